Background: an optimization exercise with open tools, aiming at small area. Do not read the settings as production practice.
Where RTL was checked, it was by simulation tests only, not by an equivalence proof against the original.
The runs stand in the order in which they began. Some may have run side by side, so a run need not build on the results above it, and the first need not be the original design.
Not every run is shown, and edits may drop behaviour that the tests do not exercise.
Only the layout flow was run in runs 3, 7, 8, 13 and 15; the RTL was not checked for function there.
Power figures rest on the tool's default switching activity, not on a simulated workload.

==> flow/design.v <==
`timescale 1ns / 1ps
module myclint #(
    parameter ADDR_W  = 32,
    parameter DATA_W  = 32,
    parameter N_CORES = 8
) (
    input                 clk,  
    input                 rt_clk,  
    input                 reset,  
    input                 valid,  
    input  [ADDR_W-1:0]   address,  
    input  [DATA_W-1:0]   wdata,  
    input  [DATA_W/8-1:0] wstrb,  
    output [DATA_W-1:0]   rdata,  
    output                ready,  
    output [N_CORES-1:0]  mtip,  
    output [N_CORES-1:0]  msip   
);
  localparam AddrSelWidth = (N_CORES == 1) ? 1 : $clog2(N_CORES);
  localparam [15:0] MSIP_BASE     = 16'h0;
  localparam [15:0] MTIMECMP_BASE = 16'h4000;
  localparam [15:0] MTIME_BASE    = 16'hbff8;
  wire   write;
  assign write = (wstrb == {4'hF});
  wire sel_timecmp = valid && (address[15:0]>=MTIMECMP_BASE) && (address[15:0]<(MTIMECMP_BASE+8*N_CORES));
  wire sel_time    = valid && (address[15:0]>=MTIME_BASE) && (address[15:0]<(MTIME_BASE+8));
  wire sel_msip    = valid && (address[15:0]>=MSIP_BASE) && (address[15:0]<(MSIP_BASE+4*N_CORES));
  reg [DATA_W-1:0] rdata_reg;
  assign rdata = rdata_reg;
  reg [63:0]        mtime_reg;
  reg [63:0]        mtimecmp_reg [N_CORES-1:0];
  reg [N_CORES-1:0] mtip_reg;
  reg               timer_rsp;
  reg               timecmp_rsp;
  wire increment_timer;
  assign mtip = mtip_reg;
  integer k, c;
  always @ ( * ) begin
    if (reset)
      for (k=0; k<N_CORES; k=k+1) begin
        mtip_reg[k] = {1'b0};
      end
    else
      for (k=0; k<N_CORES; k=k+1) begin
        mtip_reg[k] = (mtime_reg >= mtimecmp_reg[k][63:0]);
      end
  end
  always @ ( posedge clk ) begin
    if (reset) begin
      for (c=0; c<N_CORES; c=c+1) begin
        mtimecmp_reg[c] <= {64{1'b1}};
      end
      timecmp_rsp <= 0;
    end else if (sel_timecmp) begin
      if (write)
        mtimecmp_reg[address[AddrSelWidth+2:3]][(address[2]+1)*DATA_W-1 -:DATA_W] <= wdata;
      timecmp_rsp <= 1;
    end else begin
      timecmp_rsp <= 0;
    end
  end
  always @ ( posedge clk ) begin
    if (increment_timer) begin
      mtime_reg <= mtime_reg + 1;
    end
    if (reset) begin
      mtime_reg <= {64{1'b0}};
      timer_rsp <= 0;
    end else if (sel_time) begin
      if (write)
        mtime_reg[(address[2]+1)*DATA_W-1 -: DATA_W] <= wdata;
      timer_rsp <= 1;
    end else begin
      timer_rsp <= 0;
    end
  end
  reg [N_CORES-1:0] msip_reg;
  reg               msip_rsp;
  assign msip = msip_reg;
  integer j;
  always @ ( posedge clk ) begin
    if (reset) begin
      for (j=0; j<N_CORES; j=j+1) begin
        msip_reg[j] <= {1'b0};
      end
      msip_rsp <= 0;
    end else if (sel_msip) begin
      if (write) begin
        msip_reg[address[AddrSelWidth+1:2]] <= wdata[0];
      end
      msip_rsp <= 1;
    end else begin
      msip_rsp <= 0;
    end
  end
  always @ ( posedge clk ) begin
    if (reset)
      rdata_reg <= {DATA_W{1'b0}};
    else if (sel_timecmp && !write)
      rdata_reg <= mtimecmp_reg[address[AddrSelWidth+2:3]][(address[2]+1)*DATA_W-1 -: DATA_W];
    else if (sel_time && !write)
      rdata_reg <= mtime_reg[(address[2]+1)*DATA_W-1 -: DATA_W];
    else if (sel_msip && !write)
      rdata_reg <= {{31{1'b0}}, msip_reg[address[AddrSelWidth+1:2]]};
  end
  reg ready_reg;
  always @ ( posedge clk )
    ready_reg <= msip_rsp || timer_rsp || timecmp_rsp;
  assign ready = ready_reg;
  localparam STAGES = 2;
  wire rtc_value;
  reg  rtc_previous;
  reg  [STAGES-1:0] rtc_states;
  assign increment_timer =  rtc_value & (~rtc_previous);  
  assign rtc_value = rtc_states[STAGES-1];
  always @( posedge clk ) begin
    if (reset)
        rtc_states <= {STAGES{1'b0}};
    else
        rtc_states <= {rtc_states[STAGES-2:0], rt_clk};
  end
  always @( posedge clk ) begin
    if (reset)
        rtc_previous <= 1'b0;
    else
        rtc_previous <= rtc_value;
  end
endmodule
==> flow/run.sh <==
#!/bin/bash
# synth_recipe.tcl (not shown) runs the flow's synth.tcl, then flattens the netlist and writes it again
# the make line also repeats each setting of config.mk as NAME=value (left out here)
make -C /OpenROAD-flow-scripts/flow DESIGN_CONFIG=/design/flow/config.mk WORK_HOME=/design/flow/orfs CLKGATE_MAP_FILE= SYNTH_SCRIPT=/design/flow/synth_recipe.tcl finish
==> flow/config.mk <==
export PLATFORM = sky130hd
export DESIGN_NAME = myclint
export DESIGN_NICKNAME = myclint
export VERILOG_FILES = /design/flow/design.v
export SDC_FILE = /design/flow/constraint.sdc
export NUM_CORES = 4
export LEC_CHECK = 0
export CAP_MARGIN = 20
export CORE_MARGIN = 2
export CORE_UTILIZATION = 40
export SLEW_MARGIN = 20
==> flow/constraint.sdc <==
create_clock -name core_clock -period 6.0 [get_ports {clk}]
set_input_delay 1.2000 -clock core_clock [delete_from_list [all_inputs] [get_ports {clk}]]
set_output_delay 1.2000 -clock core_clock [all_outputs]
set_load 0.01 [all_outputs]
==> results of run 1 <==
routing by layer:
metal	vias to the layer above	share of wire [%]	wire length [um]
li1	15300	-	-
met1	16400	40	64800
met4	10	5.9	9520
met2	2154	41	66100
met3	390	13	21000
met5	-	0.043	69
critical path, cell delays in order, from the launching register on:
cell and delay (ps):
dfxtp_1 570, ha_1 350, a21oi_1 130, nor2_1 70, a211oi_1 510, o21ai_0 360
o311ai_1 1050, a21o_1 240, o211ai_1 210, clkdlybuf4s50_1 560
placed cells by master, fill, tap and decap left out, types with 10 or more instances in the layout:
master | synthesis | final
a21o_1 | 106 | 106
ha_1 | 516 | 516
nand3_1 | 67 | 66
mux2_2 | 12 | 12
a22o_1 | 14 | 14
nor2b_1 | 26 | 22
a221oi_1 | 36 | 36
nor3_1 | 32 | 31
o211ai_1 | 39 | 39
clkinv_2 | 0 | 11
a21oi_1 | 266 | 266
edfxtp_1 | 512 | 512
clkbuf_1 | 87 | 14
xor2_1 | 33 | 33
clkdlybuf4s50_1 | 0 | 97
nor4_1 | 20 | 20
mux4_2 | 47 | 47
a22oi_1 | 24 | 24
a211oi_1 | 71 | 71
buf_4 | 6 | 135
nor2_1 | 200 | 187
o21ai_0 | 175 | 167
or3_1 | 14 | 14
nand2_1 | 778 | 777
clkinv_1 | 1 | 10
clkbuf_16 | 0 | 76
and4_1 | 11 | 11
nand4_1 | 104 | 104
a221o_1 | 14 | 14
nand2b_1 | 12 | 12
inv_1 | 529 | 527
o22ai_1 | 11 | 11
dfxtp_1 | 111 | 111
or2_2 | 11 | 11
xnor2_1 | 26 | 26
mux2i_1 | 71 | 71
and3_1 | 14 | 14
cell families (layout without fill, tap and decap cells):
group                    count (synthesis)  in the layout  synth area share (%)
AO/OA/AOI/OAI                          839            839                  13.3
XOR/XNOR                                59             59                  1.28
adder cells (fa/ha/maj)                516            516                  16.0
buffers and inverters                  705            897                  6.80
flip-flops                             623            623                  43.5
multiplexers                           130            130                  4.71
other                                    0              1                     0
AND/OR/NAND/NOR                       1326           1326                  14.5
synth_stat cells (all sizes together) (14+ instances only):
cell | number | area (um2)
ha | 516 | 6460
buf | 88 | 433
mux4 | 47 | 1060
a21o | 106 | 796
a221o | 14 | 140
o21ai | 176 | 881
or3 | 15 | 98.8
xnor2 | 26 | 228
dfxtp | 111 | 2220
nor3 | 40 | 246
and3 | 14 | 87.6
a22oi | 24 | 180
o211ai | 39 | 293
a221oi | 36 | 315
xor2 | 33 | 289
a21oi | 266 | 1330
nand2 | 778 | 2920
inv | 529 | 1990
nor2b | 26 | 163
nor4 | 23 | 171
nor2 | 201 | 757
edfxtp | 512 | 15400
clkbuf | 87 | 327
nand3 | 67 | 335
mux2i | 71 | 711
nand4 | 104 | 651
a211oi | 72 | 546
a22o | 14 | 123
final timing paths:
| path | start | end | slack [ps] | cells past startpoint |
|---|---|---|---|---|
| min | timecmp_rsp | ready_reg | 410 | 1 |
| max | mtime_reg[4] | mtip[1] | 80 | 9 |
| max reg2reg | mtime_reg[11] | mtime_reg[61] | 2490 | 9 |
| min reg2reg | timecmp_rsp | ready_reg | 410 | 1 |
layout make-up:
class                           instances  area share [%]
Antenna cell                            1         0.00544
Clock buffer                           97            4.43
Clock inverter                         30           0.582
Inverter                              530            4.32
Multi-Input combinational cell       2870            44.3
Sequential cell                       623            38.3
Tap cell                             1298            3.53
Timing Repair Buffer                  240            4.61
metrics by stage:
step                hold slack (ps)  total power [W]  setup slack, ps  util (%)  std cells
finish                          412           0.0105             81.3      45.9       5689
global route                    435           0.0107              164      45.9       5688
CTS                             411           0.0105              277      45.9       5688
detailed placement              397          0.00608              977      43.6       5561
global placement                396          0.00607             1000      43.6       5561
floorplan                       384          0.00559              921         -       4198
power groups by stage:
stage	clock network (W)	logic, W	registers [W]
floorplan	0	0.000586	0.00500
global placement	0	0.00104	0.00503
detailed placement	0	0.00105	0.00503
CTS	0.00445	0.00106	0.00494
global route	0.00462	0.00114	0.00496
finish	0.00445	0.00108	0.00495
==> results.py, run 1 <==
metrics = {
    "sta": {
        "finalCritPeriodShare_pct": 98.6,
        "finalHoldViolCount": 0,
        "fin_tns_setup_ps": 0,
        "max_freq_mhz": 169,
        "fin_worst_skew_ps": 37.3,
        "finalMaxSlewViolations": 0,
        "relSlewSlack_pct": 21.1,
        "rsz0062_at_grt": "false",
        "min_period_ps": 5920,
        "finalSetupViolCount": 0,
        "worst_pin_slew_ps": 1170,
    },
    "floorplan": {
        "initial_core_util_pct": 40.4,
        "ios": 121,
        "dieArea_um2": 104000,
        "die_h_um": 322,
        "die_x_um": 322,
        "coreArea_um2": 100000,
        "rows": 116,
    },
    "drt": {
        "vias": 34200,
        "ant_nets": 0,
        "totalWireLength_mm": 161,
        "drcViolationCount": 0,
        "firstDrtPassIters": 8,
        "vias_per_cell": 6.02,
        "first_iter_violations": 4604,
        "routedWlPerCell_um": 28.4,
    },
    "synth": {
        "netlist_area_um2": 40500,
        "netlist_instances": 4198,
        "synth-seq-cells": 623,
        "synth_edf_count": 512,
        "syn_avg_cell_area_um2": 9.64,
        "ys_async_sr_fraction_pct": 0,
        "syn-num-nets": 4786,
        "ys_seq_area_share_pct": 43.5,
        "synth_warnings": 1,
        "synth_cell_type_count": 72,
        "ys.flop_type": "edfxtp_1",
    },
    "global_route": {
        "grt_overflow": 0,
        "grt_pass1_vias": 32300,
        "use_met1_pct": 42.5,
        "antenna_found_initial": 17,
        "met3_usage_pct": 8.03,
        "grt_pass1_wl_mm": 231,
        "met2_usage_pct": 44.7,
        "grt_usage_pct": 31.0,
        "grt_max_degree": 69,
        "grt.busiest_layer": "met2",
    },
    "cts": {
        "clk_pin_slew_ps": 60,
        "cts.sinks": 623,
        "postCtsSetupBuffers": 0,
        "cts_root_buf": "clkbuf_16",
        "h-tree-depth": 3,
        "cts_buffers": 72,
        "clk_latency_ps": 660,
        "cts_tree": "done",
        "holdBufCountCts": 0,
        "clk_path_buf_depth": 3,
        "post_cts_resized": 0,
    },
    "worst_setup_path": {
        "end_kind": "primary output",
        "worstPathMaxFanout": 14,
        "worst_ep_required_time_ps": 4800,
        "cp-start-kind": "flip-flop",
        "critical_path_class": "flip-flop to primary output",
        "crit_arrival_ps": 4720,
    },
    "cells_and_area": {
        "largest_reg_flops": 512,
        "fill_cells": 9416,
        "fin_nets": 4925,
        "finish.instance_area_um2": 46000,
        "area_growth_pct": 13.7,
        "multiInputGateArea_um2": 20400,
        "seq_area_um2": 17600,
        "drive_above_1_share_pct": 8.36,
    },
    "job": {
        "maxCapViolations": 0,
    },
    "pwr": {
        "combPwrFrac_pct": 10.3,
        "p_per_area_nw_per_um2": 228,
        "pwr-share-clk_pct": 42.4,
        "p_seq_share_pct": 47.2,
        "switching_power_w": 0.00279,
        "p_sw_share_pct": 26.6,
        "power.internal_w": 0.00769,
        "ir_drop_mv": 0.187,
        "power.leakage_nw": 20.2,
    },
    "outcome": {
        "outcome": "finished clean",
    },
    "placement": {
        "gp_congestion": 1.01,
        "dpl_cell_area_um2": 43700,
        "dp_hpwl_mm": 118,
        "io_buffers": 102,
    },
    "min_path": {
        "worstHoldPathType": "flip-flop to flip-flop",
    },
}
==> run 2, diff against run 1 <==
==> flow/design.v (replaced) <==
`timescale 1ns / 1ps
module myclint #(
    parameter ADDR_W  = 32,
    parameter DATA_W  = 32,
    parameter N_CORES = 8
) (
    input                 clk,  
    input                 rt_clk,  
    input                 reset,  
    input                 valid,  
    input  [ADDR_W-1:0]   address,  
    input  [DATA_W-1:0]   wdata,  
    input  [DATA_W/8-1:0] wstrb,  
    output [DATA_W-1:0]   rdata,  
    output                ready,  
    output [N_CORES-1:0]  mtip,  
    output [N_CORES-1:0]  msip   
);
  wire [15:0] a = address[15:0];
  wire write    = &wstrb;
  wire req      = valid & ~reset;
  wire hit_cmp  = (a[15:6] == 10'h100);    
  wire hit_time = (a[15:3] == 13'h17ff);   
  wire hit_msip = (a[15:5] == 11'h000);    
  wire wr       = req & write;
  reg rsp, ready_q;
  always @(posedge clk) begin
    rsp     <= req & (hit_cmp | hit_time | hit_msip);
    ready_q <= rsp;
  end
  assign ready = ready_q;
  reg [1:0] rtc_s;
  reg       rtc_p;
  always @(posedge clk) begin
    if (reset) begin
      rtc_s <= 2'b00;
      rtc_p <= 1'b0;
    end else begin
      rtc_s <= {rtc_s[0], rt_clk};
      rtc_p <= rtc_s[1];
    end
  end
  wire inc = rtc_s[1] & ~rtc_p;
  reg  [63:0] mtime;
  wire [63:0] mtime_inc = mtime + {63'b0, inc};
  always @(posedge clk) begin
    if (reset) begin
      mtime <= 64'b0;
    end else begin
      mtime[31:0]  <= (wr & hit_time & ~a[2]) ? wdata : mtime_inc[31:0];
      mtime[63:32] <= (wr & hit_time &  a[2]) ? wdata : mtime_inc[63:32];
    end
  end
  reg [63:0] cmpn0, cmpn1, cmpn2, cmpn3, cmpn4, cmpn5, cmpn6, cmpn7;
  wire [511:0] cmpn = {cmpn7, cmpn6, cmpn5, cmpn4, cmpn3, cmpn2, cmpn1, cmpn0};
  wire [7:0] wr_cmp_lo, wr_cmp_hi;
  genvar k;
  generate
    for (k = 0; k < 8; k = k + 1) begin : g_cmp
      assign wr_cmp_lo[k] = wr & hit_cmp & (a[5:3] == k) & ~a[2];
      assign wr_cmp_hi[k] = wr & hit_cmp & (a[5:3] == k) &  a[2];
    end
  endgenerate
  wire [31:0] wdn = ~wdata & {32{~reset}};
  always @(posedge clk) begin 
    if (reset | wr_cmp_lo[0]) cmpn0[31:0]  <= wdn; 
    if (reset | wr_cmp_hi[0]) cmpn0[63:32] <= wdn; 
  end
  always @(posedge clk) begin 
    if (reset | wr_cmp_lo[1]) cmpn1[31:0]  <= wdn; 
    if (reset | wr_cmp_hi[1]) cmpn1[63:32] <= wdn; 
  end
  always @(posedge clk) begin 
    if (reset | wr_cmp_lo[2]) cmpn2[31:0]  <= wdn; 
    if (reset | wr_cmp_hi[2]) cmpn2[63:32] <= wdn; 
  end
  always @(posedge clk) begin 
    if (reset | wr_cmp_lo[3]) cmpn3[31:0]  <= wdn; 
    if (reset | wr_cmp_hi[3]) cmpn3[63:32] <= wdn; 
  end
  always @(posedge clk) begin 
    if (reset | wr_cmp_lo[4]) cmpn4[31:0]  <= wdn; 
    if (reset | wr_cmp_hi[4]) cmpn4[63:32] <= wdn; 
  end
  always @(posedge clk) begin 
    if (reset | wr_cmp_lo[5]) cmpn5[31:0]  <= wdn; 
    if (reset | wr_cmp_hi[5]) cmpn5[63:32] <= wdn; 
  end
  always @(posedge clk) begin 
    if (reset | wr_cmp_lo[6]) cmpn6[31:0]  <= wdn; 
    if (reset | wr_cmp_hi[6]) cmpn6[63:32] <= wdn; 
  end
  always @(posedge clk) begin 
    if (reset | wr_cmp_lo[7]) cmpn7[31:0]  <= wdn; 
    if (reset | wr_cmp_hi[7]) cmpn7[63:32] <= wdn; 
  end
  generate
    for (k = 0; k < 8; k = k + 1) begin : g_ge
      myclint_ge64 u_ge (.m(mtime), .cn(cmpn[64*k +: 64]), .ge(mtip[k]));
    end
  endgenerate
  reg [7:0] msip_q;
  generate
    for (k = 0; k < 8; k = k + 1) begin : g_msip
      always @(posedge clk)
        if (reset | (wr & hit_msip & (a[4:2] == k))) msip_q[k] <= wdata[0] & ~reset;
    end
  endgenerate
  assign msip = msip_q;
  wire [63:0] cmpn_sel = cmpn[64*a[5:3] +: 64];
  wire [31:0] rsel =
      hit_cmp  ? ~(a[2] ? cmpn_sel[63:32] : cmpn_sel[31:0]) :
      hit_time ?  (a[2] ? mtime[63:32]    : mtime[31:0]) :
                  {31'b0, msip_q[a[4:2]]};
  reg [31:0] rdata_q;
  always @(posedge clk) if (valid) rdata_q <= rsel;
  assign rdata = rdata_q;
endmodule
module myclint_ge64 (input [63:0] m, input [63:0] cn, output ge);
  wire [4:0] c0;
  assign c0[1] = m[0] | cn[0];
  assign c0[2] = (m[1] & cn[1]) | (m[1] & c0[1]) | (cn[1] & c0[1]);
  assign c0[3] = (m[2] & cn[2]) | (m[2] & c0[2]) | (cn[2] & c0[2]);
  assign c0[4] = (m[3] & cn[3]) | (m[3] & c0[3]) | (cn[3] & c0[3]);
  wire [4:0] c1;
  assign c1[1] = m[4] & cn[4];
  assign c1[2] = (m[5] & cn[5]) | (m[5] & c1[1]) | (cn[5] & c1[1]);
  assign c1[3] = (m[6] & cn[6]) | (m[6] & c1[2]) | (cn[6] & c1[2]);
  assign c1[4] = (m[7] & cn[7]) | (m[7] & c1[3]) | (cn[7] & c1[3]);
  wire p1 = &(m[7:4] | cn[7:4]);
  wire [4:0] c2;
  assign c2[1] = m[8] & cn[8];
  assign c2[2] = (m[9] & cn[9]) | (m[9] & c2[1]) | (cn[9] & c2[1]);
  assign c2[3] = (m[10] & cn[10]) | (m[10] & c2[2]) | (cn[10] & c2[2]);
  assign c2[4] = (m[11] & cn[11]) | (m[11] & c2[3]) | (cn[11] & c2[3]);
  wire p2 = &(m[11:8] | cn[11:8]);
  wire [4:0] c3;
  assign c3[1] = m[12] & cn[12];
  assign c3[2] = (m[13] & cn[13]) | (m[13] & c3[1]) | (cn[13] & c3[1]);
  assign c3[3] = (m[14] & cn[14]) | (m[14] & c3[2]) | (cn[14] & c3[2]);
  assign c3[4] = (m[15] & cn[15]) | (m[15] & c3[3]) | (cn[15] & c3[3]);
  wire p3 = &(m[15:12] | cn[15:12]);
  wire [4:0] c4;
  assign c4[1] = m[16] & cn[16];
  assign c4[2] = (m[17] & cn[17]) | (m[17] & c4[1]) | (cn[17] & c4[1]);
  assign c4[3] = (m[18] & cn[18]) | (m[18] & c4[2]) | (cn[18] & c4[2]);
  assign c4[4] = (m[19] & cn[19]) | (m[19] & c4[3]) | (cn[19] & c4[3]);
  wire p4 = &(m[19:16] | cn[19:16]);
  wire [4:0] c5;
  assign c5[1] = m[20] & cn[20];
  assign c5[2] = (m[21] & cn[21]) | (m[21] & c5[1]) | (cn[21] & c5[1]);
  assign c5[3] = (m[22] & cn[22]) | (m[22] & c5[2]) | (cn[22] & c5[2]);
  assign c5[4] = (m[23] & cn[23]) | (m[23] & c5[3]) | (cn[23] & c5[3]);
  wire p5 = &(m[23:20] | cn[23:20]);
  wire [4:0] c6;
  assign c6[1] = m[24] & cn[24];
  assign c6[2] = (m[25] & cn[25]) | (m[25] & c6[1]) | (cn[25] & c6[1]);
  assign c6[3] = (m[26] & cn[26]) | (m[26] & c6[2]) | (cn[26] & c6[2]);
  assign c6[4] = (m[27] & cn[27]) | (m[27] & c6[3]) | (cn[27] & c6[3]);
  wire p6 = &(m[27:24] | cn[27:24]);
  wire [4:0] c7;
  assign c7[1] = m[28] & cn[28];
  assign c7[2] = (m[29] & cn[29]) | (m[29] & c7[1]) | (cn[29] & c7[1]);
  assign c7[3] = (m[30] & cn[30]) | (m[30] & c7[2]) | (cn[30] & c7[2]);
  assign c7[4] = (m[31] & cn[31]) | (m[31] & c7[3]) | (cn[31] & c7[3]);
  wire p7 = &(m[31:28] | cn[31:28]);
  wire [4:0] c8;
  assign c8[1] = m[32] & cn[32];
  assign c8[2] = (m[33] & cn[33]) | (m[33] & c8[1]) | (cn[33] & c8[1]);
  assign c8[3] = (m[34] & cn[34]) | (m[34] & c8[2]) | (cn[34] & c8[2]);
  assign c8[4] = (m[35] & cn[35]) | (m[35] & c8[3]) | (cn[35] & c8[3]);
  wire p8 = &(m[35:32] | cn[35:32]);
  wire [4:0] c9;
  assign c9[1] = m[36] & cn[36];
  assign c9[2] = (m[37] & cn[37]) | (m[37] & c9[1]) | (cn[37] & c9[1]);
  assign c9[3] = (m[38] & cn[38]) | (m[38] & c9[2]) | (cn[38] & c9[2]);
  assign c9[4] = (m[39] & cn[39]) | (m[39] & c9[3]) | (cn[39] & c9[3]);
  wire p9 = &(m[39:36] | cn[39:36]);
  wire [4:0] c10;
  assign c10[1] = m[40] & cn[40];
  assign c10[2] = (m[41] & cn[41]) | (m[41] & c10[1]) | (cn[41] & c10[1]);
  assign c10[3] = (m[42] & cn[42]) | (m[42] & c10[2]) | (cn[42] & c10[2]);
  assign c10[4] = (m[43] & cn[43]) | (m[43] & c10[3]) | (cn[43] & c10[3]);
  wire p10 = &(m[43:40] | cn[43:40]);
  wire [4:0] c11;
  assign c11[1] = m[44] & cn[44];
  assign c11[2] = (m[45] & cn[45]) | (m[45] & c11[1]) | (cn[45] & c11[1]);
  assign c11[3] = (m[46] & cn[46]) | (m[46] & c11[2]) | (cn[46] & c11[2]);
  assign c11[4] = (m[47] & cn[47]) | (m[47] & c11[3]) | (cn[47] & c11[3]);
  wire p11 = &(m[47:44] | cn[47:44]);
  wire [4:0] c12;
  assign c12[1] = m[48] & cn[48];
  assign c12[2] = (m[49] & cn[49]) | (m[49] & c12[1]) | (cn[49] & c12[1]);
  assign c12[3] = (m[50] & cn[50]) | (m[50] & c12[2]) | (cn[50] & c12[2]);
  assign c12[4] = (m[51] & cn[51]) | (m[51] & c12[3]) | (cn[51] & c12[3]);
  wire p12 = &(m[51:48] | cn[51:48]);
  wire [4:0] c13;
  assign c13[1] = m[52] & cn[52];
  assign c13[2] = (m[53] & cn[53]) | (m[53] & c13[1]) | (cn[53] & c13[1]);
  assign c13[3] = (m[54] & cn[54]) | (m[54] & c13[2]) | (cn[54] & c13[2]);
  assign c13[4] = (m[55] & cn[55]) | (m[55] & c13[3]) | (cn[55] & c13[3]);
  wire p13 = &(m[55:52] | cn[55:52]);
  wire [4:0] c14;
  assign c14[1] = m[56] & cn[56];
  assign c14[2] = (m[57] & cn[57]) | (m[57] & c14[1]) | (cn[57] & c14[1]);
  assign c14[3] = (m[58] & cn[58]) | (m[58] & c14[2]) | (cn[58] & c14[2]);
  assign c14[4] = (m[59] & cn[59]) | (m[59] & c14[3]) | (cn[59] & c14[3]);
  wire p14 = &(m[59:56] | cn[59:56]);
  wire [4:0] c15;
  assign c15[1] = m[60] & cn[60];
  assign c15[2] = (m[61] & cn[61]) | (m[61] & c15[1]) | (cn[61] & c15[1]);
  assign c15[3] = (m[62] & cn[62]) | (m[62] & c15[2]) | (cn[62] & c15[2]);
  assign c15[4] = (m[63] & cn[63]) | (m[63] & c15[3]) | (cn[63] & c15[3]);
  wire p15 = &(m[63:60] | cn[63:60]);
  wire t0_0g = c1[4] | (p1 & c0[4]);
  wire t0_1g = c3[4] | (p3 & c2[4]);
  wire t0_1p = p3 & p2;
  wire t0_2g = c5[4] | (p5 & c4[4]);
  wire t0_2p = p5 & p4;
  wire t0_3g = c7[4] | (p7 & c6[4]);
  wire t0_3p = p7 & p6;
  wire t0_4g = c9[4] | (p9 & c8[4]);
  wire t0_4p = p9 & p8;
  wire t0_5g = c11[4] | (p11 & c10[4]);
  wire t0_5p = p11 & p10;
  wire t0_6g = c13[4] | (p13 & c12[4]);
  wire t0_6p = p13 & p12;
  wire t0_7g = c15[4] | (p15 & c14[4]);
  wire t0_7p = p15 & p14;
  wire t1_0g = t0_1g | (t0_1p & t0_0g);
  wire t1_1g = t0_3g | (t0_3p & t0_2g);
  wire t1_1p = t0_3p & t0_2p;
  wire t1_2g = t0_5g | (t0_5p & t0_4g);
  wire t1_2p = t0_5p & t0_4p;
  wire t1_3g = t0_7g | (t0_7p & t0_6g);
  wire t1_3p = t0_7p & t0_6p;
  wire t2_0g = t1_1g | (t1_1p & t1_0g);
  wire t2_1g = t1_3g | (t1_3p & t1_2g);
  wire t2_1p = t1_3p & t1_2p;
  wire t3_0g = t2_1g | (t2_1p & t2_0g);
  assign ge = t3_0g;
endmodule
==> run 2 against run 1 <==
Compared with the run above:
- register-to-register slack worse by 640 ps
- hold slack worse by 49 ps
- final area is 18% lower
- critical path type unchanged
- largest power group unchanged
==> results.py, run 2 <==
metrics = {
    "global_route": {
        "grt_usage_pct": 27.6,
        "grt_pass1_wl_mm": 173,
        "grt_overflow": 0,
        "antenna_found_initial": 5,
        "grt_max_degree": 59,
        "grt_pass1_vias": 25000,
    },
    "pwr": {
        "power.leakage_nw": 12.2,
        "p_per_area_nw_per_um2": 288,
        "ir_drop_mv": 0.220,
    },
    "floorplan": {
        "die_x_um": 291,
        "die_h_um": 291,
        "coreArea_um2": 82000,
        "rows": 105,
        "initial_core_util_pct": 40.3,
        "dieArea_um2": 85000,
        "ios": 121,
    },
    "cts": {
        "cts_root_buf": "clkbuf_16",
        "postCtsSetupBuffers": 0,
        "clk_latency_ps": 620,
        "cts_tree": "done",
        "clk_pin_slew_ps": 60,
        "h-tree-depth": 3,
        "cts_buffers": 71,
        "clk_path_buf_depth": 3,
        "cts.sinks": 621,
    },
    "cells_and_area": {
        "drive_above_1_share_pct": 16.1,
        "area_growth_pct": 14.7,
        "final_common_cell": "edfxtp_1",
        "finalNonFillerCells": 3880,
        "fin_util_pct": 46.3,
        "mostFrequentLayoutCells": "edfxtp_1, nor2_1, o22ai_1, mux4_2, nand2_1",
        "fin_nets": 2826,
    },
    "drt": {
        "top_layer": "met5",
        "vias": 26100,
        "met2_wirelength_mm": 57.2,
        "firstDrtPassIters": 6,
        "drcViolationCount": 0,
        "first_iter_violations": 3883,
        "route.met3.wl_mm": 11.9,
        "vias_per_cell": 6.73,
        "ant_nets": 0,
        "totalWireLength_mm": 120,
        "routedWlPerCell_um": 30.8,
        "m1WireLength_mm": 46.2,
    },
    "synth": {
        "synth_edf_count": 552,
        "ys.flop_type": "edfxtp_1",
        "synthTopCellsByArea": "edfxtp_1, mux4_2, dfxtp_1",
        "syn-num-nets": 2780,
        "syn_avg_cell_area_um2": 12.2,
        "yosysMostFrequentCell": "edfxtp_1",
        "synth_cell_type_count": 89,
        "yosysTopAreaCellShare_pct": 50.1,
        "ys_seq_area_share_pct": 54.3,
        "synth_top_cell_by_area": "edfxtp_1",
        "netlist_area_um2": 33100,
        "ys_async_sr_fraction_pct": 0,
        "synth_warnings": 1,
        "synth_common_cells": "edfxtp_1, nor2_1, o22ai_1",
        "synth-seq-cells": 621,
        "netlist_instances": 2706,
    },
    "worst_setup_path": {
        "end_kind": "primary output",
        "rr_worst_depth": 8,
        "worst_ep_required_time_ps": 4800,
        "crit_arrival_ps": 4610,
        "critical_path_class": "flip-flop to primary output",
        "critPathLaunch": "mtime[44]",
        "r2r-start": "mtime[13]",
        "worstPathMaxFanout": 24,
        "cp-endpoint": "mtip[0]",
        "cp-start-kind": "flip-flop",
        "regToRegSetupSlack_ps": 1850,
        "worst_r2r_endpoint": "mtime[63]",
    },
    "min_path": {
        "min_path_cells": 0,
        "worstHoldPathType": "flip-flop to flip-flop",
    },
    "placement": {
        "dp_hpwl_mm": 84.0,
        "io_buffers": 102,
        "dpl.cell_count": 3749,
        "gp_congestion": 0.979,
    },
    "sta": {
        "finalHoldViolCount": 0,
        "fin_tns_setup_ps": 0,
        "rsz0062_at_grt": "false",
        "min_period_ps": 5810,
        "worst_pin_slew_ps": 1180,
        "finalCritPeriodShare_pct": 96.8,
        "finalMaxSlewViolations": 0,
        "finalSetupViolCount": 0,
        "fin_worst_skew_ps": 26.0,
        "max_freq_mhz": 172,
        "relSlewSlack_pct": 20.9,
    },
    "job": {
        "maxCapViolations": 0,
    },
    "outcome": {
        "outcome": "finished clean",
    },
}
[run 2: cell count changes after synthesis, sizes merged, moves of 115 or more]
cell   previous run  this run
inv             529        22
o22ai            11       180
nand2           778       119
ha              516         2
mux4             47       162
a21oi           266       115
[run 2: worst max-delay path, cell delays in order (launching register included)]
cell             delay (ps)
dfxtp_1                 960
nor2_1                   80
nor4_1                  440
nor4b_1                 320
buf_4                   220
o211ai_1                200
or3_1                   530
a31o_1                  220
a31oi_1                 310
or3_1                   180
clkdlybuf4s50_1         530
[run 2: cell type report]
cell class / instances / area [um2]
Multi-Input combinational cell: 1822 / 14100
Sequential cell: 621 / 18000
Clock inverter: 30 / 408
Fill cell: 7359 / 44100
Tap cell: 1070 / 1340
Antenna cell: 1 / 2.50
Clock buffer: 100 / 2070
Inverter: 22 / 82.6
Timing Repair Buffer: 214 / 1920
[run 2: logic make-up (layout without fill, tap and decap cells)]
logic type	after synthesis	after routing	share of synthesized area, %
muxes	196	196	12.1
xor gates and xnor gates	60	60	1.59
buffers and inverters	263	366	3.32
other	0	1	0
AOI/OAI and AO/OA	820	820	16.8
and+or+nand+nor	665	665	9.40
DFF	621	621	54.3
adders and majority gates	81	81	2.51
[run 2: metrics by stage]
stage	worst slack [ps]	hold slack, ps	power (W)	area (um2)
global route	43.7	369	0.0112	37900
finish	194	363	0.0109	37900
global placement	170	323	0.00632	35400
floorplan	1530	310	0.00588	33100
detailed placement	425	321	0.00635	35400
CTS	75.5	360	0.0109	37900
[run 2: worst min-delay path by stage]
stage / start / endpoint / slack [ps]
2_1_floorplan: rsp / ready_q / 310
3_3_place_gp: rsp / ready_q / 320
3_5_place_dp: rsp / ready_q / 320
4_1_cts: rsp / ready_q / 360
5_1_grt: rsp / ready_q / 370
6_report: rsp / ready_q / 360
[run 2: power by group]
group	leakage, nW	switching (W)	internal, W	total [W]
clock	1.20	0.00182	0.00281	0.00462
sequential	5.90	0.000295	0.00505	0.00535
combinational	5.12	0.000511	0.000424	0.000935
total	12.2	0.00262	0.00829	0.0109
[run 2: metal layers]
layer  vias up  global-route usage [%]
met4         6                    9.43
met1     13300                    37.0
met2      1604                    45.3
met5         -                       0
met3       207                    4.98
li1      11000                       -
[run 2: repair_timing]
| item | in CTS | in global routing |
|---|---|---|
| pin swaps | 0 | 0 |
| endpoints found under the setup margin | 1 | 1 |
| hold buffers | 0 | 0 |
| gates resized for setup | 1 | 1 |
==> run 3, diff against run 2 <==
--- a/flow/design.v
+++ b/flow/design.v
@@ -107,11 +107,26 @@
     end
   endgenerate
   assign msip = msip_q;
-  wire [63:0] cmpn_sel = cmpn[64*a[5:3] +: 64];
-  wire [31:0] rsel =
-      hit_cmp  ? ~(a[2] ? cmpn_sel[63:32] : cmpn_sel[31:0]) :
-      hit_time ?  (a[2] ? mtime[63:32]    : mtime[31:0]) :
-                  {31'b0, msip_q[a[4:2]]};
+  wire [15:0] rs_cmp;
+  wire [7:0]  rs_msip;
+  generate
+    for (k = 0; k < 16; k = k + 1) begin : g_rs_cmp
+      assign rs_cmp[k] = hit_cmp & (a[5:2] == k);
+    end
+    for (k = 0; k < 8; k = k + 1) begin : g_rs_msip
+      assign rs_msip[k] = hit_msip & (a[4:2] == k);
+    end
+  endgenerate
+  wire rs_tlo = hit_time & ~a[2];
+  wire rs_thi = hit_time &  a[2];
+  reg [31:0] rsel;
+  integer i;
+  always @(*) begin
+    rsel = ({32{rs_tlo}} & mtime[31:0]) | ({32{rs_thi}} & mtime[63:32]);
+    for (i = 0; i < 16; i = i + 1)
+      rsel = rsel | ({32{rs_cmp[i]}} & ~cmpn[32*i +: 32]);
+    rsel[0] = rsel[0] | (|(rs_msip & msip_q));
+  end
   reg [31:0] rdata_q;
   always @(posedge clk) if (valid) rdata_q <= rsel;
   assign rdata = rdata_q;
==> flow/flow/run.sh (new file) <==
#!/bin/bash
# Own layout flow: the standard ORFS flow (standard.sh) with
#  - synthesis using an area-oriented abc script (flow/synth.tcl, flow/area.abc),
#  - the smallest buffer on the ports,
#  - a clock tree of small clock buffers without dummy loads.
# Each step's full log stays in orfs/logs/ (ORFS writes one per step); make's
# own output goes to flow_make.log in the work folder.
set -euo pipefail
W=$(pwd)
export OWN_FLOW_DIR=$W/flow
CTS="-sink_clustering_enable -repair_clock_nets -dont_use_dummy_load"
CTS="$CTS -buf_list {sky130_fd_sc_hd__clkbuf_4 sky130_fd_sc_hd__clkbuf_8}"
bash standard.sh \
  SYNTH_SCRIPT=$W/flow/synth.tcl \
  "BUFFER_PORTS_ARGS=-buffer_cell sky130_fd_sc_hd__buf_1" \
  "CTS_ARGS=$CTS" \
  finish > $W/flow_make.log 2>&1
==> flow/flow/area.abc (new file) <==
&get -n
&st
&syn2
&dch
&nf -R 1000
&put
==> flow/flow/synth.tcl (new file) <==
# The standard flow's synthesis script (synth_recipe.tcl), with the abc step given an
# area-oriented script; everything else, the flip-flop mapping included, is as
# in the standard synthesis.
proc synth {args} { yosys synth -nofsm -noshare {*}$args }
proc abc {args} {
  set i [lsearch -exact $args -script]
  if {$i >= 0} { lset args [expr {$i + 1}] $::env(OWN_FLOW_DIR)/area.abc }
  yosys abc {*}$args
}
source $::env(SCRIPTS_DIR)/synth.tcl
# left out here: clear keep_hierarchy, flatten, clean up, hide names made inside functions, write 1_2_yosys.v
==> flow/standard.sh (new file) <==
#!/bin/bash
# synth_recipe.tcl (not shown) runs the flow's synth.tcl, then flattens the netlist and writes it again
# the make line also repeats each setting of config.mk as NAME=value (left out here)
make -C /OpenROAD-flow-scripts/flow DESIGN_CONFIG=/design/flow/config.mk WORK_HOME=/design/flow/orfs CLKGATE_MAP_FILE= SYNTH_SCRIPT=/design/flow/synth_recipe.tcl "${@:-finish}"
removed: flow/run.sh
==> run 3 against run 2 <==
Compared with the run above:
- final area is 11% lower
- total power is 18% lower
- non-clock buffer count is 37 higher
- largest power group unchanged
- utilization is 0.54 points higher
- combinational power is about 50% lower
- critical path depth is 12 higher
- clock skew is 21 ps higher
- via count is 0.20% higher
- cell count is 3.9% lower
- register-to-register slack worse by 960 ps
- highest routed layer is now met4
- synthesized cell count is 10% lower
==> results.py, run 3 <==
metrics = {
    "floorplan": {
        "die_x_um": 273,
        "dieArea_um2": 74800,
        "rows": 98,
        "ios": 121,
        "coreArea_um2": 71700,
        "initial_core_util_pct": 40.5,
        "die_h_um": 273,
    },
    "global_route": {
        "grt_usage_pct": 31.0,
        "met3_usage_pct": 6.02,
        "grt_max_degree": 53,
        "grt_pass1_vias": 24500,
        "use_met1_pct": 43.2,
        "grt_pass1_wl_mm": 170,
        "grt_overflow": 0,
        "met2_usage_pct": 47.0,
        "antenna_found_initial": 1,
        "grt.busiest_layer": "met2",
    },
    "synth": {
        "netlist_instances": 2431,
        "ys_seq_area_share_pct": 61.9,
        "synthTopCellsByArea": "edfxtp_1, o22ai_1, dfxtp_1",
        "synth_edf_count": 552,
        "ys.flop_type": "edfxtp_1",
        "synth_warnings": 1,
        "synth_top_cell_by_area": "edfxtp_1",
        "synth_cell_type_count": 53,
        "syn_avg_cell_area_um2": 11.9,
        "synth-seq-cells": 621,
        "synth_common_cells": "edfxtp_1, o22ai_1, nor2_1",
        "syn-num-nets": 2505,
        "yosysMostFrequentCell": "edfxtp_1",
        "netlist_area_um2": 29000,
        "yosysTopAreaCellShare_pct": 57.1,
        "ys_async_sr_fraction_pct": 0,
    },
    "placement": {
        "dp_hpwl_mm": 80.6,
        "gp_congestion": 0.989,
        "io_buffers": 102,
    },
    "sta": {
        "relSlewSlack_pct": 16.9,
        "finalSetupViolCount": 0,
        "fin_worst_skew_ps": 46.8,
        "min_period_ps": 5920,
        "rsz0062_at_grt": "true",
        "max_freq_mhz": 169,
        "finalCritPeriodShare_pct": 98.7,
        "finalMaxSlewViolations": 0,
        "worst_pin_slew_ps": 1230,
        "finalHoldViolCount": 0,
    },
    "min_path": {
        "worstHoldPathType": "flip-flop to flip-flop",
        "holdCritStartpoint": "rsp",
    },
    "cts": {
        "cts_root_buf": "clkbuf_8",
        "cts_buffers": 103,
        "h-tree-depth": 3,
        "clk_pin_slew_ps": 50,
        "holdBufCountCts": 0,
        "cts_tree": "done",
        "clk_path_buf_depth": 3,
        "cts.sinks": 621,
        "clk_latency_ps": 730,
    },
    "outcome": {
        "outcome": "finished clean",
    },
    "worst_setup_path": {
        "r2r-start": "mtime[17]",
        "end_kind": "primary output",
        "cp-start-kind": "flip-flop",
        "critical_path_class": "flip-flop to primary output",
        "critPathLaunch": "mtime[1]",
        "worstPathMaxFanout": 8,
        "crit_arrival_ps": 4720,
        "worst_ep_required_time_ps": 4800,
    },
    "drt": {
        "vias_per_cell": 7.02,
        "drcViolationCount": 0,
        "vias": 26200,
        "totalWireLength_mm": 119,
        "first_iter_violations": 4212,
        "routedWlPerCell_um": 31.9,
        "ant_nets": 0,
        "firstDrtPassIters": 9,
    },
    "cells_and_area": {
        "fin_nets": 2853,
        "fin_util_pct": 46.8,
        "area_growth_pct": 15.6,
        "drive_above_1_share_pct": 12.1,
        "final_common_cell": "edfxtp_1",
        "mostFrequentLayoutCells": "edfxtp_1, o22ai_1, nor2_1, a21oi_1, buf_4",
    },
    "pwr": {
        "p_sw_share_pct": 25.3,
        "power_w": 0.00894,
        "combPwrFrac_pct": 5.3,
        "p_seq_share_pct": 59.9,
        "pwr-share-clk_pct": 34.9,
        "ir_drop_mv": 0.155,
        "switching_power_w": 0.00226,
        "power.internal_w": 0.00668,
        "power.leakage_nw": 10.2,
        "p_per_area_nw_per_um2": 266,
    },
    "job": {
        "maxCapViolations": 0,
    },
}
[run 3: per-stage QoR]
step	hold WS, ps	area [um2]	instances	setup TNS, ps	worst slack [ps]
2_1_floorplan	310	29000	2431	0	155
3_3_place_gp	312	31700	3614	0	371
3_5_place_dp	314	31800	3616	0	301
4_1_cts	326	33300	3721	0	12.0
5_1_grt	326	33600	3728	-291	-81.2
6_report	323	33600	3728	0	76.5
[run 3: power by group through the flow]
stage               combinational [W]  clock [W]  sequential (W)
floorplan                    0.000219          0         0.00531
detailed placement           0.000444          0         0.00542
finish                       0.000472    0.00312         0.00535
global placement             0.000433          0         0.00541
global route                 0.000496    0.00332         0.00538
CTS                          0.000449    0.00314         0.00534
[run 3: worst max-delay path: stages (launching register included)]
cell and delay (ps):
dfxtp_4 360, buf_12 140, a211oi_1 210, nor2_1 100, a221oi_2 220, o21ai_1 110, o21ai_1 140, a21oi_1 110
a21oi_2 240, o22ai_2 180, nand2_1 110, a21oi_1 110, a2111oi_2 340, buf_4 200, nor3_1 60, nor4_1 170
buf_4 180, o41ai_1 80, a21oi_1 170, buf_4 170, nor3_1 60, or3_1 390, buf_1 140
[run 3: what timing repair did]
action                     4_1_cts  5_1_grt
gates cloned                     0        1
pin swaps                        7       34
resized for setup               25       44
setup buffers                    2        3
setup endpoints to repair        7        7
[run 3: final timing paths]
path,slack (ps),to,depth (start not counted)
setup / recovery,80,mtip[0],22
hold / removal,320,ready_q,0
setup reg to reg,890,mtime[62],19
hold reg to reg,320,ready_q,0
[run 3: kinds of logic after synthesis]
| group | share of synthesized area, % |
|---|---|
| DFF | 61.9 |
| buffers and inverters | 0.284 |
| and+or+nand+nor | 9.66 |
| adders and majority gates | 0.121 |
| AOI/OAI and AO/OA | 25.0 |
| muxes | 1.38 |
| xor gates and xnor gates | 1.75 |
[run 3: layer usage]
metal / up-vias / part of all wire (%)
met5: - / 0
met4: 0 / 4.5
met3: 313 / 12
met2: 2055 / 44
met1: 12800 / 39
li1: 11000 / -
[run 3: cell type report]
| type | instances | area (um2) |
|---|---|---|
| antenna | 1 | 2.50 |
| multi-input combinational | 1796 | 11400 |
| sequential | 621 | 18000 |
| fill | 6594 | 38200 |
| inverter | 6 | 22.5 |
| clock buffer | 103 | 1420 |
| timing repair buffer | 251 | 1590 |
| tap | 950 | 1190 |
==> run 4, diff against run 3 <==
==> flow/design.v (replaced) <==
`timescale 1ns / 1ps
module myclint #(
    parameter ADDR_W  = 32,
    parameter DATA_W  = 32,
    parameter N_CORES = 8
) (
    input                 clk,  
    input                 rt_clk,  
    input                 reset,  
    input                 valid,  
    input  [ADDR_W-1:0]   address,  
    input  [DATA_W-1:0]   wdata,  
    input  [DATA_W/8-1:0] wstrb,  
    output [DATA_W-1:0]   rdata,  
    output                ready,  
    output [N_CORES-1:0]  mtip,  
    output [N_CORES-1:0]  msip   
);
  wire [15:0] a = address[15:0];
  wire write    = &wstrb;
  wire req      = valid & ~reset;
  wire hit_cmp  = (a[15:6] == 10'h100);    
  wire hit_time = (a[15:3] == 13'h17ff);   
  wire hit_msip = (a[15:5] == 11'h000);    
  wire wr       = req & write;
  reg rsp, ready_q;
  always @(posedge clk) begin
    rsp     <= req & (hit_cmp | hit_time | hit_msip);
    ready_q <= rsp;
  end
  assign ready = ready_q;
  reg [1:0] rtc_s;
  reg       rtc_p;
  always @(posedge clk) begin
    if (reset) begin
      rtc_s <= 2'b00;
      rtc_p <= 1'b0;
    end else begin
      rtc_s <= {rtc_s[0], rt_clk};
      rtc_p <= rtc_s[1];
    end
  end
  wire inc = rtc_s[1] & ~rtc_p;
  wire [31:0] wd0     = wdata & {32{~reset}};
  wire        wr_tlo  = reset | (wr & hit_time & ~a[2]);
  wire        wr_thi  = reset | (wr & hit_time &  a[2]);
  reg  [63:0] mtime;
  wire [63:0] mtime_inc = mtime + {63'b0, inc};
  always @(posedge clk) begin
    mtime[31:0]  <= wr_tlo ? wd0 : mtime_inc[31:0];
    mtime[63:32] <= wr_thi ? wd0 : mtime_inc[63:32];
  end
  reg [63:0] cmpn0, cmpn1, cmpn2, cmpn3, cmpn4, cmpn5, cmpn6, cmpn7;
  wire [511:0] cmpn = {cmpn7, cmpn6, cmpn5, cmpn4, cmpn3, cmpn2, cmpn1, cmpn0};
  wire [7:0] wr_cmp_lo, wr_cmp_hi;
  genvar k;
  generate
    for (k = 0; k < 8; k = k + 1) begin : g_cmp
      assign wr_cmp_lo[k] = wr & hit_cmp & (a[5:3] == k) & ~a[2];
      assign wr_cmp_hi[k] = wr & hit_cmp & (a[5:3] == k) &  a[2];
    end
  endgenerate
  wire [31:0] wdn = ~wdata & {32{~reset}};
  always @(posedge clk) begin 
    if (reset | wr_cmp_lo[0]) cmpn0[31:0]  <= wdn; 
    if (reset | wr_cmp_hi[0]) cmpn0[63:32] <= wdn; 
  end
  always @(posedge clk) begin 
    if (reset | wr_cmp_lo[1]) cmpn1[31:0]  <= wdn; 
    if (reset | wr_cmp_hi[1]) cmpn1[63:32] <= wdn; 
  end
  always @(posedge clk) begin 
    if (reset | wr_cmp_lo[2]) cmpn2[31:0]  <= wdn; 
    if (reset | wr_cmp_hi[2]) cmpn2[63:32] <= wdn; 
  end
  always @(posedge clk) begin 
    if (reset | wr_cmp_lo[3]) cmpn3[31:0]  <= wdn; 
    if (reset | wr_cmp_hi[3]) cmpn3[63:32] <= wdn; 
  end
  always @(posedge clk) begin 
    if (reset | wr_cmp_lo[4]) cmpn4[31:0]  <= wdn; 
    if (reset | wr_cmp_hi[4]) cmpn4[63:32] <= wdn; 
  end
  always @(posedge clk) begin 
    if (reset | wr_cmp_lo[5]) cmpn5[31:0]  <= wdn; 
    if (reset | wr_cmp_hi[5]) cmpn5[63:32] <= wdn; 
  end
  always @(posedge clk) begin 
    if (reset | wr_cmp_lo[6]) cmpn6[31:0]  <= wdn; 
    if (reset | wr_cmp_hi[6]) cmpn6[63:32] <= wdn; 
  end
  always @(posedge clk) begin 
    if (reset | wr_cmp_lo[7]) cmpn7[31:0]  <= wdn; 
    if (reset | wr_cmp_hi[7]) cmpn7[63:32] <= wdn; 
  end
  generate
    for (k = 0; k < 8; k = k + 1) begin : g_ge
      myclint_ge64 u_ge (.m(mtime), .cn(cmpn[64*k +: 64]), .ge(mtip[k]));
    end
  endgenerate
  reg [7:0] msip_q;
  generate
    for (k = 0; k < 8; k = k + 1) begin : g_msip
      always @(posedge clk)
        if (reset | (wr & hit_msip & (a[4:2] == k))) msip_q[k] <= wdata[0] & ~reset;
    end
  endgenerate
  assign msip = msip_q;
  wire [15:0] rs_cmp;
  wire [7:0]  rs_msip;
  generate
    for (k = 0; k < 16; k = k + 1) begin : g_rs_cmp
      assign rs_cmp[k] = hit_cmp & (a[5:2] == k);
    end
    for (k = 0; k < 8; k = k + 1) begin : g_rs_msip
      assign rs_msip[k] = hit_msip & (a[4:2] == k);
    end
  endgenerate
  wire rs_tlo = hit_time & ~a[2];
  wire rs_thi = hit_time &  a[2];
  reg [31:0] rsel;
  integer i;
  always @(*) begin
    rsel = ({32{rs_tlo}} & mtime[31:0]) | ({32{rs_thi}} & mtime[63:32]);
    for (i = 0; i < 16; i = i + 1)
      rsel = rsel | ({32{rs_cmp[i]}} & ~cmpn[32*i +: 32]);
    rsel[0] = rsel[0] | (|(rs_msip & msip_q));
  end
  reg [31:0] rdata_q;
  always @(posedge clk) if (valid) rdata_q <= rsel;
  assign rdata = rdata_q;
endmodule
module myclint_ge64 (input [63:0] m, input [63:0] cn, output ge);
  wire [8:0] c0;
  assign c0[1] = m[0] | cn[0];
  assign c0[2] = (m[1] & cn[1]) | (m[1] & c0[1]) | (cn[1] & c0[1]);
  assign c0[3] = (m[2] & cn[2]) | (m[2] & c0[2]) | (cn[2] & c0[2]);
  assign c0[4] = (m[3] & cn[3]) | (m[3] & c0[3]) | (cn[3] & c0[3]);
  assign c0[5] = (m[4] & cn[4]) | (m[4] & c0[4]) | (cn[4] & c0[4]);
  assign c0[6] = (m[5] & cn[5]) | (m[5] & c0[5]) | (cn[5] & c0[5]);
  assign c0[7] = (m[6] & cn[6]) | (m[6] & c0[6]) | (cn[6] & c0[6]);
  assign c0[8] = (m[7] & cn[7]) | (m[7] & c0[7]) | (cn[7] & c0[7]);
  wire [8:0] c1;
  assign c1[1] = m[8] & cn[8];
  assign c1[2] = (m[9] & cn[9]) | (m[9] & c1[1]) | (cn[9] & c1[1]);
  assign c1[3] = (m[10] & cn[10]) | (m[10] & c1[2]) | (cn[10] & c1[2]);
  assign c1[4] = (m[11] & cn[11]) | (m[11] & c1[3]) | (cn[11] & c1[3]);
  assign c1[5] = (m[12] & cn[12]) | (m[12] & c1[4]) | (cn[12] & c1[4]);
  assign c1[6] = (m[13] & cn[13]) | (m[13] & c1[5]) | (cn[13] & c1[5]);
  assign c1[7] = (m[14] & cn[14]) | (m[14] & c1[6]) | (cn[14] & c1[6]);
  assign c1[8] = (m[15] & cn[15]) | (m[15] & c1[7]) | (cn[15] & c1[7]);
  wire p1 = &(m[15:8] | cn[15:8]);
  wire [8:0] c2;
  assign c2[1] = m[16] & cn[16];
  assign c2[2] = (m[17] & cn[17]) | (m[17] & c2[1]) | (cn[17] & c2[1]);
  assign c2[3] = (m[18] & cn[18]) | (m[18] & c2[2]) | (cn[18] & c2[2]);
  assign c2[4] = (m[19] & cn[19]) | (m[19] & c2[3]) | (cn[19] & c2[3]);
  assign c2[5] = (m[20] & cn[20]) | (m[20] & c2[4]) | (cn[20] & c2[4]);
  assign c2[6] = (m[21] & cn[21]) | (m[21] & c2[5]) | (cn[21] & c2[5]);
  assign c2[7] = (m[22] & cn[22]) | (m[22] & c2[6]) | (cn[22] & c2[6]);
  assign c2[8] = (m[23] & cn[23]) | (m[23] & c2[7]) | (cn[23] & c2[7]);
  wire p2 = &(m[23:16] | cn[23:16]);
  wire [8:0] c3;
  assign c3[1] = m[24] & cn[24];
  assign c3[2] = (m[25] & cn[25]) | (m[25] & c3[1]) | (cn[25] & c3[1]);
  assign c3[3] = (m[26] & cn[26]) | (m[26] & c3[2]) | (cn[26] & c3[2]);
  assign c3[4] = (m[27] & cn[27]) | (m[27] & c3[3]) | (cn[27] & c3[3]);
  assign c3[5] = (m[28] & cn[28]) | (m[28] & c3[4]) | (cn[28] & c3[4]);
  assign c3[6] = (m[29] & cn[29]) | (m[29] & c3[5]) | (cn[29] & c3[5]);
  assign c3[7] = (m[30] & cn[30]) | (m[30] & c3[6]) | (cn[30] & c3[6]);
  assign c3[8] = (m[31] & cn[31]) | (m[31] & c3[7]) | (cn[31] & c3[7]);
  wire p3 = &(m[31:24] | cn[31:24]);
  wire [8:0] c4;
  assign c4[1] = m[32] & cn[32];
  assign c4[2] = (m[33] & cn[33]) | (m[33] & c4[1]) | (cn[33] & c4[1]);
  assign c4[3] = (m[34] & cn[34]) | (m[34] & c4[2]) | (cn[34] & c4[2]);
  assign c4[4] = (m[35] & cn[35]) | (m[35] & c4[3]) | (cn[35] & c4[3]);
  assign c4[5] = (m[36] & cn[36]) | (m[36] & c4[4]) | (cn[36] & c4[4]);
  assign c4[6] = (m[37] & cn[37]) | (m[37] & c4[5]) | (cn[37] & c4[5]);
  assign c4[7] = (m[38] & cn[38]) | (m[38] & c4[6]) | (cn[38] & c4[6]);
  assign c4[8] = (m[39] & cn[39]) | (m[39] & c4[7]) | (cn[39] & c4[7]);
  wire p4 = &(m[39:32] | cn[39:32]);
  wire [8:0] c5;
  assign c5[1] = m[40] & cn[40];
  assign c5[2] = (m[41] & cn[41]) | (m[41] & c5[1]) | (cn[41] & c5[1]);
  assign c5[3] = (m[42] & cn[42]) | (m[42] & c5[2]) | (cn[42] & c5[2]);
  assign c5[4] = (m[43] & cn[43]) | (m[43] & c5[3]) | (cn[43] & c5[3]);
  assign c5[5] = (m[44] & cn[44]) | (m[44] & c5[4]) | (cn[44] & c5[4]);
  assign c5[6] = (m[45] & cn[45]) | (m[45] & c5[5]) | (cn[45] & c5[5]);
  assign c5[7] = (m[46] & cn[46]) | (m[46] & c5[6]) | (cn[46] & c5[6]);
  assign c5[8] = (m[47] & cn[47]) | (m[47] & c5[7]) | (cn[47] & c5[7]);
  wire p5 = &(m[47:40] | cn[47:40]);
  wire [8:0] c6;
  assign c6[1] = m[48] & cn[48];
  assign c6[2] = (m[49] & cn[49]) | (m[49] & c6[1]) | (cn[49] & c6[1]);
  assign c6[3] = (m[50] & cn[50]) | (m[50] & c6[2]) | (cn[50] & c6[2]);
  assign c6[4] = (m[51] & cn[51]) | (m[51] & c6[3]) | (cn[51] & c6[3]);
  assign c6[5] = (m[52] & cn[52]) | (m[52] & c6[4]) | (cn[52] & c6[4]);
  assign c6[6] = (m[53] & cn[53]) | (m[53] & c6[5]) | (cn[53] & c6[5]);
  assign c6[7] = (m[54] & cn[54]) | (m[54] & c6[6]) | (cn[54] & c6[6]);
  assign c6[8] = (m[55] & cn[55]) | (m[55] & c6[7]) | (cn[55] & c6[7]);
  wire p6 = &(m[55:48] | cn[55:48]);
  wire [8:0] c7;
  assign c7[1] = m[56] & cn[56];
  assign c7[2] = (m[57] & cn[57]) | (m[57] & c7[1]) | (cn[57] & c7[1]);
  assign c7[3] = (m[58] & cn[58]) | (m[58] & c7[2]) | (cn[58] & c7[2]);
  assign c7[4] = (m[59] & cn[59]) | (m[59] & c7[3]) | (cn[59] & c7[3]);
  assign c7[5] = (m[60] & cn[60]) | (m[60] & c7[4]) | (cn[60] & c7[4]);
  assign c7[6] = (m[61] & cn[61]) | (m[61] & c7[5]) | (cn[61] & c7[5]);
  assign c7[7] = (m[62] & cn[62]) | (m[62] & c7[6]) | (cn[62] & c7[6]);
  assign c7[8] = (m[63] & cn[63]) | (m[63] & c7[7]) | (cn[63] & c7[7]);
  wire p7 = &(m[63:56] | cn[63:56]);
  wire t0_0g = c1[8] | (p1 & c0[8]);
  wire t0_1g = c3[8] | (p3 & c2[8]);
  wire t0_1p = p3 & p2;
  wire t0_2g = c5[8] | (p5 & c4[8]);
  wire t0_2p = p5 & p4;
  wire t0_3g = c7[8] | (p7 & c6[8]);
  wire t0_3p = p7 & p6;
  wire t1_0g = t0_1g | (t0_1p & t0_0g);
  wire t1_1g = t0_3g | (t0_3p & t0_2g);
  wire t1_1p = t0_3p & t0_2p;
  wire t2_0g = t1_1g | (t1_1p & t1_0g);
  assign ge = t2_0g;
endmodule
--- a/flow/flow/run.sh
+++ b/flow/flow/run.sh
@@ -9,7 +9,8 @@
 W=$(pwd)
 export OWN_FLOW_DIR=$W/flow
 CTS="-sink_clustering_enable -repair_clock_nets -dont_use_dummy_load"
-CTS="$CTS -buf_list {sky130_fd_sc_hd__clkbuf_4 sky130_fd_sc_hd__clkbuf_8}"
+CTS="$CTS -buf_list {sky130_fd_sc_hd__clkbuf_8} -root_buf sky130_fd_sc_hd__clkbuf_16"
+CTS="$CTS -sink_clustering_size 16 -sink_clustering_max_diameter 100"
 bash standard.sh \
   SYNTH_SCRIPT=$W/flow/synth.tcl \
   "BUFFER_PORTS_ARGS=-buffer_cell sky130_fd_sc_hd__buf_1" \
==> run 4 against run 3 <==
Compared with the run above:
- non-clock buffer count is 56 lower
- still clean on timing, DRC and antenna
- utilization is 2.1 points lower
- cell count is 3.6% lower
- largest power group unchanged
- total power is 0.69% lower
==> results.py, run 4 <==
metrics = {
    "cts": {
        "clk_path_buf_depth": 3,
        "holdBufCountCts": 0,
        "clk_latency_ps": 610,
        "cts_buffers": 44,
        "cts_tree": "done",
        "clk_pin_slew_ps": 100,
        "cts_root_buf": "clkbuf_16",
        "h-tree-depth": 2,
        "cts.sinks": 621,
    },
    "worst_setup_path": {
        "cp-start-kind": "flip-flop",
        "worstPathMaxFanout": 21,
        "critPathLaunch": "mtime[2]",
        "critical_path_class": "flip-flop to primary output",
        "worst_ep_required_time_ps": 4800,
        "rr_worst_depth": 21,
        "crit_arrival_ps": 4650,
        "cp-endpoint": "mtip[1]",
        "regToRegSetupSlack_ps": 470,
        "end_kind": "primary output",
        "r2r-start": "mtime[16]",
        "worst_r2r_endpoint": "mtime[63]",
    },
    "synth": {
        "syn-num-nets": 2487,
        "yosysMostFrequentCell": "edfxtp_1",
        "netlist_area_um2": 28600,
        "netlist_instances": 2413,
        "synthTopCellsByArea": "edfxtp_1, o22ai_1, dfxtp_1",
        "synth_warnings": 1,
        "synth-seq-cells": 621,
        "synth_top_cell_by_area": "edfxtp_1",
        "synth_edf_count": 552,
        "synth_common_cells": "edfxtp_1, o22ai_1, nor2_1",
        "syn_avg_cell_area_um2": 11.8,
        "yosysTopAreaCellShare_pct": 58.0,
        "ys_seq_area_share_pct": 62.8,
        "ys.flop_type": "edfxtp_1",
        "ys_async_sr_fraction_pct": 0,
        "synth_cell_type_count": 39,
    },
    "placement": {
        "dp_hpwl_mm": 80.3,
        "gp_congestion": 0.958,
        "io_buffers": 102,
        "dpl_cell_area_um2": 31100,
    },
    "global_route": {
        "grt_max_degree": 43,
        "antenna_found_initial": 2,
        "grt_pass1_wl_mm": 165,
        "grt_pass1_vias": 23500,
        "grt_overflow": 0,
        "grt_usage_pct": 30.4,
    },
    "drt": {
        "ant_nets": 0,
        "vias": 25500,
        "drcViolationCount": 0,
        "totalWireLength_mm": 116,
        "vias_per_cell": 7.09,
        "first_iter_violations": 4546,
        "firstDrtPassIters": 6,
        "routedWlPerCell_um": 32.2,
    },
    "cells_and_area": {
        "mostFrequentLayoutCells": "edfxtp_1, o22ai_1, nor2_1, nand2_1, a21oi_1",
        "fill_cells": 6587,
        "area_growth_pct": 11.3,
        "fin_nets": 2720,
        "final_common_cell": "edfxtp_1",
        "finish.instance_area_um2": 31800,
        "antennaDiodeCount": 0,
        "drive_above_1_share_pct": 6.88,
    },
    "sta": {
        "fin_worst_skew_ps": 46.9,
        "fin_tns_setup_ps": 0,
        "finalHoldViolCount": 0,
        "worst_pin_slew_ps": 1240,
        "relSlewSlack_pct": 16.3,
        "rsz0062_at_grt": "false",
        "min_period_ps": 5850,
        "finalCritPeriodShare_pct": 97.4,
        "finalMaxSlewViolations": 0,
        "finalSetupViolCount": 0,
        "max_freq_mhz": 171,
    },
    "pwr": {
        "p_sw_share_pct": 29.8,
        "pwr-share-clk_pct": 24.2,
        "switching_power_w": 0.00265,
        "power.internal_w": 0.00624,
        "power.leakage_nw": 9.76,
        "p_seq_share_pct": 62.5,
        "combPwrFrac_pct": 13.3,
        "power_w": 0.00888,
        "ir_drop_mv": 0.152,
        "p_per_area_nw_per_um2": 279,
    },
    "floorplan": {
        "dieArea_um2": 73600,
        "die_h_um": 271,
        "initial_core_util_pct": 40.2,
        "die_x_um": 271,
        "coreArea_um2": 71100,
        "rows": 98,
        "ios": 121,
    },
    "outcome": {
        "outcome": "finished clean",
    },
    "min_path": {
        "worstHoldPathType": "flip-flop to flip-flop",
        "min_path_cells": 0,
    },
    "job": {
        "maxCapViolations": 0,
    },
}
-- run 4: cells by family after synthesis --
kind of cell             count (synthesis)  synth area share, %
buffers and inverters                   16                0.315
AO/OA/AOI/OAI                         1033                 23.7
adder cells (fa/ha/maj)                  2               0.0875
multiplexers                            32                 1.12
AND/OR/NAND/NOR                        660                 10.4
XOR/XNOR                                49                 1.50
flip-flops                             621                 62.8
-- run 4: timing repair --
action	in CTS	in global routing
pin swaps	0	0
setup endpoints to repair	3	5
gates resized for setup	3	2
buffers inserted	0	0
-- run 4: metal layers --
metal	vias up	global-route usage (%)	wire length (um)
met4	2	10.8	4580
met2	2066	45.3	50400
met1	12500	44.1	46600
met3	290	6.00	14400
li1	10700	-	-
met5	-	0	9
-- run 4: critical path: stages, from the launching register on --
cell and delay [ps]:
dfxtp_2 590, o22ai_1 140, o21ai_0 200, o221ai_1 190
a21oi_1 240, a221oi_1 90, o41ai_1 770, o221ai_1 300
a21oi_1 220, a221oi_1 130, nor4_1 350, o21ai_0 130
o211ai_1 140, nand4_1 190, o211ai_1 190, buf_1 180
-- run 4: cell type report --
| cell class | count | area [um2] | area share, % |
|---|---|---|---|
| well taps | 950 | 1190 | 3.74 |
| multi-input cells | 1776 | 10900 | 34.1 |
| inverters | 8 | 30.0 | 0.0944 |
| clock buffers | 44 | 662 | 2.08 |
| flip-flops and latches | 621 | 18000 | 56.5 |
| repair buffers | 195 | 1110 | 3.50 |
-- run 4: through the flow --
step / utilization [%] / setup WS (ps) / instances / hold slack, ps
global placement: 43.7 / 523 / 3548 / 319
finish: 44.7 / 153 / 3594 / 345
floorplan: - / 278 / 2413 / 310
detailed placement: 43.7 / 456 / 3548 / 316
global route: 44.7 / 32.9 / 3594 / 356
CTS: 44.7 / 43.8 / 3592 / 352
-- run 4: power groups by stage --
stage	sequential, W	combinational [W]	clock, W
3_5_place_dp	0.00562	0.00113	0
6_report	0.00555	0.00118	0.00215
4_1_cts	0.00553	0.00114	0.00216
2_1_floorplan	0.00550	0.000632	0
5_1_grt	0.00558	0.00125	0.00230
3_3_place_gp	0.00562	0.00111	0
-- run 4: worst min path at each step --
stage               startpoint      end  slack, ps
global route               rsp  ready_q        360
CTS                        rsp  ready_q        350
detailed placement         rsp  ready_q        320
global placement           rsp  ready_q        320
floorplan                  rsp  ready_q        310
finish                     rsp  ready_q        340
==> run 5, diff against run 4 <==
--- a/flow/config.mk
+++ b/flow/config.mk
@@ -8,4 +8,5 @@
 export CAP_MARGIN = 20
 export CORE_MARGIN = 2
 export CORE_UTILIZATION = 40
+export GPL_TIMING_DRIVEN = 0
 export SLEW_MARGIN = 20
==> run 5 against run 4 <==
Compared with the run above:
- total power grew 0.55%
- clock-buffer cell count is the same
- clock power is essentially flat
- via count shrank 0.12%
- sequential share of layout area shrank 0.87 points
- utilization grew 0.74 points
- die area is the same
- maximum frequency shrank 1.5%
- register-to-register slack lost 290 ps
- global-route usage grew 0.15 points
- hold slack lost 3.2 ps
- largest power group unchanged
==> results.py, run 5 <==
metrics = {
    "placement": {
        "dp_hpwl_mm": 82.8,
        "gp_congestion": 0.943,
        "io_buffers": 102,
        "place_ws_ps": -681,
    },
    "sta": {
        "whs_ps": 341,
        "min_period_ps": 5940,
        "fin_worst_skew_ps": 28.8,
        "worst_pin_slew_ps": 1200,
        "finalSetupViolCount": 0,
        "max_freq_mhz": 168,
        "finalHoldViolCount": 0,
        "rsz0062_at_grt": "false",
        "relSlewSlack_pct": 19.1,
        "finalMaxSlewViolations": 0,
        "finalCritPeriodShare_pct": 98.9,
        "setup_slack_ps": 64.2,
    },
    "synth": {
        "synth_top_family_by_area": "compound AO/OA/AOI/OAI gates",
        "ys.flop_type": "edfxtp_1",
        "ys_seq_area_share_pct": 62.8,
        "synth_edf_count": 552,
        "synth_warnings": 1,
        "netlist_area_um2": 28600,
        "synthTopCellsByArea": "edfxtp_1, o22ai_1, dfxtp_1",
        "synth_xor_area_share_pct": 1.50,
        "synth-seq-cells": 621,
        "yosysMostFrequentCell": "edfxtp_1",
        "syn-num-nets": 2487,
        "ys_async_sr_fraction_pct": 0,
        "yosys.area_share.simple_pct": 10.4,
        "synth_compound_area_share_pct": 23.7,
        "yosys-mux-area-fraction_pct": 1.12,
        "synth_top_cell_by_area": "edfxtp_1",
        "synth_cell_type_count": 39,
        "synth_adder_area_share_pct": 0.0875,
        "yosysTopAreaCellShare_pct": 58.0,
        "syn_avg_cell_area_um2": 11.8,
        "synth_common_cells": "edfxtp_1, o22ai_1, nor2_1",
        "netlist_instances": 2413,
    },
    "global_route": {
        "grt_pass1_vias": 23500,
        "grt_max_degree": 57,
        "grt_usage_pct": 30.6,
        "antenna_found_initial": 2,
        "grt_pass1_wl_mm": 167,
        "grt_overflow": 0,
    },
    "drt": {
        "firstDrtPassIters": 7,
        "first_iter_violations": 4721,
        "vias_per_cell": 7.12,
        "vias": 25500,
        "routedWlPerCell_um": 32.6,
        "totalWireLength_mm": 116,
        "drcViolationCount": 0,
        "ant_nets": 0,
    },
    "cts": {
        "clk_path_buf_depth": 3,
        "clk_pin_slew_ps": 110,
        "cts_buffers": 44,
        "clk_latency_ps": 590,
        "holdBufCountCts": 0,
        "cts_tree": "done",
        "cts.sinks": 621,
        "h-tree-depth": 2,
        "cts_root_buf": "clkbuf_16",
        "postCtsSetupBuffers": 0,
    },
    "floorplan": {
        "ios": 121,
        "coreArea_um2": 71100,
        "rows": 98,
        "die_h_um": 271,
        "initial_core_util_pct": 40.2,
        "die_x_um": 271,
        "dieArea_um2": 73600,
    },
    "pwr": {
        "power.leakage_nw": 9.97,
        "combPwrFrac_pct": 12.9,
        "power.internal_w": 0.00626,
        "switching_power_w": 0.00267,
        "p_per_area_nw_per_um2": 276,
        "p_sw_share_pct": 29.9,
        "ir_drop_mv": 0.180,
        "pwr-share-clk_pct": 24.1,
        "p_seq_share_pct": 63.0,
    },
    "job": {
        "maxCapViolations": 0,
    },
    "cells_and_area": {
        "area_growth_pct": 13.1,
        "drive_above_1_share_pct": 7.89,
        "mostFrequentLayoutCells": "edfxtp_1, o22ai_1, nor2_1, nand2_1, a21oi_1",
        "final_common_cell": "edfxtp_1",
        "antennaDiodeCount": 0,
        "fin_nets": 2700,
    },
    "worst_setup_path": {
        "worstPathMaxFanout": 21,
        "end_kind": "primary output",
        "crit_arrival_ps": 4740,
        "crit_family": "compound AO/OA/AOI/OAI gates",
        "critical_path_class": "flip-flop to primary output",
        "worst_ep_required_time_ps": 4800,
        "cp_slowest_stage_delay_ps": 590,
        "crit_buf_inv": 2,
        "slowest_stage": "dfxtp_2",
        "cp-start-kind": "flip-flop",
        "crit_chain": "o22ai_1 -> o21ai_0 -> o221ai_1 -> a21oi_1 -> a221oi_2 -> o41ai_2 -> a222oi_1 -> o21ai_2 -> a221oi_1 -> o21ai_2 -> a31oi_2 -> o21ai_0 -> buf_4 -> buf_1",
    },
    "outcome": {
        "outcome": "finished clean",
    },
    "min_path": {
        "worstHoldPathType": "flip-flop to flip-flop",
    },
}
run 5: changes by cell type in the layout (fill, tap and decap cells not counted), sizes merged:
cell    previous run  this run
buf              192       175
inv                1         0
clkbuf            47        44
clkinv             7         8
run 5: stage by stage:
stage | cells | utilization (%) | cell area (um2) | setup TNS (ps) | power (W)
floorplan | 2413 | - | 28600 | 0 | 0.00614
global placement | 3465 | 42.4 | 30200 | -3028140 | 0.00673
detailed placement | 3530 | 44.4 | 31500 | -2200 | 0.00679
CTS | 3574 | 45.4 | 32300 | 0 | 0.00886
global route | 3574 | 45.5 | 32300 | 0 | 0.00917
finish | 3574 | 45.5 | 32300 | 0 | 0.00893
run 5: metal layers:
metal / GRT usage, % / up-vias / wire (um)
met5: 0 / - / 18
met3: 5.06 / 254 / 14300
met2: 44.4 / 2105 / 49400
li1: - / 10600 / -
met4: 12.0 / 4 / 4900
met1: 45.5 / 12500 / 47800
run 5: cells by family after synthesis:
group           Yosys count
fa+ha+maj                 2
flops                   621
xor+xnor                 49
mux                      32
compound gates         1033
buf+inv                  16
simple gates            660
run 5: what timing repair did:
action / CTS / global route
endpoints found under the setup margin: 13 / 7
pin swaps: 0 / 1
cloned: 0 / 0
resized for setup: 20 / 14
endpoints found under the hold margin: 0 / 0
run 5: power by group through the flow:
stage / registers [W] / clock network, W / logic (W)
2_1_floorplan: 0.00550 / 0 / 0.000632
3_3_place_gp: 0.00572 / 0 / 0.00100
3_5_place_dp: 0.00570 / 0 / 0.00109
4_1_cts: 0.00560 / 0.00216 / 0.00110
5_1_grt: 0.00567 / 0.00229 / 0.00121
6_report: 0.00563 / 0.00215 / 0.00115
run 5: worst paths after layout:
check	endpoint	start	slack, ps	depth (start not counted)
worst max-delay path	mtip[3]	mtime[2]	60	14
worst min-delay path	ready_q	rsp	340	0
worst max register to register	mtime[63]	mtime[16]	180	21
worst min register to register	ready_q	rsp	340	0
run 5: final cells by class:
| type | count | area (um2) |
|---|---|---|
| Buffer | 8 | 60.1 |
| Timing Repair Buffer | 167 | 1380 |
| Multi-Input combinational cell | 1776 | 11000 |
| Tap cell | 950 | 1190 |
| Clock buffer | 44 | 662 |
| Inverter | 8 | 35.0 |
| Fill cell | 6513 | 38800 |
| Sequential cell | 621 | 18000 |
==> run 6, diff against run 5 <==
==> flow/config.mk (replaced) <==
export PLATFORM = sky130hd
export DESIGN_NAME = myclint
export DESIGN_NICKNAME = myclint
export VERILOG_FILES = /design/flow/design.v
export SDC_FILE = /design/flow/constraint.sdc
export NUM_CORES = 4
export LEC_CHECK = 0
export CAP_MARGIN = 5
export CORE_MARGIN = 2
export CORE_UTILIZATION = 40
export SLEW_MARGIN = 5
==> run 6 against run 5 <==
Compared with the run above:
- still clean on timing, DRC and antenna
- sequential power down 1%
- total power down 0.57%
- die area unchanged
- critical path depth did not move
- synthesized area unchanged
- combinational power is essentially flat
- largest cell class unchanged
==> results.py, run 6 <==
metrics = {
    "outcome": {
        "outcome": "finished clean",
    },
    "drt": {
        "first_iter_violations": 4265,
        "ant_nets": 0,
        "drcViolationCount": 0,
        "routedWlPerCell_um": 32.2,
        "vias": 25200,
        "firstDrtPassIters": 6,
        "totalWireLength_mm": 116,
        "vias_per_cell": 7.02,
    },
    "cells_and_area": {
        "mostFrequentLayoutCells": "edfxtp_1, o22ai_1, nor2_1, nand2_1, a21oi_1",
        "antennaDiodeCount": 0,
        "fin_nets": 2718,
        "final_common_cell": "edfxtp_1",
        "drive_above_1_share_pct": 6.51,
        "area_growth_pct": 11.1,
        "fin_util_pct": 44.7,
    },
    "synth": {
        "synthTopCellsByArea": "edfxtp_1, o22ai_1, dfxtp_1",
        "netlist_instances": 2413,
        "synth_cell_type_count": 39,
        "syn_avg_cell_area_um2": 11.8,
        "synth-seq-cells": 621,
        "yosysMostFrequentCell": "edfxtp_1",
        "ys_async_sr_fraction_pct": 0,
        "synth_warnings": 1,
        "synth_edf_count": 552,
        "ys.flop_type": "edfxtp_1",
        "synth_common_cells": "edfxtp_1, o22ai_1, nor2_1",
        "netlist_area_um2": 28600,
        "synth_top_cell_by_area": "edfxtp_1",
        "syn-num-nets": 2487,
        "ys_seq_area_share_pct": 62.8,
        "yosysTopAreaCellShare_pct": 58.0,
    },
    "sta": {
        "relSlewSlack_pct": 7.33,
        "finalCritPeriodShare_pct": 96.5,
        "worst_pin_slew_ps": 1380,
        "finalMaxSlewViolations": 0,
        "fin_worst_skew_ps": 35.6,
        "fin_tns_setup_ps": 0,
        "rsz0062_at_grt": "false",
        "finalHoldViolCount": 0,
        "finalSetupViolCount": 0,
        "min_period_ps": 5790,
        "max_freq_mhz": 173,
    },
    "worst_setup_path": {
        "end_kind": "primary output",
        "critical_path_class": "flip-flop to primary output",
        "cp-endpoint": "mtip[5]",
        "cp-start-kind": "flip-flop",
        "crit_arrival_ps": 4590,
        "worst_ep_required_time_ps": 4800,
        "rr_worst_depth": 21,
        "r2r-start": "mtime[16]",
        "critPathLaunch": "mtime[1]",
        "worstPathMaxFanout": 20,
        "regToRegSetupSlack_ps": 400,
        "worst_r2r_endpoint": "mtime[63]",
    },
    "floorplan": {
        "dieArea_um2": 73600,
        "initial_core_util_pct": 40.2,
        "coreArea_um2": 71100,
        "rows": 98,
        "die_h_um": 271,
        "ios": 121,
        "die_x_um": 271,
    },
    "cts": {
        "cts.sinks": 621,
        "clk_latency_ps": 610,
        "clk_path_buf_depth": 3,
        "cts_tree": "done",
        "h-tree-depth": 2,
        "holdBufCountCts": 0,
        "cts_buffers": 44,
        "clk_pin_slew_ps": 110,
        "cts_root_buf": "clkbuf_16",
    },
    "pwr": {
        "ir_drop_mv": 0.159,
        "power.leakage_nw": 9.75,
        "p_per_area_nw_per_um2": 280,
    },
    "placement": {
        "gp_congestion": 0.958,
        "dp_hpwl_mm": 80.4,
        "io_buffers": 102,
    },
    "job": {
        "maxCapViolations": 0,
    },
    "global_route": {
        "grt_usage_pct": 30.5,
        "grt_pass1_vias": 23500,
        "grt_overflow": 0,
        "grt_max_degree": 43,
        "antenna_found_initial": 2,
        "grt_pass1_wl_mm": 165,
    },
    "min_path": {
        "worstHoldPathType": "flip-flop to flip-flop",
    },
}
-- run 6: cell counts after synthesis --
Identical to the previous run, type by type.
-- run 6: per-layer routing --
metal	vias up	global-route usage, %	routed length, um
met3	260	6.97	15300
met4	2	11.5	4590
met2	2108	45.2	50100
met5	-	0	14
li1	10700	-	-
met1	12200	43.6	45800
-- run 6: cell families (layout without fill, tap and decap cells) --
kind of cell,after synthesis,count (layout),share of synthesized area (%)
fa+ha+maj,2,2,0.0875
simple gates,660,660,10.4
buf+inv,16,245,0.315
flops,621,621,62.8
compound gates,1033,1033,23.7
mux,32,32,1.12
xor+xnor,49,49,1.50
-- run 6: layout make-up --
type	instances	area (um2)
Clock buffer	44	662
Fill cell	6684	39400
Inverter	8	30.0
Multi-Input combinational cell	1776	10800
Sequential cell	621	18000
Tap cell	950	1190
Timing Repair Buffer	193	1090
-- run 6: worst min-delay path by stage --
stage / startpoint / to / cells after the start
2_1_floorplan: rsp / ready_q / 0
3_3_place_gp: rsp / ready_q / 0
3_5_place_dp: rsp / ready_q / 0
4_1_cts: rsp / ready_q / 0
5_1_grt: rsp / ready_q / 0
6_report: rsp / ready_q / 0
-- run 6: stage by stage --
stage	area [um2]	setup WS (ps)	hold slack, ps	std cells	total power, W
floorplan	28600	278	310	2413	0.00614
global placement	31100	523	319	3548	0.00673
detailed placement	31100	467	319	3548	0.00675
CTS	31800	57.7	342	3592	0.00882
global route	31800	18.0	348	3592	0.00913
finish	31800	209	341	3592	0.00888
-- run 6: timing repair --
action / in CTS / in global routing
buffers inserted: 0 / 0
endpoints found under the setup margin: 3 / 5
gates cloned: 0 / 0
gates resized for setup: 3 / 2
-- run 6: report_power, final --
group | switching [W] | total, W | internal [W] | leakage (nW)
clock network | 0.00141 | 0.00215 | 0.000743 | 0.342
logic | 0.000769 | 0.00118 | 0.000408 | 3.49
registers | 0.000469 | 0.00555 | 0.00508 | 5.91
total | 0.00265 | 0.00888 | 0.00623 | 9.75
-- run 6: worst max-delay path, stage by stage (launching register included) --
cell      delay [ps]
dfxtp_2          590
a211oi_1         130
o21ai_0          290
o221ai_1         220
a21oi_1          220
a221oi_1         110
o41ai_2          610
o221ai_1         250
a21oi_1          210
a221oi_1         110
o41ai_1          550
a21oi_1          190
o21a_1           210
o21ai_0          100
buf_1            180
==> run 7, diff against run 6 <==
==> flow/design.v (replaced) <==
`timescale 1ns / 1ps
module myclint #(
    parameter ADDR_W  = 32,
    parameter DATA_W  = 32,
    parameter N_CORES = 8
) (
    input                 clk,  
    input                 rt_clk,  
    input                 reset,  
    input                 valid,  
    input  [ADDR_W-1:0]   address,  
    input  [DATA_W-1:0]   wdata,  
    input  [DATA_W/8-1:0] wstrb,  
    output [DATA_W-1:0]   rdata,  
    output                ready,  
    output [N_CORES-1:0]  mtip,  
    output [N_CORES-1:0]  msip   
);
  wire [15:0] a = address[15:0];
  wire write    = &wstrb;
  wire req      = valid & ~reset;
  wire hit_cmp  = (a[15:6] == 10'h100);    
  wire hit_time = (a[15:3] == 13'h17ff);   
  wire hit_msip = (a[15:5] == 11'h000);    
  wire wr       = req & write;
  reg rsp, ready_q;
  always @(posedge clk) begin
    rsp     <= req & (hit_cmp | hit_time | hit_msip);
    ready_q <= rsp;
  end
  assign ready = ready_q;
  reg [1:0] rtc_s;
  reg       rtc_p;
  always @(posedge clk) begin
    if (reset) begin
      rtc_s <= 2'b00;
      rtc_p <= 1'b0;
    end else begin
      rtc_s <= {rtc_s[0], rt_clk};
      rtc_p <= rtc_s[1];
    end
  end
  wire inc = rtc_s[1] & ~rtc_p;
  wire [31:0] wd0     = wdata & {32{~reset}};
  wire        wr_tlo  = reset | (wr & hit_time & ~a[2]);
  wire        wr_thi  = reset | (wr & hit_time &  a[2]);
  reg  [63:0] mtime;
  wire [63:0] mtime_inc = mtime + {63'b0, inc};
  wire [31:0] mtime_lo_d = wr_tlo ? wd0 : mtime_inc[31:0];    
  always @(posedge clk) begin
    mtime[31:0]  <= mtime_lo_d;
    mtime[63:32] <= wr_thi ? wd0 : mtime_inc[63:32];
  end
  reg [63:0] cmpn0, cmpn1, cmpn2, cmpn3, cmpn4, cmpn5, cmpn6, cmpn7;
  wire [511:0] cmpn = {cmpn7, cmpn6, cmpn5, cmpn4, cmpn3, cmpn2, cmpn1, cmpn0};
  wire [7:0] wr_cmp_lo, wr_cmp_hi;
  genvar k;
  generate
    for (k = 0; k < 8; k = k + 1) begin : g_cmp
      assign wr_cmp_lo[k] = wr & hit_cmp & (a[5:3] == k) & ~a[2];
      assign wr_cmp_hi[k] = wr & hit_cmp & (a[5:3] == k) &  a[2];
    end
  endgenerate
  wire [31:0] wdn = ~wdata & {32{~reset}};
  always @(posedge clk) begin 
    if (reset | wr_cmp_lo[0]) cmpn0[31:0]  <= wdn; 
    if (reset | wr_cmp_hi[0]) cmpn0[63:32] <= wdn; 
  end
  always @(posedge clk) begin 
    if (reset | wr_cmp_lo[1]) cmpn1[31:0]  <= wdn; 
    if (reset | wr_cmp_hi[1]) cmpn1[63:32] <= wdn; 
  end
  always @(posedge clk) begin 
    if (reset | wr_cmp_lo[2]) cmpn2[31:0]  <= wdn; 
    if (reset | wr_cmp_hi[2]) cmpn2[63:32] <= wdn; 
  end
  always @(posedge clk) begin 
    if (reset | wr_cmp_lo[3]) cmpn3[31:0]  <= wdn; 
    if (reset | wr_cmp_hi[3]) cmpn3[63:32] <= wdn; 
  end
  always @(posedge clk) begin 
    if (reset | wr_cmp_lo[4]) cmpn4[31:0]  <= wdn; 
    if (reset | wr_cmp_hi[4]) cmpn4[63:32] <= wdn; 
  end
  always @(posedge clk) begin 
    if (reset | wr_cmp_lo[5]) cmpn5[31:0]  <= wdn; 
    if (reset | wr_cmp_hi[5]) cmpn5[63:32] <= wdn; 
  end
  always @(posedge clk) begin 
    if (reset | wr_cmp_lo[6]) cmpn6[31:0]  <= wdn; 
    if (reset | wr_cmp_hi[6]) cmpn6[63:32] <= wdn; 
  end
  always @(posedge clk) begin 
    if (reset | wr_cmp_lo[7]) cmpn7[31:0]  <= wdn; 
    if (reset | wr_cmp_hi[7]) cmpn7[63:32] <= wdn; 
  end
  wire        ge_lo_w;                                       
  myclint_ge_lo u_ge_lo_w (.m(mtime_lo_d), .cn(wdn), .cin(1'b1), .ge(ge_lo_w));
  reg  [7:0]  ge_lo;
  generate
    for (k = 0; k < 8; k = k + 1) begin : g_ge
      wire ge_lo_k;
      myclint_ge_lo u_ge_lo (.m(mtime_lo_d), .cn(cmpn[64*k +: 32]), .cin(1'b1), .ge(ge_lo_k));
      always @(posedge clk)
        ge_lo[k] <= (reset | wr_cmp_lo[k]) ? ge_lo_w : ge_lo_k;
      myclint_ge_hi u_ge_hi (.m(mtime[63:32]), .cn(cmpn[64*k+32 +: 32]), .cin(ge_lo[k]), .ge(mtip[k]));
    end
  endgenerate
  reg [7:0] msip_q;
  generate
    for (k = 0; k < 8; k = k + 1) begin : g_msip
      always @(posedge clk)
        if (reset | (wr & hit_msip & (a[4:2] == k))) msip_q[k] <= wdata[0] & ~reset;
    end
  endgenerate
  assign msip = msip_q;
  wire [15:0] rs_cmp;
  wire [7:0]  rs_msip;
  generate
    for (k = 0; k < 16; k = k + 1) begin : g_rs_cmp
      assign rs_cmp[k] = hit_cmp & (a[5:2] == k);
    end
    for (k = 0; k < 8; k = k + 1) begin : g_rs_msip
      assign rs_msip[k] = hit_msip & (a[4:2] == k);
    end
  endgenerate
  wire rs_tlo = hit_time & ~a[2];
  wire rs_thi = hit_time &  a[2];
  reg [31:0] rsel;
  integer i;
  always @(*) begin
    rsel = ({32{rs_tlo}} & mtime[31:0]) | ({32{rs_thi}} & mtime[63:32]);
    for (i = 0; i < 16; i = i + 1)
      rsel = rsel | ({32{rs_cmp[i]}} & ~cmpn[32*i +: 32]);
    rsel[0] = rsel[0] | (|(rs_msip & msip_q));
  end
  reg [31:0] rdata_q;
  always @(posedge clk) if (valid) rdata_q <= rsel;
  assign rdata = rdata_q;
endmodule
module myclint_ge_lo (input [31:0] m, input [31:0] cn, input cin, output ge);
  wire [32:0] c0;
  assign c0[0] = cin;
  assign c0[1] = (m[0] & cn[0]) | (m[0] & c0[0]) | (cn[0] & c0[0]);
  assign c0[2] = (m[1] & cn[1]) | (m[1] & c0[1]) | (cn[1] & c0[1]);
  assign c0[3] = (m[2] & cn[2]) | (m[2] & c0[2]) | (cn[2] & c0[2]);
  assign c0[4] = (m[3] & cn[3]) | (m[3] & c0[3]) | (cn[3] & c0[3]);
  assign c0[5] = (m[4] & cn[4]) | (m[4] & c0[4]) | (cn[4] & c0[4]);
  assign c0[6] = (m[5] & cn[5]) | (m[5] & c0[5]) | (cn[5] & c0[5]);
  assign c0[7] = (m[6] & cn[6]) | (m[6] & c0[6]) | (cn[6] & c0[6]);
  assign c0[8] = (m[7] & cn[7]) | (m[7] & c0[7]) | (cn[7] & c0[7]);
  assign c0[9] = (m[8] & cn[8]) | (m[8] & c0[8]) | (cn[8] & c0[8]);
  assign c0[10] = (m[9] & cn[9]) | (m[9] & c0[9]) | (cn[9] & c0[9]);
  assign c0[11] = (m[10] & cn[10]) | (m[10] & c0[10]) | (cn[10] & c0[10]);
  assign c0[12] = (m[11] & cn[11]) | (m[11] & c0[11]) | (cn[11] & c0[11]);
  assign c0[13] = (m[12] & cn[12]) | (m[12] & c0[12]) | (cn[12] & c0[12]);
  assign c0[14] = (m[13] & cn[13]) | (m[13] & c0[13]) | (cn[13] & c0[13]);
  assign c0[15] = (m[14] & cn[14]) | (m[14] & c0[14]) | (cn[14] & c0[14]);
  assign c0[16] = (m[15] & cn[15]) | (m[15] & c0[15]) | (cn[15] & c0[15]);
  assign c0[17] = (m[16] & cn[16]) | (m[16] & c0[16]) | (cn[16] & c0[16]);
  assign c0[18] = (m[17] & cn[17]) | (m[17] & c0[17]) | (cn[17] & c0[17]);
  assign c0[19] = (m[18] & cn[18]) | (m[18] & c0[18]) | (cn[18] & c0[18]);
  assign c0[20] = (m[19] & cn[19]) | (m[19] & c0[19]) | (cn[19] & c0[19]);
  assign c0[21] = (m[20] & cn[20]) | (m[20] & c0[20]) | (cn[20] & c0[20]);
  assign c0[22] = (m[21] & cn[21]) | (m[21] & c0[21]) | (cn[21] & c0[21]);
  assign c0[23] = (m[22] & cn[22]) | (m[22] & c0[22]) | (cn[22] & c0[22]);
  assign c0[24] = (m[23] & cn[23]) | (m[23] & c0[23]) | (cn[23] & c0[23]);
  assign c0[25] = (m[24] & cn[24]) | (m[24] & c0[24]) | (cn[24] & c0[24]);
  assign c0[26] = (m[25] & cn[25]) | (m[25] & c0[25]) | (cn[25] & c0[25]);
  assign c0[27] = (m[26] & cn[26]) | (m[26] & c0[26]) | (cn[26] & c0[26]);
  assign c0[28] = (m[27] & cn[27]) | (m[27] & c0[27]) | (cn[27] & c0[27]);
  assign c0[29] = (m[28] & cn[28]) | (m[28] & c0[28]) | (cn[28] & c0[28]);
  assign c0[30] = (m[29] & cn[29]) | (m[29] & c0[29]) | (cn[29] & c0[29]);
  assign c0[31] = (m[30] & cn[30]) | (m[30] & c0[30]) | (cn[30] & c0[30]);
  assign c0[32] = (m[31] & cn[31]) | (m[31] & c0[31]) | (cn[31] & c0[31]);
  assign ge = c0[32];
endmodule
module myclint_ge_hi (input [31:0] m, input [31:0] cn, input cin, output ge);
  wire [32:0] c0;
  assign c0[0] = cin;
  assign c0[1] = (m[0] & cn[0]) | (m[0] & c0[0]) | (cn[0] & c0[0]);
  assign c0[2] = (m[1] & cn[1]) | (m[1] & c0[1]) | (cn[1] & c0[1]);
  assign c0[3] = (m[2] & cn[2]) | (m[2] & c0[2]) | (cn[2] & c0[2]);
  assign c0[4] = (m[3] & cn[3]) | (m[3] & c0[3]) | (cn[3] & c0[3]);
  assign c0[5] = (m[4] & cn[4]) | (m[4] & c0[4]) | (cn[4] & c0[4]);
  assign c0[6] = (m[5] & cn[5]) | (m[5] & c0[5]) | (cn[5] & c0[5]);
  assign c0[7] = (m[6] & cn[6]) | (m[6] & c0[6]) | (cn[6] & c0[6]);
  assign c0[8] = (m[7] & cn[7]) | (m[7] & c0[7]) | (cn[7] & c0[7]);
  assign c0[9] = (m[8] & cn[8]) | (m[8] & c0[8]) | (cn[8] & c0[8]);
  assign c0[10] = (m[9] & cn[9]) | (m[9] & c0[9]) | (cn[9] & c0[9]);
  assign c0[11] = (m[10] & cn[10]) | (m[10] & c0[10]) | (cn[10] & c0[10]);
  assign c0[12] = (m[11] & cn[11]) | (m[11] & c0[11]) | (cn[11] & c0[11]);
  assign c0[13] = (m[12] & cn[12]) | (m[12] & c0[12]) | (cn[12] & c0[12]);
  assign c0[14] = (m[13] & cn[13]) | (m[13] & c0[13]) | (cn[13] & c0[13]);
  assign c0[15] = (m[14] & cn[14]) | (m[14] & c0[14]) | (cn[14] & c0[14]);
  assign c0[16] = (m[15] & cn[15]) | (m[15] & c0[15]) | (cn[15] & c0[15]);
  assign c0[17] = (m[16] & cn[16]) | (m[16] & c0[16]) | (cn[16] & c0[16]);
  assign c0[18] = (m[17] & cn[17]) | (m[17] & c0[17]) | (cn[17] & c0[17]);
  assign c0[19] = (m[18] & cn[18]) | (m[18] & c0[18]) | (cn[18] & c0[18]);
  assign c0[20] = (m[19] & cn[19]) | (m[19] & c0[19]) | (cn[19] & c0[19]);
  assign c0[21] = (m[20] & cn[20]) | (m[20] & c0[20]) | (cn[20] & c0[20]);
  assign c0[22] = (m[21] & cn[21]) | (m[21] & c0[21]) | (cn[21] & c0[21]);
  assign c0[23] = (m[22] & cn[22]) | (m[22] & c0[22]) | (cn[22] & c0[22]);
  assign c0[24] = (m[23] & cn[23]) | (m[23] & c0[23]) | (cn[23] & c0[23]);
  assign c0[25] = (m[24] & cn[24]) | (m[24] & c0[24]) | (cn[24] & c0[24]);
  assign c0[26] = (m[25] & cn[25]) | (m[25] & c0[25]) | (cn[25] & c0[25]);
  assign c0[27] = (m[26] & cn[26]) | (m[26] & c0[26]) | (cn[26] & c0[26]);
  assign c0[28] = (m[27] & cn[27]) | (m[27] & c0[27]) | (cn[27] & c0[27]);
  assign c0[29] = (m[28] & cn[28]) | (m[28] & c0[28]) | (cn[28] & c0[28]);
  assign c0[30] = (m[29] & cn[29]) | (m[29] & c0[29]) | (cn[29] & c0[29]);
  assign c0[31] = (m[30] & cn[30]) | (m[30] & c0[30]) | (cn[30] & c0[30]);
  assign c0[32] = (m[31] & cn[31]) | (m[31] & c0[31]) | (cn[31] & c0[31]);
  assign ge = c0[32];
endmodule
--- a/flow/config.mk
+++ b/flow/config.mk
@@ -5,7 +5,7 @@
 export SDC_FILE = /design/flow/constraint.sdc
 export NUM_CORES = 4
 export LEC_CHECK = 0
-export CAP_MARGIN = 5
+export CAP_MARGIN = 20
 export CORE_MARGIN = 2
 export CORE_UTILIZATION = 40
-export SLEW_MARGIN = 5
+export SLEW_MARGIN = 20
==> run 7 against run 6 <==
Compared with the run above:
- the layout now fails its checks (negative setup slack)
- final area rose by 7.6%
- hold slack improved by 3.7 ps
- flip-flop and latch count increased by 8
- largest cell class unchanged
- highest routed layer is now met4
==> results.py, run 7 <==
metrics = {
    "cts": {
        "holdBufCountCts": 0,
        "h-tree-depth": 2,
        "cts.sinks": 629,
        "clk_latency_ps": 600,
        "clk_pin_slew_ps": 110,
        "cts_tree": "done",
        "cts_buffers": 45,
        "cts_root_buf": "clkbuf_16",
        "clk_path_buf_depth": 3,
    },
    "worst_setup_path": {
        "cp_slowest_stage_delay_ps": 590,
        "critical_path_class": "primary input to flip-flop",
        "slowest_stage": "or4_4",
        "worst_ep_required_time_ps": 6470,
        "worstPathMaxFanout": 17,
        "cp-start-kind": "primary input",
        "end_kind": "flip-flop",
        "crit_arrival_ps": 7910,
    },
    "floorplan": {
        "die_h_um": 271,
        "ios": 121,
        "die_x_um": 271,
        "coreArea_um2": 70100,
        "initial_core_util_pct": 40.5,
        "dieArea_um2": 73200,
        "rows": 97,
    },
    "sta": {
        "setup_slack_ps": -1440,
        "fin_worst_skew_ps": 52.2,
        "relSlewSlack_pct": 18.8,
        "finalSetupViolCount": 16,
        "min_period_ps": 7440,
        "finalHoldViolCount": 0,
        "worst_pin_slew_ps": 1220,
        "finalMaxSlewViolations": 0,
        "rsz0062_at_grt": "true",
        "max_freq_mhz": 134,
        "finalCritPeriodShare_pct": 124,
    },
    "synth": {
        "syn_avg_cell_area_um2": 12.6,
        "synth_top_cell_by_area": "edfxtp_1",
        "ys_async_sr_fraction_pct": 0,
        "synth_edf_count": 552,
        "synth_warnings": 1,
        "synth_common_cells": "edfxtp_1, o22ai_1, o21ai_0",
        "netlist_area_um2": 28400,
        "yosysMostFrequentCell": "edfxtp_1",
        "syn-num-nets": 2337,
        "netlist_instances": 2263,
        "ys_seq_area_share_pct": 63.7,
        "synthTopCellsByArea": "edfxtp_1, o22ai_1, dfxtp_1",
        "yosysTopAreaCellShare_pct": 58.3,
        "synth-seq-cells": 629,
        "ys.flop_type": "edfxtp_1",
        "synth_cell_type_count": 38,
    },
    "placement": {
        "dpl_cell_area_um2": 32200,
        "dp_hpwl_mm": 78.1,
        "io_buffers": 102,
        "place_ws_ps": -2340,
        "gp_congestion": 0.945,
    },
    "global_route": {
        "grt_pass1_wl_mm": 164,
        "antenna_found_initial": 1,
        "grt_overflow": 0,
        "grt_pass1_vias": 24100,
        "grt_max_degree": 49,
        "grt_usage_pct": 29.7,
    },
    "cells_and_area": {
        "antennaDiodeCount": 0,
        "drive_above_1_share_pct": 20.7,
        "finish.instance_area_um2": 34200,
        "fill_cells": 6302,
        "final_common_cell": "edfxtp_1",
        "mostFrequentLayoutCells": "edfxtp_1, o22ai_1, buf_4, a22oi_1, nand2_1",
        "fin_nets": 2738,
        "area_growth_pct": 20.1,
    },
    "drt": {
        "vias_per_cell": 6.95,
        "vias": 25000,
        "routedWlPerCell_um": 31.2,
        "drcViolationCount": 0,
        "first_iter_violations": 3412,
        "totalWireLength_mm": 112,
        "ant_nets": 0,
        "firstDrtPassIters": 9,
    },
    "outcome": {
        "outcome": "finished with violations",
        "so_faults": "negative setup slack",
    },
    "pwr": {
        "p_per_area_nw_per_um2": 263,
        "ir_drop_mv": 0.163,
        "power.leakage_nw": 10.7,
        "power_w": 0.00897,
    },
    "min_path": {
        "worstHoldPathType": "flip-flop to flip-flop",
    },
    "job": {
        "maxCapViolations": 0,
    },
}
-- run 7: cell count changes after synthesis, sizes merged, moves of 12 or more --
cell     before  now
a21oi       119  134
nor2        279  121
o21ai        99  169
xnor2        33   45
o22a          2   62
o211ai       57    0
a22oi        91  160
o2111ai       0   31
nand4        52   13
a221oi      112   92
o22ai       486  347
nand2       153  132
o221ai       14   76
-- run 7: final timing paths --
| path | startpoint | end | slack, ps | cells after the start |
|---|---|---|---|---|
| hold reg to reg | rsp | ready_q | 340 | 0 |
| setup reg to reg | rtc_s[1] | ge_lo[4] | -260 | 34 |
| setup / recovery | address[4] | ge_lo[6] | -1440 | 33 |
| hold / removal | rsp | ready_q | 340 | 0 |
-- run 7: logic make-up after synthesis --
logic type      Yosys count  share of synthesized area [%]
compound gates         1098                           26.0
flops                   629                           63.7
simple gates            417                           6.71
xor+xnor                 58                           1.79
mux                      32                           1.13
buf+inv                  20                          0.370
fa+ha+maj                 9                          0.334
-- run 7: per-layer routing --
metal | vias to the layer above | global-route usage, % | share of wire, % | wire length [um]
met1 | 12500 | 40.3 | 40 | 44400
met2 | 1739 | 46.9 | 45 | 50900
li1 | 10500 | - | - | -
met3 | 302 | 5.26 | 10 | 11400
met5 | - | 0 | 0 | 0
met4 | 0 | 12.8 | 5.1 | 5740
-- run 7: report_power, final --
part / internal, W / total (W) / switching (W)
Clock: 0.000757 / 0.00216 / 0.00140
Combinational: 0.000509 / 0.00125 / 0.000741
Sequential: 0.00514 / 0.00556 / 0.000426
Total: 0.00640 / 0.00897 / 0.00257
-- run 7: worst max-delay path, delay by kind of cell --
| kind | cells | cell delay, ps |
|---|---|---|
| AOI/OAI and AO/OA | 24 | 4620 |
| and+or+nand+nor | 6 | 1660 |
| buffers and inverters | 3 | 450 |
-- run 7: through the flow --
| stage | setup TNS, ps | cells | utilization (%) | hold WS (ps) |
|---|---|---|---|---|
| after global routing | -16370 | 3602 | 48.7 | 355 |
| final | -12970 | 3602 | 48.7 | 344 |
| after global placement | -22160 | 3538 | 45.9 | 320 |
| after floorplan | -15590 | 2263 | - | 310 |
| after CTS | -13280 | 3594 | 48.2 | 350 |
| after detailed placement | -21900 | 3538 | 45.9 | 315 |
-- run 7: cell type report --
| class | instances | area [um2] | area share (%) |
|---|---|---|---|
| well taps | 940 | 1180 | 3.44 |
| repair buffers | 362 | 2620 | 7.66 |
| flip-flops and latches | 629 | 18100 | 53.1 |
| multi-input cells | 1614 | 11500 | 33.7 |
| inverters | 12 | 46.3 | 0.136 |
| clock buffers | 45 | 676 | 1.98 |
-- run 7: repair_timing --
action | in CTS | in global routing
endpoints found under the setup margin | 16 | 20
buffers inserted | 14 | 13
gates resized for setup | 223 | 62
pin swaps | 102 | 114
==> run 8, diff against run 7 <==
==> flow/design.v (replaced) <==
`timescale 1ns / 1ps
module myclint #(
    parameter ADDR_W  = 32,
    parameter DATA_W  = 32,
    parameter N_CORES = 8
) (
    input                 clk,  
    input                 rt_clk,  
    input                 reset,  
    input                 valid,  
    input  [ADDR_W-1:0]   address,  
    input  [DATA_W-1:0]   wdata,  
    input  [DATA_W/8-1:0] wstrb,  
    output [DATA_W-1:0]   rdata,  
    output                ready,  
    output [N_CORES-1:0]  mtip,  
    output [N_CORES-1:0]  msip   
);
  wire [15:0] a = address[15:0];
  wire write    = &wstrb;
  wire req      = valid & ~reset;
  wire hit_cmp  = (a[15:6] == 10'h100);    
  wire hit_time = (a[15:3] == 13'h17ff);   
  wire hit_msip = (a[15:5] == 11'h000);    
  wire wr       = req & write;
  reg rsp, ready_q;
  always @(posedge clk) begin
    rsp     <= req & (hit_cmp | hit_time | hit_msip);
    ready_q <= rsp;
  end
  assign ready = ready_q;
  reg [1:0] rtc_s;
  reg       rtc_p;
  always @(posedge clk) begin
    if (reset) begin
      rtc_s <= 2'b00;
      rtc_p <= 1'b0;
    end else begin
      rtc_s <= {rtc_s[0], rt_clk};
      rtc_p <= rtc_s[1];
    end
  end
  wire inc = rtc_s[1] & ~rtc_p;
  wire [31:0] wd0     = wdata & {32{~reset}};
  wire        wr_tlo  = reset | (wr & hit_time & ~a[2]);
  wire        wr_thi  = reset | (wr & hit_time &  a[2]);
  reg  [63:0] mtime;
  wire [63:0] mtime_inc = mtime + {63'b0, inc};
  always @(posedge clk) begin
    mtime[31:0]  <= wr_tlo ? wd0 : mtime_inc[31:0];
    mtime[63:32] <= wr_thi ? wd0 : mtime_inc[63:32];
  end
  reg [63:0] cmpn0, cmpn1, cmpn2, cmpn3, cmpn4, cmpn5, cmpn6, cmpn7;
  wire [511:0] cmpn = {cmpn7, cmpn6, cmpn5, cmpn4, cmpn3, cmpn2, cmpn1, cmpn0};
  wire [7:0] wr_cmp_lo, wr_cmp_hi;
  genvar k;
  generate
    for (k = 0; k < 8; k = k + 1) begin : g_cmp
      assign wr_cmp_lo[k] = wr & hit_cmp & (a[5:3] == k) & ~a[2];
      assign wr_cmp_hi[k] = wr & hit_cmp & (a[5:3] == k) &  a[2];
    end
  endgenerate
  wire [31:0] wdn = ~wdata & {32{~reset}};
  always @(posedge clk) begin 
    if (reset | wr_cmp_lo[0]) cmpn0[31:0]  <= wdn; 
    if (reset | wr_cmp_hi[0]) cmpn0[63:32] <= wdn; 
  end
  always @(posedge clk) begin 
    if (reset | wr_cmp_lo[1]) cmpn1[31:0]  <= wdn; 
    if (reset | wr_cmp_hi[1]) cmpn1[63:32] <= wdn; 
  end
  always @(posedge clk) begin 
    if (reset | wr_cmp_lo[2]) cmpn2[31:0]  <= wdn; 
    if (reset | wr_cmp_hi[2]) cmpn2[63:32] <= wdn; 
  end
  always @(posedge clk) begin 
    if (reset | wr_cmp_lo[3]) cmpn3[31:0]  <= wdn; 
    if (reset | wr_cmp_hi[3]) cmpn3[63:32] <= wdn; 
  end
  always @(posedge clk) begin 
    if (reset | wr_cmp_lo[4]) cmpn4[31:0]  <= wdn; 
    if (reset | wr_cmp_hi[4]) cmpn4[63:32] <= wdn; 
  end
  always @(posedge clk) begin 
    if (reset | wr_cmp_lo[5]) cmpn5[31:0]  <= wdn; 
    if (reset | wr_cmp_hi[5]) cmpn5[63:32] <= wdn; 
  end
  always @(posedge clk) begin 
    if (reset | wr_cmp_lo[6]) cmpn6[31:0]  <= wdn; 
    if (reset | wr_cmp_hi[6]) cmpn6[63:32] <= wdn; 
  end
  always @(posedge clk) begin 
    if (reset | wr_cmp_lo[7]) cmpn7[31:0]  <= wdn; 
    if (reset | wr_cmp_hi[7]) cmpn7[63:32] <= wdn; 
  end
  generate
    for (k = 0; k < 8; k = k + 1) begin : g_ge
      myclint_ge64 u_ge (.m(mtime), .cn(cmpn[64*k +: 64]), .ge(mtip[k]));
    end
  endgenerate
  reg [7:0] msip_q;
  generate
    for (k = 0; k < 8; k = k + 1) begin : g_msip
      always @(posedge clk)
        if (reset | (wr & hit_msip & (a[4:2] == k))) msip_q[k] <= wdata[0] & ~reset;
    end
  endgenerate
  assign msip = msip_q;
  wire [15:0] rs_cmp;
  wire [7:0]  rs_msip;
  generate
    for (k = 0; k < 16; k = k + 1) begin : g_rs_cmp
      assign rs_cmp[k] = hit_cmp & (a[5:2] == k);
    end
    for (k = 0; k < 8; k = k + 1) begin : g_rs_msip
      assign rs_msip[k] = hit_msip & (a[4:2] == k);
    end
  endgenerate
  wire rs_tlo = hit_time & ~a[2];
  wire rs_thi = hit_time &  a[2];
  reg [31:0] rsel;
  integer i;
  always @(*) begin
    rsel = ({32{rs_tlo}} & mtime[31:0]) | ({32{rs_thi}} & mtime[63:32]);
    for (i = 0; i < 16; i = i + 1)
      rsel = rsel | ({32{rs_cmp[i]}} & ~cmpn[32*i +: 32]);
    rsel[0] = rsel[0] | (|(rs_msip & msip_q));
  end
  reg [31:0] rdata_q;
  always @(posedge clk) if (valid) rdata_q <= rsel;
  assign rdata = rdata_q;
endmodule
module myclint_ge64 (input [63:0] m, input [63:0] cn, output ge);
  wire [4:0] c0;
  assign c0[1] = m[0] | cn[0];
  assign c0[2] = (m[1] & cn[1]) | (m[1] & c0[1]) | (cn[1] & c0[1]);
  assign c0[3] = (m[2] & cn[2]) | (m[2] & c0[2]) | (cn[2] & c0[2]);
  assign c0[4] = (m[3] & cn[3]) | (m[3] & c0[3]) | (cn[3] & c0[3]);
  wire [4:0] c1;
  assign c1[1] = m[4] & cn[4];
  assign c1[2] = (m[5] & cn[5]) | (m[5] & c1[1]) | (cn[5] & c1[1]);
  assign c1[3] = (m[6] & cn[6]) | (m[6] & c1[2]) | (cn[6] & c1[2]);
  assign c1[4] = (m[7] & cn[7]) | (m[7] & c1[3]) | (cn[7] & c1[3]);
  wire p1 = &(m[7:4] | cn[7:4]);
  wire [4:0] c2;
  assign c2[1] = m[8] & cn[8];
  assign c2[2] = (m[9] & cn[9]) | (m[9] & c2[1]) | (cn[9] & c2[1]);
  assign c2[3] = (m[10] & cn[10]) | (m[10] & c2[2]) | (cn[10] & c2[2]);
  assign c2[4] = (m[11] & cn[11]) | (m[11] & c2[3]) | (cn[11] & c2[3]);
  wire p2 = &(m[11:8] | cn[11:8]);
  wire [4:0] c3;
  assign c3[1] = m[12] & cn[12];
  assign c3[2] = (m[13] & cn[13]) | (m[13] & c3[1]) | (cn[13] & c3[1]);
  assign c3[3] = (m[14] & cn[14]) | (m[14] & c3[2]) | (cn[14] & c3[2]);
  assign c3[4] = (m[15] & cn[15]) | (m[15] & c3[3]) | (cn[15] & c3[3]);
  wire p3 = &(m[15:12] | cn[15:12]);
  wire [4:0] c4;
  assign c4[1] = m[16] & cn[16];
  assign c4[2] = (m[17] & cn[17]) | (m[17] & c4[1]) | (cn[17] & c4[1]);
  assign c4[3] = (m[18] & cn[18]) | (m[18] & c4[2]) | (cn[18] & c4[2]);
  assign c4[4] = (m[19] & cn[19]) | (m[19] & c4[3]) | (cn[19] & c4[3]);
  wire p4 = &(m[19:16] | cn[19:16]);
  wire [4:0] c5;
  assign c5[1] = m[20] & cn[20];
  assign c5[2] = (m[21] & cn[21]) | (m[21] & c5[1]) | (cn[21] & c5[1]);
  assign c5[3] = (m[22] & cn[22]) | (m[22] & c5[2]) | (cn[22] & c5[2]);
  assign c5[4] = (m[23] & cn[23]) | (m[23] & c5[3]) | (cn[23] & c5[3]);
  wire p5 = &(m[23:20] | cn[23:20]);
  wire [4:0] c6;
  assign c6[1] = m[24] & cn[24];
  assign c6[2] = (m[25] & cn[25]) | (m[25] & c6[1]) | (cn[25] & c6[1]);
  assign c6[3] = (m[26] & cn[26]) | (m[26] & c6[2]) | (cn[26] & c6[2]);
  assign c6[4] = (m[27] & cn[27]) | (m[27] & c6[3]) | (cn[27] & c6[3]);
  wire p6 = &(m[27:24] | cn[27:24]);
  wire [4:0] c7;
  assign c7[1] = m[28] & cn[28];
  assign c7[2] = (m[29] & cn[29]) | (m[29] & c7[1]) | (cn[29] & c7[1]);
  assign c7[3] = (m[30] & cn[30]) | (m[30] & c7[2]) | (cn[30] & c7[2]);
  assign c7[4] = (m[31] & cn[31]) | (m[31] & c7[3]) | (cn[31] & c7[3]);
  wire p7 = &(m[31:28] | cn[31:28]);
  wire [4:0] c8;
  assign c8[1] = m[32] & cn[32];
  assign c8[2] = (m[33] & cn[33]) | (m[33] & c8[1]) | (cn[33] & c8[1]);
  assign c8[3] = (m[34] & cn[34]) | (m[34] & c8[2]) | (cn[34] & c8[2]);
  assign c8[4] = (m[35] & cn[35]) | (m[35] & c8[3]) | (cn[35] & c8[3]);
  wire p8 = &(m[35:32] | cn[35:32]);
  wire [4:0] c9;
  assign c9[1] = m[36] & cn[36];
  assign c9[2] = (m[37] & cn[37]) | (m[37] & c9[1]) | (cn[37] & c9[1]);
  assign c9[3] = (m[38] & cn[38]) | (m[38] & c9[2]) | (cn[38] & c9[2]);
  assign c9[4] = (m[39] & cn[39]) | (m[39] & c9[3]) | (cn[39] & c9[3]);
  wire p9 = &(m[39:36] | cn[39:36]);
  wire [4:0] c10;
  assign c10[1] = m[40] & cn[40];
  assign c10[2] = (m[41] & cn[41]) | (m[41] & c10[1]) | (cn[41] & c10[1]);
  assign c10[3] = (m[42] & cn[42]) | (m[42] & c10[2]) | (cn[42] & c10[2]);
  assign c10[4] = (m[43] & cn[43]) | (m[43] & c10[3]) | (cn[43] & c10[3]);
  wire p10 = &(m[43:40] | cn[43:40]);
  wire [4:0] c11;
  assign c11[1] = m[44] & cn[44];
  assign c11[2] = (m[45] & cn[45]) | (m[45] & c11[1]) | (cn[45] & c11[1]);
  assign c11[3] = (m[46] & cn[46]) | (m[46] & c11[2]) | (cn[46] & c11[2]);
  assign c11[4] = (m[47] & cn[47]) | (m[47] & c11[3]) | (cn[47] & c11[3]);
  wire p11 = &(m[47:44] | cn[47:44]);
  wire [4:0] c12;
  assign c12[1] = m[48] & cn[48];
  assign c12[2] = (m[49] & cn[49]) | (m[49] & c12[1]) | (cn[49] & c12[1]);
  assign c12[3] = (m[50] & cn[50]) | (m[50] & c12[2]) | (cn[50] & c12[2]);
  assign c12[4] = (m[51] & cn[51]) | (m[51] & c12[3]) | (cn[51] & c12[3]);
  wire p12 = &(m[51:48] | cn[51:48]);
  wire [4:0] c13;
  assign c13[1] = m[52] & cn[52];
  assign c13[2] = (m[53] & cn[53]) | (m[53] & c13[1]) | (cn[53] & c13[1]);
  assign c13[3] = (m[54] & cn[54]) | (m[54] & c13[2]) | (cn[54] & c13[2]);
  assign c13[4] = (m[55] & cn[55]) | (m[55] & c13[3]) | (cn[55] & c13[3]);
  wire p13 = &(m[55:52] | cn[55:52]);
  wire [4:0] c14;
  assign c14[1] = m[56] & cn[56];
  assign c14[2] = (m[57] & cn[57]) | (m[57] & c14[1]) | (cn[57] & c14[1]);
  assign c14[3] = (m[58] & cn[58]) | (m[58] & c14[2]) | (cn[58] & c14[2]);
  assign c14[4] = (m[59] & cn[59]) | (m[59] & c14[3]) | (cn[59] & c14[3]);
  wire p14 = &(m[59:56] | cn[59:56]);
  wire [4:0] c15;
  assign c15[1] = m[60] & cn[60];
  assign c15[2] = (m[61] & cn[61]) | (m[61] & c15[1]) | (cn[61] & c15[1]);
  assign c15[3] = (m[62] & cn[62]) | (m[62] & c15[2]) | (cn[62] & c15[2]);
  assign c15[4] = (m[63] & cn[63]) | (m[63] & c15[3]) | (cn[63] & c15[3]);
  wire p15 = &(m[63:60] | cn[63:60]);
  wire t0_0g = c1[4] | (p1 & c0[4]);
  wire t0_1g = c3[4] | (p3 & c2[4]);
  wire t0_1p = p3 & p2;
  wire t0_2g = c5[4] | (p5 & c4[4]);
  wire t0_2p = p5 & p4;
  wire t0_3g = c7[4] | (p7 & c6[4]);
  wire t0_3p = p7 & p6;
  wire t0_4g = c9[4] | (p9 & c8[4]);
  wire t0_4p = p9 & p8;
  wire t0_5g = c11[4] | (p11 & c10[4]);
  wire t0_5p = p11 & p10;
  wire t0_6g = c13[4] | (p13 & c12[4]);
  wire t0_6p = p13 & p12;
  wire t0_7g = c15[4] | (p15 & c14[4]);
  wire t0_7p = p15 & p14;
  wire t1_0g = t0_1g | (t0_1p & t0_0g);
  wire t1_1g = t0_3g | (t0_3p & t0_2g);
  wire t1_1p = t0_3p & t0_2p;
  wire t1_2g = t0_5g | (t0_5p & t0_4g);
  wire t1_2p = t0_5p & t0_4p;
  wire t1_3g = t0_7g | (t0_7p & t0_6g);
  wire t1_3p = t0_7p & t0_6p;
  wire t2_0g = t1_1g | (t1_1p & t1_0g);
  wire t2_1g = t1_3g | (t1_3p & t1_2g);
  wire t2_1p = t1_3p & t1_2p;
  wire t3_0g = t2_1g | (t2_1p & t2_0g);
  assign ge = t3_0g;
endmodule
==> run 8 against run 7 <==
Compared with the run above:
- now clean on timing, DRC and antenna
- highest routed layer is now met5
- non-clock buffer count is 151 lower
- maximum frequency is 28% higher
- global-route usage is 1.0 points higher
- total power is 0.61% lower
==> results.py, run 8 <==
metrics = {
    "outcome": {
        "outcome": "finished clean",
    },
    "sta": {
        "finalHoldViolCount": 0,
        "fin_tns_setup_ps": 0,
        "finalCritPeriodShare_pct": 97.0,
        "finalMaxSlewViolations": 0,
        "relSlewSlack_pct": 25.5,
        "max_freq_mhz": 172,
        "worst_pin_slew_ps": 1110,
        "fin_worst_skew_ps": 41.8,
        "rsz0062_at_grt": "false",
        "min_period_ps": 5820,
        "finalSetupViolCount": 0,
    },
    "cells_and_area": {
        "fin_nets": 2805,
        "mostFrequentLayoutCells": "edfxtp_1, o22ai_1, nor2_1, nand2_1, a21oi_1",
        "multiInputGateArea_um2": 11100,
        "final_common_cell": "edfxtp_1",
        "seq_area_um2": 18000,
        "antennaDiodeCount": 0,
        "finish.instance_area_um2": 32300,
        "fill_cells": 6558,
        "finalNonFillerCells": 3679,
        "drive_above_1_share_pct": 7.22,
        "area_growth_pct": 11.9,
    },
    "worst_setup_path": {
        "regToRegSetupSlack_ps": 500,
        "worst_ep_required_time_ps": 4800,
        "r2r-start": "mtime[17]",
        "crit_buf_inv": 1,
        "crit_arrival_ps": 4620,
        "rr_worst_depth": 21,
        "worstPathMaxFanout": 10,
        "crit_family": "compound AO/OA/AOI/OAI gates",
        "cp_slowest_stage_delay_ps": 720,
        "cp-start-kind": "flip-flop",
        "worst_r2r_endpoint": "mtime[63]",
        "end_kind": "primary output",
        "cp-endpoint": "mtip[2]",
        "crit_path_frequent_cell": "a21oi_1",
        "cp.depth": 17,
        "critPathLaunch": "mtime[0]",
        "slowest_stage": "a2111oi_0",
        "crit_chain": "a211oi_1 -> nor2_1 -> a221oi_1 -> o21ai_0 -> o21ai_0 -> a21oi_1 -> a21oi_1 -> o22ai_1 -> nand2_1 -> a21oi_1 -> a2111oi_0 -> nor3_1 -> o31ai_1 -> nand2_1 -> nand4_1 -> nand3_1 -> buf_1",
        "critical_path_class": "flip-flop to primary output",
    },
    "drt": {
        "vias": 25600,
        "first_iter_violations": 4320,
        "top_layer": "met5",
        "vias_per_cell": 6.96,
        "firstDrtPassIters": 9,
        "routedWlPerCell_um": 31.9,
        "m1WireLength_mm": 47.2,
        "totalWireLength_mm": 117,
        "met2_wirelength_mm": 50.1,
        "route.met3.wl_mm": 14.8,
        "ant_nets": 0,
        "drcViolationCount": 0,
    },
    "floorplan": {
        "coreArea_um2": 71500,
        "die_h_um": 273,
        "dieArea_um2": 74300,
        "die_x_um": 273,
        "initial_core_util_pct": 40.4,
        "ios": 121,
        "rows": 98,
    },
    "cts": {
        "clk_latency_ps": 600,
        "cts_tree": "done",
        "clk_path_buf_depth": 3,
        "cts.sinks": 621,
        "cts_root_buf": "clkbuf_16",
        "h-tree-depth": 2,
        "clk_pin_slew_ps": 110,
        "cts_buffers": 44,
    },
    "global_route": {
        "grt_pass1_wl_mm": 167,
        "grt_pass1_vias": 24100,
        "antenna_found_initial": 4,
        "grt_overflow": 0,
        "grt_max_degree": 49,
        "grt_usage_pct": 30.7,
    },
    "job": {
        "maxCapViolations": 0,
    },
    "placement": {
        "dpl_cell_area_um2": 31600,
        "gp_congestion": 0.984,
        "dpl.cell_count": 3631,
        "dp_hpwl_mm": 81.0,
        "io_buffers": 102,
    },
    "synth": {
        "synth_common_cells": "edfxtp_1, o22ai_1, nor2_1",
        "synth_compound_area_share_pct": 23.5,
        "synth_edf_count": 552,
        "synth_top_cell_by_area": "edfxtp_1",
        "synth-seq-cells": 621,
        "synth_warnings": 1,
        "synth_cell_type_count": 50,
        "yosys.area_share.simple_pct": 11.1,
        "synth_adder_area_share_pct": 0.0867,
        "synth_top_family_by_area": "compound AO/OA/AOI/OAI gates",
        "yosysTopAreaCellShare_pct": 57.4,
        "netlist_area_um2": 28900,
        "yosys-mux-area-fraction_pct": 1.11,
        "synth_xor_area_share_pct": 1.67,
        "yosysMostFrequentCell": "edfxtp_1",
        "syn_avg_cell_area_um2": 11.6,
        "synthTopCellsByArea": "edfxtp_1, o22ai_1, dfxtp_1",
        "ys_seq_area_share_pct": 62.2,
        "ys.flop_type": "edfxtp_1",
        "syn-num-nets": 2556,
        "netlist_instances": 2482,
        "ys_async_sr_fraction_pct": 0,
    },
    "pwr": {
        "switching_power_w": 0.00267,
        "p_sw_share_pct": 29.9,
        "ir_drop_mv": 0.158,
        "combPwrFrac_pct": 14.2,
        "power.internal_w": 0.00625,
        "power.leakage_nw": 10.1,
        "p_seq_share_pct": 61.7,
        "p_per_area_nw_per_um2": 276,
        "pwr-share-clk_pct": 24.1,
    },
    "min_path": {
        "worstHoldPathType": "flip-flop to flip-flop",
        "holdCritStartpoint": "rsp",
    },
}
==> run 8: cell types whose count changed in the layout (fill, tap and decap cells not counted), sizes merged, moves of 11 or more <==
cell / before / now
o21ai: 169 / 91
a22oi: 160 / 98
o22ai: 347 / 465
o22a: 62 / 9
o211ai: 0 / 62
nand2: 132 / 165
nor3: 36 / 65
a211oi: 0 / 11
o221ai: 76 / 22
o2111ai: 31 / 1
nand4: 13 / 51
nor2: 121 / 320
buf: 358 / 209
==> run 8: how the worst min path moves through the flow <==
stage	to	slack, ps	cells past startpoint
2_1_floorplan	ready_q	310	0
3_3_place_gp	ready_q	320	0
3_5_place_dp	ready_q	330	0
4_1_cts	ready_q	370	0
5_1_grt	ready_q	370	0
6_report	ready_q	360	0
==> run 8: cell families after synthesis <==
family	count (synthesis)
AOI/OAI and AO/OA	1034
and+or+nand+nor	725
DFF	621
xor gates and xnor gates	55
muxes	32
buffers and inverters	13
adders and majority gates	2
==> run 8: repair_timing <==
item | in CTS | in global routing
hold buffers | 0 | 0
setup buffers | 0 | 0
endpoints found under the setup margin | 1 | 4
resized for setup | 1 | 7
==> run 8: routing by layer <==
metal,track usage [%],vias up
met5,0,-
met4,12.5,6
met3,7.42,259
met2,44.9,1909
met1,43.7,12600
li1,-,10900
==> run 8: final cells by class <==
class | count | share of cell area, %
Timing Repair Buffer | 211 | 4.18
Clock buffer | 44 | 2.05
Multi-Input combinational cell | 1848 | 34.5
Tap cell | 950 | 3.68
Sequential cell | 621 | 55.6
Inverter | 5 | 0.0620
==> run 8: through the flow <==
step	worst slack [ps]	hold slack (ps)	power, W	utilization (%)
after floorplan	281	310	0.00614	-
final	178	356	0.00892	45.2
after detailed placement	604	325	0.00679	44.2
after global placement	748	320	0.00676	44.1
after CTS	144	374	0.00886	45.1
after global routing	40.2	373	0.00918	45.2
==> run 8: worst register-to-register path, cell delays in order (launching register included) <==
cell,delay [ps]
dfxtp_1,350
and3_1,220
and3_1,210
and3_1,210
nand2_1,130
nor2_1,160
nand4_1,190
nor2_1,400
and4_1,350
and2_0,330
and3_1,250
nand2_1,130
nor3_1,690
and3_1,290
and3_1,250
and4_1,290
and4_1,220
nand2_1,80
nor2_1,200
nand3_1,120
xor2_1,160
a21oi_1,190
==> run 8: power by group through the flow <==
| stage | sequential [W] | combinational, W | clock, W |
|---|---|---|---|
| 6_report | 0.00550 | 0.00127 | 0.00215 |
| 5_1_grt | 0.00553 | 0.00134 | 0.00230 |
| 4_1_cts | 0.00548 | 0.00122 | 0.00216 |
| 3_5_place_dp | 0.00557 | 0.00121 | 0 |
| 3_3_place_gp | 0.00556 | 0.00120 | 0 |
| 2_1_floorplan | 0.00550 | 0.000632 | 0 |
==> run 9, diff against run 8 <==
==> flow/design.v: back to that of run 4 <==
==> flow/flow/area.abc (replaced) <==
&get -n
&st
&dc2
&syn2
&dch
&nf -R 1000 -p
&st
&dch
&nf -R 1000 -p
&put
==> run 9 against run 8 <==
Compared with the run above:
- now fails the layout checks on negative setup slack
- sequential share of layout area is 1.6 points higher
- clock power about the same
- sequential power down 2%
- maximum frequency down 3.7%
- die area fell by 1.4%
==> results.py, run 9 <==
metrics = {
    "outcome": {
        "outcome": "finished with violations",
        "so_faults": "negative setup slack",
    },
    "synth": {
        "ys_seq_area_share_pct": 63.1,
        "synth_top_cell_by_area": "edfxtp_1",
        "synth_edf_count": 552,
        "synthTopCellsByArea": "edfxtp_1, o22ai_1, dfxtp_1",
        "synth_warnings": 1,
        "netlist_area_um2": 28500,
        "netlist_instances": 2331,
        "yosysTopAreaCellShare_pct": 58.2,
        "ys_async_sr_fraction_pct": 0,
        "yosysMostFrequentCell": "edfxtp_1",
        "synth-seq-cells": 621,
        "syn-num-nets": 2405,
        "synth_common_cells": "edfxtp_1, o22ai_1, nor2_1",
        "ys.flop_type": "edfxtp_1",
        "syn_avg_cell_area_um2": 12.2,
        "synth_cell_type_count": 53,
    },
    "pwr": {
        "switching_power_w": 0.00211,
        "power.internal_w": 0.00591,
        "power.leakage_nw": 9.37,
        "ir_drop_mv": 0.162,
        "p_seq_share_pct": 67.2,
        "p_per_area_nw_per_um2": 255,
        "combPwrFrac_pct": 5.9,
        "power_w": 0.00802,
        "pwr-share-clk_pct": 26.9,
        "p_sw_share_pct": 26.4,
    },
    "sta": {
        "setup_slack_ps": -47.0,
        "whs_ps": 351,
        "finalCritPeriodShare_pct": 101,
        "finalMaxSlewViolations": 0,
        "fin_worst_skew_ps": 36.4,
        "max_freq_mhz": 165,
        "finalHoldViolCount": 0,
        "min_period_ps": 6050,
        "finalSetupViolCount": 1,
        "relSlewSlack_pct": 22.8,
        "worst_pin_slew_ps": 1150,
    },
    "drt": {
        "firstDrtPassIters": 9,
        "vias_per_cell": 7.40,
        "routedWlPerCell_um": 36.6,
        "totalWireLength_mm": 128,
        "vias": 25800,
        "drcViolationCount": 0,
        "first_iter_violations": 5738,
        "ant_nets": 0,
    },
    "floorplan": {
        "die_h_um": 271,
        "initial_core_util_pct": 40.5,
        "ios": 121,
        "coreArea_um2": 70300,
        "rows": 97,
        "die_x_um": 271,
        "dieArea_um2": 73300,
    },
    "cts": {
        "h-tree-depth": 2,
        "cts_buffers": 44,
        "holdBufCountCts": 0,
        "clk_latency_ps": 600,
        "postCtsSetupBuffers": 0,
        "cts.sinks": 621,
        "cts_root_buf": "clkbuf_16",
        "cts_tree": "done",
        "clk_pin_slew_ps": 110,
        "clk_path_buf_depth": 3,
    },
    "cells_and_area": {
        "final_common_cell": "edfxtp_1",
        "drive_above_1_share_pct": 6.78,
        "finalNonFillerCells": 3492,
        "area_growth_pct": 10.4,
        "mostFrequentLayoutCells": "edfxtp_1, o22ai_1, nor2_1, o21ai_0, a22oi_1",
        "finish.instance_area_um2": 31400,
        "fin_nets": 2626,
    },
    "worst_setup_path": {
        "crit_arrival_ps": 4850,
        "critical_path_class": "flip-flop to primary output",
        "r2r-start": "mtime[0]",
        "cp-start-kind": "flip-flop",
        "crit_chain": "o22ai_1 -> o21ai_0 -> o221ai_1 -> a21oi_1 -> a221oi_1 -> o21ai_0 -> o221ai_1 -> a21oi_1 -> a221oi_1 -> o32ai_1 -> a31o_1 -> a21oi_1 -> o21ai_0 -> buf_1",
        "slowest_stage": "o32ai_1",
        "rr_worst_depth": 21,
        "worst_ep_required_time_ps": 4800,
        "regToRegSetupSlack_ps": 610,
        "worst_r2r_endpoint": "mtime[63]",
        "cp_slowest_stage_delay_ps": 750,
        "end_kind": "primary output",
        "worstPathMaxFanout": 18,
    },
    "global_route": {
        "grt_max_degree": 65,
        "antenna_found_initial": 5,
        "grt_overflow": 0,
        "grt_usage_pct": 33.8,
        "grt_pass1_vias": 23900,
        "grt_pass1_wl_mm": 179,
    },
    "min_path": {
        "min_path_cells": 0,
        "holdCritStartpoint": "rsp",
        "min_to": "ready_q",
        "worstHoldPathType": "flip-flop to flip-flop",
    },
    "placement": {
        "dp_hpwl_mm": 87.5,
        "place_ws_ps": 367,
        "io_buffers": 102,
        "gp_congestion": 1.02,
        "dpl.cell_count": 3444,
        "dpl_cell_area_um2": 30600,
    },
    "job": {
        "maxCapViolations": 0,
    },
}
==> run 9: metrics by stage <==
step	utilization [%]	TNS, ps
4_1_cts	44.6	0
3_5_place_dp	43.6	0
3_3_place_gp	43.6	0
6_report	44.7	-47.0
5_1_grt	44.7	-1.51
2_1_floorplan	-	0
==> run 9: critical path, delay by kind of cell, from the launching register on <==
family / cells / cell delay [ps]
AO/OA/AOI/OAI: 13 / 3520
flip-flops: 1 / 480
buffers and inverters: 1 / 230
==> run 9: kinds of logic after synthesis <==
| logic type | Yosys count | share of synthesized area (%) |
|---|---|---|
| AO/OA/AOI/OAI | 1094 | 26.5 |
| XOR/XNOR | 15 | 0.462 |
| adder cells (fa/ha/maj) | 3 | 0.123 |
| buffers and inverters | 11 | 0.251 |
| flip-flops | 621 | 63.1 |
| AND/OR/NAND/NOR | 587 | 9.61 |
==> run 9: routing by layer <==
metal / GRT usage (%) / share of wire [%] / up-vias
met3: 10.1 / 15 / 398
met5: 0 / 0.059 / -
li1: - / - / 10500
met2: 47.7 / 41 / 2432
met1: 48.5 / 39 / 12600
met4: 13.1 / 4.8 / 8
==> run 9: power by group through the flow <==
stage	Sequential, W	Combinational [W]	Clock, W
global route	0.00540	0.000495	0.00228
detailed placement	0.00546	0.000449	0
CTS	0.00536	0.000448	0.00215
finish	0.00539	0.000472	0.00216
global placement	0.00546	0.000443	0
floorplan	0.00530	0.000223	0
==> run 9: worst max path at each step <==
stage	startpoint	endpoint	slack, ps	cells after the start
after floorplan	address[4]	mtime[28]	1040	7
after global placement	mtime[1]	mtip[4]	340	17
after detailed placement	mtime[1]	mtip[4]	370	17
after CTS	mtime[2]	mtip[1]	3	17
after global routing	mtime[1]	mtip[2]	-2	14
final	mtime[2]	mtip[5]	-50	14
==> run 9: layout make-up <==
cell class              instances  area, um2
fillers                      6436      38800
flip-flops and latches        621      18000
multi-input cells            1699      10600
well taps                     940       1180
repair buffers                183       1030
clock buffers                  44        662
inverters                       3       11.3
diodes                          2       5.00
==> run 9: what timing repair did <==
action | in CTS | in global routing
gates cloned | 0 | 0
resized for setup | 6 | 8
setup endpoints to repair | 5 | 5
==> run 10, diff against run 9 <==
--- a/flow/config.mk
+++ b/flow/config.mk
@@ -8,4 +8,5 @@
 export CAP_MARGIN = 20
 export CORE_MARGIN = 2
 export CORE_UTILIZATION = 40
+export SETUP_SLACK_MARGIN = 0.2
 export SLEW_MARGIN = 20
==> run 10 against run 9 <==
Compared with the run above:
- the run now finishes clean
- clock-buffer cell count is the same
- clock power is essentially flat
- die area is the same
- via count grew 0.45%
- largest power group unchanged
==> results.py, run 10 <==
metrics = {
    "placement": {
        "io_buffers": 102,
        "place_ws_ps": 367,
        "dpl_cell_area_um2": 30600,
        "dp_hpwl_mm": 87.5,
        "gp_congestion": 1.02,
    },
    "worst_setup_path": {
        "crit_path_frequent_cell": "a21oi_1",
        "cp_slowest_stage_delay_ps": 710,
        "critical_path_class": "flip-flop to primary output",
        "worst_ep_required_time_ps": 4800,
        "worstPathMaxFanout": 10,
        "cp-endpoint": "mtip[5]",
        "regToRegSetupSlack_ps": 730,
        "critPathLaunch": "mtime[2]",
        "r2r-start": "mtime[0]",
        "slowest_stage": "o32ai_1",
        "crit_chain": "clkbuf_4 -> a22oi_1 -> o21ai_0 -> o221ai_1 -> a21oi_1 -> a221oi_1 -> o21ai_0 -> o221ai_1 -> a21oi_1 -> a221oi_1 -> o32ai_1 -> a31o_1 -> a21oi_1 -> o21ai_1 -> buf_1",
        "crit_arrival_ps": 4600,
        "worst_r2r_endpoint": "mtime[63]",
        "cp-start-kind": "flip-flop",
        "end_kind": "primary output",
        "rr_worst_depth": 21,
    },
    "global_route": {
        "grt_overflow": 0,
        "grt_pass1_wl_mm": 179,
        "antenna_found_initial": 5,
        "grt_usage_pct": 33.8,
        "grt_max_degree": 65,
        "grt_pass1_vias": 23900,
    },
    "synth": {
        "yosysMostFrequentCell": "edfxtp_1",
        "syn-num-nets": 2405,
        "synth-seq-cells": 621,
        "syn_avg_cell_area_um2": 12.2,
        "synth_edf_count": 552,
        "synth_top_cell_by_area": "edfxtp_1",
        "ys.flop_type": "edfxtp_1",
        "synth_common_cells": "edfxtp_1, o22ai_1, nor2_1",
        "synth_cell_type_count": 53,
        "yosysTopAreaCellShare_pct": 58.2,
        "ys_seq_area_share_pct": 63.1,
        "netlist_area_um2": 28500,
        "ys_async_sr_fraction_pct": 0,
        "synth_warnings": 1,
        "synthTopCellsByArea": "edfxtp_1, o22ai_1, dfxtp_1",
        "netlist_instances": 2331,
    },
    "pwr": {
        "ir_drop_mv": 0.159,
        "p_per_area_nw_per_um2": 255,
        "power.leakage_nw": 9.39,
        "power_w": 0.00802,
    },
    "sta": {
        "setup_slack_ps": 203,
        "finalMaxSlewViolations": 0,
        "max_freq_mhz": 172,
        "finalHoldViolCount": 0,
        "rsz0062_at_grt": "true",
        "min_period_ps": 5800,
        "fin_tns_setup_ps": 0,
        "fin_worst_skew_ps": 35.0,
        "relSlewSlack_pct": 24.1,
        "worst_pin_slew_ps": 1130,
        "finalSetupViolCount": 0,
        "finalCritPeriodShare_pct": 96.6,
    },
    "outcome": {
        "outcome": "finished clean",
    },
    "floorplan": {
        "die_h_um": 271,
        "ios": 121,
        "dieArea_um2": 73300,
        "coreArea_um2": 70300,
        "initial_core_util_pct": 40.5,
        "rows": 97,
        "die_x_um": 271,
    },
    "drt": {
        "firstDrtPassIters": 11,
        "vias": 26000,
        "drcViolationCount": 0,
        "routedWlPerCell_um": 36.7,
        "first_iter_violations": 5675,
        "totalWireLength_mm": 128,
        "vias_per_cell": 7.43,
        "ant_nets": 0,
    },
    "cells_and_area": {
        "drive_above_1_share_pct": 7.13,
        "finish.instance_area_um2": 31500,
        "fin_util_pct": 44.8,
        "final_common_cell": "edfxtp_1",
        "fin_nets": 2628,
        "area_growth_pct": 10.6,
        "mostFrequentLayoutCells": "edfxtp_1, o22ai_1, nor2_1, o21ai_0, a22oi_1",
    },
    "cts": {
        "holdBufCountCts": 0,
        "cts_buffers": 44,
        "clk_pin_slew_ps": 110,
        "cts_root_buf": "clkbuf_16",
        "clk_path_buf_depth": 3,
        "h-tree-depth": 2,
        "cts.sinks": 621,
        "clk_latency_ps": 590,
        "cts_tree": "done",
    },
    "job": {
        "maxCapViolations": 0,
    },
    "min_path": {
        "worstHoldPathType": "flip-flop to flip-flop",
        "min_path_cells": 0,
    },
}
## run 10: cell counts after synthesis
No cell type changed its count.
## run 10: worst min path at each step
stage | from | endpoint
2_1_floorplan | rsp | ready_q
3_3_place_gp | rsp | ready_q
3_5_place_dp | rsp | ready_q
4_1_cts | rsp | ready_q
5_1_grt | rsp | ready_q
6_report | rsp | ready_q
## run 10: kinds of logic (layout without fill, tap and decap cells)
kind of cell / count (synthesis) / in the layout / synth area share, %
buffers and inverters: 11 / 232 / 0.251
other: 0 / 2 / 0
flip-flops: 621 / 621 / 63.1
XOR/XNOR: 15 / 15 / 0.462
adder cells (fa/ha/maj): 3 / 3 / 0.123
AO/OA/AOI/OAI: 1094 / 1094 / 26.5
AND/OR/NAND/NOR: 587 / 587 / 9.61
## run 10: worst max-delay path: cells and delay by family (launching register included)
kind            cells  cell delay [ps]
compound gates     13             3110
buf+inv             2              450
flops               1              440
## run 10: final cells by class
| type | instances | area, um2 |
|---|---|---|
| multi-input combinational | 1699 | 10600 |
| tap | 940 | 1180 |
| sequential | 621 | 18000 |
| inverter | 3 | 11.3 |
| clock buffer | 44 | 662 |
| fill | 6429 | 38800 |
| timing repair buffer | 185 | 1040 |
| antenna | 2 | 5.00 |
## run 10: metal layers
metal	up-vias	GRT usage, %	part of all wire [%]
li1	10500	-	-
met1	12600	48.5	39
met2	2488	47.7	41
met3	369	10.1	15
met4	8	13.1	4.6
met5	-	0	0.038
## run 10: power breakdown
part | total (W) | switching, W | internal [W]
Clock | 0.00216 | 0.00141 | 0.000743
Combinational | 0.000473 | 0.000354 | 0.000119
Sequential | 0.00539 | 0.000344 | 0.00505
## run 10: stage by stage
stage	std cells	hold slack, ps
detailed placement	3444	319
floorplan	2331	310
global placement	3444	341
CTS	3488	357
global route	3492	366
finish	3494	351
## run 10: what timing repair did
item,CTS,global route
buffers inserted,0,2
hold endpoints to repair,0,0
setup endpoints to repair,6,7
pin swaps,0,3
resized for setup,10,15
==> run 11, diff against run 10 <==
--- a/flow/flow/run.sh
+++ b/flow/flow/run.sh
@@ -10,7 +10,7 @@
 export OWN_FLOW_DIR=$W/flow
 CTS="-sink_clustering_enable -repair_clock_nets -dont_use_dummy_load"
 CTS="$CTS -buf_list {sky130_fd_sc_hd__clkbuf_8} -root_buf sky130_fd_sc_hd__clkbuf_16"
-CTS="$CTS -sink_clustering_size 16 -sink_clustering_max_diameter 100"
+CTS="$CTS -sink_clustering_size 14 -sink_clustering_max_diameter 100"
 bash standard.sh \
   SYNTH_SCRIPT=$W/flow/synth.tcl \
   "BUFFER_PORTS_ARGS=-buffer_cell sky130_fd_sc_hd__buf_1" \
==> flow/flow/area.abc (replaced) <==
&get -n
&st
&syn2
&dch
&nf -R 1000
&put
--- a/flow/config.mk
+++ b/flow/config.mk
@@ -8,5 +8,4 @@
 export CAP_MARGIN = 20
 export CORE_MARGIN = 2
 export CORE_UTILIZATION = 40
-export SETUP_SLACK_MARGIN = 0.2
 export SLEW_MARGIN = 20
==> run 11 against run 10 <==
Compared with the run above:
- still clean on timing, DRC and antenna
- setup slack got worse by 23 ps
- final area rose by 1.3%
- synthesized cell count rose by 3.5%
- utilization rose by 0.054 points
- die area rose by 0.45%
- sequential share of layout area fell by 0.79 points
- global-route usage fell by 3.3 points
- clock-buffer cell count rose by 6
- maximum frequency fell by 0.39%
- sequential power rose by 3%
- critical path type unchanged
- largest cell class unchanged
==> results.py, run 11 <==
metrics = {
    "outcome": {
        "outcome": "finished clean",
    },
    "drt": {
        "totalWireLength_mm": 116,
        "first_iter_violations": 4482,
        "drcViolationCount": 0,
        "vias": 25200,
        "vias_per_cell": 7.01,
        "firstDrtPassIters": 9,
        "routedWlPerCell_um": 32.2,
        "ant_nets": 0,
    },
    "floorplan": {
        "initial_core_util_pct": 40.2,
        "die_x_um": 271,
        "dieArea_um2": 73600,
        "coreArea_um2": 71100,
        "rows": 98,
        "die_h_um": 271,
        "ios": 121,
    },
    "pwr": {
        "ir_drop_mv": 0.178,
        "p_per_area_nw_per_um2": 282,
        "power.leakage_nw": 9.80,
    },
    "cells_and_area": {
        "drive_above_1_share_pct": 7.06,
        "fin_nets": 2725,
        "antennaDiodeCount": 0,
        "area_growth_pct": 11.5,
        "final_common_cell": "edfxtp_1",
        "finalNonFillerCells": 3599,
        "mostFrequentLayoutCells": "edfxtp_1, o22ai_1, nor2_1, nand2_1, a21oi_1",
    },
    "sta": {
        "max_freq_mhz": 172,
        "rsz0062_at_grt": "false",
        "fin_worst_skew_ps": 37.7,
        "relSlewSlack_pct": 21.3,
        "worst_pin_slew_ps": 1180,
        "finalHoldViolCount": 0,
        "finalMaxSlewViolations": 0,
        "whs_ps": 348,
        "min_period_ps": 5820,
        "fin_tns_setup_ps": 0,
        "finalCritPeriodShare_pct": 97.0,
        "finalSetupViolCount": 0,
    },
    "min_path": {
        "holdCritStartpoint": "rsp",
        "min_path_cells": 0,
        "worstHoldPathType": "flip-flop to flip-flop",
    },
    "cts": {
        "holdBufCountCts": 0,
        "cts.sinks": 621,
        "clk_path_buf_depth": 3,
        "clk_pin_slew_ps": 100,
        "cts_root_buf": "clkbuf_16",
        "cts_buffers": 50,
        "cts_tree": "done",
        "clk_latency_ps": 580,
        "h-tree-depth": 2,
    },
    "placement": {
        "dpl.cell_count": 3548,
        "dp_hpwl_mm": 80.3,
        "gp_congestion": 0.958,
        "io_buffers": 102,
    },
    "synth": {
        "ys.flop_type": "edfxtp_1",
        "synth_cell_type_count": 39,
        "synth_warnings": 1,
        "synth-seq-cells": 621,
        "yosysTopAreaCellShare_pct": 58.0,
        "ys_seq_area_share_pct": 62.8,
        "yosysMostFrequentCell": "edfxtp_1",
        "synth_top_cell_by_area": "edfxtp_1",
        "syn-num-nets": 2487,
        "syn_avg_cell_area_um2": 11.8,
        "netlist_area_um2": 28600,
        "synth_edf_count": 552,
        "synthTopCellsByArea": "edfxtp_1, o22ai_1, dfxtp_1",
        "synth_common_cells": "edfxtp_1, o22ai_1, nor2_1",
        "netlist_instances": 2413,
        "ys_async_sr_fraction_pct": 0,
    },
    "worst_setup_path": {
        "critPathLaunch": "mtime[2]",
        "end_kind": "primary output",
        "cp-start-kind": "flip-flop",
        "r2r-start": "mtime[16]",
        "rr_worst_depth": 21,
        "worstPathMaxFanout": 21,
        "crit_arrival_ps": 4620,
        "critical_path_class": "flip-flop to primary output",
        "worst_ep_required_time_ps": 4800,
    },
    "job": {
        "maxCapViolations": 0,
    },
    "global_route": {
        "grt_usage_pct": 30.5,
        "grt_pass1_wl_mm": 165,
        "antenna_found_initial": 2,
        "grt_max_degree": 43,
        "grt_pass1_vias": 23600,
        "grt_overflow": 0,
    },
}
## run 11: cell count changes after synthesis, moves of 52 or more
cell	before	now
a221oi_1	58	112
a22oi_1	159	91
nor2_1	209	279
o21ai_0	166	99
o22ai_1	373	486
o211ai_1	5	57
## run 11: what timing repair did
action | CTS | global route
setup endpoints to repair | 3 | 5
gates resized for setup | 3 | 2
cloned | 0 | 0
buffers inserted | 0 | 0
## run 11: power by group
group	total, W	internal [W]	leakage [nW]	switching [W]
combinational	0.00118	0.000409	3.50	0.000772
sequential	0.00555	0.00508	5.91	0.000466
clock	0.00227	0.000827	0.385	0.00144
## run 11: through the flow
step | total power (W) | utilization, % | instance area (um2) | setup slack [ps]
4_1_cts | 0.00895 | 44.8 | 31900 | 44.3
3_5_place_dp | 0.00675 | 43.7 | 31100 | 456
5_1_grt | 0.00926 | 44.8 | 31900 | 46.1
2_1_floorplan | 0.00614 | - | 28600 | 278
6_report | 0.00900 | 44.8 | 31900 | 180
3_3_place_gp | 0.00673 | 43.7 | 31100 | 523
## run 11: cell families (layout without fill, tap and decap cells)
group,after synthesis,after routing,share of synthesized area [%]
AND/OR/NAND/NOR,660,660,10.4
multiplexers,32,32,1.12
XOR/XNOR,49,49,1.50
buffers and inverters,16,252,0.315
AO/OA/AOI/OAI,1033,1033,23.7
flip-flops,621,621,62.8
adder cells (fa/ha/maj),2,2,0.0875
## run 11: path summary, 6_finish.rpt
| check | endpoint | slack [ps] |
|---|---|---|
| setup reg to reg | mtime[63] | 480 |
| setup / recovery | mtip[5] | 180 |
| hold / removal | ready_q | 350 |
| hold reg to reg | ready_q | 350 |
## run 11: worst max-delay path, cell delays in order (launching register included)
cell	delay, ps
dfxtp_2	580
o22ai_1	150
o21ai_0	260
o221ai_1	230
a21oi_1	230
a221oi_1	120
o41ai_2	560
o221ai_1	250
a21oi_1	240
a221oi_1	120
o41ai_1	580
a21oi_1	200
o21a_1	220
o21ai_0	110
buf_1	180
## run 11: area by class of cell
type                       instances  area [um2]
fill                            6556       39200
sequential                       621       18000
multi-input combinational       1776       10900
tap                              950        1190
timing repair buffer             194        1110
clock buffer                      50         744
inverter                           8        30.0
## run 11: per-layer routing
layer  track usage (%)  up-vias  routed length (um)
met1              44.2    12300               46600
met4              11.6        2                5070
met3              5.89      305               14100
li1                  -    10700                   -
met5                 0        -                   9
met2              45.2     1955               50000
==> run 12, diff against run 11 <==
==> flow/flow/area.abc (replaced) <==
&get -n
&st
&dc2
&syn2
&dch
&nf -R 1000 -p
&st
&dch
&nf -R 1000 -p
&put
--- a/flow/config.mk
+++ b/flow/config.mk
@@ -8,4 +8,5 @@
 export CAP_MARGIN = 20
 export CORE_MARGIN = 2
 export CORE_UTILIZATION = 40
+export SETUP_SLACK_MARGIN = 0.2
 export SLEW_MARGIN = 20
==> run 12 against run 11 <==
Compared with the run above:
- hold slack better by 0.65 ps
- sequential power is 3% lower
- clock skew increased by 15 ps
- die area shrank 0.45%
- largest power group unchanged
- still clean
==> results.py, run 12 <==
metrics = {
    "drt": {
        "totalWireLength_mm": 128,
        "ant_nets": 0,
        "vias_per_cell": 7.40,
        "first_iter_violations": 5631,
        "routedWlPerCell_um": 36.6,
        "vias": 25900,
        "firstDrtPassIters": 9,
        "drcViolationCount": 0,
    },
    "cts": {
        "clk_latency_ps": 610,
        "cts_root_buf": "clkbuf_16",
        "clk_pin_slew_ps": 100,
        "clk_path_buf_depth": 3,
        "holdBufCountCts": 0,
        "cts_buffers": 50,
        "h-tree-depth": 2,
        "cts.sinks": 621,
        "cts_tree": "done",
    },
    "global_route": {
        "antenna_found_initial": 5,
        "grt_max_degree": 65,
        "grt_overflow": 0,
        "grt_pass1_vias": 24100,
        "grt_pass1_wl_mm": 179,
        "grt_usage_pct": 33.9,
    },
    "worst_setup_path": {
        "worst_r2r_endpoint": "mtime[63]",
        "regToRegSetupSlack_ps": 700,
        "cp-start-kind": "flip-flop",
        "worstPathMaxFanout": 18,
        "cp_slowest_stage_delay_ps": 700,
        "rr_worst_depth": 21,
        "crit_arrival_ps": 4560,
        "r2r-start": "mtime[0]",
        "cp-endpoint": "mtip[5]",
        "slowest_stage": "o32ai_1",
        "end_kind": "primary output",
        "crit_path_frequent_cell": "a21oi_1",
        "crit_chain": "o22ai_1 -> o21ai_0 -> o221ai_1 -> a21oi_1 -> a221oi_1 -> o21ai_0 -> o221ai_1 -> a21oi_1 -> a221oi_1 -> o32ai_1 -> a31o_1 -> a21oi_1 -> o21ai_1 -> buf_1",
        "worst_ep_required_time_ps": 4800,
        "critical_path_class": "flip-flop to primary output",
        "critPathLaunch": "mtime[2]",
    },
    "pwr": {
        "power.internal_w": 0.00599,
        "p_sw_share_pct": 26.4,
        "combPwrFrac_pct": 5.9,
        "p_per_area_nw_per_um2": 258,
        "power.leakage_nw": 9.43,
        "switching_power_w": 0.00215,
        "ir_drop_mv": 0.166,
        "pwr-share-clk_pct": 27.9,
        "p_seq_share_pct": 66.2,
    },
    "sta": {
        "fin_worst_skew_ps": 52.6,
        "worst_pin_slew_ps": 1130,
        "setup_slack_ps": 245,
        "relSlewSlack_pct": 24.6,
        "rsz0062_at_grt": "true",
        "min_period_ps": 5760,
        "whs_ps": 349,
        "finalMaxSlewViolations": 0,
        "fin_tns_setup_ps": 0,
        "max_freq_mhz": 174,
        "finalSetupViolCount": 0,
        "finalHoldViolCount": 0,
        "finalCritPeriodShare_pct": 95.9,
    },
    "cells_and_area": {
        "fin_util_pct": 44.9,
        "drive_above_1_share_pct": 7.43,
        "mostFrequentLayoutCells": "edfxtp_1, o22ai_1, nor2_1, o21ai_0, a22oi_1",
        "area_growth_pct": 10.9,
        "final_common_cell": "edfxtp_1",
        "fin_nets": 2634,
    },
    "floorplan": {
        "die_x_um": 271,
        "initial_core_util_pct": 40.5,
        "dieArea_um2": 73300,
        "rows": 97,
        "coreArea_um2": 70300,
        "die_h_um": 271,
        "ios": 121,
    },
    "synth": {
        "yosysMostFrequentCell": "edfxtp_1",
        "yosysTopAreaCellShare_pct": 58.2,
        "ys.flop_type": "edfxtp_1",
        "synth_top_cell_by_area": "edfxtp_1",
        "yosys-mux-area-fraction_pct": 0,
        "synth_adder_area_share_pct": 0.123,
        "synth_edf_count": 552,
        "synth_top_family_by_area": "compound AO/OA/AOI/OAI gates",
        "ys_async_sr_fraction_pct": 0,
        "netlist_instances": 2331,
        "synth_warnings": 1,
        "synthTopCellsByArea": "edfxtp_1, o22ai_1, dfxtp_1",
        "syn-num-nets": 2405,
        "ys_seq_area_share_pct": 63.1,
        "syn_avg_cell_area_um2": 12.2,
        "yosys.area_share.simple_pct": 9.61,
        "synth_compound_area_share_pct": 26.5,
        "netlist_area_um2": 28500,
        "synth_xor_area_share_pct": 0.462,
        "synth-seq-cells": 621,
        "synth_common_cells": "edfxtp_1, o22ai_1, nor2_1",
        "synth_cell_type_count": 53,
    },
    "placement": {
        "gp_congestion": 1.02,
        "dp_hpwl_mm": 87.5,
        "io_buffers": 102,
        "place_ws_ps": 367,
    },
    "min_path": {
        "worstHoldPathType": "flip-flop to flip-flop",
    },
    "outcome": {
        "outcome": "finished clean",
    },
    "job": {
        "maxCapViolations": 0,
    },
}
==> run 12: what timing repair did <==
item                                    CTS  global route
setup buffers                             0             1
gates cloned                              0             0
endpoints found under the setup margin    6             7
gates resized for setup                  11            15
pin swaps                                 0             4
==> run 12: routing by layer <==
layer / global-route usage, % / part of all wire (%) / vias up
met5: 0 / 0.022 / -
met4: 13.9 / 4.5 / 4
met3: 10.6 / 15 / 383
met2: 47.5 / 41 / 2491
met1: 48.4 / 39 / 12600
li1: - / - / 10500
==> run 12: final cells by class <==
class / instances / area [um2]
multi-input combinational: 1699 / 10600
clock buffer: 50 / 744
antenna: 6 / 15.0
sequential: 621 / 18000
fill: 6424 / 38700
tap: 940 / 1180
timing repair buffer: 185 / 1040
inverter: 3 / 11.3
==> run 12: kinds of logic (layout without fill, tap and decap cells) <==
family,Yosys count,in the layout
XOR/XNOR,15,15
flip-flops,621,621
adder cells (fa/ha/maj),3,3
AO/OA/AOI/OAI,1094,1094
other,0,6
AND/OR/NAND/NOR,587,587
buffers and inverters,11,238
==> run 12: metrics by stage <==
| step | power, W | cell area, um2 | cells |
|---|---|---|---|
| 6_report | 0.00814 | 31600 | 3504 |
| 3_5_place_dp | 0.00591 | 30600 | 3444 |
| 3_3_place_gp | 0.00590 | 30600 | 3444 |
| 2_1_floorplan | 0.00553 | 28500 | 2331 |
| 5_1_grt | 0.00831 | 31600 | 3498 |
| 4_1_cts | 0.00808 | 31400 | 3494 |
==> run 12: worst max-delay path: cells and delay by family, from the launching register on <==
family | cells | cell delay, ps
flops | 1 | 470
buf+inv | 1 | 220
compound gates | 13 | 3270
==> run 12: how the worst min path moves through the flow <==
stage                          to  startpoint  cells after the start
final                     ready_q         rsp                      0
after global routing      ready_q         rsp                      0
after CTS                 ready_q         rsp                      0
after detailed placement  ready_q         rsp                      0
after global placement    ready_q         rsp                      0
after floorplan           ready_q         rsp                      0
==> run 12: power groups by stage <==
stage                     Combinational, W  Clock [W]  Sequential, W
after detailed placement          0.000449          0        0.00546
after floorplan                   0.000223          0        0.00530
final                             0.000477    0.00227        0.00539
after global routing              0.000498    0.00241        0.00540
after global placement            0.000443          0        0.00546
after CTS                         0.000449    0.00227        0.00536
==> run 13, diff against run 12 <==
==> flow/design.v (replaced) <==
`timescale 1ns / 1ps
module myclint #(
    parameter ADDR_W  = 32,
    parameter DATA_W  = 32,
    parameter N_CORES = 8
) (
    input                 clk,  
    input                 rt_clk,  
    input                 reset,  
    input                 valid,  
    input  [ADDR_W-1:0]   address,  
    input  [DATA_W-1:0]   wdata,  
    input  [DATA_W/8-1:0] wstrb,  
    output [DATA_W-1:0]   rdata,  
    output                ready,  
    output [N_CORES-1:0]  mtip,  
    output [N_CORES-1:0]  msip   
);
  wire [15:0] a = address[15:0];
  wire write    = &wstrb;
  wire req      = valid & ~reset;
  wire hit_cmp  = (a[15:6] == 10'h100);    
  wire hit_time = (a[15:3] == 13'h17ff);   
  wire hit_msip = (a[15:5] == 11'h000);    
  wire wr       = req & write;
  reg rsp, ready_q;
  always @(posedge clk) begin
    rsp     <= req & (hit_cmp | hit_time | hit_msip);
    ready_q <= rsp;
  end
  assign ready = ready_q;
  reg [1:0] rtc_s;
  reg       rtc_p;
  always @(posedge clk) begin
    if (reset) begin
      rtc_s <= 2'b00;
      rtc_p <= 1'b0;
    end else begin
      rtc_s <= {rtc_s[0], rt_clk};
      rtc_p <= rtc_s[1];
    end
  end
  wire inc = rtc_s[1] & ~rtc_p;
  wire [31:0] wd0     = wdata & {32{~reset}};
  wire        wr_tlo  = reset | (wr & hit_time & ~a[2]);
  wire        wr_thi  = reset | (wr & hit_time &  a[2]);
  reg  [63:0] mtime;
  wire [63:0] mtime_inc = mtime + {63'b0, inc};
  always @(posedge clk) begin
    mtime[31:0]  <= wr_tlo ? wd0 : mtime_inc[31:0];
    mtime[63:32] <= wr_thi ? wd0 : mtime_inc[63:32];
  end
  reg [63:0] cmpn0, cmpn1, cmpn2, cmpn3, cmpn4, cmpn5, cmpn6, cmpn7;
  wire [511:0] cmpn = {cmpn7, cmpn6, cmpn5, cmpn4, cmpn3, cmpn2, cmpn1, cmpn0};
  wire [7:0] wr_cmp_lo, wr_cmp_hi;
  genvar k;
  generate
    for (k = 0; k < 8; k = k + 1) begin : g_cmp
      assign wr_cmp_lo[k] = wr & hit_cmp & (a[5:3] == k) & ~a[2];
      assign wr_cmp_hi[k] = wr & hit_cmp & (a[5:3] == k) &  a[2];
    end
  endgenerate
  wire [31:0] wdn = ~wdata & {32{~reset}};
  always @(posedge clk) begin 
    if (reset | wr_cmp_lo[0]) cmpn0[31:0]  <= wdn; 
    if (reset | wr_cmp_hi[0]) cmpn0[63:32] <= wdn; 
  end
  always @(posedge clk) begin 
    if (reset | wr_cmp_lo[1]) cmpn1[31:0]  <= wdn; 
    if (reset | wr_cmp_hi[1]) cmpn1[63:32] <= wdn; 
  end
  always @(posedge clk) begin 
    if (reset | wr_cmp_lo[2]) cmpn2[31:0]  <= wdn; 
    if (reset | wr_cmp_hi[2]) cmpn2[63:32] <= wdn; 
  end
  always @(posedge clk) begin 
    if (reset | wr_cmp_lo[3]) cmpn3[31:0]  <= wdn; 
    if (reset | wr_cmp_hi[3]) cmpn3[63:32] <= wdn; 
  end
  always @(posedge clk) begin 
    if (reset | wr_cmp_lo[4]) cmpn4[31:0]  <= wdn; 
    if (reset | wr_cmp_hi[4]) cmpn4[63:32] <= wdn; 
  end
  always @(posedge clk) begin 
    if (reset | wr_cmp_lo[5]) cmpn5[31:0]  <= wdn; 
    if (reset | wr_cmp_hi[5]) cmpn5[63:32] <= wdn; 
  end
  always @(posedge clk) begin 
    if (reset | wr_cmp_lo[6]) cmpn6[31:0]  <= wdn; 
    if (reset | wr_cmp_hi[6]) cmpn6[63:32] <= wdn; 
  end
  always @(posedge clk) begin 
    if (reset | wr_cmp_lo[7]) cmpn7[31:0]  <= wdn; 
    if (reset | wr_cmp_hi[7]) cmpn7[63:32] <= wdn; 
  end
  generate
    for (k = 0; k < 8; k = k + 1) begin : g_ge
      myclint_ge64 u_ge (.m(mtime), .cn(cmpn[64*k +: 64]), .ge(mtip[k]));
    end
  endgenerate
  reg [7:0] msip_q;
  generate
    for (k = 0; k < 8; k = k + 1) begin : g_msip
      always @(posedge clk)
        if (reset | (wr & hit_msip & (a[4:2] == k))) msip_q[k] <= wdata[0] & ~reset;
    end
  endgenerate
  assign msip = msip_q;
  wire [15:0] rs_cmp;
  wire [7:0]  rs_msip;
  generate
    for (k = 0; k < 16; k = k + 1) begin : g_rs_cmp
      assign rs_cmp[k] = hit_cmp & (a[5:2] == k);
    end
    for (k = 0; k < 8; k = k + 1) begin : g_rs_msip
      assign rs_msip[k] = hit_msip & (a[4:2] == k);
    end
  endgenerate
  wire rs_tlo = hit_time & ~a[2];
  wire rs_thi = hit_time &  a[2];
  reg [31:0] rsel;
  integer i;
  always @(*) begin
    rsel = ({32{rs_tlo}} & mtime[31:0]) | ({32{rs_thi}} & mtime[63:32]);
    for (i = 0; i < 16; i = i + 1)
      rsel = rsel | ({32{rs_cmp[i]}} & ~cmpn[32*i +: 32]);
    rsel[0] = rsel[0] | (|(rs_msip & msip_q));
  end
  reg [31:0] rdata_q;
  always @(posedge clk) if (valid) rdata_q <= rsel;
  assign rdata = rdata_q;
endmodule
module myclint_ge64 (input [63:0] m, input [63:0] cn, output ge);
  wire [32:0] c0;
  assign c0[1] = m[0] | cn[0];
  assign c0[2] = (m[1] & cn[1]) | (m[1] & c0[1]) | (cn[1] & c0[1]);
  assign c0[3] = (m[2] & cn[2]) | (m[2] & c0[2]) | (cn[2] & c0[2]);
  assign c0[4] = (m[3] & cn[3]) | (m[3] & c0[3]) | (cn[3] & c0[3]);
  assign c0[5] = (m[4] & cn[4]) | (m[4] & c0[4]) | (cn[4] & c0[4]);
  assign c0[6] = (m[5] & cn[5]) | (m[5] & c0[5]) | (cn[5] & c0[5]);
  assign c0[7] = (m[6] & cn[6]) | (m[6] & c0[6]) | (cn[6] & c0[6]);
  assign c0[8] = (m[7] & cn[7]) | (m[7] & c0[7]) | (cn[7] & c0[7]);
  assign c0[9] = (m[8] & cn[8]) | (m[8] & c0[8]) | (cn[8] & c0[8]);
  assign c0[10] = (m[9] & cn[9]) | (m[9] & c0[9]) | (cn[9] & c0[9]);
  assign c0[11] = (m[10] & cn[10]) | (m[10] & c0[10]) | (cn[10] & c0[10]);
  assign c0[12] = (m[11] & cn[11]) | (m[11] & c0[11]) | (cn[11] & c0[11]);
  assign c0[13] = (m[12] & cn[12]) | (m[12] & c0[12]) | (cn[12] & c0[12]);
  assign c0[14] = (m[13] & cn[13]) | (m[13] & c0[13]) | (cn[13] & c0[13]);
  assign c0[15] = (m[14] & cn[14]) | (m[14] & c0[14]) | (cn[14] & c0[14]);
  assign c0[16] = (m[15] & cn[15]) | (m[15] & c0[15]) | (cn[15] & c0[15]);
  assign c0[17] = (m[16] & cn[16]) | (m[16] & c0[16]) | (cn[16] & c0[16]);
  assign c0[18] = (m[17] & cn[17]) | (m[17] & c0[17]) | (cn[17] & c0[17]);
  assign c0[19] = (m[18] & cn[18]) | (m[18] & c0[18]) | (cn[18] & c0[18]);
  assign c0[20] = (m[19] & cn[19]) | (m[19] & c0[19]) | (cn[19] & c0[19]);
  assign c0[21] = (m[20] & cn[20]) | (m[20] & c0[20]) | (cn[20] & c0[20]);
  assign c0[22] = (m[21] & cn[21]) | (m[21] & c0[21]) | (cn[21] & c0[21]);
  assign c0[23] = (m[22] & cn[22]) | (m[22] & c0[22]) | (cn[22] & c0[22]);
  assign c0[24] = (m[23] & cn[23]) | (m[23] & c0[23]) | (cn[23] & c0[23]);
  assign c0[25] = (m[24] & cn[24]) | (m[24] & c0[24]) | (cn[24] & c0[24]);
  assign c0[26] = (m[25] & cn[25]) | (m[25] & c0[25]) | (cn[25] & c0[25]);
  assign c0[27] = (m[26] & cn[26]) | (m[26] & c0[26]) | (cn[26] & c0[26]);
  assign c0[28] = (m[27] & cn[27]) | (m[27] & c0[27]) | (cn[27] & c0[27]);
  assign c0[29] = (m[28] & cn[28]) | (m[28] & c0[28]) | (cn[28] & c0[28]);
  assign c0[30] = (m[29] & cn[29]) | (m[29] & c0[29]) | (cn[29] & c0[29]);
  assign c0[31] = (m[30] & cn[30]) | (m[30] & c0[30]) | (cn[30] & c0[30]);
  assign c0[32] = (m[31] & cn[31]) | (m[31] & c0[31]) | (cn[31] & c0[31]);
  wire [32:0] c1;
  assign c1[1] = m[32] & cn[32];
  assign c1[2] = (m[33] & cn[33]) | (m[33] & c1[1]) | (cn[33] & c1[1]);
  assign c1[3] = (m[34] & cn[34]) | (m[34] & c1[2]) | (cn[34] & c1[2]);
  assign c1[4] = (m[35] & cn[35]) | (m[35] & c1[3]) | (cn[35] & c1[3]);
  assign c1[5] = (m[36] & cn[36]) | (m[36] & c1[4]) | (cn[36] & c1[4]);
  assign c1[6] = (m[37] & cn[37]) | (m[37] & c1[5]) | (cn[37] & c1[5]);
  assign c1[7] = (m[38] & cn[38]) | (m[38] & c1[6]) | (cn[38] & c1[6]);
  assign c1[8] = (m[39] & cn[39]) | (m[39] & c1[7]) | (cn[39] & c1[7]);
  assign c1[9] = (m[40] & cn[40]) | (m[40] & c1[8]) | (cn[40] & c1[8]);
  assign c1[10] = (m[41] & cn[41]) | (m[41] & c1[9]) | (cn[41] & c1[9]);
  assign c1[11] = (m[42] & cn[42]) | (m[42] & c1[10]) | (cn[42] & c1[10]);
  assign c1[12] = (m[43] & cn[43]) | (m[43] & c1[11]) | (cn[43] & c1[11]);
  assign c1[13] = (m[44] & cn[44]) | (m[44] & c1[12]) | (cn[44] & c1[12]);
  assign c1[14] = (m[45] & cn[45]) | (m[45] & c1[13]) | (cn[45] & c1[13]);
  assign c1[15] = (m[46] & cn[46]) | (m[46] & c1[14]) | (cn[46] & c1[14]);
  assign c1[16] = (m[47] & cn[47]) | (m[47] & c1[15]) | (cn[47] & c1[15]);
  assign c1[17] = (m[48] & cn[48]) | (m[48] & c1[16]) | (cn[48] & c1[16]);
  assign c1[18] = (m[49] & cn[49]) | (m[49] & c1[17]) | (cn[49] & c1[17]);
  assign c1[19] = (m[50] & cn[50]) | (m[50] & c1[18]) | (cn[50] & c1[18]);
  assign c1[20] = (m[51] & cn[51]) | (m[51] & c1[19]) | (cn[51] & c1[19]);
  assign c1[21] = (m[52] & cn[52]) | (m[52] & c1[20]) | (cn[52] & c1[20]);
  assign c1[22] = (m[53] & cn[53]) | (m[53] & c1[21]) | (cn[53] & c1[21]);
  assign c1[23] = (m[54] & cn[54]) | (m[54] & c1[22]) | (cn[54] & c1[22]);
  assign c1[24] = (m[55] & cn[55]) | (m[55] & c1[23]) | (cn[55] & c1[23]);
  assign c1[25] = (m[56] & cn[56]) | (m[56] & c1[24]) | (cn[56] & c1[24]);
  assign c1[26] = (m[57] & cn[57]) | (m[57] & c1[25]) | (cn[57] & c1[25]);
  assign c1[27] = (m[58] & cn[58]) | (m[58] & c1[26]) | (cn[58] & c1[26]);
  assign c1[28] = (m[59] & cn[59]) | (m[59] & c1[27]) | (cn[59] & c1[27]);
  assign c1[29] = (m[60] & cn[60]) | (m[60] & c1[28]) | (cn[60] & c1[28]);
  assign c1[30] = (m[61] & cn[61]) | (m[61] & c1[29]) | (cn[61] & c1[29]);
  assign c1[31] = (m[62] & cn[62]) | (m[62] & c1[30]) | (cn[62] & c1[30]);
  assign c1[32] = (m[63] & cn[63]) | (m[63] & c1[31]) | (cn[63] & c1[31]);
  wire p1 = &(m[63:32] | cn[63:32]);
  wire t0_0g = c1[32] | (p1 & c0[32]);
  assign ge = t0_0g;
endmodule
==> run 13 against run 12 <==
Compared with the run above:
- now fails the layout checks on negative setup slack
- setup slack got worse by 520 ps
- wire length decreased by 6.3%
- non-clock buffer count increased by 116
- largest power group unchanged
==> results.py, run 13 <==
metrics = {
    "floorplan": {
        "dieArea_um2": 72500,
        "die_x_um": 269,
        "coreArea_um2": 69800,
        "initial_core_util_pct": 40.3,
        "ios": 121,
        "die_h_um": 269,
        "rows": 97,
    },
    "cts": {
        "holdBufCountCts": 0,
        "cts_root_buf": "clkbuf_16",
        "cts_buffers": 50,
        "clk_path_buf_depth": 3,
        "h-tree-depth": 2,
        "clk_latency_ps": 600,
        "cts.sinks": 621,
        "clk_pin_slew_ps": 100,
        "cts_tree": "done",
    },
    "worst_setup_path": {
        "rr_worst_depth": 26,
        "crit_arrival_ps": 5070,
        "end_kind": "primary output",
        "r2r-start": "mtime[0]",
        "crit_path_frequent_cell": "a21oi_2",
        "worst_ep_required_time_ps": 4800,
        "worstPathMaxFanout": 6,
        "critical_path_class": "flip-flop to primary output",
        "cp_slowest_stage_delay_ps": 420,
        "slowest_stage": "dfxtp_4",
        "regToRegSetupSlack_ps": 430,
        "worst_r2r_endpoint": "mtime[58]",
        "critPathLaunch": "mtime[1]",
        "cp-start-kind": "flip-flop",
    },
    "outcome": {
        "so_faults": "negative setup slack",
        "outcome": "finished with violations",
    },
    "pwr": {
        "p_per_area_nw_per_um2": 246,
        "ir_drop_mv": 0.157,
        "pwr-share-clk_pct": 27.7,
        "combPwrFrac_pct": 6.5,
        "p_sw_share_pct": 26.2,
        "switching_power_w": 0.00214,
        "power.internal_w": 0.00603,
        "p_seq_share_pct": 65.8,
        "power.leakage_nw": 10.1,
    },
    "min_path": {
        "min_to": "ready_q",
        "worstHoldPathType": "flip-flop to flip-flop",
        "holdCritStartpoint": "rsp",
        "min_path_cells": 0,
    },
    "drt": {
        "first_iter_violations": 4613,
        "totalWireLength_mm": 120,
        "ant_nets": 0,
        "firstDrtPassIters": 8,
        "routedWlPerCell_um": 34.0,
        "vias": 25800,
        "route.met3.wl_mm": 14.5,
        "vias_per_cell": 7.31,
        "met2_wirelength_mm": 53.9,
        "top_layer": "met4",
        "m1WireLength_mm": 45.6,
        "drcViolationCount": 0,
    },
    "sta": {
        "finalMaxSlewViolations": 0,
        "worst_pin_slew_ps": 1280,
        "rsz0062_at_grt": "true",
        "finalCritPeriodShare_pct": 105,
        "max_freq_mhz": 159,
        "fin_worst_skew_ps": 50.9,
        "finalHoldViolCount": 0,
        "finalSetupViolCount": 8,
        "min_period_ps": 6270,
        "whs_ps": 348,
        "relSlewSlack_pct": 14.5,
        "setup_slack_ps": -271,
    },
    "global_route": {
        "grt_usage_pct": 31.8,
        "grt_max_degree": 65,
        "grt_overflow": 0,
        "grt_pass1_wl_mm": 171,
        "antenna_found_initial": 3,
        "grt_pass1_vias": 24600,
    },
    "placement": {
        "dpl_cell_area_um2": 31100,
        "io_buffers": 102,
        "gp_congestion": 0.964,
        "dp_hpwl_mm": 82.7,
        "dpl.cell_count": 3471,
    },
    "cells_and_area": {
        "drive_above_1_share_pct": 19.0,
        "fin_util_pct": 47.5,
        "fin_nets": 2670,
        "mostFrequentLayoutCells": "edfxtp_1, o22ai_1, buf_4, a22oi_1, nor2_1",
        "area_growth_pct": 17.8,
        "final_common_cell": "edfxtp_1",
        "finish.instance_area_um2": 33200,
        "finalNonFillerCells": 3536,
    },
    "synth": {
        "synth_cell_type_count": 48,
        "syn-num-nets": 2325,
        "ys.flop_type": "edfxtp_1",
        "synth-seq-cells": 621,
        "synth_common_cells": "edfxtp_1, o22ai_1, a22oi_1",
        "synth_top_cell_by_area": "edfxtp_1",
        "yosysTopAreaCellShare_pct": 58.9,
        "ys_seq_area_share_pct": 63.8,
        "ys_async_sr_fraction_pct": 0,
        "synth_edf_count": 552,
        "netlist_instances": 2251,
        "syn_avg_cell_area_um2": 12.5,
        "synthTopCellsByArea": "edfxtp_1, o22ai_1, dfxtp_1",
        "synth_warnings": 1,
        "yosysMostFrequentCell": "edfxtp_1",
        "netlist_area_um2": 28100,
    },
    "job": {
        "maxCapViolations": 0,
    },
}
## run 13: stage by stage
step / setup slack (ps) / power [W] / setup TNS (ps)
after floorplan: 1160 / 0.00552 / 0
after global placement: -911 / 0.00591 / -5480
after detailed placement: -879 / 0.00592 / -5240
after CTS: -246 / 0.00812 / -1750
after global routing: -417 / 0.00834 / -2800
final: -271 / 0.00817 / -1420
## run 13: cell type report
class / count / area [um2]
Timing Repair Buffer: 301 / 1980
Sequential cell: 621 / 18000
Tap cell: 940 / 1180
Inverter: 4 / 15.0
Clock buffer: 50 / 744
Multi-Input combinational cell: 1618 / 11300
Antenna cell: 2 / 5.00
Fill cell: 6273 / 36600
## run 13: logic make-up (layout without fill, tap and decap cells)
| kind of cell | after synthesis | count (layout) | synth area share (%) |
|---|---|---|---|
| buf+inv | 12 | 355 | 0.267 |
| other cells | 0 | 2 | 0 |
| xor+xnor | 5 | 5 | 0.156 |
| mux | 2 | 2 | 0.0711 |
| compound gates | 1132 | 1132 | 27.2 |
| flops | 621 | 621 | 63.8 |
| fa+ha+maj | 2 | 2 | 0.0889 |
| simple gates | 477 | 477 | 8.44 |
## run 13: worst max path at each step
stage / end / slack (ps) / depth (start not counted)
final: mtip[3] / -270 / 28
after global routing: mtip[0] / -420 / 25
after CTS: mtip[6] / -250 / 26
after detailed placement: mtip[3] / -880 / 28
after global placement: mtip[3] / -910 / 28
after floorplan: mtip[4] / 1160 / 25
## run 13: timing repair
item	4_1_cts	5_1_grt
pin swaps	93	63
endpoints found under the hold margin	0	0
cloned	0	0
buffers inserted	3	10
setup endpoints to repair	11	18
gates resized for setup	228	69
## run 13: metal layers
metal  global-route usage [%]  vias to the layer above
li1                         -                    10600
met1                     42.8                    12800
met2                     49.1                     2147
met3                     6.76                      356
met4                     14.8                        0
met5                        0                        -
## run 13: power groups by stage
stage / sequential, W / clock (W) / combinational [W]
after detailed placement: 0.00543 / 0 / 0.000488
after floorplan: 0.00530 / 0 / 0.000213
final: 0.00537 / 0.00226 / 0.000531
after CTS: 0.00535 / 0.00227 / 0.000504
after global routing: 0.00539 / 0.00239 / 0.000551
after global placement: 0.00543 / 0 / 0.000482
## run 13: worst max-delay path: cells and delay by family (launching register included)
| family | cells | cell delay, ps |
|---|---|---|
| AO/OA/AOI/OAI | 24 | 3490 |
| buffers and inverters | 4 | 530 |
| flip-flops | 1 | 420 |
==> run 14, diff against run 13 <==
--- a/flow/design.v
+++ b/flow/design.v
@@ -131,7 +131,7 @@
   assign rdata = rdata_q;
 endmodule
 module myclint_ge64 (input [63:0] m, input [63:0] cn, output ge);
-  wire [32:0] c0;
+  wire [16:0] c0;
   assign c0[1] = m[0] | cn[0];
   assign c0[2] = (m[1] & cn[1]) | (m[1] & c0[1]) | (cn[1] & c0[1]);
   assign c0[3] = (m[2] & cn[2]) | (m[2] & c0[2]) | (cn[2] & c0[2]);
@@ -148,56 +148,63 @@
   assign c0[14] = (m[13] & cn[13]) | (m[13] & c0[13]) | (cn[13] & c0[13]);
   assign c0[15] = (m[14] & cn[14]) | (m[14] & c0[14]) | (cn[14] & c0[14]);
   assign c0[16] = (m[15] & cn[15]) | (m[15] & c0[15]) | (cn[15] & c0[15]);
-  assign c0[17] = (m[16] & cn[16]) | (m[16] & c0[16]) | (cn[16] & c0[16]);
-  assign c0[18] = (m[17] & cn[17]) | (m[17] & c0[17]) | (cn[17] & c0[17]);
-  assign c0[19] = (m[18] & cn[18]) | (m[18] & c0[18]) | (cn[18] & c0[18]);
-  assign c0[20] = (m[19] & cn[19]) | (m[19] & c0[19]) | (cn[19] & c0[19]);
-  assign c0[21] = (m[20] & cn[20]) | (m[20] & c0[20]) | (cn[20] & c0[20]);
-  assign c0[22] = (m[21] & cn[21]) | (m[21] & c0[21]) | (cn[21] & c0[21]);
-  assign c0[23] = (m[22] & cn[22]) | (m[22] & c0[22]) | (cn[22] & c0[22]);
-  assign c0[24] = (m[23] & cn[23]) | (m[23] & c0[23]) | (cn[23] & c0[23]);
-  assign c0[25] = (m[24] & cn[24]) | (m[24] & c0[24]) | (cn[24] & c0[24]);
-  assign c0[26] = (m[25] & cn[25]) | (m[25] & c0[25]) | (cn[25] & c0[25]);
-  assign c0[27] = (m[26] & cn[26]) | (m[26] & c0[26]) | (cn[26] & c0[26]);
-  assign c0[28] = (m[27] & cn[27]) | (m[27] & c0[27]) | (cn[27] & c0[27]);
-  assign c0[29] = (m[28] & cn[28]) | (m[28] & c0[28]) | (cn[28] & c0[28]);
-  assign c0[30] = (m[29] & cn[29]) | (m[29] & c0[29]) | (cn[29] & c0[29]);
-  assign c0[31] = (m[30] & cn[30]) | (m[30] & c0[30]) | (cn[30] & c0[30]);
-  assign c0[32] = (m[31] & cn[31]) | (m[31] & c0[31]) | (cn[31] & c0[31]);
-  wire [32:0] c1;
-  assign c1[1] = m[32] & cn[32];
-  assign c1[2] = (m[33] & cn[33]) | (m[33] & c1[1]) | (cn[33] & c1[1]);
-  assign c1[3] = (m[34] & cn[34]) | (m[34] & c1[2]) | (cn[34] & c1[2]);
-  assign c1[4] = (m[35] & cn[35]) | (m[35] & c1[3]) | (cn[35] & c1[3]);
-  assign c1[5] = (m[36] & cn[36]) | (m[36] & c1[4]) | (cn[36] & c1[4]);
-  assign c1[6] = (m[37] & cn[37]) | (m[37] & c1[5]) | (cn[37] & c1[5]);
-  assign c1[7] = (m[38] & cn[38]) | (m[38] & c1[6]) | (cn[38] & c1[6]);
-  assign c1[8] = (m[39] & cn[39]) | (m[39] & c1[7]) | (cn[39] & c1[7]);
-  assign c1[9] = (m[40] & cn[40]) | (m[40] & c1[8]) | (cn[40] & c1[8]);
-  assign c1[10] = (m[41] & cn[41]) | (m[41] & c1[9]) | (cn[41] & c1[9]);
-  assign c1[11] = (m[42] & cn[42]) | (m[42] & c1[10]) | (cn[42] & c1[10]);
-  assign c1[12] = (m[43] & cn[43]) | (m[43] & c1[11]) | (cn[43] & c1[11]);
-  assign c1[13] = (m[44] & cn[44]) | (m[44] & c1[12]) | (cn[44] & c1[12]);
-  assign c1[14] = (m[45] & cn[45]) | (m[45] & c1[13]) | (cn[45] & c1[13]);
-  assign c1[15] = (m[46] & cn[46]) | (m[46] & c1[14]) | (cn[46] & c1[14]);
-  assign c1[16] = (m[47] & cn[47]) | (m[47] & c1[15]) | (cn[47] & c1[15]);
-  assign c1[17] = (m[48] & cn[48]) | (m[48] & c1[16]) | (cn[48] & c1[16]);
-  assign c1[18] = (m[49] & cn[49]) | (m[49] & c1[17]) | (cn[49] & c1[17]);
-  assign c1[19] = (m[50] & cn[50]) | (m[50] & c1[18]) | (cn[50] & c1[18]);
-  assign c1[20] = (m[51] & cn[51]) | (m[51] & c1[19]) | (cn[51] & c1[19]);
-  assign c1[21] = (m[52] & cn[52]) | (m[52] & c1[20]) | (cn[52] & c1[20]);
-  assign c1[22] = (m[53] & cn[53]) | (m[53] & c1[21]) | (cn[53] & c1[21]);
-  assign c1[23] = (m[54] & cn[54]) | (m[54] & c1[22]) | (cn[54] & c1[22]);
-  assign c1[24] = (m[55] & cn[55]) | (m[55] & c1[23]) | (cn[55] & c1[23]);
-  assign c1[25] = (m[56] & cn[56]) | (m[56] & c1[24]) | (cn[56] & c1[24]);
-  assign c1[26] = (m[57] & cn[57]) | (m[57] & c1[25]) | (cn[57] & c1[25]);
-  assign c1[27] = (m[58] & cn[58]) | (m[58] & c1[26]) | (cn[58] & c1[26]);
-  assign c1[28] = (m[59] & cn[59]) | (m[59] & c1[27]) | (cn[59] & c1[27]);
-  assign c1[29] = (m[60] & cn[60]) | (m[60] & c1[28]) | (cn[60] & c1[28]);
-  assign c1[30] = (m[61] & cn[61]) | (m[61] & c1[29]) | (cn[61] & c1[29]);
-  assign c1[31] = (m[62] & cn[62]) | (m[62] & c1[30]) | (cn[62] & c1[30]);
-  assign c1[32] = (m[63] & cn[63]) | (m[63] & c1[31]) | (cn[63] & c1[31]);
-  wire p1 = &(m[63:32] | cn[63:32]);
-  wire t0_0g = c1[32] | (p1 & c0[32]);
-  assign ge = t0_0g;
+  wire [16:0] c1;
+  assign c1[1] = m[16] & cn[16];
+  assign c1[2] = (m[17] & cn[17]) | (m[17] & c1[1]) | (cn[17] & c1[1]);
+  assign c1[3] = (m[18] & cn[18]) | (m[18] & c1[2]) | (cn[18] & c1[2]);
+  assign c1[4] = (m[19] & cn[19]) | (m[19] & c1[3]) | (cn[19] & c1[3]);
+  assign c1[5] = (m[20] & cn[20]) | (m[20] & c1[4]) | (cn[20] & c1[4]);
+  assign c1[6] = (m[21] & cn[21]) | (m[21] & c1[5]) | (cn[21] & c1[5]);
+  assign c1[7] = (m[22] & cn[22]) | (m[22] & c1[6]) | (cn[22] & c1[6]);
+  assign c1[8] = (m[23] & cn[23]) | (m[23] & c1[7]) | (cn[23] & c1[7]);
+  assign c1[9] = (m[24] & cn[24]) | (m[24] & c1[8]) | (cn[24] & c1[8]);
+  assign c1[10] = (m[25] & cn[25]) | (m[25] & c1[9]) | (cn[25] & c1[9]);
+  assign c1[11] = (m[26] & cn[26]) | (m[26] & c1[10]) | (cn[26] & c1[10]);
+  assign c1[12] = (m[27] & cn[27]) | (m[27] & c1[11]) | (cn[27] & c1[11]);
+  assign c1[13] = (m[28] & cn[28]) | (m[28] & c1[12]) | (cn[28] & c1[12]);
+  assign c1[14] = (m[29] & cn[29]) | (m[29] & c1[13]) | (cn[29] & c1[13]);
+  assign c1[15] = (m[30] & cn[30]) | (m[30] & c1[14]) | (cn[30] & c1[14]);
+  assign c1[16] = (m[31] & cn[31]) | (m[31] & c1[15]) | (cn[31] & c1[15]);
+  wire p1 = &(m[31:16] | cn[31:16]);
+  wire [16:0] c2;
+  assign c2[1] = m[32] & cn[32];
+  assign c2[2] = (m[33] & cn[33]) | (m[33] & c2[1]) | (cn[33] & c2[1]);
+  assign c2[3] = (m[34] & cn[34]) | (m[34] & c2[2]) | (cn[34] & c2[2]);
+  assign c2[4] = (m[35] & cn[35]) | (m[35] & c2[3]) | (cn[35] & c2[3]);
+  assign c2[5] = (m[36] & cn[36]) | (m[36] & c2[4]) | (cn[36] & c2[4]);
+  assign c2[6] = (m[37] & cn[37]) | (m[37] & c2[5]) | (cn[37] & c2[5]);
+  assign c2[7] = (m[38] & cn[38]) | (m[38] & c2[6]) | (cn[38] & c2[6]);
+  assign c2[8] = (m[39] & cn[39]) | (m[39] & c2[7]) | (cn[39] & c2[7]);
+  assign c2[9] = (m[40] & cn[40]) | (m[40] & c2[8]) | (cn[40] & c2[8]);
+  assign c2[10] = (m[41] & cn[41]) | (m[41] & c2[9]) | (cn[41] & c2[9]);
+  assign c2[11] = (m[42] & cn[42]) | (m[42] & c2[10]) | (cn[42] & c2[10]);
+  assign c2[12] = (m[43] & cn[43]) | (m[43] & c2[11]) | (cn[43] & c2[11]);
+  assign c2[13] = (m[44] & cn[44]) | (m[44] & c2[12]) | (cn[44] & c2[12]);
+  assign c2[14] = (m[45] & cn[45]) | (m[45] & c2[13]) | (cn[45] & c2[13]);
+  assign c2[15] = (m[46] & cn[46]) | (m[46] & c2[14]) | (cn[46] & c2[14]);
+  assign c2[16] = (m[47] & cn[47]) | (m[47] & c2[15]) | (cn[47] & c2[15]);
+  wire p2 = &(m[47:32] | cn[47:32]);
+  wire [16:0] c3;
+  assign c3[1] = m[48] & cn[48];
+  assign c3[2] = (m[49] & cn[49]) | (m[49] & c3[1]) | (cn[49] & c3[1]);
+  assign c3[3] = (m[50] & cn[50]) | (m[50] & c3[2]) | (cn[50] & c3[2]);
+  assign c3[4] = (m[51] & cn[51]) | (m[51] & c3[3]) | (cn[51] & c3[3]);
+  assign c3[5] = (m[52] & cn[52]) | (m[52] & c3[4]) | (cn[52] & c3[4]);
+  assign c3[6] = (m[53] & cn[53]) | (m[53] & c3[5]) | (cn[53] & c3[5]);
+  assign c3[7] = (m[54] & cn[54]) | (m[54] & c3[6]) | (cn[54] & c3[6]);
+  assign c3[8] = (m[55] & cn[55]) | (m[55] & c3[7]) | (cn[55] & c3[7]);
+  assign c3[9] = (m[56] & cn[56]) | (m[56] & c3[8]) | (cn[56] & c3[8]);
+  assign c3[10] = (m[57] & cn[57]) | (m[57] & c3[9]) | (cn[57] & c3[9]);
+  assign c3[11] = (m[58] & cn[58]) | (m[58] & c3[10]) | (cn[58] & c3[10]);
+  assign c3[12] = (m[59] & cn[59]) | (m[59] & c3[11]) | (cn[59] & c3[11]);
+  assign c3[13] = (m[60] & cn[60]) | (m[60] & c3[12]) | (cn[60] & c3[12]);
+  assign c3[14] = (m[61] & cn[61]) | (m[61] & c3[13]) | (cn[61] & c3[13]);
+  assign c3[15] = (m[62] & cn[62]) | (m[62] & c3[14]) | (cn[62] & c3[14]);
+  assign c3[16] = (m[63] & cn[63]) | (m[63] & c3[15]) | (cn[63] & c3[15]);
+  wire p3 = &(m[63:48] | cn[63:48]);
+  wire t0_0g = c1[16] | (p1 & c0[16]);
+  wire t0_1g = c3[16] | (p3 & c2[16]);
+  wire t0_1p = p3 & p2;
+  wire t1_0g = t0_1g | (t0_1p & t0_0g);
+  assign ge = t1_0g;
 endmodule
==> run 14 against run 13 <==
Compared with the run above:
- now clean on timing, DRC and antenna
- setup slack improved by 510 ps
- register-to-register slack better by 500 ps
- flip-flop and latch count unchanged
- largest cell class unchanged
- largest power group unchanged
==> results.py, run 14 <==
metrics = {
    "outcome": {
        "outcome": "finished clean",
    },
    "drt": {
        "routedWlPerCell_um": 37.2,
        "drcViolationCount": 0,
        "firstDrtPassIters": 7,
        "vias_per_cell": 7.42,
        "vias": 25500,
        "ant_nets": 0,
        "first_iter_violations": 4415,
        "totalWireLength_mm": 128,
    },
    "placement": {
        "dp_hpwl_mm": 87.6,
        "gp_congestion": 1.00,
        "place_ws_ps": 699,
        "io_buffers": 102,
    },
    "worst_setup_path": {
        "critical_path_class": "flip-flop to primary output",
        "worstPathMaxFanout": 20,
        "cp-start-kind": "flip-flop",
        "worst_ep_required_time_ps": 4800,
        "end_kind": "primary output",
        "crit_arrival_ps": 4560,
    },
    "synth": {
        "synth-seq-cells": 621,
        "ys_async_sr_fraction_pct": 0,
        "synth_edf_count": 552,
        "netlist_area_um2": 28200,
        "synth_top_cell_by_area": "edfxtp_1",
        "yosysMostFrequentCell": "edfxtp_1",
        "syn_avg_cell_area_um2": 12.3,
        "yosysTopAreaCellShare_pct": 58.7,
        "ys_seq_area_share_pct": 63.6,
        "ys.flop_type": "edfxtp_1",
        "synth_cell_type_count": 48,
        "synthTopCellsByArea": "edfxtp_1, o22ai_1, dfxtp_1",
        "synth_warnings": 1,
        "synth_common_cells": "edfxtp_1, o22ai_1, nor2_1",
        "netlist_instances": 2286,
        "syn-num-nets": 2360,
    },
    "global_route": {
        "grt_overflow": 0,
        "met2_usage_pct": 53.1,
        "grt_max_degree": 65,
        "use_met1_pct": 43.0,
        "grt.busiest_layer": "met2",
        "met3_usage_pct": 8.20,
        "grt_pass1_vias": 24500,
        "antenna_found_initial": 2,
        "grt_usage_pct": 34.0,
        "grt_pass1_wl_mm": 179,
    },
    "cts": {
        "cts_root_buf": "clkbuf_16",
        "clk_path_buf_depth": 3,
        "clk_latency_ps": 590,
        "cts_buffers": 50,
        "h-tree-depth": 2,
        "holdBufCountCts": 0,
        "cts_tree": "done",
        "clk_pin_slew_ps": 100,
        "cts.sinks": 621,
    },
    "min_path": {
        "worstHoldPathType": "flip-flop to flip-flop",
    },
    "sta": {
        "whs_ps": 335,
        "fin_tns_setup_ps": 0,
        "worst_pin_slew_ps": 1280,
        "finalSetupViolCount": 0,
        "min_period_ps": 5760,
        "setup_slack_ps": 239,
        "rsz0062_at_grt": "false",
        "finalCritPeriodShare_pct": 96.0,
        "max_freq_mhz": 174,
        "finalMaxSlewViolations": 0,
        "relSlewSlack_pct": 14.9,
        "fin_worst_skew_ps": 43.8,
        "finalHoldViolCount": 0,
    },
    "floorplan": {
        "initial_core_util_pct": 40.4,
        "dieArea_um2": 72700,
        "die_h_um": 270,
        "die_x_um": 270,
        "ios": 121,
        "coreArea_um2": 69900,
        "rows": 97,
    },
    "pwr": {
        "ir_drop_mv": 0.200,
        "power.leakage_nw": 9.06,
        "p_per_area_nw_per_um2": 261,
        "power_w": 0.00814,
    },
    "cells_and_area": {
        "mostFrequentLayoutCells": "edfxtp_1, o22ai_1, a22oi_1, nor2_1, o21ai_0",
        "fin_util_pct": 44.6,
        "area_growth_pct": 10.5,
        "drive_above_1_share_pct": 6.65,
        "fin_nets": 2574,
        "final_common_cell": "edfxtp_1",
    },
    "job": {
        "maxCapViolations": 0,
    },
}
==> run 14: cell types whose count changed in the layout (fill, tap and decap cells not counted), sizes merged, moves of 10 or more <==
cell,change
o221ai,-15
o22ai,+11
a21oi,-29
nand2b,+18
buf,-131
xor2,+10
nand2,+24
nor2,+35
==> run 14: where the power goes <==
group	switching (W)	leakage [nW]	total (W)	internal [W]
logic	0.000373	2.77	0.000494	0.000120
registers	0.000340	5.91	0.00539	0.00505
clock network	0.00144	0.385	0.00226	0.000828
==> run 14: path summary, 6_finish.rpt <==
kind / startpoint / endpoint / slack (ps) / cells past startpoint
worst min-delay path: rsp / ready_q / 340 / 0
worst max register to register: rtc_s[1] / mtime[63] / 930 / 20
worst min register to register: rsp / ready_q / 340 / 0
worst max-delay path: mtime[17] / mtip[4] / 240 / 15
==> run 14: logic make-up after synthesis <==
logic type                 share of synthesized area, %
xor gates and xnor gates                          0.528
buffers and inverters                             0.266
DFF                                                63.6
and+or+nand+nor                                    9.17
adders and majority gates                        0.0887
AOI/OAI and AO/OA                                  26.3
==> run 14: cell type report <==
type                            instances  area (um2)
Timing Repair Buffer                  170         908
Inverter                                4        15.0
Sequential cell                       621       18000
Multi-Input combinational cell       1653       10400
Antenna cell                            1        2.50
Tap cell                              940        1180
Fill cell                            6547       38700
Clock buffer                           50         744
==> run 14: timing repair <==
item | CTS | global route
setup endpoints to repair | 7 | 6
cloned | 0 | 0
gates resized for setup | 4 | 9
setup buffers | 0 | 0
==> run 14: through the flow <==
step / instances / area [um2]
final: 3439 / 31200
after global routing: 3438 / 31200
after CTS: 3437 / 31100
after detailed placement: 3387 / 30400
after global placement: 3387 / 30400
after floorplan: 2286 / 28200
==> run 14: critical path: stages, from the launching register on <==
cell,delay [ps]
dfxtp_1,870
o221ai_1,630
o21ai_0,460
nand2b_1,100
a21oi_1,190
a221oi_1,90
nor2_1,180
a221oi_1,100
nor2_1,180
a221oi_1,60
o21ai_0,220
a31oi_1,70
o21ai_0,390
nand4_1,130
nand2_1,120
buf_1,170
==> run 14: per-layer routing <==
layer  routed length (um)  share of wire, %  vias to the layer above
met5                   16             0.013                        -
met4                 9110               7.1                        2
met2                57200                45                     2138
li1                     -                 -                    10300
met1                45800                36                    12600
met3                15700                12                      473
==> run 15, diff against run 14 <==
--- a/flow/design.v
+++ b/flow/design.v
@@ -131,7 +131,7 @@
   assign rdata = rdata_q;
 endmodule
 module myclint_ge64 (input [63:0] m, input [63:0] cn, output ge);
-  wire [16:0] c0;
+  wire [24:0] c0;
   assign c0[1] = m[0] | cn[0];
   assign c0[2] = (m[1] & cn[1]) | (m[1] & c0[1]) | (cn[1] & c0[1]);
   assign c0[3] = (m[2] & cn[2]) | (m[2] & c0[2]) | (cn[2] & c0[2]);
@@ -148,63 +148,59 @@
   assign c0[14] = (m[13] & cn[13]) | (m[13] & c0[13]) | (cn[13] & c0[13]);
   assign c0[15] = (m[14] & cn[14]) | (m[14] & c0[14]) | (cn[14] & c0[14]);
   assign c0[16] = (m[15] & cn[15]) | (m[15] & c0[15]) | (cn[15] & c0[15]);
-  wire [16:0] c1;
-  assign c1[1] = m[16] & cn[16];
-  assign c1[2] = (m[17] & cn[17]) | (m[17] & c1[1]) | (cn[17] & c1[1]);
-  assign c1[3] = (m[18] & cn[18]) | (m[18] & c1[2]) | (cn[18] & c1[2]);
-  assign c1[4] = (m[19] & cn[19]) | (m[19] & c1[3]) | (cn[19] & c1[3]);
-  assign c1[5] = (m[20] & cn[20]) | (m[20] & c1[4]) | (cn[20] & c1[4]);
-  assign c1[6] = (m[21] & cn[21]) | (m[21] & c1[5]) | (cn[21] & c1[5]);
-  assign c1[7] = (m[22] & cn[22]) | (m[22] & c1[6]) | (cn[22] & c1[6]);
-  assign c1[8] = (m[23] & cn[23]) | (m[23] & c1[7]) | (cn[23] & c1[7]);
-  assign c1[9] = (m[24] & cn[24]) | (m[24] & c1[8]) | (cn[24] & c1[8]);
-  assign c1[10] = (m[25] & cn[25]) | (m[25] & c1[9]) | (cn[25] & c1[9]);
-  assign c1[11] = (m[26] & cn[26]) | (m[26] & c1[10]) | (cn[26] & c1[10]);
-  assign c1[12] = (m[27] & cn[27]) | (m[27] & c1[11]) | (cn[27] & c1[11]);
-  assign c1[13] = (m[28] & cn[28]) | (m[28] & c1[12]) | (cn[28] & c1[12]);
-  assign c1[14] = (m[29] & cn[29]) | (m[29] & c1[13]) | (cn[29] & c1[13]);
-  assign c1[15] = (m[30] & cn[30]) | (m[30] & c1[14]) | (cn[30] & c1[14]);
-  assign c1[16] = (m[31] & cn[31]) | (m[31] & c1[15]) | (cn[31] & c1[15]);
-  wire p1 = &(m[31:16] | cn[31:16]);
-  wire [16:0] c2;
-  assign c2[1] = m[32] & cn[32];
-  assign c2[2] = (m[33] & cn[33]) | (m[33] & c2[1]) | (cn[33] & c2[1]);
-  assign c2[3] = (m[34] & cn[34]) | (m[34] & c2[2]) | (cn[34] & c2[2]);
-  assign c2[4] = (m[35] & cn[35]) | (m[35] & c2[3]) | (cn[35] & c2[3]);
-  assign c2[5] = (m[36] & cn[36]) | (m[36] & c2[4]) | (cn[36] & c2[4]);
-  assign c2[6] = (m[37] & cn[37]) | (m[37] & c2[5]) | (cn[37] & c2[5]);
-  assign c2[7] = (m[38] & cn[38]) | (m[38] & c2[6]) | (cn[38] & c2[6]);
-  assign c2[8] = (m[39] & cn[39]) | (m[39] & c2[7]) | (cn[39] & c2[7]);
-  assign c2[9] = (m[40] & cn[40]) | (m[40] & c2[8]) | (cn[40] & c2[8]);
-  assign c2[10] = (m[41] & cn[41]) | (m[41] & c2[9]) | (cn[41] & c2[9]);
-  assign c2[11] = (m[42] & cn[42]) | (m[42] & c2[10]) | (cn[42] & c2[10]);
-  assign c2[12] = (m[43] & cn[43]) | (m[43] & c2[11]) | (cn[43] & c2[11]);
-  assign c2[13] = (m[44] & cn[44]) | (m[44] & c2[12]) | (cn[44] & c2[12]);
-  assign c2[14] = (m[45] & cn[45]) | (m[45] & c2[13]) | (cn[45] & c2[13]);
-  assign c2[15] = (m[46] & cn[46]) | (m[46] & c2[14]) | (cn[46] & c2[14]);
-  assign c2[16] = (m[47] & cn[47]) | (m[47] & c2[15]) | (cn[47] & c2[15]);
-  wire p2 = &(m[47:32] | cn[47:32]);
-  wire [16:0] c3;
-  assign c3[1] = m[48] & cn[48];
-  assign c3[2] = (m[49] & cn[49]) | (m[49] & c3[1]) | (cn[49] & c3[1]);
-  assign c3[3] = (m[50] & cn[50]) | (m[50] & c3[2]) | (cn[50] & c3[2]);
-  assign c3[4] = (m[51] & cn[51]) | (m[51] & c3[3]) | (cn[51] & c3[3]);
-  assign c3[5] = (m[52] & cn[52]) | (m[52] & c3[4]) | (cn[52] & c3[4]);
-  assign c3[6] = (m[53] & cn[53]) | (m[53] & c3[5]) | (cn[53] & c3[5]);
-  assign c3[7] = (m[54] & cn[54]) | (m[54] & c3[6]) | (cn[54] & c3[6]);
-  assign c3[8] = (m[55] & cn[55]) | (m[55] & c3[7]) | (cn[55] & c3[7]);
-  assign c3[9] = (m[56] & cn[56]) | (m[56] & c3[8]) | (cn[56] & c3[8]);
-  assign c3[10] = (m[57] & cn[57]) | (m[57] & c3[9]) | (cn[57] & c3[9]);
-  assign c3[11] = (m[58] & cn[58]) | (m[58] & c3[10]) | (cn[58] & c3[10]);
-  assign c3[12] = (m[59] & cn[59]) | (m[59] & c3[11]) | (cn[59] & c3[11]);
-  assign c3[13] = (m[60] & cn[60]) | (m[60] & c3[12]) | (cn[60] & c3[12]);
-  assign c3[14] = (m[61] & cn[61]) | (m[61] & c3[13]) | (cn[61] & c3[13]);
-  assign c3[15] = (m[62] & cn[62]) | (m[62] & c3[14]) | (cn[62] & c3[14]);
-  assign c3[16] = (m[63] & cn[63]) | (m[63] & c3[15]) | (cn[63] & c3[15]);
-  wire p3 = &(m[63:48] | cn[63:48]);
-  wire t0_0g = c1[16] | (p1 & c0[16]);
-  wire t0_1g = c3[16] | (p3 & c2[16]);
-  wire t0_1p = p3 & p2;
-  wire t1_0g = t0_1g | (t0_1p & t0_0g);
+  assign c0[17] = (m[16] & cn[16]) | (m[16] & c0[16]) | (cn[16] & c0[16]);
+  assign c0[18] = (m[17] & cn[17]) | (m[17] & c0[17]) | (cn[17] & c0[17]);
+  assign c0[19] = (m[18] & cn[18]) | (m[18] & c0[18]) | (cn[18] & c0[18]);
+  assign c0[20] = (m[19] & cn[19]) | (m[19] & c0[19]) | (cn[19] & c0[19]);
+  assign c0[21] = (m[20] & cn[20]) | (m[20] & c0[20]) | (cn[20] & c0[20]);
+  assign c0[22] = (m[21] & cn[21]) | (m[21] & c0[21]) | (cn[21] & c0[21]);
+  assign c0[23] = (m[22] & cn[22]) | (m[22] & c0[22]) | (cn[22] & c0[22]);
+  assign c0[24] = (m[23] & cn[23]) | (m[23] & c0[23]) | (cn[23] & c0[23]);
+  wire [20:0] c1;
+  assign c1[1] = m[24] & cn[24];
+  assign c1[2] = (m[25] & cn[25]) | (m[25] & c1[1]) | (cn[25] & c1[1]);
+  assign c1[3] = (m[26] & cn[26]) | (m[26] & c1[2]) | (cn[26] & c1[2]);
+  assign c1[4] = (m[27] & cn[27]) | (m[27] & c1[3]) | (cn[27] & c1[3]);
+  assign c1[5] = (m[28] & cn[28]) | (m[28] & c1[4]) | (cn[28] & c1[4]);
+  assign c1[6] = (m[29] & cn[29]) | (m[29] & c1[5]) | (cn[29] & c1[5]);
+  assign c1[7] = (m[30] & cn[30]) | (m[30] & c1[6]) | (cn[30] & c1[6]);
+  assign c1[8] = (m[31] & cn[31]) | (m[31] & c1[7]) | (cn[31] & c1[7]);
+  assign c1[9] = (m[32] & cn[32]) | (m[32] & c1[8]) | (cn[32] & c1[8]);
+  assign c1[10] = (m[33] & cn[33]) | (m[33] & c1[9]) | (cn[33] & c1[9]);
+  assign c1[11] = (m[34] & cn[34]) | (m[34] & c1[10]) | (cn[34] & c1[10]);
+  assign c1[12] = (m[35] & cn[35]) | (m[35] & c1[11]) | (cn[35] & c1[11]);
+  assign c1[13] = (m[36] & cn[36]) | (m[36] & c1[12]) | (cn[36] & c1[12]);
+  assign c1[14] = (m[37] & cn[37]) | (m[37] & c1[13]) | (cn[37] & c1[13]);
+  assign c1[15] = (m[38] & cn[38]) | (m[38] & c1[14]) | (cn[38] & c1[14]);
+  assign c1[16] = (m[39] & cn[39]) | (m[39] & c1[15]) | (cn[39] & c1[15]);
+  assign c1[17] = (m[40] & cn[40]) | (m[40] & c1[16]) | (cn[40] & c1[16]);
+  assign c1[18] = (m[41] & cn[41]) | (m[41] & c1[17]) | (cn[41] & c1[17]);
+  assign c1[19] = (m[42] & cn[42]) | (m[42] & c1[18]) | (cn[42] & c1[18]);
+  assign c1[20] = (m[43] & cn[43]) | (m[43] & c1[19]) | (cn[43] & c1[19]);
+  wire p1 = &(m[43:24] | cn[43:24]);
+  wire [20:0] c2;
+  assign c2[1] = m[44] & cn[44];
+  assign c2[2] = (m[45] & cn[45]) | (m[45] & c2[1]) | (cn[45] & c2[1]);
+  assign c2[3] = (m[46] & cn[46]) | (m[46] & c2[2]) | (cn[46] & c2[2]);
+  assign c2[4] = (m[47] & cn[47]) | (m[47] & c2[3]) | (cn[47] & c2[3]);
+  assign c2[5] = (m[48] & cn[48]) | (m[48] & c2[4]) | (cn[48] & c2[4]);
+  assign c2[6] = (m[49] & cn[49]) | (m[49] & c2[5]) | (cn[49] & c2[5]);
+  assign c2[7] = (m[50] & cn[50]) | (m[50] & c2[6]) | (cn[50] & c2[6]);
+  assign c2[8] = (m[51] & cn[51]) | (m[51] & c2[7]) | (cn[51] & c2[7]);
+  assign c2[9] = (m[52] & cn[52]) | (m[52] & c2[8]) | (cn[52] & c2[8]);
+  assign c2[10] = (m[53] & cn[53]) | (m[53] & c2[9]) | (cn[53] & c2[9]);
+  assign c2[11] = (m[54] & cn[54]) | (m[54] & c2[10]) | (cn[54] & c2[10]);
+  assign c2[12] = (m[55] & cn[55]) | (m[55] & c2[11]) | (cn[55] & c2[11]);
+  assign c2[13] = (m[56] & cn[56]) | (m[56] & c2[12]) | (cn[56] & c2[12]);
+  assign c2[14] = (m[57] & cn[57]) | (m[57] & c2[13]) | (cn[57] & c2[13]);
+  assign c2[15] = (m[58] & cn[58]) | (m[58] & c2[14]) | (cn[58] & c2[14]);
+  assign c2[16] = (m[59] & cn[59]) | (m[59] & c2[15]) | (cn[59] & c2[15]);
+  assign c2[17] = (m[60] & cn[60]) | (m[60] & c2[16]) | (cn[60] & c2[16]);
+  assign c2[18] = (m[61] & cn[61]) | (m[61] & c2[17]) | (cn[61] & c2[17]);
+  assign c2[19] = (m[62] & cn[62]) | (m[62] & c2[18]) | (cn[62] & c2[18]);
+  assign c2[20] = (m[63] & cn[63]) | (m[63] & c2[19]) | (cn[63] & c2[19]);
+  wire p2 = &(m[63:44] | cn[63:44]);
+  wire t0_0g = c1[20] | (p1 & c0[24]);
+  wire t1_0g = c2[20] | (p2 & t0_0g);
   assign ge = t1_0g;
 endmodule
==> run 15 against run 14 <==
Compared with the run above:
- still clean
- cell count up 1.4%
- flip-flop and latch count unchanged
- via count up 1.6%
- maximum frequency down 0.96%
- sequential share of layout area down 1.8 points
- setup slack worse by 56 ps
- largest cell class unchanged
- largest power group unchanged
==> results.py, run 15 <==
metrics = {
    "worst_setup_path": {
        "crit_family": "compound AO/OA/AOI/OAI gates",
        "worst_ep_required_time_ps": 4800,
        "critical_path_class": "flip-flop to primary output",
        "cp-start-kind": "flip-flop",
        "rr_worst_depth": 18,
        "worst_r2r_endpoint": "mtime[60]",
        "crit_arrival_ps": 4620,
        "regToRegSetupSlack_ps": 1080,
        "cp_slowest_stage_delay_ps": 430,
        "slowest_stage": "dfxtp_4",
        "crit_buf_inv": 2,
        "worstPathMaxFanout": 8,
        "end_kind": "primary output",
        "r2r-start": "mtime[0]",
        "crit_chain": "buf_6 -> o22ai_1 -> a21oi_2 -> a221oi_2 -> o21ai_1 -> o221ai_1 -> a21oi_1 -> a221oi_1 -> o21ai_1 -> o221ai_2 -> a21oi_2 -> a221oi_2 -> o21ai_1 -> o221ai_2 -> a21oi_2 -> a221oi_1 -> nor2_1 -> a21oi_2 -> o21ai_1 -> nand4_1 -> nand2_2 -> clkbuf_2",
    },
    "floorplan": {
        "initial_core_util_pct": 40.4,
        "dieArea_um2": 72700,
        "rows": 97,
        "die_h_um": 270,
        "ios": 121,
        "die_x_um": 270,
        "coreArea_um2": 69900,
    },
    "cts": {
        "clk_path_buf_depth": 3,
        "cts_tree": "done",
        "h-tree-depth": 2,
        "clk_pin_slew_ps": 100,
        "clk_latency_ps": 600,
        "cts_root_buf": "clkbuf_16",
        "cts.sinks": 621,
        "cts_buffers": 50,
    },
    "sta": {
        "fin_worst_skew_ps": 24.4,
        "finalMaxSlewViolations": 0,
        "rsz0062_at_grt": "true",
        "min_period_ps": 5820,
        "fin_tns_setup_ps": 0,
        "whs_ps": 336,
        "max_freq_mhz": 172,
        "finalCritPeriodShare_pct": 96.9,
        "relSlewSlack_pct": 18.0,
        "finalHoldViolCount": 0,
        "worst_pin_slew_ps": 1230,
        "finalSetupViolCount": 0,
    },
    "drt": {
        "vias": 25900,
        "totalWireLength_mm": 127,
        "routedWlPerCell_um": 36.3,
        "drcViolationCount": 0,
        "ant_nets": 0,
        "first_iter_violations": 4650,
        "firstDrtPassIters": 6,
        "vias_per_cell": 7.44,
    },
    "synth": {
        "ys_seq_area_share_pct": 63.6,
        "synth_warnings": 1,
        "synth_top_cell_by_area": "edfxtp_1",
        "synth_cell_type_count": 44,
        "netlist_area_um2": 28200,
        "yosysMostFrequentCell": "edfxtp_1",
        "yosysTopAreaCellShare_pct": 58.7,
        "syn-num-nets": 2364,
        "syn_avg_cell_area_um2": 12.3,
        "ys.flop_type": "edfxtp_1",
        "netlist_instances": 2290,
        "synth_common_cells": "edfxtp_1, o22ai_1, a22oi_1",
        "ys_async_sr_fraction_pct": 0,
        "synth_edf_count": 552,
        "synth-seq-cells": 621,
        "synthTopCellsByArea": "edfxtp_1, o22ai_1, dfxtp_1",
    },
    "cells_and_area": {
        "drive_above_1_share_pct": 12.6,
        "fill_cells": 6502,
        "final_common_cell": "edfxtp_1",
        "fin_nets": 2622,
        "antennaDiodeCount": 0,
        "area_growth_pct": 13.8,
        "fin_util_pct": 46.0,
        "mostFrequentLayoutCells": "edfxtp_1, o22ai_1, a22oi_1, nor2_1, nand2_1",
    },
    "global_route": {
        "grt_pass1_vias": 24700,
        "grt_pass1_wl_mm": 178,
        "grt_max_degree": 40,
        "grt_overflow": 0,
        "grt_usage_pct": 33.6,
        "antenna_found_initial": 1,
    },
    "job": {
        "maxCapViolations": 0,
    },
    "placement": {
        "io_buffers": 102,
        "gp_congestion": 1.05,
        "dp_hpwl_mm": 87.3,
    },
    "pwr": {
        "p_per_area_nw_per_um2": 254,
        "power.leakage_nw": 9.41,
        "ir_drop_mv": 0.163,
    },
    "min_path": {
        "min_path_cells": 0,
        "min_to": "ready_q",
        "worstHoldPathType": "flip-flop to flip-flop",
        "holdCritStartpoint": "rsp",
    },
    "outcome": {
        "outcome": "finished clean",
    },
}
-- run 15: cell types whose count changed after synthesis, moves of 12 or more --
cell | previous run | this run
o22ai_1 | 415 | 378
nor3_1 | 34 | 69
nor4_1 | 75 | 47
a222oi_1 | 30 | 10
o22a_1 | 32 | 52
a221oi_1 | 85 | 101
nand2b_1 | 43 | 30
o221ai_1 | 28 | 41
o2111ai_1 | 17 | 29
-- run 15: metal layers --
| metal | track usage [%] | share of wire [%] | routed length, um | vias up |
|---|---|---|---|---|
| met1 | 43.8 | 36 | 46000 | 12800 |
| li1 | - | - | - | 10500 |
| met2 | 51.7 | 44 | 56000 | 2213 |
| met5 | 0 | 0.0079 | 10 | - |
| met3 | 7.77 | 13 | 16200 | 475 |
| met4 | 18.7 | 6.6 | 8390 | 2 |
-- run 15: area by class of cell --
type | instances | area (um2) | share of cell area [%]
Clock buffer | 50 | 744 | 2.32
Inverter | 2 | 7.51 | 0.0233
Multi-Input combinational cell | 1659 | 10900 | 34.0
Sequential cell | 621 | 18000 | 55.9
Tap cell | 940 | 1180 | 3.66
Timing Repair Buffer | 214 | 1320 | 4.10
-- run 15: cells by family after synthesis --
| group | count (synthesis) | synth area share [%] |
|---|---|---|
| flops | 621 | 63.6 |
| buf+inv | 10 | 0.239 |
| compound gates | 1090 | 26.2 |
| fa+ha+maj | 2 | 0.0886 |
| simple gates | 556 | 9.51 |
| xor+xnor | 11 | 0.341 |
-- run 15: worst max-delay path by stage --
stage,startpoint,slack [ps],depth (start not counted),end
after CTS,mtime[2],190,22,mtip[0]
after global routing,mtime[1],60,22,mtip[3]
after detailed placement,mtime[2],90,23,mtip[2]
after global placement,mtime[2],50,23,mtip[7]
final,mtime[1],180,22,mtip[1]
after floorplan,address[8],190,4,cmpn6[0]
-- run 15: power by group --
| part | leakage [nW] | switching (W) | internal [W] |
|---|---|---|---|
| combinational | 3.12 | 0.000371 | 0.000115 |
| sequential | 5.90 | 0.000351 | 0.00505 |
| clock | 0.385 | 0.00144 | 0.000828 |
| total | 9.41 | 0.00216 | 0.00599 |
-- run 15: stage by stage --
stage                     cells  setup WS [ps]  instance area (um2)  power (W)
after floorplan            2290            191                28200    0.00551
after global routing       3486           58.0                32200    0.00832
after global placement     3422           51.2                30600    0.00590
after detailed placement   3424           86.8                30600    0.00591
after CTS                  3479            190                31700    0.00810
final                      3486            184                32200    0.00815
-- run 15: worst register-to-register path, stage by stage, from the launching register on --
cell      delay [ps]
dfxtp_2          380
buf_4            130
ha_1             210
ha_1             250
and4_1           330
nand4_1          180
nor2b_1          520
nand4_1          150
buf_4            250
nor3b_1          480
and4_1           380
and3_1           290
and3_1           330
nand3_1          140
nor4_1           220
buf_4            190
a21oi_1           70
a211oi_1         260
a21o_1           110
-- run 15: repair_timing --
action / in CTS / in global routing
pin swaps: 48 / 63
endpoints found under the setup margin: 8 / 8
cloned: 1 / 0
resized for setup: 109 / 71
hold buffers: 0 / 0
buffers inserted: 4 / 2
==> run 16, diff against run 15 <==
==> flow/design.v: back to that of run 14 <==
==> flow/flow/area.abc (replaced) <==
&get -n
&st
&dc2
&syn2
&dch
&nf -R 1000 -p -F 8 -A 8
&st
&dch
&nf -R 1000 -p -F 8 -A 8
&put
==> run 16 against run 15 <==
Compared with the run above:
- die area decreased by 0.59%
- maximum frequency up 0.73%
- combinational power up 4.3%
- synthesized cell count shrank 0.57%
- hold slack is essentially flat
- global-route usage grew 1.2 points
- clock power about the same
- clock-buffer cell count did not move
- total power increased by 0.10%
- flip-flop and latch count did not move
- critical path type unchanged
- largest cell class unchanged
==> results.py, run 16 <==
metrics = {
    "outcome": {
        "outcome": "finished clean",
    },
    "synth": {
        "synth_edf_count": 552,
        "syn-num-nets": 2351,
        "synth_cell_type_count": 48,
        "ys.flop_type": "edfxtp_1",
        "netlist_instances": 2277,
        "synthTopCellsByArea": "edfxtp_1, o22ai_1, a221oi_1",
        "netlist_area_um2": 28100,
        "synth-seq-cells": 621,
        "synth_top_cell_by_area": "edfxtp_1",
        "synth_warnings": 1,
        "synth_top_family_by_area": "compound AO/OA/AOI/OAI gates",
        "synth_common_cells": "edfxtp_1, o22ai_1, nor2_1",
        "yosysMostFrequentCell": "edfxtp_1",
        "synth_xor_area_share_pct": 0.593,
        "synth_compound_area_share_pct": 25.3,
        "synth_adder_area_share_pct": 0.0891,
        "yosys-mux-area-fraction_pct": 0,
        "yosysTopAreaCellShare_pct": 59.1,
        "ys_seq_area_share_pct": 64.0,
        "ys_async_sr_fraction_pct": 0,
        "yosys.area_share.simple_pct": 9.75,
        "syn_avg_cell_area_um2": 12.3,
    },
    "drt": {
        "vias": 25600,
        "routedWlPerCell_um": 36.9,
        "drcViolationCount": 0,
        "vias_per_cell": 7.40,
        "totalWireLength_mm": 127,
        "first_iter_violations": 4850,
        "ant_nets": 0,
        "firstDrtPassIters": 11,
    },
    "cells_and_area": {
        "area_growth_pct": 12.1,
        "antennaDiodeCount": 0,
        "drive_above_1_share_pct": 9.20,
        "mostFrequentLayoutCells": "edfxtp_1, o22ai_1, nor2_1, a221oi_1, nand2_1",
        "final_common_cell": "edfxtp_1",
        "fill_cells": 6470,
        "fin_nets": 2587,
    },
    "sta": {
        "worst_pin_slew_ps": 1200,
        "max_freq_mhz": 173,
        "setup_slack_ps": 226,
        "finalHoldViolCount": 0,
        "relSlewSlack_pct": 20.3,
        "fin_worst_skew_ps": 51.8,
        "finalMaxSlewViolations": 0,
        "finalCritPeriodShare_pct": 96.2,
        "fin_tns_setup_ps": 0,
        "finalSetupViolCount": 0,
        "rsz0062_at_grt": "true",
        "min_period_ps": 5770,
    },
    "cts": {
        "h-tree-depth": 2,
        "cts.sinks": 621,
        "clk_pin_slew_ps": 100,
        "cts_root_buf": "clkbuf_16",
        "cts_tree": "done",
        "cts_buffers": 50,
        "clk_latency_ps": 600,
        "clk_path_buf_depth": 3,
    },
    "min_path": {
        "holdCritStartpoint": "rsp",
        "worstHoldPathType": "flip-flop to flip-flop",
    },
    "global_route": {
        "grt_pass1_vias": 24600,
        "antenna_found_initial": 0,
        "grt_usage_pct": 34.7,
        "grt_overflow": 0,
        "grt_max_degree": 65,
        "grt_pass1_wl_mm": 179,
    },
    "worst_setup_path": {
        "critPathLaunch": "mtime[1]",
        "critical_path_class": "flip-flop to primary output",
        "end_kind": "primary output",
        "cp-start-kind": "flip-flop",
        "worst_ep_required_time_ps": 4800,
        "worstPathMaxFanout": 19,
        "r2r-start": "mtime[0]",
        "crit_arrival_ps": 4570,
    },
    "placement": {
        "io_buffers": 102,
        "place_ws_ps": 485,
        "dp_hpwl_mm": 88.2,
        "gp_congestion": 0.982,
    },
    "pwr": {
        "ir_drop_mv": 0.190,
        "p_per_area_nw_per_um2": 259,
        "power_w": 0.00816,
        "power.leakage_nw": 9.30,
    },
    "floorplan": {
        "rows": 97,
        "dieArea_um2": 72300,
        "die_x_um": 269,
        "coreArea_um2": 69800,
        "die_h_um": 269,
        "ios": 121,
        "initial_core_util_pct": 40.2,
    },
    "job": {
        "maxCapViolations": 0,
    },
}
## run 16: final cells by class
cell class / instances / area, um2 / area share, %
inverters: 4 / 15.0 / 0.0477
clock buffers: 50 / 744 / 2.37
repair buffers: 192 / 1070 / 3.41
flip-flops and latches: 621 / 18000 / 57.2
multi-input cells: 1644 / 10500 / 33.3
well taps: 940 / 1180 / 3.74
## run 16: metrics by stage
stage | instances | utilization (%) | instance area (um2) | hold WS [ps]
global route | 3451 | 45.1 | 31500 | 353
finish | 3451 | 45.1 | 31500 | 336
floorplan | 2277 | - | 28100 | 310
global placement | 3393 | 43.5 | 30300 | 316
CTS | 3443 | 44.6 | 31100 | 339
detailed placement | 3393 | 43.5 | 30300 | 317
## run 16: repair_timing
action                     4_1_cts  5_1_grt
setup endpoints to repair        8       10
hold buffers                     0        0
resized for setup               13       57
setup buffers                    0        7
pin swaps                        0       10
## run 16: worst paths after layout
path               endpoint  slack, ps  depth (start not counted)
setup / recovery    mtip[5]        230                         17
hold / removal      ready_q        340                          0
setup reg to reg  mtime[60]        630                         21
hold reg to reg     ready_q        340                          0
## run 16: report_power, final
part,internal [W],switching (W)
Clock,0.000828,0.00144
Sequential,0.00504,0.000340
Combinational,0.000124,0.000383
## run 16: cells by family (layout without fill, tap and decap cells)
kind of cell             count (synthesis)  count (layout)
AO/OA/AOI/OAI                         1017            1017
adder cells (fa/ha/maj)                  2               2
flip-flops                             621             621
AND/OR/NAND/NOR                        606             606
XOR/XNOR                                19              19
buffers and inverters                   12             246
## run 16: per-layer routing
layer | track usage [%] | wire (um) | up-vias
met2 | 54.2 | 56700 | 2130
met5 | 0 | 0 | -
met3 | 6.72 | 14700 | 464
met4 | 20.6 | 9330 | 0
met1 | 45.1 | 46700 | 12600
li1 | - | - | 10300
## run 16: critical path: stages (launching register included)
cell and delay, ps:
dfxtp_4 490, o22ai_1 130, a21oi_1 210, a221oi_1 100, o21ai_0 390, o221ai_1 270
a21oi_1 240, a221oi_1 100, o21ai_0 310, o221ai_1 220, a21oi_1 240, a21oi_1 90
o22ai_1 270, nand3_1 110, o211ai_1 330, nand4_1 160, o211ai_1 140, buf_1 190

==> separate check: timing with driven ports <==
How much do the figures lean on ideal ports? The routed layouts below were timed once more, with nothing changed but the port constraints. Step 1 sets driving cells, clkbuf_16 on the clock port and buf_2 on the other inputs (assumed; they add their load-dependent delay and slew). Step 2, shift: input delay + t, output delay - t, t = (earliest + latest rising clock arrival at the registers) / 2. This alone moves slack from input paths to output paths. Slacks: ideal / step 1 / step 2; pairs: ideal / step 1.
run | t, ns | slack for setup (ns) | clock arrival spread, ns | cell pins on the clock port's net
run 1 | 0.708 | 0.081 / 0.012 / 0.721 | 0.039 / 0.039 | 1
run 2 | 0.670 | 0.194 / 0.131 / 0.801 | 0.033 / 0.032 | 1
run 3 | 0.764 | 0.077 / 0.018 / 0.781 | 0.050 / 0.049 | 1
run 4 | 0.649 | 0.153 / 0.089 / 0.473 | 0.050 / 0.050 | 1
run 5 | 0.642 | 0.064 / -0.001 / 0.176 | 0.034 / 0.034 | 1
run 6 | 0.655 | 0.209 / 0.145 / 0.405 | 0.041 / 0.041 | 1
run 7 | 0.641 | -1.441 / -1.405 / -2.046 | 0.063 / 0.063 | 1
run 8 | 0.639 | 0.178 / 0.120 / 0.498 | 0.044 / 0.043 | 1
run 9 | 0.648 | -0.047 / -0.114 / 0.534 | 0.045 / 0.046 | 1
run 10 | 0.647 | 0.203 / 0.137 / 0.728 | 0.045 / 0.045 | 1
run 11 | 0.640 | 0.180 / 0.117 / 0.477 | 0.064 / 0.064 | 1
run 12 | 0.642 | 0.245 / 0.189 / 0.703 | 0.064 / 0.064 | 1
run 13 | 0.639 | -0.271 / -0.334 / 0.305 | 0.062 / 0.062 | 1
run 14 | 0.637 | 0.239 / 0.175 / 0.812 | 0.051 / 0.051 | 1
run 15 | 0.639 | 0.184 / 0.120 / 0.759 | 0.045 / 0.046 | 1
run 16 | 0.638 | 0.226 / 0.162 / 0.628 | 0.052 / 0.052 | 1
The setup slack of run 7, which loses most, moves by +0.036 ns with the drivers and by -0.605 ns with both steps.
